What follows belongs to an exercise in optimizing a design on an open flow for small area, a short achievable clock period and few clock cycles; a production flow would make more cautious choices.
Function was checked by simulation only, so behaviour that the tests miss may differ from the original.
Runs are listed by start time; runs that overlapped did not see each other's results, and the first one shown may already differ from the original design.
The series may have gaps, and a smaller design here may also do less where the tests do not look.

## flow/run.sh

```bash
#!/bin/bash
# synth_recipe.tcl (not shown) runs the flow's synth.tcl, then flattens the netlist and writes it again
# the make line also repeats each setting of config.mk as NAME=value (left out here)
make -C /OpenROAD-flow-scripts/flow DESIGN_CONFIG=/design/flow/config.mk WORK_HOME=/design/flow/orfs CLKGATE_MAP_FILE= SYNTH_SCRIPT=/design/flow/synth_recipe.tcl finish
```

## flow/config.mk

```make
export PLATFORM = sky130hd
export DESIGN_NAME = mycpu_top
export DESIGN_NICKNAME = mycpu_top
export VERILOG_FILES = /design/flow/design.v
export SDC_FILE = /design/flow/constraint.sdc
export NUM_CORES = 4
export LEC_CHECK = 0
export CAP_MARGIN = 20
export CORE_MARGIN = 2
export CORE_UTILIZATION = 40
export SLEW_MARGIN = 20
```

## flow/constraint.sdc

```tcl
create_clock -name core_clock -period 11.0 [get_ports {clk}]
set_input_delay 2.2000 -clock core_clock [delete_from_list [all_inputs] [get_ports {clk}]]
set_output_delay 2.2000 -clock core_clock [all_outputs]
set_load 0.01 [all_outputs]
```

## flow/design.v

```verilog
module alu(
	input [31:0] A,
	input [31:0] B,
	input [3:0] ALUop,
	output reg Overflow,
	output reg CarryOut,
	output reg Zero,
	output reg [31:0] Result
);
reg [31:0] reswithsign;
reg sltres1;
reg sltres2;
reg Cout;
reg [31:0] negb;
reg [30:0] negbs;
reg signed [31:0] A_shift_signed;
reg signed [31:0] B_shift_signed;
always@(A or B or ALUop) 
begin
	case(ALUop)
	4'b0000:  
	begin
		Result = A & B; 
		Zero = 0;
		CarryOut = 0;
		Overflow = 0;
	end
	4'b0001:  
	begin
		Result = A | B; 
		Zero = 0;
		CarryOut = 0;
		Overflow = 0; 
	end
	4'b0010:  
	begin
		{CarryOut,Result} = A + B; 
		reswithsign = A[30:0] + B[30:0];
		Overflow = reswithsign[31] ^ CarryOut; 
		Zero = (Result == 0);
	end
	4'b0011:  
	begin
		Result = B << A[4:0];  
		Overflow = 0;  
		CarryOut = 0;  
		Zero = (Result == 0);  
    	end
	4'b0100:  
	begin
		Result = {B[15:0],16'b0};  
		Overflow = 0;  
		CarryOut = 0;  
		Zero = (Result == 0);  
	end
	4'b0101:  
	begin
		negb = ~B;
		negbs = ~B[30:0];
		{Cout,Result} = A + negb + 1;
		reswithsign = A[30:0] + negbs + 1;
		Overflow = reswithsign[31] ^ Cout;
		CarryOut = ~Cout; 
		sltres2 = CarryOut; 
		Result = {{(31){1'b0}},sltres2};
		Zero = 0;
	end
	4'b0110:  
	begin
		negb = ~B;
		negbs = ~B[30:0];
		{Cout,Result} = A + negb + 1;
		reswithsign = A[30:0] + negbs + 1;
		Overflow = reswithsign[31] ^ Cout;
		CarryOut = ~Cout; 
		Zero = (A == B);
	end
	4'b0111:  
	begin
		negb = ~B;
		negbs = ~B[30:0];
		{Cout,Result} = A + negb + 1;
		reswithsign = A[30:0] + negbs + 1;
		Overflow = reswithsign[31] ^ Cout;
		CarryOut = ~Cout; 
		sltres1 = Overflow ^ Result[31]; 
		Result = {{(31){1'b0}},sltres1};
		Zero = 0;
	end
    4'b1000:  
    begin
        Result = ~(A | B);
        Zero = 0;
        CarryOut = 0;
        Overflow = 0;
    end
    4'b1001:  
    begin
        Result = A ^ B;
        Zero = 0;
        CarryOut = 0;
        Overflow = 0;
    end
    4'b1010:  
    begin
        Result = B >> A[4:0]; 
        Overflow = 0;  
        CarryOut = 0;  
        Zero = (Result == 0);  
    end
    4'b1011:  
    begin
        B_shift_signed = B;
        Result = B_shift_signed >>> A[4:0];
        Overflow = 0;  
        CarryOut = 0;  
        Zero = (Result == 0);  
    end
    default:
	begin
		Overflow = 0;
		CarryOut = 0;
		Zero = 0;
		Result = 0;
	end
	endcase
end
endmodule
module regfile_2r1w(
    input         clk,
    input         resetn,
    input  [ 4:0] ra1,
    output [31:0] rd1,
    input  [ 4:0] ra2,
    output [31:0] rd2,
    input         we1,
    input  [ 4:0] wa1,
    input  [31:0] wd1
);
reg  [31:0] heap [31:0];
assign rd1 = heap[ra1];
assign rd2 = heap[ra2];
integer i;
always @(posedge clk)
begin
    if(~resetn) begin
    for (i=0;i<32;i=i+1) heap[i] <= 32'b0; 
    end
    heap[0] <= 32'b0;
    if (we1 && (|wa1)) begin
        heap[wa1] <= wd1;
    end
end
endmodule  
module mul(
    input  wire        mul_clk,
    input  wire        resetn,
    input  wire        mul_signed,
    input  wire [31:0] x,
    input  wire [31:0] y,    
    output wire [63:0] result
);
wire [63:0] exe_C;
wire [63:0] exe_S;
wire        exe_cout;
reg  [63:0] C;
reg  [63:0] S;
reg         cin;
always @(posedge mul_clk)
begin
    if (!resetn)
    begin
        C          <= 64'd0;
        S          <= 64'd0;
        cin        <= 1'b0;
    end
    else
    begin
        C          <= exe_C;
        S          <= exe_S;
        cin        <= exe_cout;
    end
end
mul_exe mul_exe(
    .x( {{34{ mul_signed&x[31]}},x}),
    .y({ {2{ mul_signed&y[31]}},y} ),
    .C(exe_C),
    .S(exe_S),
    .cout(exe_cout)
);
mul_mem mul_meml(
    .C     ( C    ),
    .S     ( S    ),
    .cin   (cin   ),
    .result(result)
);
endmodule
module mul_exe(
    input  wire [65:0] x,
    input  wire [33:0] y,
    output wire [63:0] C,
    output wire [63:0] S,
    output wire        cout
);
wire [1121:66]  booth_sum;                  
wire [1121:0]   part_sum;                   
wire [1121:0]   switch_sum;                 
wire [16:0]     c;                          
wire [989:0]    tree_c;                     
wire [66:0]     add_C;                     
wire [65:0]     add_S;
booth booth_0(
    .x    ( x             ),
    .y    ( {y[1:0],1'b0} ),
    .p    ( part_sum[65:0]),
    .c    ( c[0]          )
);
    generate
        genvar i;
        for (i = 1; i < 17; i = i + 1)
        begin:BOOTH
            booth booth_i(
                .x    ( x                   ),
                .y    ( y[i*2+1:i*2-1]      ),
                .p    ( booth_sum[66*i+:66] ),
                .c    ( c[i]                )
            );
            assign part_sum[66*i+:66] = {booth_sum[66*i+:66-2*i],{i*2{c[i]}}};
        end
    endgenerate
    generate
        genvar j,k;
        for (j = 0; j < 66; j = j + 1)
        begin:SWITCH
            for(k = 0; k < 17; k = k + 1)
            begin:SWITCH
                assign switch_sum[j*17+k] = part_sum[k*66+j];
            end
        end
    endgenerate
    Wallace tree_0(
        .x     (switch_sum[16:0]),
        .cin   (c[14:0]         ),
        .cout  (tree_c[14:0]    ),
        .C     (add_C[1]        ),
        .S     (add_S[0]        )
    );
    generate
        genvar l;
        for (l = 1; l < 66; l = l + 1)
        begin:plus64
            Wallace tree_i(
                .x     (switch_sum[17*l+:17]),
                .cin   (tree_c[15*(l-1)+:15]),
                .cout  (tree_c[15*l+:15]    ),
                .C     (add_C[l+1]          ),
                .S     (add_S[l]            )
            );
        end
    endgenerate
    assign add_C[0] = c[15];
    assign cout = c[16];
    assign C = add_C[63:0];
    assign S = add_S[63:0];
endmodule
module bit_plus(
    input  wire a,
    input  wire b,
    input  wire cin,
    output wire cout,
    output wire s
);
    assign s = a^b^cin;
    assign cout = a&b | a&cin | b&cin;
endmodule
module Wallace(
    input  wire [16:0] x,
    input  wire [14:0] cin,
    output wire [14:0] cout,
    output wire C,
    output wire S
);
    wire [14:0]s;
    bit_plus p00(x[0] ,x[1] ,x[2] ,cout[0],s[0]);
    bit_plus p01(x[3] ,x[4] ,x[5] ,cout[1],s[1]);
    bit_plus p02(x[6] ,x[7] ,x[8] ,cout[2],s[2]);
    bit_plus p03(x[9] ,x[10],x[11],cout[3],s[3]);
    bit_plus p04(x[12],x[13],x[14],cout[4],s[4]);
    bit_plus p05(x[15],x[16],1'b0 ,cout[5],s[5]);
    bit_plus p10(s[0]  ,s[1]  ,s[2]  ,cout[6],s[6]);
    bit_plus p11(s[3]  ,s[4]  ,s[5]  ,cout[7],s[7]);
    bit_plus p12(cin[0],cin[1],cin[2],cout[8],s[8]);
    bit_plus p13(cin[3],cin[4],cin[5],cout[9],s[9]);
    bit_plus p20(s[6],s[7]  ,s[8]  ,cout[10],s[10]);
    bit_plus p21(s[9],cin[6],cin[7],cout[11],s[11]);
    bit_plus p30(s[10] ,s[11]  ,cin[8] ,cout[12],s[12]);
    bit_plus p31(cin[9],cin[10],cin[11],cout[13],s[13]);
    bit_plus p40(s[12],s[13],cin[12],cout[14],s[14]);
    bit_plus p50(s[14],cin[13],cin[14],C,S);
endmodule
module booth(
    input  wire [65:0] x,
    input  wire [ 2:0] y,
    output wire [65:0] p,
    output wire        c
);
    wire [65:0] x_;
    wire [65:0] x2;
    wire [65:0] x_2;
    assign x_ = ~x;
    assign x2 = {x[64:0],1'b0};
    assign x_2 = ~x2;
    assign {c,p} = (y==3'b000) ? 67'b0:
                   (y==3'b001) ? {1'b0,x}:
                   (y==3'b010) ? {1'b0,x}:
                   (y==3'b011) ? {1'b0,x2}:
                   (y==3'b100) ? {1'b1,x_2}:
                   (y==3'b101) ? {1'b1,x_}:
                   (y==3'b110) ? {1'b1,x_}:
                   0;
endmodule 
module mul_mem(
    input  wire [63:0] C,
    input  wire [63:0] S,
    input  wire        cin,
    output wire [63:0] result
);
    assign result = C+S+cin;
endmodule
module divider
(	input wire clk,
	input wire resetn,
	input wire div_en,
	input wire sign_en,
	input wire [31:0] nume,  
	input wire [31:0] deno,  
	output wire [31:0] quot,  
	output wire [31:0] rema,  
	output wire 	   calc,  
	output wire 	   done
);
	wire nume_sign = nume[31] & sign_en;
	wire deno_sign = deno[31] & sign_en;
	wire [31:0] nume_0;  
	wire [31:0] deno_0;  
	assign nume_0 = (({32{nume_sign}}^nume) + nume_sign);
	assign deno_0 = (({32{deno_sign}}^deno) + deno_sign);
	wire quot_sign = (nume[31]^deno[31]) & sign_en;
	wire rema_sign = nume[31] & sign_en;
	reg [31:0] count;
	reg [63:0] nume_div;
	reg [31:0] deno_div;
	reg quot_sign_tmp;
	reg rema_sign_tmp;
	reg start;
	assign calc = |count;
	always @(posedge clk)
	begin
		if(!resetn) begin
			start    <= 0;
		end
		else
			if(div_en) begin		
				nume_div 	  <= {32'b0,nume_0};
				deno_div 	  <= deno_0;
				quot_sign_tmp <= quot_sign;
				rema_sign_tmp <= rema_sign;
				start	 	  <= ~calc & ~start;
			end
			else begin
				start 		  <= 0;
			end
	end
	wire [32:0] div_tmp0;
	wire [32:0] div_tmp1;
	wire [32:0] div_tmp2;
	wire [32:0] div_tmp3;
	wire [32:0] div_tmp4;
	wire [32:0] div_tmp5;
	wire [32:0] div_tmp6;
	wire [32:0] div_tmp7;
	wire [32:0] div_tmp8;
	wire [32:0] div_tmp9;
	wire [32:0] div_tmp10;
	wire [32:0] div_tmp11;
	wire [32:0] div_tmp12;
	wire [32:0] div_tmp13;
	wire [32:0] div_tmp14;
	wire [32:0] div_tmp15;
	wire [32:0] div_tmp16;
	wire [32:0] div_tmp17;
	wire [32:0] div_tmp18;
	wire [32:0] div_tmp19;
	wire [32:0] div_tmp20;
	wire [32:0] div_tmp21;
	wire [32:0] div_tmp22;
	wire [32:0] div_tmp23;
	wire [32:0] div_tmp24;
	wire [32:0] div_tmp25;
	wire [32:0] div_tmp26;
	wire [32:0] div_tmp27;
	wire [32:0] div_tmp28;
	wire [32:0] div_tmp29;
	wire [32:0] div_tmp30;
	wire [32:0] div_tmp31;
	wire [32:0] deno_expend;
	assign deno_expend = {1'b0,deno_div};
	assign div_tmp0  = nume_div  [63:31] - deno_expend;
	assign div_tmp1  = nume_tmp0 [62:30] - deno_expend;
	assign div_tmp2  = nume_tmp1 [61:29] - deno_expend;
	assign div_tmp3  = nume_tmp2 [60:28] - deno_expend;
	assign div_tmp4  = nume_tmp3 [59:27] - deno_expend;
	assign div_tmp5  = nume_tmp4 [58:26] - deno_expend;
	assign div_tmp6  = nume_tmp5 [57:25] - deno_expend;
	assign div_tmp7  = nume_tmp6 [56:24] - deno_expend;
	assign div_tmp8  = nume_tmp7 [55:23] - deno_expend;
	assign div_tmp9  = nume_tmp8 [54:22] - deno_expend;
	assign div_tmp10 = nume_tmp9 [53:21] - deno_expend;
	assign div_tmp11 = nume_tmp10[52:20] - deno_expend;
	assign div_tmp12 = nume_tmp11[51:19] - deno_expend;
	assign div_tmp13 = nume_tmp12[50:18] - deno_expend;
	assign div_tmp14 = nume_tmp13[49:17] - deno_expend;
	assign div_tmp15 = nume_tmp14[48:16] - deno_expend;
	assign div_tmp16 = nume_tmp15[47:15] - deno_expend;
	assign div_tmp17 = nume_tmp16[46:14] - deno_expend;
	assign div_tmp18 = nume_tmp17[45:13] - deno_expend;
	assign div_tmp19 = nume_tmp18[44:12] - deno_expend;
	assign div_tmp20 = nume_tmp19[43:11] - deno_expend;
	assign div_tmp21 = nume_tmp20[42:10] - deno_expend;
	assign div_tmp22 = nume_tmp21[41: 9] - deno_expend;
	assign div_tmp23 = nume_tmp22[40: 8] - deno_expend;
	assign div_tmp24 = nume_tmp23[39: 7] - deno_expend;
	assign div_tmp25 = nume_tmp24[38: 6] - deno_expend;
	assign div_tmp26 = nume_tmp25[37: 5] - deno_expend;
	assign div_tmp27 = nume_tmp26[36: 4] - deno_expend;
	assign div_tmp28 = nume_tmp27[35: 3] - deno_expend;
	assign div_tmp29 = nume_tmp28[34: 2] - deno_expend;
	assign div_tmp30 = nume_tmp29[33: 1] - deno_expend;
	assign div_tmp31 = nume_tmp30[32: 0] - deno_expend;
	reg [31:0] quot_0;
	reg [63:0] nume_tmp0;
	reg [63:0] nume_tmp1;
	reg [63:0] nume_tmp2;
	reg [63:0] nume_tmp3;
	reg [63:0] nume_tmp4;
	reg [63:0] nume_tmp5;
	reg [63:0] nume_tmp6;
	reg [63:0] nume_tmp7;
	reg [63:0] nume_tmp8;
	reg [63:0] nume_tmp9;
	reg [63:0] nume_tmp10;
	reg [63:0] nume_tmp11;
	reg [63:0] nume_tmp12;
	reg [63:0] nume_tmp13;
	reg [63:0] nume_tmp14;
	reg [63:0] nume_tmp15;
	reg [63:0] nume_tmp16;
	reg [63:0] nume_tmp17;
	reg [63:0] nume_tmp18;
	reg [63:0] nume_tmp19;
	reg [63:0] nume_tmp20;
	reg [63:0] nume_tmp21;
	reg [63:0] nume_tmp22;
	reg [63:0] nume_tmp23;
	reg [63:0] nume_tmp24;
	reg [63:0] nume_tmp25;
	reg [63:0] nume_tmp26;
	reg [63:0] nume_tmp27;
	reg [63:0] nume_tmp28;
	reg [63:0] nume_tmp29;
	reg [63:0] nume_tmp30;
	reg [63:0] nume_tmp31;
	always @(posedge clk)
	begin
		quot_0[31]			<= !div_tmp0[32];
		nume_tmp0[63:31]	<= div_tmp0[32] ? nume_div[63:31] : div_tmp0;
		nume_tmp0[30: 0]	<= nume_div[30: 0];
	end
	always @(posedge clk)
	begin
		quot_0[30]			<= !div_tmp1[32];
		nume_tmp1[62:30]	<= div_tmp1[32] ? nume_tmp0[62:30] : div_tmp1;
		nume_tmp1[29: 0]	<= nume_tmp0[29: 0];
	end
	always @(posedge clk)
	begin
		quot_0[29]			<= !div_tmp2[32];
		nume_tmp2[61:29]	<= div_tmp2[32] ? nume_tmp1[61:29] : div_tmp2;
		nume_tmp2[28: 0]	<= nume_tmp1[28: 0];
	end
	always @(posedge clk)
	begin
		quot_0[28]			<= !div_tmp3[32];
		nume_tmp3[60:28]	<= div_tmp3[32] ? nume_tmp2[60:28] : div_tmp3;
		nume_tmp3[27: 0]	<= nume_tmp2[27: 0];
	end
	always @(posedge clk)
	begin
		quot_0[27]			<= !div_tmp4[32];
		nume_tmp4[59:27]	<= div_tmp4[32] ? nume_tmp3[59:27] : div_tmp4;
		nume_tmp4[26: 0]	<= nume_tmp3[26: 0];
	end
	always @(posedge clk)
	begin
		quot_0[26]			<= !div_tmp5[32];
		nume_tmp5[58:26]	<= div_tmp5[32] ? nume_tmp4[58:26] : div_tmp5;
		nume_tmp5[25: 0]	<= nume_tmp4[25: 0];
	end
	always @(posedge clk)
	begin
		quot_0[25]			<= !div_tmp6[32];
		nume_tmp6[57:25]	<= div_tmp6[32] ? nume_tmp5[57:25] : div_tmp6;
		nume_tmp6[24: 0]	<= nume_tmp5[24: 0];
	end
	always @(posedge clk)
	begin
		quot_0[24]			<= !div_tmp7[32];
		nume_tmp7[56:24]	<= div_tmp7[32] ? nume_tmp6[56:24] : div_tmp7;
		nume_tmp7[23: 0]	<= nume_tmp6[23: 0];
	end
	always @(posedge clk)
	begin
		quot_0[23]			<= !div_tmp8[32];
		nume_tmp8[55:23]	<= div_tmp8[32] ? nume_tmp7[55:23] : div_tmp8;
		nume_tmp8[22: 0]	<= nume_tmp7[22: 0];
	end
	always @(posedge clk)
	begin
		quot_0[22]			<= !div_tmp9[32];
		nume_tmp9[54:22]	<= div_tmp9[32] ? nume_tmp8[54:22] : div_tmp9;
		nume_tmp9[21: 0]	<= nume_tmp8[21: 0];
	end
	always @(posedge clk)
	begin
		quot_0[21]			<= !div_tmp10[32];
		nume_tmp10[53:21]	<= div_tmp10[32] ? nume_tmp9[53:21] : div_tmp10;
		nume_tmp10[20: 0]	<= nume_tmp9[20: 0];
	end
	always @(posedge clk)
	begin
		quot_0[20]			<= !div_tmp11[32];
		nume_tmp11[52:20]	<= div_tmp11[32] ? nume_tmp10[52:20] : div_tmp11;
		nume_tmp11[19: 0]	<= nume_tmp10[19: 0];
	end
	always @(posedge clk)
	begin
		quot_0[19]			<= !div_tmp12[32];
		nume_tmp12[51:19]	<= div_tmp12[32] ? nume_tmp11[51:19] : div_tmp12;
		nume_tmp12[18: 0]	<= nume_tmp11[18: 0];
	end
	always @(posedge clk)
	begin
		quot_0[18]			<= !div_tmp13[32];
		nume_tmp13[50:18]	<= div_tmp13[32] ? nume_tmp12[50:18] : div_tmp13;
		nume_tmp13[17: 0]	<= nume_tmp12[17: 0];
	end
	always @(posedge clk)
	begin
		quot_0[17]			<= !div_tmp14[32];
		nume_tmp14[49:17]	<= div_tmp14[32] ? nume_tmp13[49:17] : div_tmp14;
		nume_tmp14[16: 0]	<= nume_tmp13[16: 0];
	end
	always @(posedge clk)
	begin
		quot_0[16]			<= !div_tmp15[32];
		nume_tmp15[48:16]	<= div_tmp15[32] ? nume_tmp14[48:16] : div_tmp15;
		nume_tmp15[15: 0]	<= nume_tmp14[15: 0];
	end
	always @(posedge clk)
	begin
		quot_0[15]			<= !div_tmp16[32];
		nume_tmp16[47:15]	<= div_tmp16[32] ? nume_tmp15[47:15] : div_tmp16;
		nume_tmp16[14: 0]	<= nume_tmp15[14: 0];
	end
	always @(posedge clk)
	begin
		quot_0[14]			<= !div_tmp17[32];
		nume_tmp17[46:14]	<= div_tmp17[32] ? nume_tmp16[46:14] : div_tmp17;
		nume_tmp17[13: 0]	<= nume_tmp16[13: 0];
	end
	always @(posedge clk)
	begin
		quot_0[13]			<= !div_tmp18[32];
		nume_tmp18[45:13]	<= div_tmp18[32] ? nume_tmp17[45:13] : div_tmp18;
		nume_tmp18[12: 0]	<= nume_tmp17[12: 0];
	end
	always @(posedge clk)
	begin
		quot_0[12]			<= !div_tmp19[32];
		nume_tmp19[44:12]	<= div_tmp19[32] ? nume_tmp18[44:12] : div_tmp19;
		nume_tmp19[11: 0]	<= nume_tmp18[11: 0];
	end
	always @(posedge clk)
	begin
		quot_0[11]			<= !div_tmp20[32];
		nume_tmp20[43:11]	<= div_tmp20[32] ? nume_tmp19[43:11] : div_tmp20;
		nume_tmp20[10: 0]	<= nume_tmp19[10: 0];
	end
	always @(posedge clk)
	begin
		quot_0[10]			<= !div_tmp21[32];
		nume_tmp21[42:10]	<= div_tmp21[32] ? nume_tmp20[42:10] : div_tmp21;
		nume_tmp21[ 9: 0]	<= nume_tmp20[ 9: 0];
	end
	always @(posedge clk)
	begin
		quot_0[ 9]			<= !div_tmp22[32];
		nume_tmp22[41: 9]	<= div_tmp22[32] ? nume_tmp21[41: 9] : div_tmp22;
		nume_tmp22[ 8: 0]	<= nume_tmp21[ 8: 0];
	end
	always @(posedge clk)
	begin
		quot_0[ 8]			<= !div_tmp23[32];
		nume_tmp23[40: 8]	<= div_tmp23[32] ? nume_tmp22[40: 8] : div_tmp23;
		nume_tmp23[ 7: 0]	<= nume_tmp22[ 7: 0];
	end
	always @(posedge clk)
	begin
		quot_0[ 7]			<= !div_tmp24[32];
		nume_tmp24[39: 7]	<= div_tmp24[32] ? nume_tmp23[39: 7] : div_tmp24;
		nume_tmp24[ 6: 0]	<= nume_tmp23[ 6: 0];
	end
	always @(posedge clk)
	begin
		quot_0[ 6]			<= !div_tmp25[32];
		nume_tmp25[38: 6]	<= div_tmp25[32] ? nume_tmp24[38: 6] : div_tmp25;
		nume_tmp25[ 5: 0]	<= nume_tmp24[ 5: 0];
	end
	always @(posedge clk)
	begin
		quot_0[ 5]			<= !div_tmp26[32];
		nume_tmp26[37: 5]	<= div_tmp26[32] ? nume_tmp25[37: 5] : div_tmp26;
		nume_tmp26[ 4: 0]	<= nume_tmp25[ 4: 0];
	end
	always @(posedge clk)
	begin
		quot_0[ 4]			<= !div_tmp27[32];
		nume_tmp27[36: 4]	<= div_tmp27[32] ? nume_tmp26[36: 4] : div_tmp27;
		nume_tmp27[ 3: 0]	<= nume_tmp26[ 3: 0];
	end
	always @(posedge clk)
	begin
		quot_0[ 3]			<= !div_tmp28[32];
		nume_tmp28[35: 3]	<= div_tmp28[32] ? nume_tmp27[35: 3] : div_tmp28;
		nume_tmp28[ 2: 0]	<= nume_tmp27[ 2: 0];
	end
	always @(posedge clk)
	begin
		quot_0[ 2]			<= !div_tmp29[32];
		nume_tmp29[34: 2]	<= div_tmp29[32] ? nume_tmp28[34: 2] : div_tmp29;
		nume_tmp29[ 1: 0]	<= nume_tmp28[ 1: 0];
	end
	always @(posedge clk)
	begin
		quot_0[ 1]			<= !div_tmp30[32];
		nume_tmp30[33: 1]	<= div_tmp30[32] ? nume_tmp29[33: 1] : div_tmp30;
		nume_tmp30[0]		<= nume_tmp29[0];
	end
	always @(posedge clk)
	begin
		quot_0[ 0]			<= !div_tmp31[32];
		nume_tmp31[32: 0]	<= div_tmp31[32] ? nume_tmp30[32: 0] : div_tmp31;
	end
	assign quot = ({32{quot_sign_tmp}}^quot_0) + {30'd0,quot_sign_tmp}; 
	assign rema = ({32{rema_sign_tmp}}^nume_tmp31[31:0]) + rema_sign_tmp;
	always @(posedge clk)
	begin
		if(!resetn)
			count <= 32'b0;
		else
			count <= {count[30:0], start};
	end
	assign done = count[31];
endmodule
module nextpc_gen(
    input  wire        resetn,
    input  wire [31:0] fe_pc,
    input  wire        fe_wen,
    input  wire        de_br_taken,      
    input  wire        de_br_is_br,      
    input  wire        de_br_is_j,       
    input  wire        de_br_is_jr,      
    input  wire [15:0] de_br_offset,     
    input  wire [25:0] de_br_index,      
    input  wire [31:0] de_br_target,     
    output wire        inst_sram_en,
    output wire [31:0] inst_sram_addr,
    output wire [31:0] nextpc
);
assign inst_sram_en   = fe_wen;
assign inst_sram_addr = fe_pc;
wire [31: 0] fe_pc_add      = de_br_is_br ? {{14{de_br_offset[15]}},de_br_offset,2'd0} : 32'd4;
wire [31: 0] fe_alu_result;
assign nextpc               = de_br_is_jr ? de_br_target :
                              de_br_is_j ? {fe_pc[31:28],de_br_index,2'b0}:
                              fe_alu_result;
alu alu_pc_cal
	(
	.A       (fe_pc          ),
	.B       (fe_pc_add      ),
	.ALUop   (2              ),
	.Result  (fe_alu_result  )
    );
endmodule  
module fetch_stage(
    input  wire        clk,
    input  wire        resetn,
    input  wire [31:0] nextpc,
    input  wire [31:0] inst_sram_rdata,
    output reg  [31:0] fe_pc,            
    output wire        fe_wen,
    output wire [31:0] fe_inst,           
    input  wire        next_allowin,
    output wire        now_allowin,
    input  wire        pre_to_now_valid,
    output wire        now_to_next_valid,
    output reg         now_valid,
    input  wire        now_ready_go        
);
assign now_allowin = !now_valid || now_ready_go && next_allowin;
assign now_to_next_valid = now_valid && now_ready_go;
assign fe_inst = inst_sram_rdata;
assign fe_wen  = pre_to_now_valid && now_allowin && resetn;
always @(posedge clk)
begin
    if (!resetn) begin
        fe_pc <= 32'hbfc0_0000;
    end
    else if (pre_to_now_valid && now_allowin) begin 
        fe_pc <= nextpc;	
    end
end
always @(posedge clk)
begin
    if (!resetn) begin
        now_valid <= 0;
    end
    else if (now_allowin) begin 
        now_valid <= pre_to_now_valid;
    end
end
endmodule  
module decode_stage(
    input  wire        clk,
    input  wire        resetn,
    input  wire [31:0] fe_inst,
    input  wire [31:0] fe_pc,
    output wire [ 4:0] de_rf_raddr1,
    input  wire [31:0] de_rf_rdata1,
    output wire [ 4:0] de_rf_raddr2,
    input  wire [31:0] de_rf_rdata2,
    output wire        de_br_taken,      
    output wire        de_br_is_br,      
    output wire        de_br_is_j,       
    output wire        de_br_is_jr,      
    output wire [15:0] de_br_offset,     
    output wire [25:0] de_br_index,      
    output wire [31:0] de_br_target,     
    output wire [39:0] de_out_op,        
    output wire [ 4:0] de_dest,          
    output wire [31:0] de_vsrc1,         
    output wire [31:0] de_vsrc2,         
    output wire [31:0] de_st_value,       
    input  wire [ 4:0] exe_dest,
    input  wire [ 4:0] mem_dest,
    input  wire [ 4:0] wb_dest,
    input  wire        exe_RegWrite,
    input  wire        mem_RegWrite,
    input  wire        wb_RegWrite,
    input  wire [31:0] exe_value,
    input  wire [31:0] mem_value,
    input  wire [31:0] wb_value,
    input  wire        exe_valid,
    input  wire        mem_valid,
    input  wire        wb_valid,
    output reg  [31:0] de_pc,
    output      [31:0] de_inst,          
    input  wire        next_allowin,
    output wire        now_allowin,
    input  wire        pre_to_now_valid,
    output wire        now_to_next_valid,
    output reg         now_valid,
    input  wire        now_ready_go        
);
assign now_allowin = !now_valid || now_ready_go && next_allowin;
assign now_to_next_valid = now_valid && now_ready_go;
wire [31:0] de_tempsrc1;
wire [31:0] de_tempsrc2;
wire [1 :0] de_forward_control1;
wire [1 :0] de_forward_control2;
wire [31:0 ] Instruction = fe_inst;
wire [5 :0 ] op_code = Instruction[31:26];
wire [4 :0 ] shamt = Instruction[10:6];
wire [5 :0 ] func = Instruction[5:0];  
wire [15:0 ] immediate = Instruction[15:0];
wire [31:0 ] sign_extend = {{16{immediate[15]}},immediate};
wire [31:0 ] zero_extend = {{16'b0},immediate};
wire [4 :0 ] regf = Instruction[20:16];
wire inst_addiu = (op_code==6'b001001                   );   
wire inst_addu  = (op_code==6'b000000 && func==6'b100001);   
wire inst_nop   = (op_code==6'b000000 && func==6'b000000);   
wire inst_lw    = (op_code==6'b100011                   );   
wire inst_sw    = (op_code==6'b101011                   );   
wire inst_bne   = (op_code==6'b000101                   );   
wire inst_beq   = (op_code==6'b000100                   );   
wire inst_j     = (op_code==6'b000010                   );   
wire inst_jal   = (op_code==6'b000011                   );   
wire inst_jr    = (op_code==6'b000000 && func==6'b001000);   
wire inst_lui   = (op_code==6'b001111                   );   
wire inst_or    = (op_code==6'b000000 && func==6'b100101);   
wire inst_sll   = (op_code==6'b000000 && func==6'b000000);   
wire inst_slt   = (op_code==6'b000000 && func==6'b101010);   
wire inst_sltu  = (op_code==6'b000000 && func==6'b101011);   
wire inst_slti  = (op_code==6'b001010                   );   
wire inst_sltiu = (op_code==6'b001011                   );   
wire inst_add   = (op_code==6'b000000 && func==6'b100000);   
wire inst_addi  = (op_code==6'b001000                   );   
wire inst_sub   = (op_code==6'd000000 && func==6'b100010);   
wire inst_subu  = (op_code==6'b000000 && func==6'b100011);   
wire inst_and   = (op_code==6'b000000 && func==6'b100100);   
wire inst_andi  = (op_code==6'b001100                   );   
wire inst_nor   = (op_code==6'b000000 && func==6'b100111);   
wire inst_ori   = (op_code==6'b001101                   );   
wire inst_xor   = (op_code==6'b000000 && func==6'b100110);   
wire inst_xori  = (op_code==6'b001110                   );   
wire inst_sllv  = (op_code==6'b000000 && func==6'b000100);   
wire inst_sra   = (op_code==6'b000000 && func==6'b000011);   
wire inst_srav  = (op_code==6'b000000 && func==6'b000111);   
wire inst_srl   = (op_code==6'b000000 && func==6'b000010);   
wire inst_srlv  = (op_code==6'b000000 && func==6'b000110);   
wire inst_div   = (op_code==6'b000000 && func==6'b011010);   
wire inst_divu  = (op_code==6'b000000 && func==6'b011011);   
wire inst_mult  = (op_code==6'b000000 && func==6'b011000);   
wire inst_multu = (op_code==6'b000000 && func==6'b011001);   
wire inst_mfhi  = (op_code==6'b000000 && func==6'b010000);   
wire inst_mflo  = (op_code==6'b000000 && func==6'b010010);   
wire inst_mthi  = (op_code==6'b000000 && func==6'b010001);   
wire inst_mtlo  = (op_code==6'b000000 && func==6'b010011);   
wire inst_bgez  = (op_code==6'b000001 && regf==5'b00001 );   
wire inst_bgtz  = (op_code==6'b000111 && regf==5'b00000 );   
wire inst_blez  = (op_code==6'b000110 && regf==5'b00000 );   
wire inst_bltz  = (op_code==6'b000001 && regf==5'b00000 );   
wire inst_bltzal= (op_code==6'b000001 && regf==5'b10000 );   
wire inst_bgezal= (op_code==6'b000001 && regf==5'b10001 );   
wire inst_jalr  = (op_code==6'b000000 && func==6'b001001);   
wire r_type     = (op_code==6'b000000 && !inst_jr       );
assign de_rf_raddr1 = Instruction[25:21];
assign de_rf_raddr2 = Instruction[20:16];
wire         de_pc_zero;
wire [31:0 ] de_pc_slt;
assign         de_br_is_br  = (inst_bne && !de_pc_zero) || 
                              (inst_beq && de_pc_zero) ||
                              (inst_bgez && !de_tempsrc1[31]) ||
                              (inst_bgtz && !de_tempsrc1[31] && |de_tempsrc1) ||
                              (inst_blez && !(!de_tempsrc1[31] && |de_tempsrc1)) ||
                              (inst_bltz && de_tempsrc1[31]) ||
                              (inst_bgezal && !de_tempsrc1[31]) ||
                              (inst_bltzal && de_tempsrc1[31]);
assign         de_br_is_j   = inst_j || inst_jal;
assign         de_br_is_jr  = inst_jr || inst_jalr;
assign         de_br_taken  = de_br_is_br || de_br_is_j || de_br_is_jr;
assign         de_br_offset = Instruction[15:0];
assign         de_br_index  = Instruction[25:0];
assign         de_br_target = de_tempsrc1;
wire RegDst = r_type;   
wire use_sign_extend_imme = inst_addiu|inst_addi|inst_lui|inst_lw|inst_sw|inst_beq|inst_bne|inst_slti|inst_sltiu;
wire use_zero_extend_imme = inst_andi|inst_ori|inst_xori;
wire use_shamt = inst_sll|inst_srl|inst_sra;
wire save_ra   = inst_jal|inst_bgezal|inst_bltzal;
assign de_dest = r_type ? Instruction[15:11] : 
                 save_ra ? 31 :
                 Instruction[20:16];
assign de_st_value = (save_ra||inst_jalr) ? fe_pc+4 : de_tempsrc2;
assign de_forward_control1 = (exe_valid && exe_RegWrite && (|exe_dest) && exe_dest==de_rf_raddr1) ? 2:
                             (mem_valid && mem_RegWrite && (|mem_dest) && mem_dest==de_rf_raddr1) ? 1:
                             (wb_valid  && wb_RegWrite  && (|wb_dest)  && wb_dest==de_rf_raddr1) ? 3:
                             0;
assign de_forward_control2 = (exe_valid && exe_RegWrite && (|exe_dest) && exe_dest==de_rf_raddr2) ? 2:
                             (mem_valid && mem_RegWrite && (|mem_dest) && mem_dest==de_rf_raddr2) ? 1:
                             (wb_valid  && wb_RegWrite  && (|wb_dest)  && wb_dest==de_rf_raddr2 ) ? 3:
                             0; 
assign de_vsrc1    = use_shamt? shamt : de_tempsrc1;
assign de_vsrc2    = use_sign_extend_imme ? sign_extend :
                     use_zero_extend_imme ? zero_extend :
                     de_tempsrc2;
assign de_tempsrc1 = (de_forward_control1==0) ?  de_rf_rdata1:    
                     (de_forward_control1==2) ?  exe_value   :
                     (de_forward_control1==3) ?  wb_value    :
                      mem_value;
assign de_tempsrc2 = (de_forward_control2==0) ?  de_rf_rdata2:    
                     (de_forward_control2==2) ?  exe_value   :
                     (de_forward_control2==3) ?  wb_value    :
                     mem_value;
wire [3 :0 ] exe_alu_op   = (inst_addiu|inst_addu|inst_lw|inst_sw|inst_add|inst_addi)   ? 2 :    
                            (inst_sub|inst_subu)                                        ? 6 :    
                            (inst_and|inst_andi)                                        ? 0 :    
                            (inst_nor)                                                  ? 8 :    
                            (inst_xor|inst_xori)                                        ? 9 :    
                            (inst_or|inst_ori|inst_mthi|inst_mtlo)                      ? 1 :    
                            (inst_slt|inst_slti)                                        ? 7 :    
                            (inst_sll|inst_sllv)                                        ? 3 :    
                            (inst_srl|inst_srlv)                                        ? 10:    
                            (inst_sra|inst_srav)                                        ? 11:    
                            (inst_sltiu|inst_sltu)                                      ? 5 :    
                            (inst_lui)                                                  ? 4 :    
                            (inst_div)                                                  ? 12:    
                            (inst_divu)                                                 ? 13:    
                            (inst_mult)                                                 ? 14:    
                            (inst_multu)                                                ? 15:    
                            16;                                                                  
wire  mem_MemRead  = inst_lw;
wire  mem_MemWrite = inst_sw;
wire  de_RegWrite  = inst_addiu|inst_addi|r_type|inst_lw|inst_lui|inst_sll|inst_slti|inst_sltiu|save_ra|
                     inst_ori|inst_andi|inst_xori|inst_mfhi|inst_mflo;
wire  wb_MemtoReg  = inst_lw;
assign de_out_op[23]   = inst_mult|inst_multu;                               
assign de_out_op[24]   = inst_mult;                                         
assign de_out_op[25]   = inst_mfhi;                                          
assign de_out_op[26]   = inst_mflo;                                          
assign de_out_op[27]   = inst_mthi;                                          
assign de_out_op[28]   = inst_mtlo;                                          
assign de_out_op[29]   = inst_mult|inst_multu|inst_div|inst_divu;            
assign de_out_op[22:19] = exe_alu_op;
assign de_out_op[10] = mem_MemRead;
assign de_out_op[11] = mem_MemWrite;
assign de_out_op[12] = save_ra || inst_jalr;
assign de_out_op[0] = de_RegWrite;
assign de_out_op[1] = wb_MemtoReg;
always @(posedge clk)
begin
    if (!resetn) begin
        now_valid <= 0;
    end
    else if (now_allowin) begin 
        now_valid <= pre_to_now_valid;
    end
end
alu alu_pc_judge
  (
  .A       (de_tempsrc1),
  .B       (de_tempsrc2),
  .ALUop   (6           ),
  .Zero    (de_pc_zero  ),
  .Result  (de_pc_slt   )
    );
assign de_inst = fe_inst;
always @(posedge clk)
begin
    if (!resetn) begin
        de_pc <= 0;
    end
    else if (pre_to_now_valid && now_allowin) begin 
      de_pc   <= fe_pc;
  end
end
endmodule  
module execute_stage(
    input  wire        clk,
    input  wire        resetn,
    input  wire [39:0] de_out_op,        
    input  wire [ 4:0] de_dest,          
    input  wire [31:0] de_vsrc1,         
    input  wire [31:0] de_vsrc2,         
    input  wire [31:0] de_st_value,      
    output wire [39:0] exe_out_op,       
    output reg  [ 4:0] exe_dest,         
    output wire [31:0] exe_value,        
    output wire        data_sram_en,
    output wire [ 3:0] data_sram_wen,
    output wire [31:0] data_sram_addr,
    output wire [31:0] data_sram_wdata, 
    output wire [31:0] exe_reg_hi,
    output wire [31:0] exe_reg_lo,
    input  wire [31:0] de_pc,            
    input  wire [31:0] de_inst,          
    output reg  [31:0] exe_pc,           
    output reg  [31:0] exe_inst,         
    output wire [31:0] exe_mul_x,
    output wire [31:0] exe_mul_y,
    output wire        exe_div_ing,
    output wire        exe_div_ok,
    input  wire        next_allowin,
    output wire        now_allowin,
    input  wire        pre_to_now_valid,
    output wire        now_to_next_valid,
    output reg         now_valid,
    input  wire        now_ready_go        
);
reg  [39:0] exe_op;
reg  [31:0] exe_vsrc1;
reg  [31:0] exe_vsrc2;
reg  [31:0] exe_st_value;
assign now_allowin = !now_valid || now_ready_go && next_allowin;
assign now_to_next_valid = now_valid && now_ready_go;
wire [31:0 ]  exe_alu_result;
wire [31:0 ]  exe_alu_res2;
wire [3 :0 ]  exe_alu_op = exe_op[22:19];
assign  data_sram_en  = exe_op[10] | data_sram_wen;
assign  data_sram_wen = {4{exe_op[11]}};
assign  data_sram_addr = exe_alu_result;
assign  data_sram_wdata = exe_st_value;
wire exe_div_en= (exe_alu_op[3:1] == 3'b110);
wire exe_div_sign = (exe_alu_op == 4'b1100);
assign exe_out_op = exe_op;
assign exe_value = exe_op[12]    ? exe_st_value   : 
                   exe_alu_result;
always @(posedge clk)
begin
    if (!resetn) begin
        exe_dest <= 0;
        exe_st_value <= 0;
        exe_vsrc1 <= 0;
        exe_vsrc2 <= 0;
        exe_op   <= 0;
    end
    else if (pre_to_now_valid && now_allowin) begin 
        exe_dest <= de_dest;
        exe_st_value <= de_st_value;
        exe_vsrc1 <= de_vsrc1;
        exe_vsrc2 <= de_vsrc2; 
        exe_op <= de_out_op;
    end
end
always @(posedge clk)
begin
    if (!resetn) begin
        now_valid <= 0;
    end
    else if (now_allowin) begin 
        now_valid <= pre_to_now_valid;
    end
end
assign exe_mul_x = exe_vsrc1;
assign exe_mul_y = exe_vsrc2;
alu alu4cpu
	(
	.A       (exe_vsrc1),
	.B       (exe_vsrc2),
	.ALUop   (exe_alu_op   ),
	.Result  (exe_alu_result)
    );
divider div4cpu
(
    .clk    (clk        ),
    .resetn (resetn     ),
    .div_en (exe_div_en ),
    .sign_en(exe_div_sign),
    .nume   (exe_vsrc1  ),
    .deno   (exe_vsrc2  ),
    .quot   (exe_reg_lo ),
    .rema   (exe_reg_hi ),
    .calc   (exe_div_ing),
    .done   (exe_div_ok )
    );
always @(posedge clk)
begin
    if (!resetn) begin
        exe_pc <= 0;
        exe_inst <= 0;
    end
    else if (pre_to_now_valid && now_allowin) begin 
	exe_pc <= de_pc;
	exe_inst <= de_inst;
	end
end
endmodule  
module memory_stage(
    input  wire        clk,
    input  wire        resetn,
    input  wire [39:0] exe_out_op,       
    input  wire [ 4:0] exe_dest,         
    input  wire [31:0] exe_value,        
    input  wire [31:0] data_sram_rdata,
    input  wire [63:0] mem_mul_result,
    input  wire [31:0] exe_reg_hi,
    input  wire [31:0] exe_reg_lo,
    output wire [31:0] mem_reg_hi,
    output wire [31:0] mem_reg_lo,
    output wire [39:0] mem_out_op,       
    output reg  [ 4:0] mem_dest,         
    output wire [31:0] mem_value,         
    input  wire [31:0] exe_pc,           
    input  wire [31:0] exe_inst,         
    output reg  [31:0] mem_pc,           
    output reg  [31:0] mem_inst,         
    input  wire        next_allowin,
    output wire        now_allowin,
    input  wire        pre_to_now_valid,
    output wire        now_to_next_valid,
    output reg         now_valid,
    input  wire        now_ready_go        
);
assign now_allowin = !now_valid || now_ready_go && next_allowin;
assign now_to_next_valid = now_valid && now_ready_go;
reg  [39:0] mem_op;
reg  [31:0] value;
reg  [31:0] mem_hi;
reg  [31:0] mem_lo;
assign mem_reg_hi = mem_op[23] ? mem_mul_result[63:32] : mem_hi;
assign mem_reg_lo = mem_op[23] ? mem_mul_result[31:0 ] : mem_lo;
assign mem_out_op = mem_op;
assign mem_value = mem_op[1] ? data_sram_rdata : value;
always @(posedge clk)
begin
    if (!resetn) begin
        mem_op <= 0;
        value <=0;
        mem_dest <=0;
        mem_hi <= 0;
        mem_lo <= 0;
    end
    else if (pre_to_now_valid && now_allowin) begin 
        mem_op <= exe_out_op;
        value <= exe_value;
        mem_dest <= exe_dest;
        mem_hi <= exe_reg_hi;
        mem_lo <= exe_reg_lo;
    end
end
always @(posedge clk)
begin
    if (!resetn) begin
        now_valid <= 0;
    end
    else if (now_allowin) begin 
        now_valid <= pre_to_now_valid;
    end
end
always @(posedge clk)
begin
    if (!resetn) begin
        mem_pc <= 0;
        mem_inst <= 0;
    end
    else if (pre_to_now_valid && now_allowin) begin 
	mem_pc <= exe_pc;
	mem_inst <= exe_inst;
	end
end
endmodule  
module writeback_stage(
    input  wire        clk,
    input  wire        resetn,
    input  wire [39:0] mem_out_op,       
    input  wire [ 4:0] mem_dest,         
    input  wire [31:0] mem_value,        
    input  wire [31:0] mem_reg_hi,
    input  wire [31:0] mem_reg_lo,
    output wire        wb_rf_wen,
    output wire [ 4:0] wb_rf_waddr,
    output wire [31:0] wb_rf_wdata, 
    input  wire [31:0] mem_pc,           
    input  wire [31:0] mem_inst,         
    output reg  [31:0] wb_pc,
    output wire [39:0] wb_out_op,
    input  wire        next_allowin,
    output wire        now_allowin,
    input  wire        pre_to_now_valid,
    output wire        now_to_next_valid,
    output reg         now_valid,
    input  wire        now_ready_go        
);
reg  [31:0] HI;
reg  [31:0] LO;
reg  [39:0] wb_op;
reg  [ 4:0] wb_dest;
reg  [31:0] wb_value;
reg  [31:0] wb_hi;
reg  [31:0] wb_lo;
assign now_allowin = !now_valid || now_ready_go && next_allowin;
assign now_to_next_valid = now_valid && now_ready_go;
assign wb_rf_wen = wb_op[0] && now_valid;
assign wb_rf_waddr = wb_dest; 
assign wb_rf_wdata = wb_op[25] ? HI:
                     wb_op[26] ? LO:
                     wb_value;
assign wb_out_op = wb_op;
always @(posedge clk)
begin
    if (!resetn) begin
        wb_op <= 0;
        wb_value <=0;
        wb_dest <=0;
        wb_lo <= 0;
        wb_hi <= 0;
        HI <= 0;
        LO <= 0;
    end
    else if (pre_to_now_valid && now_allowin) begin 
        wb_op <= mem_out_op;
        wb_value <= mem_value;
        wb_dest <= mem_dest;
        wb_hi <= mem_reg_hi;
        wb_lo  <= mem_reg_lo;
        HI <= wb_op[27] ? wb_value:
              wb_op[29] ? wb_hi:
              HI;
        LO <= wb_op[28] ? wb_value:
              wb_op[29] ? wb_lo:
              LO;        
    end
end
always @(posedge clk)
begin
    if (!resetn) begin
        now_valid <= 0;
    end
    else if (now_allowin) begin 
        now_valid <= pre_to_now_valid;
    end
end
reg  [31:0] wb_inst;      
always @(posedge clk)
begin
    if (!resetn) begin
        wb_pc <= 0;
        wb_inst <= 0;
    end
    else if (pre_to_now_valid && now_allowin) begin 
	wb_pc <= mem_pc;
	wb_inst <= mem_inst;
	end
end
endmodule  
module mycpu_top(
    input  wire        clk,
    input  wire        resetn,             
    output wire        inst_sram_en,
    output wire [ 3:0] inst_sram_wen,
    output wire [31:0] inst_sram_addr,
    output wire [31:0] inst_sram_wdata,
    input  wire [31:0] inst_sram_rdata,
    output wire        data_sram_en,
    output wire [ 3:0] data_sram_wen,
    output wire [31:0] data_sram_addr,
    output wire [31:0] data_sram_wdata,
    input  wire [31:0] data_sram_rdata 
   ,output wire [31:0] debug_wb_pc,
    output wire [ 3:0] debug_wb_rf_wen,
    output wire [ 4:0] debug_wb_rf_wnum,
    output wire [31:0] debug_wb_rf_wdata
);
wire [31:0] nextpc;
wire [31:0] fe_pc;
wire [31:0] fe_inst;
wire        fe_wen;
wire [ 4:0] de_rf_raddr1;
wire [ 4:0] de_rf_raddr2;
wire        de_br_taken;    
wire        de_br_is_br;    
wire        de_br_is_j;     
wire        de_br_is_jr;    
wire [15:0] de_br_offset;   
wire [25:0] de_br_index;    
wire [31:0] de_br_target;   
wire [39:0] de_out_op;      
wire [ 4:0] de_dest;         
wire [31:0] de_vsrc1;        
wire [31:0] de_vsrc2;        
wire [31:0] de_st_value;
wire [39:0] exe_out_op;
wire [ 4:0] exe_dest;
wire [31:0] exe_value;
wire [39:0] mem_out_op;
wire [ 4:0] mem_dest;
wire [31:0] mem_value;
wire        wb_rf_wen;
wire [ 4:0] wb_rf_waddr;
wire [31:0] wb_rf_wdata;
wire [31:0] de_rf_rdata1;
wire [31:0] de_rf_rdata2;
wire [63:0] mul_result;
wire [31:0] mul_x;
wire [31:0] mul_y;
wire [31:0] exe_reg_hi;
wire [31:0] exe_reg_lo;
wire [31:0] mem_reg_hi;
wire [31:0] mem_reg_lo;
wire [39:0] wb_out_op;
wire [31:0] de_pc;
wire [31:0] de_inst;
wire [31:0] exe_pc;
wire [31:0] exe_inst;
wire [31:0] mem_pc;
wire [31:0] mem_inst;
wire [31:0] wb_pc;
wire        fe_allowin;
wire        de_allowin;
wire        exe_allowin;
wire        mem_allowin;
wire        wb_allowin;
wire        fe_to_de_valid;
wire        de_to_exe_valid;
wire        exe_to_mem_valid;
wire        mem_to_wb_valid;
wire        fe_valid;
wire        de_valid;
wire        mem_valid;
wire        exe_valid;
wire        wb_valid;
wire        fe_ready_go;
wire        de_ready_go;
wire        exe_ready_go;
wire        mem_ready_go;
wire        wb_ready_go;
wire        exe_div_ing;
wire        exe_div_ok;
assign      fe_ready_go = 1;
assign      de_ready_go = !(exe_valid&&exe_out_op[10]&&exe_out_op[0]&&(|exe_dest)&&(de_rf_raddr2==exe_dest||de_rf_raddr1==exe_dest)
                           || (exe_valid&&(|exe_out_op[28:25])) || (mem_valid&&(|mem_out_op[28:25])) || (wb_valid&&(|wb_out_op[28:25]))
                           );  
assign      exe_ready_go = !(exe_div_ing || exe_out_op[22:20] == 3'b110) || exe_div_ok;
assign      mem_ready_go = 1;
assign      wb_ready_go = 1;
assign inst_sram_wen   = 4'b0;
assign inst_sram_wdata = 32'b0;
nextpc_gen nextpc_gen
    (
    .resetn         (resetn         ),  
    .fe_pc          (fe_pc          ),  
    .fe_wen         (fe_wen         ),  
    .de_br_taken    (de_br_taken    ),  
    .de_br_is_br    (de_br_is_br    ),  
    .de_br_is_j     (de_br_is_j     ),  
    .de_br_is_jr    (de_br_is_jr    ),  
    .de_br_offset   (de_br_offset   ),  
    .de_br_index    (de_br_index    ),  
    .de_br_target   (de_br_target   ),  
    .inst_sram_en   (inst_sram_en   ),  
    .inst_sram_addr (inst_sram_addr ),  
    .nextpc         (nextpc         )   
    );
fetch_stage fe_stage
    (
    .clk            (clk            ),  
    .resetn         (resetn         ),  
    .nextpc         (nextpc         ),  
    .inst_sram_rdata(inst_sram_rdata),  
    .fe_pc          (fe_pc          ),  
    .fe_inst        (fe_inst        ),  
    .fe_wen         (fe_wen         ),  
    .now_allowin    (fe_allowin     ),  
    .next_allowin   (de_allowin     ),   
    .pre_to_now_valid (1             ),  
    .now_to_next_valid(fe_to_de_valid),   
    .now_valid        (fe_valid),        
    .now_ready_go      (fe_ready_go)        
    );
decode_stage de_stage
    (
    .clk            (clk            ),  
    .resetn         (resetn         ),  
    .fe_inst        (fe_inst        ),  
    .fe_pc          (fe_pc          ),  
    .de_rf_raddr1   (de_rf_raddr1   ),  
    .de_rf_rdata1   (de_rf_rdata1   ),  
    .de_rf_raddr2   (de_rf_raddr2   ),  
    .de_rf_rdata2   (de_rf_rdata2   ),  
    .de_br_taken    (de_br_taken    ),  
    .de_br_is_br    (de_br_is_br    ),  
    .de_br_is_j     (de_br_is_j     ),  
    .de_br_is_jr    (de_br_is_jr    ),  
    .de_br_offset   (de_br_offset   ),  
    .de_br_index    (de_br_index    ),  
    .de_br_target   (de_br_target   ),  
    .de_out_op      (de_out_op      ),  
    .de_dest        (de_dest        ),  
    .de_vsrc1       (de_vsrc1       ),  
    .de_vsrc2       (de_vsrc2       ),  
    .de_st_value    (de_st_value    ),   
    .exe_dest       (exe_dest       ), 
    .mem_dest       (mem_dest       ), 
    .wb_dest        (wb_rf_waddr    ), 
    .exe_RegWrite   (exe_out_op[0]  ), 
    .mem_RegWrite   (mem_out_op[0]  ), 
    .wb_RegWrite    (wb_rf_wen      ), 
    .exe_value      (exe_value      ), 
    .mem_value      (mem_value      ), 
    .wb_value       (wb_rf_wdata    ), 
    .exe_valid      (exe_valid      ), 
    .mem_valid      (mem_valid      ), 
    .wb_valid       (wb_valid       ), 
    .de_pc          (de_pc          ),  
    .de_inst        (de_inst        ),   
    .now_allowin    (de_allowin     ),  
    .next_allowin   (exe_allowin    ),   
    .pre_to_now_valid (fe_to_de_valid),  
    .now_to_next_valid(de_to_exe_valid),   
    .now_valid        (de_valid),        
    .now_ready_go      (de_ready_go)        
    );
execute_stage exe_stage
    (
    .clk            (clk            ),  
    .resetn         (resetn         ),  
    .de_out_op      (de_out_op      ),  
    .de_dest        (de_dest        ),  
    .de_vsrc1       (de_vsrc1       ),  
    .de_vsrc2       (de_vsrc2       ),  
    .de_st_value    (de_st_value    ),  
    .exe_out_op     (exe_out_op     ),  
    .exe_dest       (exe_dest       ),  
    .exe_value      (exe_value      ),  
    .exe_mul_x      (mul_x          ),
    .exe_mul_y      (mul_y          ),
    .exe_div_ing    (exe_div_ing    ),  
    .exe_div_ok     (exe_div_ok     ),  
    .data_sram_en   (data_sram_en   ),  
    .data_sram_wen  (data_sram_wen  ),  
    .data_sram_addr (data_sram_addr),  
    .data_sram_wdata(data_sram_wdata),   
    .exe_reg_hi     (exe_reg_hi     ), 
    .exe_reg_lo     (exe_reg_lo     ), 
    .de_pc          (de_pc          ),  
    .de_inst        (de_inst        ),  
    .exe_pc         (exe_pc         ),  
    .exe_inst       (exe_inst       ),   
    .now_allowin    (exe_allowin    ),  
    .next_allowin   (mem_allowin    ),   
    .pre_to_now_valid (de_to_exe_valid),  
    .now_to_next_valid(exe_to_mem_valid),   
    .now_valid        (exe_valid),        
    .now_ready_go      (exe_ready_go)        
    );
memory_stage mem_stage
    (
    .clk            (clk            ),  
    .resetn         (resetn         ),  
    .exe_out_op     (exe_out_op     ),  
    .exe_dest       (exe_dest       ),  
    .exe_value      (exe_value      ),  
    .data_sram_rdata(data_sram_rdata),  
    .mem_mul_result (mul_result     ),  
    .exe_reg_hi     (exe_reg_hi     ), 
    .exe_reg_lo     (exe_reg_lo     ), 
    .mem_reg_hi     (mem_reg_hi     ), 
    .mem_reg_lo     (mem_reg_lo     ), 
    .mem_out_op     (mem_out_op     ),  
    .mem_dest       (mem_dest       ),  
    .mem_value      (mem_value      ),   
    .exe_pc         (exe_pc         ),  
    .exe_inst       (exe_inst       ),  
    .mem_pc         (mem_pc         ),  
    .mem_inst       (mem_inst       ),   
    .next_allowin   (wb_allowin     ),   
    .now_allowin    (mem_allowin    ),  
    .pre_to_now_valid (exe_to_mem_valid),  
    .now_to_next_valid(mem_to_wb_valid),   
    .now_valid        (mem_valid),        
    .now_ready_go     (mem_ready_go)      
    );
writeback_stage wb_stage
    (
    .clk            (clk            ),  
    .resetn         (resetn         ),  
    .mem_out_op     (mem_out_op     ),  
    .mem_dest       (mem_dest       ),  
    .mem_value      (mem_value      ),  
    .mem_reg_hi     (mem_reg_hi     ), 
    .mem_reg_lo     (mem_reg_lo     ), 
    .wb_rf_wen      (wb_rf_wen      ),  
    .wb_rf_waddr    (wb_rf_waddr    ),  
    .wb_rf_wdata    (wb_rf_wdata    ),   
    .mem_pc         (mem_pc         ),  
    .mem_inst       (mem_inst       ),  
    .wb_pc          (wb_pc          ),   
    .wb_out_op      (wb_out_op      ),  
    .now_allowin    (wb_allowin     ),  
    .next_allowin   (1'b1           ),  
    .pre_to_now_valid (mem_to_wb_valid),   
    .now_valid        (wb_valid),        
    .now_ready_go      (fe_ready_go)        
    );
mul uut (
    .mul_clk         (clk), 
    .resetn          (resetn), 
    .mul_signed      (exe_out_op[24]), 
    .x               (mul_x), 
    .y               (mul_y), 
    .result          (mul_result)
);
regfile_2r1w regfile
    (
    .clk    (clk            ),  
    .resetn (resetn        ),  
    .ra1    (de_rf_raddr1   ),  
    .rd1    (de_rf_rdata1   ),  
    .ra2    (de_rf_raddr2   ),  
    .rd2    (de_rf_rdata2   ),  
    .we1    (wb_rf_wen      ),  
    .wa1    (wb_rf_waddr    ),  
    .wd1    (wb_rf_wdata    )   
    );
assign debug_wb_pc       = wb_pc;
assign debug_wb_rf_wen   = {4{wb_rf_wen}};
assign debug_wb_rf_wnum  = wb_rf_waddr;
assign debug_wb_rf_wdata = wb_rf_wdata;
endmodule  
```

==> qor.csv, run 1 <==
metric,value,unit
maxCapViolations,0,
synth_common_cells,"nor2_1 (2730), dfxtp_1 (2307), a21oi_1 (1508)",
worstSetupPathType,in2reg,
cp_slowest_cell,a211oi_1,
gr-total-overflow,0,
finalHoldViolations,0,
grt_pass1_vias,176900,
clock_skew,0.1258,ns
dr.pass1.iters,10,
finalSetupViolCount,0,
dieArea,0.5581,mm²
drc,0,
end_kind,register,
crit_cells,38,
clockBufferDepth,4,
place_congestion,1.022,
fmaxAchievable,95.04,MHz
fin_cells,30320,
synth_seq_area_share,0.3530,
ys_types,115,
clk_pin_slew,0.06,ns
dp_hpwl,611.8,mm
numClockSinks,3365,
cp_top_family,compound AO/OA/AOI/OAI gates,
rsz0062_at_grt,no,
cp-endpoint,fe_stage.fe_pc[30],
antenna_found_initial,81,
drt_iter0_drc,21610,
grt_max_degree,199,
cts_setup_buffers,0,
crit_start,inst_sram_rdata[16],
reg2reg_depth,41,
design_area,0.2506,mm²
synth_area,0.2208,mm²
hold_path_class,reg2reg,
die_h,747.0,µm
cp.required,11.93,ns
cts_max_level,5,
drive_gt1_frac,0.1583,
ant_nets,0,
grt_usage,0.2974,
syn_to_final_growth,13.46,%
ys_async_sr_fraction,0,
status,"complete, no violations",
start_kind,input port,
wire_per_inst,28.39,µm
synthFlopType,dfxtp_1,
dpl_cell_area,0.2372,mm²
rr_endpoint,fe_stage.fe_pc[30],
avgSynthCellArea,9.903,µm²
cts-resized-gates,0,
fillCellCount,51590,
synth_top_area_cell,dfxtp_1,
fin_nets,24790,
fin_crit,10.52,ns
initial_core_util,0.4021,
via_per_inst,6.019,
synth_cells,22300,
yosys-top-cells-area,"dfxtp_1 (21%), edfxtp_1 (14%), fa_1 (7.2%)",
r2r_slack,0.61,ns
crit_arrival,11.45,ns
cts-root-buf,clkbuf_16,
slew_violations,0,
clk-insertion-delay-late,1.08,ns
path_max_fanout,17,
ctsHoldBuffers,0,
slowest_delay,0.60,ns
yosysMostFrequentCell,nor2_1,
timing.rr.start,exe_stage.exe_vsrc1[9],
rows,272,
wirelength,860.6,mm
netlist.area_leader.share,0.2091,
dp_cells,29570,
worst_slew_pin_slew,1.268,ns
core,0.5493,mm²
portBuffers,240,
ys_ff_latch,3365,
fin_crit_sh,0.9565,
max_slew_margin,0.1460,
critPathBufInv,6,
yosys_warnings,36,
crit_top_cell,buf_4,
grt_pass1_wl,1231,mm
cts_tree,built,
io_pins,277,
vias,182500,
die_w,747.0,µm
synth_edf_count,1058,
cts_buffers,382,
-- metrics by stage --
step	setup slack, ns	hold slack, ns	util	TNS [ns]
global route	0.04234	0.2824	0.4561	0
detailed placement	-0.6000	0.3121	0.4319	-1.958
floorplan	1.059	0.3096	-	0
global placement	-1.465	0.3100	0.4318	-11.14
CTS	0.4297	0.2395	0.4559	0
finish	0.4781	0.2970	0.4562	0
-- metal layers --
metal | GRT usage | wire [µm] | vias to the layer above
li1 | - | - | 80660
met1 | 0.3783 | 335000 | 89360
met2 | 0.4577 | 373900 | 10120
met3 | 0.08175 | 93930 | 2282
met4 | 0.1632 | 57350 | 50
met5 | 0.0008574 | 417 | -
-- logic make-up (layout without fill, tap and decap cells) --
group / Yosys count / count (layout) / share of synthesized area
and+or+nand+nor: 5965 / 5965 / 0.1211
xor gates and xnor gates: 1650 / 1650 / 0.06550
muxes: 1932 / 1932 / 0.1281
adders and majority gates: 2029 / 2029 / 0.1421
AOI/OAI and AO/OA: 4767 / 4767 / 0.1432
buffers and inverters: 2593 / 3218 / 0.04690
other: 1 / 131 / 0.00001698
DFF: 3365 / 3365 / 0.3530
-- layout by cell type (no fill, tap or decap), types with 95 or more instances in the layout --
master and count:
a221o_1 260, nor2b_1 265, mux2_2 825, o211ai_1 106
nor2_1 2718, or3_1 115, xnor2_1 951, xor2_1 652
fa_1 798, edfxtp_1 1058, dfxtp_1 2248, inv_1 1071
and2_1 211, a211oi_1 338, ha_1 1230, clkdlybuf4s50_1 229
clkbuf_16 392, mux4_2 631, nand2_1 1229, and3_1 121
a221oi_1 95, o21ai_0 663, nand2b_1 229, a41oi_1 111
a21o_1 338, o21a_1 166, buf_4 1095, nand3_1 317
mux2i_1 470, o22ai_1 240, a21oi_1 1476, nor3_1 357
a31oi_1 159
-- cell type report --
| cell class | instances | area [µm²] | share of cell area |
|---|---|---|---|
| antenna | 44 | 110.1 | 0.0004394 |
| clock buffer | 525 | 10870 | 0.04338 |
| clock inverter | 177 | 2330 | 0.009297 |
| inverter | 1123 | 4227 | 0.01687 |
| multi-input combinational | 16430 | 134100 | 0.5352 |
| sequential | 3365 | 78050 | 0.3115 |
| tap | 7261 | 9085 | 0.03626 |
| timing repair buffer | 1393 | 11810 | 0.04712 |
-- how the worst min path moves through the flow --
stage                     slack, ns                            start  cells past startpoint                                to
after floorplan                0.31   exe_stage.div4cpu.nume_tmp9[0]                      0   exe_stage.div4cpu.nume_tmp10[0]
after global placement         0.31  exe_stage.div4cpu.nume_tmp20[4]                      0   exe_stage.div4cpu.nume_tmp21[4]
after detailed placement       0.31  exe_stage.div4cpu.nume_tmp9[11]                      0  exe_stage.div4cpu.nume_tmp10[11]
after CTS                      0.24  exe_stage.div4cpu.nume_tmp5[18]                      0   exe_stage.div4cpu.nume_tmp6[18]
after global routing           0.28  exe_stage.div4cpu.nume_tmp5[18]                      0   exe_stage.div4cpu.nume_tmp6[18]
final                          0.30  exe_stage.div4cpu.nume_tmp5[12]                      0   exe_stage.div4cpu.nume_tmp6[12]
-- flip-flops by register name, summed over array words and instances, names as in the netlist, 51 cells and up --
register,cells
exe_stage.div4cpu.nume_tmp7,56
uut.S,64
exe_stage.div4cpu.nume_tmp3,60
exe_stage.div4cpu.nume_tmp2,61
exe_stage.div4cpu.nume_tmp11,52
exe_stage.div4cpu.nume_tmp4,59
exe_stage.div4cpu.nume_tmp12,51
exe_stage.div4cpu.nume_tmp10,53
exe_stage.div4cpu.nume_tmp0,63
exe_stage.div4cpu.nume_tmp6,57
regfile.heap,1024
uut.C,64
exe_stage.div4cpu.nume_tmp5,58
exe_stage.div4cpu.nume_tmp9,54
exe_stage.div4cpu.nume_tmp1,62
exe_stage.div4cpu.nume_tmp8,55
-- worst reg2reg max path: cells and delay by family (launching register included) --
kind                       cells  cell delay, ns
buffers and inverters          5            1.40
AOI/OAI and AO/OA             21            4.85
xor gates and xnor gates       2            0.37
and+or+nand+nor               10            2.27
DFF                            1            0.34
adders and majority gates      3            1.04
Testbench counts, summed over its fixed seeds: cycles 51,352.
Power of run 1 is not shown: the default activity estimate is doubtful for this run.
==> run 2, diff against run 1 <==
==> flow/design.v (replaced) <==
module alu(
    input  wire [31:0] a,
    input  wire [31:0] b,
    input  wire        sub,
    input  wire [ 4:0] sa,
    input  wire        sh_left,
    input  wire        sh_arith,
    input  wire [15:0] imm,
    input  wire [31:0] hi,
    input  wire [31:0] lo,
    input  wire [31:0] link,
    input  wire [11:0] sel,    
    output wire [31:0] sum,
    output wire [31:0] result
);
wire [32:0] s33 = {1'b0, a} + {1'b0, b ^ {32{sub}}} + {32'd0, sub};
assign sum = s33[31:0];
wire slt  = (a[31] ^ b[31]) ? a[31] : s33[31];
wire sltu = ~s33[32];
function [31:0] rev(input [31:0] x);
    integer i;
    for (i = 0; i < 32; i = i + 1) rev[i] = x[31 - i];
endfunction
wire [31:0] shin  = sh_left ? rev(b) : b;
wire        fill  = sh_arith & b[31];
wire [31:0] shr   = (shin >> sa) | ({32{fill}} & ~(32'hffffffff >> sa));
wire [31:0] sft   = sh_left ? rev(shr) : shr;
assign result = ({32{sel[0]}}  & sum)
              | ({32{sel[1]}}  & {31'd0, slt})
              | ({32{sel[2]}}  & {31'd0, sltu})
              | ({32{sel[3]}}  & (a & b))
              | ({32{sel[4]}}  & (a | b))
              | ({32{sel[5]}}  & (a ^ b))
              | ({32{sel[6]}}  & ~(a | b))
              | ({32{sel[7]}}  & sft)
              | ({32{sel[8]}}  & {imm, 16'd0})
              | ({32{sel[9]}}  & hi)
              | ({32{sel[10]}} & lo)
              | ({32{sel[11]}} & link);
endmodule
module regfile_2r1w(
    input         clk,
    input         resetn,
    input  [ 4:0] ra1,
    output [31:0] rd1,
    input  [ 4:0] ra2,
    output [31:0] rd2,
    input         we1,
    input  [ 4:0] wa1,
    input  [31:0] wd1
);
reg  [31:0] vld;
wire [31:0] q [31:0];
assign q[0] = 32'b0;
genvar g;
generate
    for (g = 1; g < 32; g = g + 1) begin : R
        reg [31:0] r;
        always @(posedge clk)
            if (we1 && wa1 == g) r <= wd1;
        assign q[g] = r;
    end
endgenerate
always @(posedge clk) begin
    if (!resetn) vld <= 32'b0;
    else if (we1) vld[wa1] <= (wa1 != 5'd0);
end
wire [31:0] a1 [15:0], a2 [7:0], a3 [3:0], a4 [1:0];
wire [31:0] b1 [15:0], b2 [7:0], b3 [3:0], b4 [1:0];
generate
    for (g = 0; g < 16; g = g + 1) begin : L1
        assign a1[g] = ra1[0] ? q[2*g+1] : q[2*g];
        assign b1[g] = ra2[0] ? q[2*g+1] : q[2*g];
    end
    for (g = 0; g < 8; g = g + 1) begin : L2
        assign a2[g] = ra1[1] ? a1[2*g+1] : a1[2*g];
        assign b2[g] = ra2[1] ? b1[2*g+1] : b1[2*g];
    end
    for (g = 0; g < 4; g = g + 1) begin : L3
        assign a3[g] = ra1[2] ? a2[2*g+1] : a2[2*g];
        assign b3[g] = ra2[2] ? b2[2*g+1] : b2[2*g];
    end
    for (g = 0; g < 2; g = g + 1) begin : L4
        assign a4[g] = ra1[3] ? a3[2*g+1] : a3[2*g];
        assign b4[g] = ra2[3] ? b3[2*g+1] : b3[2*g];
    end
endgenerate
assign rd1 = (ra1[4] ? a4[1] : a4[0]) & {32{vld[ra1]}};
assign rd2 = (ra2[4] ? b4[1] : b4[0]) & {32{vld[ra2]}};
endmodule
module muldiv(
    input  wire        clk,
    input  wire        resetn,
    input  wire        start_mul,
    input  wire        start_div,
    input  wire        sgn,
    input  wire [31:0] a,
    input  wire [31:0] b,
    input  wire        wr_hi,
    input  wire        wr_lo,
    input  wire [31:0] wdata,
    output reg  [31:0] hi,
    output reg  [31:0] lo,
    output wire        busy
);
localparam IDLE = 3'd0, MUL = 3'd1, DALN = 3'd2, DIT = 3'd3, DFIX = 3'd4;
reg  [ 2:0] st;
reg  [ 4:0] cnt;
reg  [31:0] m;
reg         msgn;
reg         qneg;
reg         rneg;
assign busy = (st != IDLE);
wire        last  = (cnt == 5'd0);
wire        neg3  = msgn & last;
wire [36:0] aext  = {{5{msgn & m[31]}}, m};
wire [36:0] accx  = {{5{msgn & hi[31]}}, hi};
wire [36:0] pp0   = lo[0] ? aext : 37'd0;
wire [36:0] pp1   = lo[1] ? {aext[35:0], 1'b0} : 37'd0;
wire [36:0] pp2   = lo[2] ? {aext[34:0], 2'b0} : 37'd0;
wire [36:0] pp3   = lo[3] ? ({aext[33:0], 3'b0} ^ {37{neg3}}) : 37'd0;
wire [36:0] msum  = accx + pp0 + pp1 + pp2 + pp3 + {36'd0, lo[3] & neg3};
wire [31:0] a_abs = (sgn & a[31]) ? (~a + 32'd1) : a;
wire [31:0] b_abs = (sgn & b[31]) ? (~b + 32'd1) : b;
wire [32:0] rsh   = {hi, lo[31]};
wire [32:0] diff  = rsh - {1'b0, m};
wire [31:0] aa    = {hi[30:0], lo[31]};    
wire        m_zero = (m == 32'd0);
wire [1:0]  ba = aa[31:24] != 0 ? 2'd3 : aa[23:16] != 0 ? 2'd2 : aa[15:8] != 0 ? 2'd1 : 2'd0;
wire [1:0]  bb = m[31:24]  != 0 ? 2'd3 : m[23:16]  != 0 ? 2'd2 : m[15:8]  != 0 ? 2'd1 : 2'd0;
wire [1:0]  bd = ba - bb;                  
wire [1:0]  k  = 2'd3 - bd;                
wire [63:0] aln = {32'd0, aa} << {k, 3'b000};
always @(posedge clk) begin
    if (!resetn) begin
        st <= IDLE;
        hi <= 32'd0;
        lo <= 32'd0;
    end else begin
        case (st)
        IDLE: begin
            if (start_mul) begin
                m    <= a;
                msgn <= sgn;
                hi   <= 32'd0;
                lo   <= b;
                cnt  <= 5'd7;
                st   <= MUL;
            end else if (start_div) begin
                m    <= b_abs;
                hi   <= {1'b0, a_abs[31:1]};
                lo   <= {a_abs[0], 31'd0};
                qneg <= sgn & (a[31] ^ b[31]);
                rneg <= sgn & a[31];
                st   <= DALN;
            end else begin
                if (wr_hi) hi <= wdata;
                if (wr_lo) lo <= wdata;
            end
        end
        MUL: begin
            hi  <= msum[35:4];
            lo  <= {msum[3:0], lo[31:4]};
            cnt <= cnt - 5'd1;
            if (last) st <= IDLE;
        end
        DALN: begin
            if (m_zero) begin
                hi <= aa;
                lo <= 32'hffffffff;
                st <= DFIX;
            end else if (diff[32]) begin
                hi <= aa;
                lo <= 32'd0;
                st <= DFIX;
            end else begin
                hi  <= aln[63:32];
                lo  <= aln[31:0];
                cnt <= {bd, 3'b111};
                st  <= DIT;
            end
        end
        DIT: begin
            hi  <= diff[32] ? rsh[31:0] : diff[31:0];
            lo  <= {lo[30:0], ~diff[32]};
            cnt <= cnt - 5'd1;
            if (cnt == 5'd0) st <= DFIX;
        end
        DFIX: begin
            if (rneg) hi <= ~hi + 32'd1;
            if (qneg) lo <= ~lo + 32'd1;
            st <= IDLE;
        end
        default: st <= IDLE;
        endcase
    end
end
endmodule
module mycpu_top(
    input  wire        clk,
    input  wire        resetn,
    output wire        inst_sram_en,
    output wire [ 3:0] inst_sram_wen,
    output wire [31:0] inst_sram_addr,
    output wire [31:0] inst_sram_wdata,
    input  wire [31:0] inst_sram_rdata,
    output wire        data_sram_en,
    output wire [ 3:0] data_sram_wen,
    output wire [31:0] data_sram_addr,
    output wire [31:0] data_sram_wdata,
    input  wire [31:0] data_sram_rdata,
    output wire [31:0] debug_wb_pc,
    output wire [ 3:0] debug_wb_rf_wen,
    output wire [ 4:0] debug_wb_rf_wnum,
    output wire [31:0] debug_wb_rf_wdata
);
reg  [13:0] fe_pc;       
reg         id_valid;
reg  [13:0] id_pc;
reg         ex_valid;
reg  [13:0] ex_pc;
reg  [31:0] ex_a, ex_b;
reg  [15:0] ex_imm;
reg         ex_late_a, ex_late_b;
reg         ex_wr;
reg  [ 4:0] ex_dest;
reg         ex_load, ex_store;
reg         ex_sub, ex_useimm, ex_zext;
reg  [11:0] ex_sel;
reg         ex_sh_left, ex_sh_arith, ex_sh_var;
reg         ex_br, ex_jr, ex_pred;
reg  [ 5:0] ex_brt;      
reg         ex_mul, ex_div, ex_msgn, ex_mthi, ex_mtlo, ex_hilo;
reg         mem_valid;
reg  [13:0] mem_pc;
reg  [31:0] mem_res;
reg         mem_wr;
reg  [ 4:0] mem_dest;
reg         mem_load;
reg         wb_wen;
reg  [13:0] wb_pc;
reg  [ 4:0] wb_wnum;
reg  [31:0] wb_wdata;
wire        md_busy;
wire [31:0] hi, lo;
wire stall = ex_valid & (ex_late_a | ex_late_b | (ex_hilo & md_busy));
wire        redirect;
wire [13:0] redirect_pc;
assign inst_sram_en    = ~stall;
assign inst_sram_wen   = 4'b0;
assign inst_sram_wdata = 32'b0;
assign inst_sram_addr  = {16'hbfc0, fe_pc, 2'b00};
wire [31:0] ir = inst_sram_rdata;
wire [ 5:0] op = ir[31:26];
wire [ 5:0] fn = ir[5:0];
wire [ 4:0] rs = ir[25:21];
wire [ 4:0] rt = ir[20:16];
wire [ 4:0] rd = ir[15:11];
wire op_sp    = (op == 6'b000000);
wire op_ri    = (op == 6'b000001);
wire i_j      = (op == 6'b000010);
wire i_jal    = (op == 6'b000011);
wire i_beq    = (op == 6'b000100);
wire i_bne    = (op == 6'b000101);
wire i_blez   = (op == 6'b000110);
wire i_bgtz   = (op == 6'b000111);
wire i_addi   = (op == 6'b001000) | (op == 6'b001001);
wire i_slti   = (op == 6'b001010);
wire i_sltiu  = (op == 6'b001011);
wire i_andi   = (op == 6'b001100);
wire i_ori    = (op == 6'b001101);
wire i_xori   = (op == 6'b001110);
wire i_lui    = (op == 6'b001111);
wire i_lw     = (op == 6'b100011);
wire i_sw     = (op == 6'b101011);
wire f_add    = op_sp & ((fn == 6'b100000) | (fn == 6'b100001));
wire f_sub    = op_sp & ((fn == 6'b100010) | (fn == 6'b100011));
wire f_and    = op_sp & (fn == 6'b100100);
wire f_or     = op_sp & (fn == 6'b100101);
wire f_xor    = op_sp & (fn == 6'b100110);
wire f_nor    = op_sp & (fn == 6'b100111);
wire f_slt    = op_sp & (fn == 6'b101010);
wire f_sltu   = op_sp & (fn == 6'b101011);
wire f_sll    = op_sp & (fn == 6'b000000);
wire f_srl    = op_sp & (fn == 6'b000010);
wire f_sra    = op_sp & (fn == 6'b000011);
wire f_sllv   = op_sp & (fn == 6'b000100);
wire f_srlv   = op_sp & (fn == 6'b000110);
wire f_srav   = op_sp & (fn == 6'b000111);
wire f_jr     = op_sp & (fn == 6'b001000);
wire f_jalr   = op_sp & (fn == 6'b001001);
wire f_mfhi   = op_sp & (fn == 6'b010000);
wire f_mthi   = op_sp & (fn == 6'b010001);
wire f_mflo   = op_sp & (fn == 6'b010010);
wire f_mtlo   = op_sp & (fn == 6'b010011);
wire f_mult   = op_sp & ((fn == 6'b011000) | (fn == 6'b011001));
wire f_div    = op_sp & ((fn == 6'b011010) | (fn == 6'b011011));
wire ri_link  = op_ri & rt[4];
wire cond_br  = i_beq | i_bne | i_blez | i_bgtz | op_ri;
wire f_shift  = f_sll | f_srl | f_sra | f_sllv | f_srlv | f_srav;
wire d_wr_rd  = f_add | f_sub | f_and | f_or | f_xor | f_nor | f_slt | f_sltu |
                f_shift | f_mfhi | f_mflo | f_jalr;
wire d_wr_rt  = i_addi | i_slti | i_sltiu | i_andi | i_ori | i_xori | i_lui | i_lw;
wire d_wr_31  = i_jal | ri_link;
wire [4:0] d_dest = d_wr_rd ? rd : d_wr_rt ? rt : d_wr_31 ? 5'd31 : 5'd0;
wire       d_wr   = d_wr_rd | d_wr_rt | d_wr_31;
wire uses_rs = ~(i_j | i_jal);
wire uses_rt = op_sp | i_beq | i_bne | i_sw;
wire [31:0] rf_rd1, rf_rd2;
wire [31:0] ex_result;
wire [31:0] mem_value = mem_load ? data_sram_rdata : mem_res;
wire ex_hit_a  = ex_valid & ex_wr & (ex_dest == rs) & (rs != 5'd0);
wire ex_hit_b  = ex_valid & ex_wr & (ex_dest == rt) & (rt != 5'd0);
wire mem_hit_a = mem_valid & mem_wr & (mem_dest == rs) & (rs != 5'd0);
wire mem_hit_b = mem_valid & mem_wr & (mem_dest == rt) & (rt != 5'd0);
wire [31:0] d_a = ex_hit_a ? ex_result : mem_hit_a ? mem_value : rf_rd1;
wire [31:0] d_b = ex_hit_b ? ex_result : mem_hit_b ? mem_value : rf_rd2;
wire d_late_a = ex_hit_a & ex_load & uses_rs;
wire d_late_b = ex_hit_b & ex_load & uses_rt;
wire [13:0] br_tgt  = id_pc + 14'd1 + ir[13:0];
wire        pred_br = cond_br & ir[15];
wire        id_take = id_valid & (i_j | i_jal | pred_br);
wire [13:0] id_tgt  = (i_j | i_jal) ? ir[13:0] : br_tgt;
regfile_2r1w regfile(
    .clk    (clk),
    .resetn (resetn),
    .ra1    (rs),
    .rd1    (rf_rd1),
    .ra2    (rt),
    .rd2    (rf_rd2),
    .we1    (mem_valid & mem_wr),
    .wa1    (mem_dest),
    .wd1    (mem_value)
);
always @(posedge clk) begin
    if (!resetn) begin
        fe_pc    <= 14'd1;           
        id_valid <= 1'b0;
    end else if (!stall) begin
        fe_pc    <= redirect ? redirect_pc : id_take ? id_tgt : fe_pc + 14'd1;
        id_valid <= ~redirect;
    end
end
always @(posedge clk) begin
    if (!stall) id_pc <= fe_pc;
end
always @(posedge clk) begin
    if (!resetn) begin
        ex_valid <= 1'b0;
    end else if (!stall) begin
        ex_valid <= id_valid;
    end
end
always @(posedge clk) begin
    if (!stall) begin
        ex_pc       <= id_pc;
        ex_a        <= d_a;
        ex_b        <= d_b;
        ex_imm      <= ir[15:0];
        ex_late_a   <= d_late_a;
        ex_late_b   <= d_late_b;
        ex_wr       <= d_wr;
        ex_dest     <= d_dest;
        ex_load     <= i_lw;
        ex_store    <= i_sw;
        ex_sub      <= f_sub | f_slt | f_sltu | i_slti | i_sltiu;
        ex_useimm   <= i_addi | i_slti | i_sltiu | i_andi | i_ori | i_xori | i_lw | i_sw;
        ex_zext     <= i_andi | i_ori | i_xori;
        ex_sel      <= {f_jalr | d_wr_31,                     
                        f_mflo, f_mfhi, i_lui, f_shift,
                        f_nor, f_xor | i_xori, f_or | i_ori, f_and | i_andi,
                        f_sltu | i_sltiu, f_slt | i_slti,
                        f_add | f_sub | i_addi | i_lw | i_sw};
        ex_sh_left  <= f_sll | f_sllv;
        ex_sh_arith <= f_sra | f_srav;
        ex_sh_var   <= f_sllv | f_srlv | f_srav;
        ex_br       <= cond_br;
        ex_jr       <= f_jr | f_jalr;
        ex_pred     <= pred_br;
        ex_brt      <= {op_ri & rt[0], op_ri & ~rt[0], i_bgtz, i_blez, i_bne, i_beq};
        ex_mul      <= f_mult;
        ex_div      <= f_div;
        ex_msgn     <= ~fn[0];
        ex_mthi     <= f_mthi;
        ex_mtlo     <= f_mtlo;
        ex_hilo     <= f_mult | f_div | f_mthi | f_mtlo | f_mfhi | f_mflo;
    end else begin
        if (ex_late_a) ex_a <= mem_value;
        if (ex_late_b) ex_b <= mem_value;
        ex_late_a <= 1'b0;
        ex_late_b <= 1'b0;
    end
end
wire [31:0] ex_immx = ex_zext ? {16'd0, ex_imm} : {{16{ex_imm[15]}}, ex_imm};
wire [31:0] alu_b   = ex_useimm ? ex_immx : ex_b;
wire [13:0] ex_seq  = ex_pc + 14'd2;
wire [31:0] ex_link = {16'hbfc0, ex_pc, 2'b00} + 32'd8;
wire [31:0] ex_sum;
alu alu(
    .a        (ex_a),
    .b        (alu_b),
    .sub      (ex_sub),
    .sa       (ex_sh_var ? ex_a[4:0] : ex_imm[10:6]),
    .sh_left  (ex_sh_left),
    .sh_arith (ex_sh_arith),
    .imm      (ex_imm),
    .hi       (hi),
    .lo       (lo),
    .link     (ex_link),
    .sel      (ex_sel),
    .sum      (ex_sum),
    .result   (ex_result)
);
wire a_eq   = (ex_a == ex_b);
wire a_zero = (ex_a == 32'd0);
wire a_neg  = ex_a[31];
wire taken  = (ex_brt[0] & a_eq) | (ex_brt[1] & ~a_eq) |
              (ex_brt[2] & (a_neg | a_zero)) | (ex_brt[3] & ~(a_neg | a_zero)) |
              (ex_brt[4] & a_neg) | (ex_brt[5] & ~a_neg);
wire [13:0] ex_tgt = ex_pc + 14'd1 + ex_imm[13:0];
assign redirect    = ex_valid & ~stall &
                     ((ex_br & (taken ^ ex_pred)) | (ex_jr & (ex_a[15:2] != ex_seq)));
assign redirect_pc = ex_jr ? ex_a[15:2] : taken ? ex_tgt : ex_seq;
wire ex_go = ex_valid & ~ex_late_a & ~ex_late_b;
assign data_sram_en    = ex_go & (ex_load | ex_store);
assign data_sram_wen   = {4{ex_go & ex_store}};
assign data_sram_addr  = ex_sum;
assign data_sram_wdata = ex_b;
muldiv md(
    .clk       (clk),
    .resetn    (resetn),
    .start_mul (ex_valid & ~stall & ex_mul),
    .start_div (ex_valid & ~stall & ex_div),
    .sgn       (ex_msgn),
    .a         (ex_a),
    .b         (ex_b),
    .wr_hi     (ex_valid & ~stall & ex_mthi),
    .wr_lo     (ex_valid & ~stall & ex_mtlo),
    .wdata     (ex_a),
    .hi        (hi),
    .lo        (lo),
    .busy      (md_busy)
);
always @(posedge clk) begin
    if (!resetn) mem_valid <= 1'b0;
    else         mem_valid <= ex_valid & ~stall;
end
always @(posedge clk) begin
    mem_pc   <= ex_pc;
    mem_res  <= ex_result;
    mem_wr   <= ex_wr;
    mem_dest <= ex_dest;
    mem_load <= ex_load;
end
always @(posedge clk) begin
    if (!resetn) wb_wen <= 1'b0;
    else         wb_wen <= mem_valid & mem_wr & (mem_dest != 5'd0);
end
always @(posedge clk) begin
    wb_pc    <= mem_pc;
    wb_wnum  <= mem_dest;
    wb_wdata <= mem_value;
end
assign debug_wb_pc       = {16'hbfc0, wb_pc, 2'b00};
assign debug_wb_rf_wen   = {4{wb_wen}};
assign debug_wb_rf_wnum  = wb_wnum;
assign debug_wb_rf_wdata = wb_wdata;
endmodule
==> qor.csv, run 2 <==
metric,value,unit
netlist.area_leader.share,0.4151,
end_kind,output pin,
numClockSinks,1404,
synth_common_cells,"edfxtp_1 (1181), mux4_2 (628), nor2_1 (430)",
dp_hpwl,235.4,mm
ys_ff_latch,1404,
synth_edf_count,1181,
path_max_fanout,19,
finalSetupViolCount,0,
portBuffers,204,
dieArea,0.2173,mm²
clk_pin_slew,0.06,ns
synth_area,0.08543,mm²
gr-total-overflow,0,
mostFrequentLayoutCell,edfxtp_1,
largest_register_ffs,992,
die_w,466.2,µm
maxCapViolations,0,
yosysMostFrequentCell,edfxtp_1,
hp-start,mem_pc[1],
status,"complete, no violations",
core,0.2123,mm²
timing.rr.start,md.cnt[0],
ys_async_sr_fraction,0,
synthFlopType,edfxtp_1,
hold_path_class,reg2reg,
drc,0,
cts-root-buf,clkbuf_16,
fin_crit_sh,0.8422,
cts_buffers,158,
synth_cells,6770,
grt_usage,0.3102,
syn_to_final_growth,12.51,%
clk-insertion-delay-late,0.85,ns
drive_gt1_frac,0.1886,
initial_core_util,0.4024,
fin_nets,7203,
clockBufferDepth,3,
cts_setup_buffers,0,
crit_arrival,7.06,ns
fin_crit,9.264,ns
vias,63680,
crit_start,ex_useimm,
worst_slew_pin_slew,1.201,ns
die_h,466.2,µm
clock_skew,0.06513,ns
slew_violations,0,
io_pins,277,
rows,169,
rsz0062_at_grt,no,
avgSynthCellArea,12.62,µm²
synth_seq_area_share,0.4674,
grt_pass1_vias,61390,
grt_pass1_wl,479.1,mm
cts_max_level,4,
start_kind,register,
grt_max_degree,102,
drt_iter0_drc,8706,
wire_per_inst,35.20,µm
place_congestion,1.030,
worstHoldEndpoint,wb_pc[1],
ant_nets,0,
worstSetupPathType,reg2out,
max_slew_margin,0.1995,
antenna_found_initial,11,
via_per_inst,6.509,
synth_top_area_cell,edfxtp_1,
wirelength,344.4,mm
fmaxAchievable,107.9,MHz
cts-resized-gates,0,
yosys-top-cells-area,"edfxtp_1 (42%), mux4_2 (17%), dfxtp_1 (5.2%)",
yosys_warnings,4,
reg2reg_depth,23,
ctsHoldBuffers,0,
dr.pass1.iters,8,
fin_setup_tns,0,ns
finalHoldViolations,0,
cp.required,8.80,ns
ys_types,103,
cts_tree,built,
r2r_slack,4.02,ns
layout_common_cells,"edfxtp_1 (1181), mux4_2 (628), nor2_1 (394)",
top_register,regfile.R.r,
whs_path_depth,0,
rr_endpoint,md.hi[29],
[run 2: cell types whose count changed after synthesis, sizes merged, moves of 696 or more]
cell | previous run | this run
a21oi | 1510 | 345
dfxtp | 2307 | 223
fa | 799 | 103
ha | 1230 | 206
inv | 1113 | 381
mux2 | 828 | 95
nand2 | 1268 | 360
nor2 | 2732 | 430
xnor2 | 986 | 282
[run 2: worst max-delay path, stage by stage (launching register included)]
cell,delay [ns]
edfxtp_1,0.80
buf_4,0.46
nand2_1,0.08
o21ai_1,0.33
inv_1,0.31
xnor2_1,0.19
ha_1,0.42
and3_1,0.19
o211ai_1,0.16
a211oi_1,0.51
o21ai_0,0.38
nor4_1,0.42
o22a_1,0.44
xor2_1,0.82
clkdlybuf4s50_1,0.70
[run 2: layout make-up]
cell class,count,area [µm²]
inverters,383,1440
flip-flops and latches,1404,39930
clock buffers,214,4324
well taps,2821,3530
repair buffers,410,3781
clock inverters,80,960.9
fillers,19210,116200
diodes,1,2.502
multi-input cells,4471,42150
[run 2: kinds of logic (layout without fill, tap and decap cells)]
| group | count (synthesis) | count (layout) | share of synthesized area |
|---|---|---|---|
| adders and majority gates | 309 | 309 | 0.05431 |
| buffers and inverters | 965 | 1087 | 0.04665 |
| xor gates and xnor gates | 369 | 369 | 0.03831 |
| muxes | 942 | 942 | 0.2046 |
| and+or+nand+nor | 1340 | 1340 | 0.07393 |
| other | 2 | 73 | 0.00008790 |
| DFF | 1404 | 1404 | 0.4674 |
| AOI/OAI and AO/OA | 1439 | 1439 | 0.1148 |
[run 2: through the flow]
stage | setup WS, ns | instance area (µm²) | utilization | hold slack, ns | cells
after floorplan | 4.732 | 85700 | - | 0.3096 | 6840
after global placement | 2.805 | 90630 | 0.4269 | 0.3102 | 9480
after detailed placement | 2.887 | 90680 | 0.4271 | 0.3121 | 9482
after CTS | 1.947 | 95960 | 0.4520 | 0.3268 | 9776
after global routing | 1.660 | 96120 | 0.4528 | 0.3297 | 9783
final | 1.736 | 96120 | 0.4528 | 0.3260 | 9784
[run 2: worst max-delay path by stage]
stage                                    end  slack [ns]  depth (start not counted)
after floorplan                 inst_sram_en        4.73                          7
after global placement    data_sram_addr[28]        2.80                         14
after detailed placement  data_sram_addr[28]        2.89                         14
after CTS                 data_sram_addr[28]        1.95                         14
after global routing      data_sram_addr[28]        1.66                         14
final                     data_sram_addr[28]        1.74                         14
[run 2: metal layers]
| metal | part of all wire | global-route usage | up-vias |
|---|---|---|---|
| li1 | - | - | 26230 |
| met4 | 0.062 | 0.1615 | 8 |
| met3 | 0.095 | 0.06487 | 833 |
| met2 | 0.46 | 0.4881 | 3857 |
| met1 | 0.38 | 0.4044 | 32760 |
| met5 | 0.00017 | 0 | - |
Testbench counts for the RTL of run 2, summed over its fixed seeds: cycles 40,110.
Power of run 2 is not shown: the default activity estimate is doubtful for this run.
==> run 3, diff against run 2 <==
--- a/flow/design.v
+++ b/flow/design.v
@@ -14,8 +14,8 @@
     output wire [31:0] result
 );
-wire [32:0] s33 = {1'b0, a} + {1'b0, b ^ {32{sub}}} + {32'd0, sub};
-assign sum = s33[31:0];
-wire slt  = (a[31] ^ b[31]) ? a[31] : s33[31];
-wire sltu = ~s33[32];
+wire        cout;
+ksadd #(32) add(.a(a), .b(b ^ {32{sub}}), .cin(sub), .s(sum), .cout(cout));
+wire slt  = (a[31] ^ b[31]) ? a[31] : sum[31];
+wire sltu = ~cout;
 function [31:0] rev(input [31:0] x);
     integer i;
@@ -39,4 +39,34 @@
               | ({32{sel[11]}} & link);
 endmodule
+module ksadd #(parameter W = 32) (
+    input  wire [W-1:0] a,
+    input  wire [W-1:0] b,
+    input  wire         cin,
+    output wire [W-1:0] s,
+    output wire         cout
+);
+localparam L = (W <= 2) ? 1 : (W <= 4) ? 2 : (W <= 8) ? 3 : (W <= 16) ? 4 : (W <= 32) ? 5 : 6;
+wire [W*(L+1)-1:0] G, P;
+wire [W-1:0] p0 = a ^ b;
+wire [W-1:0] g0 = a & b;
+assign G[W-1:0] = {g0[W-1:1], g0[0] | (p0[0] & cin)};
+assign P[W-1:0] = p0;
+genvar l, i;
+generate
+    for (l = 0; l < L; l = l + 1) begin : LV
+        for (i = 0; i < W; i = i + 1) begin : B
+            if (i >= (1 << l)) begin : C
+                assign G[(l+1)*W + i] = G[l*W + i] | (P[l*W + i] & G[l*W + i - (1 << l)]);
+                assign P[(l+1)*W + i] = P[l*W + i] & P[l*W + i - (1 << l)];
+            end else begin : T
+                assign G[(l+1)*W + i] = G[l*W + i];
+                assign P[(l+1)*W + i] = P[l*W + i];
+            end
+        end
+    end
+endgenerate
+assign s    = p0 ^ {G[L*W +: W-1], cin};
+assign cout = G[L*W + W-1];
+endmodule
 module regfile_2r1w(
     input         clk,
@@ -50,7 +80,8 @@
     input  [31:0] wd1
 );
-reg  [31:0] vld;
-wire [31:0] q [31:0];
-assign q[0] = 32'b0;
+reg  [31:0]   vld;
+wire [1023:0] q;
+wire [31:0]   s1, s2;
+assign q[31:0] = 32'b0;
 genvar g;
 generate
@@ -59,5 +90,9 @@
         always @(posedge clk)
             if (we1 && wa1 == g) r <= wd1;
-        assign q[g] = r;
+        assign q[32*g +: 32] = r;
+    end
+    for (g = 0; g < 32; g = g + 1) begin : SEL
+        assign s1[g] = (ra1 == g) & vld[g];
+        assign s2[g] = (ra2 == g) & vld[g];
     end
 endgenerate
@@ -66,26 +101,13 @@
     else if (we1) vld[wa1] <= (wa1 != 5'd0);
 end
-wire [31:0] a1 [15:0], a2 [7:0], a3 [3:0], a4 [1:0];
-wire [31:0] b1 [15:0], b2 [7:0], b3 [3:0], b4 [1:0];
-generate
-    for (g = 0; g < 16; g = g + 1) begin : L1
-        assign a1[g] = ra1[0] ? q[2*g+1] : q[2*g];
-        assign b1[g] = ra2[0] ? q[2*g+1] : q[2*g];
-    end
-    for (g = 0; g < 8; g = g + 1) begin : L2
-        assign a2[g] = ra1[1] ? a1[2*g+1] : a1[2*g];
-        assign b2[g] = ra2[1] ? b1[2*g+1] : b1[2*g];
-    end
-    for (g = 0; g < 4; g = g + 1) begin : L3
-        assign a3[g] = ra1[2] ? a2[2*g+1] : a2[2*g];
-        assign b3[g] = ra2[2] ? b2[2*g+1] : b2[2*g];
-    end
-    for (g = 0; g < 2; g = g + 1) begin : L4
-        assign a4[g] = ra1[3] ? a3[2*g+1] : a3[2*g];
-        assign b4[g] = ra2[3] ? b3[2*g+1] : b3[2*g];
+function [31:0] aor(input [31:0] s, input [1023:0] d);
+    integer k;
+    begin
+        aor = 32'b0;
+        for (k = 1; k < 32; k = k + 1) aor = aor | ({32{s[k]}} & d[32*k +: 32]);
     end
-endgenerate
-assign rd1 = (ra1[4] ? a4[1] : a4[0]) & {32{vld[ra1]}};
-assign rd2 = (ra2[4] ? b4[1] : b4[0]) & {32{vld[ra2]}};
+endfunction
+assign rd1 = aor(s1, q);
+assign rd2 = aor(s2, q);
 endmodule
 module muldiv(
@@ -102,25 +124,44 @@
     output reg  [31:0] hi,
     output reg  [31:0] lo,
-    output wire        busy
+    output wire        busy,
+    output wire        busy_next
 );
-localparam IDLE = 3'd0, MUL = 3'd1, DALN = 3'd2, DIT = 3'd3, DFIX = 3'd4;
+localparam IDLE = 3'd0, MUL = 3'd1, MFIN = 3'd2, DALN = 3'd3, DIT = 3'd4, FIX = 3'd5, DSH = 3'd6;
 reg  [ 2:0] st;
 reg  [ 4:0] cnt;
 reg  [31:0] m;
-reg         msgn;
-reg         qneg;
-reg         rneg;
+reg  [31:0] mc;          
+reg         cbit;        
+reg         last;        
+reg         qneg;        
+reg         rneg;        
+reg         fixmul;      
+reg         lozero;      
+reg         d_zero;      
+reg         d_less;      
+reg  [1:0]  d_k;         
 assign busy = (st != IDLE);
-wire        last  = (cnt == 5'd0);
-wire        neg3  = msgn & last;
-wire [36:0] aext  = {{5{msgn & m[31]}}, m};
-wire [36:0] accx  = {{5{msgn & hi[31]}}, hi};
-wire [36:0] pp0   = lo[0] ? aext : 37'd0;
-wire [36:0] pp1   = lo[1] ? {aext[35:0], 1'b0} : 37'd0;
-wire [36:0] pp2   = lo[2] ? {aext[34:0], 2'b0} : 37'd0;
-wire [36:0] pp3   = lo[3] ? ({aext[33:0], 3'b0} ^ {37{neg3}}) : 37'd0;
-wire [36:0] msum  = accx + pp0 + pp1 + pp2 + pp3 + {36'd0, lo[3] & neg3};
+assign busy_next = (st == IDLE) ? (start_mul | start_div) :
+                   (st == MUL)  ? 1'b1 :
+                   (st == MFIN) ? qneg :
+                   (st != FIX);
 wire [31:0] a_abs = (sgn & a[31]) ? (~a + 32'd1) : a;
 wire [31:0] b_abs = (sgn & b[31]) ? (~b + 32'd1) : b;
+wire [35:0] pp0 = lo[0] ? {4'd0, m}        : 36'd0;
+wire [35:0] pp1 = lo[1] ? {3'd0, m, 1'b0}  : 36'd0;
+wire [35:0] pp2 = lo[2] ? {2'd0, m, 2'b0}  : 36'd0;
+wire [35:0] pp3 = lo[3] ? {1'd0, m, 3'b0}  : 36'd0;
+wire [35:0] x0  = {4'd0, hi};
+wire [35:0] x1  = {4'd0, mc};
+wire [35:0] s1  = x0 ^ x1 ^ pp0;
+wire [35:0] c1  = {((x0 & x1) | (x0 & pp0) | (x1 & pp0)), 1'b0};
+wire [35:0] s2  = pp1 ^ pp2 ^ pp3;
+wire [35:0] c2  = {((pp1 & pp2) | (pp1 & pp3) | (pp2 & pp3)), 1'b0};
+wire [35:0] s3  = s1 ^ c1 ^ s2;
+wire [35:0] c3  = {((s1 & c1) | (s1 & s2) | (c1 & s2)), 1'b0};
+wire [35:0] s4  = s3 ^ c3 ^ c2;
+wire [35:0] c4  = {((s3 & c3) | (s3 & c2) | (c3 & c2)), 1'b0};
+wire [ 4:0] low = {1'b0, s4[3:0]} + {1'b0, c4[3:0]} + {4'd0, cbit};
+wire [31:0] mfin = hi + mc + {31'd0, cbit};
 wire [32:0] rsh   = {hi, lo[31]};
 wire [32:0] diff  = rsh - {1'b0, m};
@@ -131,5 +172,6 @@
 wire [1:0]  bd = ba - bb;                  
 wire [1:0]  k  = 2'd3 - bd;                
-wire [63:0] aln = {32'd0, aa} << {k, 3'b000};
+wire [63:0] aln = {32'd0, aa} << {d_k, 3'b000};
+wire        hcin = ~fixmul | lozero;
 always @(posedge clk) begin
     if (!resetn) begin
@@ -141,17 +183,23 @@
         IDLE: begin
             if (start_mul) begin
-                m    <= a;
-                msgn <= sgn;
-                hi   <= 32'd0;
-                lo   <= b;
-                cnt  <= 5'd7;
-                st   <= MUL;
+                m      <= a_abs;
+                hi     <= 32'd0;
+                mc     <= 32'd0;
+                cbit   <= 1'b0;
+                lo     <= b_abs;
+                qneg   <= sgn & (a[31] ^ b[31]);
+                rneg   <= sgn & (a[31] ^ b[31]);
+                fixmul <= 1'b1;
+                cnt    <= 5'd7;
+                last   <= 1'b0;
+                st     <= MUL;
             end else if (start_div) begin
-                m    <= b_abs;
-                hi   <= {1'b0, a_abs[31:1]};
-                lo   <= {a_abs[0], 31'd0};
-                qneg <= sgn & (a[31] ^ b[31]);
-                rneg <= sgn & a[31];
-                st   <= DALN;
+                m      <= b_abs;
+                hi     <= {1'b0, a_abs[31:1]};
+                lo     <= {a_abs[0], 31'd0};
+                qneg   <= sgn & (a[31] ^ b[31]);
+                rneg   <= sgn & a[31];
+                fixmul <= 1'b0;
+                st     <= DALN;
             end else begin
                 if (wr_hi) hi <= wdata;
@@ -160,22 +208,36 @@
         end
         MUL: begin
-            hi  <= msum[35:4];
-            lo  <= {msum[3:0], lo[31:4]};
-            cnt <= cnt - 5'd1;
-            if (last) st <= IDLE;
+            hi   <= s4[35:4];
+            mc   <= c4[35:4];
+            lo   <= {low[3:0], lo[31:4]};
+            cbit <= low[4];
+            cnt  <= cnt - 5'd1;
+            last <= (cnt == 5'd1);
+            if (last) st <= MFIN;
+        end
+        MFIN: begin
+            hi <= mfin;
+            lozero <= (lo == 32'd0);
+            st <= qneg ? FIX : IDLE;
         end
         DALN: begin
-            if (m_zero) begin
+            d_zero <= m_zero;
+            d_less <= diff[32];
+            d_k    <= k;
+            cnt    <= {bd, 3'b111};
+            st     <= DSH;
+        end
+        DSH: begin
+            if (d_zero) begin
                 hi <= aa;
                 lo <= 32'hffffffff;
-                st <= DFIX;
-            end else if (diff[32]) begin
+                st <= FIX;
+            end else if (d_less) begin
                 hi <= aa;
                 lo <= 32'd0;
-                st <= DFIX;
+                st <= FIX;
             end else begin
                 hi  <= aln[63:32];
                 lo  <= aln[31:0];
-                cnt <= {bd, 3'b111};
                 st  <= DIT;
             end
@@ -185,8 +247,8 @@
             lo  <= {lo[30:0], ~diff[32]};
             cnt <= cnt - 5'd1;
-            if (cnt == 5'd0) st <= DFIX;
+            if (cnt == 5'd0) st <= FIX;
         end
-        DFIX: begin
-            if (rneg) hi <= ~hi + 32'd1;
+        FIX: begin
+            if (rneg) hi <= ~hi + {31'd0, hcin};
             if (qneg) lo <= ~lo + 32'd1;
             st <= IDLE;
@@ -220,11 +282,12 @@
 reg         ex_valid;
 reg  [13:0] ex_pc;
-reg  [31:0] ex_a, ex_b;
+reg  [31:0] ex_a, ex_b;    
+reg  [31:0] ex_sd;         
 reg  [15:0] ex_imm;
-reg         ex_late_a, ex_late_b;
+reg         ex_la2, ex_la1, ex_lb2, ex_lb1;    
 reg         ex_wr;
 reg  [ 4:0] ex_dest;
 reg         ex_load, ex_store;
-reg         ex_sub, ex_useimm, ex_zext;
+reg         ex_sub, ex_useimm;
 reg  [11:0] ex_sel;
 reg         ex_sh_left, ex_sh_arith, ex_sh_var;
@@ -232,20 +295,32 @@
 reg  [ 5:0] ex_brt;      
 reg         ex_mul, ex_div, ex_msgn, ex_mthi, ex_mtlo, ex_hilo;
+reg         ex_addsub;   
 reg         mem_valid;
 reg  [13:0] mem_pc;
-reg  [31:0] mem_res;
+reg  [31:0] mem_res;     
+reg  [31:0] mem_sd;      
 reg         mem_wr;
 reg  [ 4:0] mem_dest;
 reg         mem_load;
-reg         wb_wen;
+reg         mem_en;      
+reg         mem_st;      
+reg         wb_valid;
 reg  [13:0] wb_pc;
-reg  [ 4:0] wb_wnum;
-reg  [31:0] wb_wdata;
-wire        md_busy;
+reg  [31:0] wb_res;
+reg         wb_wr;
+reg  [ 4:0] wb_dest;
+reg         wb_load;
+reg         dbg_wen;
+reg  [13:0] dbg_pc;
+reg  [ 4:0] dbg_wnum;
+reg  [31:0] dbg_wdata;
+wire        md_busy, md_busy_next;
+reg         stall_q;     
+reg         fetch_en_q;  
 wire [31:0] hi, lo;
-wire stall = ex_valid & (ex_late_a | ex_late_b | (ex_hilo & md_busy));
+wire stall = stall_q;
 wire        redirect;
 wire [13:0] redirect_pc;
-assign inst_sram_en    = ~stall;
+assign inst_sram_en    = fetch_en_q;
 assign inst_sram_wen   = 4'b0;
 assign inst_sram_wdata = 32'b0;
@@ -309,16 +384,34 @@
 wire [31:0] rf_rd1, rf_rd2;
 wire [31:0] ex_result;
-wire [31:0] mem_value = mem_load ? data_sram_rdata : mem_res;
+wire [31:0] wb_value = wb_load ? data_sram_rdata : wb_res;
 wire ex_hit_a  = ex_valid & ex_wr & (ex_dest == rs) & (rs != 5'd0);
 wire ex_hit_b  = ex_valid & ex_wr & (ex_dest == rt) & (rt != 5'd0);
 wire mem_hit_a = mem_valid & mem_wr & (mem_dest == rs) & (rs != 5'd0);
 wire mem_hit_b = mem_valid & mem_wr & (mem_dest == rt) & (rt != 5'd0);
-wire [31:0] d_a = ex_hit_a ? ex_result : mem_hit_a ? mem_value : rf_rd1;
-wire [31:0] d_b = ex_hit_b ? ex_result : mem_hit_b ? mem_value : rf_rd2;
-wire d_late_a = ex_hit_a & ex_load & uses_rs;
-wire d_late_b = ex_hit_b & ex_load & uses_rt;
-wire [13:0] br_tgt  = id_pc + 14'd1 + ir[13:0];
+wire wb_hit_a  = wb_valid & wb_wr & (wb_dest == rs) & (rs != 5'd0);
+wire wb_hit_b  = wb_valid & wb_wr & (wb_dest == rt) & (rt != 5'd0);
+wire [31:0] d_a = ex_hit_a ? ex_result : mem_hit_a ? mem_res : wb_hit_a ? wb_value : rf_rd1;
+wire [31:0] d_b = ex_hit_b ? ex_result : mem_hit_b ? mem_res : wb_hit_b ? wb_value : rf_rd2;
+wire        d_useimm = i_addi | i_slti | i_sltiu | i_andi | i_ori | i_xori | i_lw | i_sw;
+wire        d_zext   = i_andi | i_ori | i_xori;
+wire [31:0] d_immx   = {{16{ir[15] & ~d_zext}}, ir[15:0]};
+wire [31:0] d_bop    = d_useimm ? d_immx : d_b;
+wire d_la2 = ex_hit_a & ex_load & uses_rs;
+wire d_lb2 = ex_hit_b & ex_load & uses_rt;
+wire d_la1 = ~ex_hit_a & mem_hit_a & mem_load & uses_rs;
+wire d_lb1 = ~ex_hit_b & mem_hit_b & mem_load & uses_rt;
+wire        ex_zero;     
+wire id_jr     = f_jr | f_jalr;
+wire jr_fast   = id_jr & ((ex_hit_a & ~ex_load) | (~ex_hit_a & mem_hit_a & ~mem_load));
+wire [13:0] jr_tgt = ex_hit_a ? ex_result[15:2] : mem_res[15:2];
+wire br_fast   = (i_beq | i_bne) &
+                 (((rt == 5'd0) & ex_hit_a & ex_addsub) | ((rs == 5'd0) & ex_hit_b & ex_addsub));
+wire br_fast_t = i_beq ? ex_zero : ~ex_zero;
+wire [13:0] br_tgt;
+wire        br_tgt_co;
+ksadd #(14) tgt_add(.a(fe_pc), .b(ir[13:0]), .cin(1'b0), .s(br_tgt), .cout(br_tgt_co));
 wire        pred_br = cond_br & ir[15];
-wire        id_take = id_valid & (i_j | i_jal | pred_br);
+wire        id_pred = br_fast ? br_fast_t : pred_br;
+wire        id_take = id_valid & (i_j | i_jal | id_pred);
 wire [13:0] id_tgt  = (i_j | i_jal) ? ir[13:0] : br_tgt;
 regfile_2r1w regfile(
@@ -329,7 +422,7 @@
     .ra2    (rt),
     .rd2    (rf_rd2),
-    .we1    (mem_valid & mem_wr),
-    .wa1    (mem_dest),
-    .wd1    (mem_value)
+    .we1    (wb_valid & wb_wr),
+    .wa1    (wb_dest),
+    .wd1    (wb_value)
 );
 always @(posedge clk) begin
@@ -338,5 +431,7 @@
         id_valid <= 1'b0;
     end else if (!stall) begin
-        fe_pc    <= redirect ? redirect_pc : id_take ? id_tgt : fe_pc + 14'd1;
+        fe_pc    <= redirect ? redirect_pc :
+                    (id_valid & jr_fast) ? jr_tgt :
+                    id_take ? id_tgt : fe_pc + 14'd1;
         id_valid <= ~redirect;
     end
@@ -356,8 +451,11 @@
         ex_pc       <= id_pc;
         ex_a        <= d_a;
-        ex_b        <= d_b;
-        ex_imm      <= ir[15:0];
-        ex_late_a   <= d_late_a;
-        ex_late_b   <= d_late_b;
+        ex_b        <= d_bop;
+        ex_sd       <= d_b;
+        ex_imm      <= cond_br ? {2'b00, br_tgt} : ir[15:0];    
+        ex_la2      <= d_la2;
+        ex_la1      <= d_la1;
+        ex_lb2      <= d_lb2;
+        ex_lb1      <= d_lb1;
         ex_wr       <= d_wr;
         ex_dest     <= d_dest;
@@ -365,6 +463,5 @@
         ex_store    <= i_sw;
         ex_sub      <= f_sub | f_slt | f_sltu | i_slti | i_sltiu;
-        ex_useimm   <= i_addi | i_slti | i_sltiu | i_andi | i_ori | i_xori | i_lw | i_sw;
-        ex_zext     <= i_andi | i_ori | i_xori;
+        ex_useimm   <= d_useimm;
         ex_sel      <= {f_jalr | d_wr_31,                     
                         f_mflo, f_mfhi, i_lui, f_shift,
@@ -377,5 +474,6 @@
         ex_br       <= cond_br;
         ex_jr       <= f_jr | f_jalr;
-        ex_pred     <= pred_br;
+        ex_pred     <= id_jr ? jr_fast : id_pred;
+        ex_addsub   <= (f_add | f_sub | i_addi) & ~(i_lw);
         ex_brt      <= {op_ri & rt[0], op_ri & ~rt[0], i_bgtz, i_blez, i_bne, i_beq};
         ex_mul      <= f_mult;
@@ -386,13 +484,18 @@
         ex_hilo     <= f_mult | f_div | f_mthi | f_mtlo | f_mfhi | f_mflo;
     end else begin
-        if (ex_late_a) ex_a <= mem_value;
-        if (ex_late_b) ex_b <= mem_value;
-        ex_late_a <= 1'b0;
-        ex_late_b <= 1'b0;
+        if (ex_la1) ex_a <= wb_value;
+        if (ex_lb1) begin
+            ex_sd <= wb_value;
+            if (!ex_useimm) ex_b <= wb_value;
+        end
+        ex_la1 <= ex_la2;
+        ex_lb1 <= ex_lb2;
+        ex_la2 <= 1'b0;
+        ex_lb2 <= 1'b0;
     end
 end
-wire [31:0] ex_immx = ex_zext ? {16'd0, ex_imm} : {{16{ex_imm[15]}}, ex_imm};
-wire [31:0] alu_b   = ex_useimm ? ex_immx : ex_b;
+wire [31:0] alu_b   = ex_b;
 wire [13:0] ex_seq  = ex_pc + 14'd2;
+wire [13:0] ex_tgt  = ex_imm[13:0];
 wire [31:0] ex_link = {16'hbfc0, ex_pc, 2'b00} + 32'd8;
 wire [31:0] ex_sum;
@@ -412,4 +515,6 @@
     .result   (ex_result)
 );
+wire [31:0] zb = alu_b ^ {32{ex_sub}};
+assign ex_zero = &(~(ex_a ^ zb ^ {ex_a[30:0] | zb[30:0], ex_sub}));
 wire a_eq   = (ex_a == ex_b);
 wire a_zero = (ex_a == 32'd0);
@@ -418,13 +523,7 @@
               (ex_brt[2] & (a_neg | a_zero)) | (ex_brt[3] & ~(a_neg | a_zero)) |
               (ex_brt[4] & a_neg) | (ex_brt[5] & ~a_neg);
-wire [13:0] ex_tgt = ex_pc + 14'd1 + ex_imm[13:0];
 assign redirect    = ex_valid & ~stall &
-                     ((ex_br & (taken ^ ex_pred)) | (ex_jr & (ex_a[15:2] != ex_seq)));
+                     ((ex_br & (taken ^ ex_pred)) | (ex_jr & ~ex_pred & (ex_a[15:2] != ex_seq)));
 assign redirect_pc = ex_jr ? ex_a[15:2] : taken ? ex_tgt : ex_seq;
-wire ex_go = ex_valid & ~ex_late_a & ~ex_late_b;
-assign data_sram_en    = ex_go & (ex_load | ex_store);
-assign data_sram_wen   = {4{ex_go & ex_store}};
-assign data_sram_addr  = ex_sum;
-assign data_sram_wdata = ex_b;
 muldiv md(
     .clk       (clk),
@@ -440,29 +539,67 @@
     .hi        (hi),
     .lo        (lo),
-    .busy      (md_busy)
+    .busy      (md_busy),
+    .busy_next (md_busy_next)
 );
+wire n_ex_valid = stall ? ex_valid : id_valid;
+wire n_late     = stall ? (ex_la2 | ex_lb2) : (d_la2 | d_la1 | d_lb2 | d_lb1);
+wire n_hilo     = stall ? ex_hilo : (f_mult | f_div | f_mthi | f_mtlo | f_mfhi | f_mflo);
+wire n_stall    = n_ex_valid & (n_late | (n_hilo & md_busy_next));
 always @(posedge clk) begin
-    if (!resetn) mem_valid <= 1'b0;
-    else         mem_valid <= ex_valid & ~stall;
+    if (!resetn) begin
+        stall_q    <= 1'b0;
+        fetch_en_q <= 1'b1;
+    end else begin
+        stall_q    <= n_stall;
+        fetch_en_q <= ~n_stall;
+    end
+end
+wire ex_go = ex_valid & ~stall;
+always @(posedge clk) begin
+    if (!resetn) begin
+        mem_valid <= 1'b0;
+        mem_en    <= 1'b0;
+        mem_st    <= 1'b0;
+    end else begin
+        mem_valid <= ex_go;
+        mem_en    <= ex_go & (ex_load | ex_store);
+        mem_st    <= ex_go & ex_store;
+    end
 end
 always @(posedge clk) begin
     mem_pc   <= ex_pc;
     mem_res  <= ex_result;
+    mem_sd   <= ex_sd;
     mem_wr   <= ex_wr;
     mem_dest <= ex_dest;
     mem_load <= ex_load;
 end
+assign data_sram_en    = mem_en;
+assign data_sram_wen   = {4{mem_st}};
+assign data_sram_addr  = mem_res;
+assign data_sram_wdata = mem_sd;
+always @(posedge clk) begin
+    if (!resetn) wb_valid <= 1'b0;
+    else         wb_valid <= mem_valid;
+end
 always @(posedge clk) begin
-    if (!resetn) wb_wen <= 1'b0;
-    else         wb_wen <= mem_valid & mem_wr & (mem_dest != 5'd0);
+    wb_pc   <= mem_pc;
+    wb_res  <= mem_res;
+    wb_wr   <= mem_wr;
+    wb_dest <= mem_dest;
+    wb_load <= mem_load;
 end
 always @(posedge clk) begin
-    wb_pc    <= mem_pc;
-    wb_wnum  <= mem_dest;
-    wb_wdata <= mem_value;
-end
-assign debug_wb_pc       = {16'hbfc0, wb_pc, 2'b00};
-assign debug_wb_rf_wen   = {4{wb_wen}};
-assign debug_wb_rf_wnum  = wb_wnum;
-assign debug_wb_rf_wdata = wb_wdata;
+    if (!resetn) dbg_wen <= 1'b0;
+    else         dbg_wen <= wb_valid & wb_wr & (wb_dest != 5'd0);
+end
+always @(posedge clk) begin
+    dbg_pc    <= wb_pc;
+    dbg_wnum  <= wb_dest;
+    dbg_wdata <= wb_value;
+end
+assign debug_wb_pc       = {16'hbfc0, dbg_pc, 2'b00};
+assign debug_wb_rf_wen   = {4{dbg_wen}};
+assign debug_wb_rf_wnum  = dbg_wnum;
+assign debug_wb_rf_wdata = dbg_wdata;
 endmodule
==> flow/flow/run.sh (new file) <==
#!/bin/bash
# The standard layout (standard.sh), with two knobs changed:
#  - port buffers are buf_8 cells instead of the default delay-cell buffers
set -euo pipefail
bash standard.sh "BUFFER_PORTS_ARGS=-buffer_cell sky130_fd_sc_hd__buf_8" \
    SETUP_SLACK_MARGIN=6.5 finish > make_finish.log 2>&1
==> flow/standard.sh (new file) <==
#!/bin/bash
# synth_recipe.tcl (not shown) runs the flow's synth.tcl, then flattens the netlist and writes it again
# the make line also repeats each setting of config.mk as NAME=value (left out here)
make -C /OpenROAD-flow-scripts/flow DESIGN_CONFIG=/design/flow/config.mk WORK_HOME=/design/flow/orfs CLKGATE_MAP_FILE= SYNTH_SCRIPT=/design/flow/synth_recipe.tcl "${@:-finish}"
removed: flow/run.sh
==> qor.csv, run 3 <==
metric,value,unit
drive_gt1_frac,0.1355,
hold_path_class,reg2reg,
path_max_fanout,25,
finalHoldViolations,0,
fillCellCount,19800,
synth_area,0.08770,mm²
die_h,472.3,µm
yosys_warnings,4,
synth_edf_count,1251,
via_per_inst,7.122,
dieArea,0.2230,mm²
cts-root-buf,clkbuf_16,
fin_crit_sh,0.4339,
gr-total-overflow,0,
clock_skew,0.09235,ns
grt_max_degree,71,
start_kind,input port,
finalSetupViolCount,0,
fmaxAchievable,209.5,MHz
mostFrequentLayoutCell,edfxtp_1,
fin_crit,4.773,ns
vias,80060,
top_register,regfile.R.r,
clk-insertion-delay-late,0.87,ns
dpl_cell_area,0.09383,mm²
die_w,472.3,µm
synth_common_cells,"edfxtp_1 (1251), a22oi_1 (807), nand2_1 (580)",
ys_types,88,
wl_met2,190.4,mm
drt-met1-wl,144.5,mm
ctsHoldBuffers,0,
dp_slack,5.048,ns
synth_cells,8216,
rows,171,
reg2reg_depth,13,
synth_seq_area_share,0.5002,
dp_cells,10840,
avgSynthCellArea,10.67,µm²
max_slew_margin,0.2480,
dp_hpwl,281.4,mm
ant_nets,0,
io_pins,277,
clockBufferDepth,3,
crit_arrival,5.44,ns
numClockSinks,1566,
worstSetupPathType,in2reg,
syn_to_final_growth,15.79,%
initial_core_util,0.4031,
regArea,0.04388,mm²
wl_met3,56.67,mm
multiInputGateArea,0.04102,mm²
yosysMostFrequentCell,edfxtp_1,
slew_violations,0,
place_congestion,1.016,
core,0.2176,mm²
cts_tree,built,
wire_per_inst,39.36,µm
largest_register_ffs,992,
grt_pass1_vias,76380,
status,"complete, no violations",
slowest_delay,0.56,ns
antenna_found_initial,13,
fin_setup_tns,0,ns
cp.required,11.67,ns
fin_nets,8652,
portBuffers,204,
end_kind,register,
routed.top_layer,met5,
yosys-top-cells-area,"edfxtp_1 (43%), dfxtp_1 (7.2%), a22oi_1 (6.9%)",
ys_async_sr_fraction,0,
maxCapViolations,0,
worst_slew_pin_slew,1.128,ns
grt_usage,0.3804,
cts_max_level,4,
synth_top_area_cell,edfxtp_1,
netlist.area_leader.share,0.4283,
design_area,0.1016,mm²
layout_setup_ws,6.227,ns
cts_buffers,168,
dr.pass1.iters,17,
wirelength,442.5,mm
clk_pin_slew,0.07,ns
drc,0,
fin_cells,11240,
whs_path_depth,0,
synthFlopType,edfxtp_1,
cp_slowest_cell,and4b_4,
ys_ff_latch,1566,
drt_iter0_drc,17360,
rsz0062_at_grt,yes,
grt_pass1_wl,601.0,mm
crit_chain,buf_8 -> and3b_2 -> and4b_4 -> buf_6 -> a222oi_1 -> nand3_1 -> nor4_2 -> a211oi_1 -> a211oi_2 -> nor3_1 -> a21oi_1 -> o21ai_0,
layout_common_cells,"edfxtp_1 (1251), a22oi_1 (803), nand2_1 (575)",
## run 3: logic make-up after synthesis
| family | after synthesis | share of synthesized area |
|---|---|---|
| DFF | 1566 | 0.5002 |
| muxes | 277 | 0.03407 |
| adders and majority gates | 355 | 0.06169 |
| AOI/OAI and AO/OA | 2565 | 0.2069 |
| and+or+nand+nor | 2081 | 0.1171 |
| other | 2 | 0.00008563 |
| buffers and inverters | 1060 | 0.04895 |
| xor gates and xnor gates | 310 | 0.03096 |
## run 3: through the flow
stage,utilization,hold slack [ns]
after floorplan,-,0.3096
after global placement,0.4312,0.3096
after detailed placement,0.4312,0.3121
after CTS,0.4625,0.3224
after global routing,0.4666,0.3278
final,0.4667,0.3209
## run 3: layer usage
layer	up-vias	track usage
met2	7495	0.5844
met4	10	0.3225
met3	2555	0.1225
li1	31590	-
met5	-	0.003894
met1	38410	0.4289
## run 3: repair_timing
action,CTS,global route
gates resized for setup,97,155
gates cloned,0,4
setup buffers,47,28
endpoints found under the setup margin,117,112
hold endpoints to repair,0,0
pin swaps,4,19
## run 3: worst paths after layout
check	start	end	slack [ns]
max reg2reg	md.lo[0]	md.lo[31]	6.46
min reg2reg	wb_pc[8]	dbg_pc[8]	0.32
min	wb_pc[8]	dbg_pc[8]	0.32
max	inst_sram_rdata[19]	ex_b[11]	6.23
## run 3: area by class of cell
type	count	area share
Sequential cell	1566	0.4321
Multi-Input combinational cell	5663	0.4040
Timing Repair Buffer	506	0.05691
Clock buffer	217	0.04596
Tap cell	2854	0.03516
Clock inverter	98	0.01341
Inverter	326	0.01220
Antenna cell	11	0.0002711
## run 3: critical path: cells and delay by family
family,cells,cell delay [ns]
AND/OR/NAND/NOR,5,1.49
AO/OA/AOI/OAI,5,1.06
buffers and inverters,2,0.64
Testbench counts for the RTL of run 3, summed over its fixed seeds: cycles 39,777.
Power of run 3 is not shown: the default activity estimate is doubtful for this run.
==> run 4, diff against run 3 <==
--- a/flow/design.v
+++ b/flow/design.v
@@ -285,5 +285,7 @@
 reg  [31:0] ex_sd;         
 reg  [15:0] ex_imm;
-reg         ex_la2, ex_la1, ex_lb2, ex_lb1;    
+reg         fa_m, fa_w, fa_d, fa_ld;
+reg         fb_m, fb_w, fb_d, fb_ld;
+reg         fs_m, fs_w, fs_d, fs_ld;
 reg         ex_wr;
 reg  [ 4:0] ex_dest;
@@ -391,14 +393,19 @@
 wire wb_hit_a  = wb_valid & wb_wr & (wb_dest == rs) & (rs != 5'd0);
 wire wb_hit_b  = wb_valid & wb_wr & (wb_dest == rt) & (rt != 5'd0);
-wire [31:0] d_a = ex_hit_a ? ex_result : mem_hit_a ? mem_res : wb_hit_a ? wb_value : rf_rd1;
-wire [31:0] d_b = ex_hit_b ? ex_result : mem_hit_b ? mem_res : wb_hit_b ? wb_value : rf_rd2;
 wire        d_useimm = i_addi | i_slti | i_sltiu | i_andi | i_ori | i_xori | i_lw | i_sw;
 wire        d_zext   = i_andi | i_ori | i_xori;
 wire [31:0] d_immx   = {{16{ir[15] & ~d_zext}}, ir[15:0]};
-wire [31:0] d_bop    = d_useimm ? d_immx : d_b;
-wire d_la2 = ex_hit_a & ex_load & uses_rs;
-wire d_lb2 = ex_hit_b & ex_load & uses_rt;
-wire d_la1 = ~ex_hit_a & mem_hit_a & mem_load & uses_rs;
-wire d_lb1 = ~ex_hit_b & mem_hit_b & mem_load & uses_rt;
+wire [31:0] d_bop    = d_useimm ? d_immx : rf_rd2;
+wire da_m  = uses_rs & ex_hit_a;
+wire da_w  = uses_rs & ~ex_hit_a & mem_hit_a;
+wire da_d  = uses_rs & ~ex_hit_a & ~mem_hit_a & wb_hit_a;
+wire da_ld = ex_hit_a ? ex_load : mem_load;
+wire ub    = uses_rt & ~d_useimm;
+wire us    = i_sw;
+wire dt_m  = ex_hit_b;
+wire dt_w  = ~ex_hit_b & mem_hit_b;
+wire dt_d  = ~ex_hit_b & ~mem_hit_b & wb_hit_b;
+wire dt_ld = ex_hit_b ? ex_load : mem_load;
+wire d_nr  = (da_ld & (da_m | da_w)) | ((ub | us) & dt_ld & (dt_m | dt_w));
 wire        ex_zero;     
 wire id_jr     = f_jr | f_jalr;
@@ -450,12 +457,20 @@
     if (!stall) begin
         ex_pc       <= id_pc;
-        ex_a        <= d_a;
+        ex_a        <= rf_rd1;
         ex_b        <= d_bop;
-        ex_sd       <= d_b;
+        ex_sd       <= rf_rd2;
         ex_imm      <= cond_br ? {2'b00, br_tgt} : ir[15:0];    
-        ex_la2      <= d_la2;
-        ex_la1      <= d_la1;
-        ex_lb2      <= d_lb2;
-        ex_lb1      <= d_lb1;
+        fa_m        <= da_m;
+        fa_w        <= da_w;
+        fa_d        <= da_d;
+        fa_ld       <= da_ld;
+        fb_m        <= ub & dt_m;
+        fb_w        <= ub & dt_w;
+        fb_d        <= ub & dt_d;
+        fb_ld       <= dt_ld;
+        fs_m        <= us & dt_m;
+        fs_w        <= us & dt_w;
+        fs_d        <= us & dt_d;
+        fs_ld       <= dt_ld;
         ex_wr       <= d_wr;
         ex_dest     <= d_dest;
@@ -484,16 +499,15 @@
         ex_hilo     <= f_mult | f_div | f_mthi | f_mtlo | f_mfhi | f_mflo;
     end else begin
-        if (ex_la1) ex_a <= wb_value;
-        if (ex_lb1) begin
-            ex_sd <= wb_value;
-            if (!ex_useimm) ex_b <= wb_value;
-        end
-        ex_la1 <= ex_la2;
-        ex_lb1 <= ex_lb2;
-        ex_la2 <= 1'b0;
-        ex_lb2 <= 1'b0;
+        if (fa_d) ex_a  <= dbg_wdata;
+        if (fb_d) ex_b  <= dbg_wdata;
+        if (fs_d) ex_sd <= dbg_wdata;
+        fa_d <= fa_w;  fa_w <= fa_m;  fa_m <= 1'b0;
+        fb_d <= fb_w;  fb_w <= fb_m;  fb_m <= 1'b0;
+        fs_d <= fs_w;  fs_w <= fs_m;  fs_m <= 1'b0;
     end
 end
-wire [31:0] alu_b   = ex_b;
+wire [31:0] op_a  = fa_m ? mem_res : fa_w ? wb_res : fa_d ? dbg_wdata : ex_a;
+wire [31:0] alu_b = fb_m ? mem_res : fb_w ? wb_res : fb_d ? dbg_wdata : ex_b;
+wire [31:0] op_sd = fs_m ? mem_res : fs_w ? wb_res : fs_d ? dbg_wdata : ex_sd;
 wire [13:0] ex_seq  = ex_pc + 14'd2;
 wire [13:0] ex_tgt  = ex_imm[13:0];
@@ -501,8 +515,8 @@
 wire [31:0] ex_sum;
 alu alu(
-    .a        (ex_a),
+    .a        (op_a),
     .b        (alu_b),
     .sub      (ex_sub),
-    .sa       (ex_sh_var ? ex_a[4:0] : ex_imm[10:6]),
+    .sa       (ex_sh_var ? op_a[4:0] : ex_imm[10:6]),
     .sh_left  (ex_sh_left),
     .sh_arith (ex_sh_arith),
@@ -516,14 +530,14 @@
 );
 wire [31:0] zb = alu_b ^ {32{ex_sub}};
-assign ex_zero = &(~(ex_a ^ zb ^ {ex_a[30:0] | zb[30:0], ex_sub}));
-wire a_eq   = (ex_a == ex_b);
-wire a_zero = (ex_a == 32'd0);
-wire a_neg  = ex_a[31];
+assign ex_zero = &(~(op_a ^ zb ^ {op_a[30:0] | zb[30:0], ex_sub}));
+wire a_eq   = (op_a == alu_b);
+wire a_zero = (op_a == 32'd0);
+wire a_neg  = op_a[31];
 wire taken  = (ex_brt[0] & a_eq) | (ex_brt[1] & ~a_eq) |
               (ex_brt[2] & (a_neg | a_zero)) | (ex_brt[3] & ~(a_neg | a_zero)) |
               (ex_brt[4] & a_neg) | (ex_brt[5] & ~a_neg);
 assign redirect    = ex_valid & ~stall &
-                     ((ex_br & (taken ^ ex_pred)) | (ex_jr & ~ex_pred & (ex_a[15:2] != ex_seq)));
-assign redirect_pc = ex_jr ? ex_a[15:2] : taken ? ex_tgt : ex_seq;
+                     ((ex_br & (taken ^ ex_pred)) | (ex_jr & ~ex_pred & (op_a[15:2] != ex_seq)));
+assign redirect_pc = ex_jr ? op_a[15:2] : taken ? ex_tgt : ex_seq;
 muldiv md(
     .clk       (clk),
@@ -532,9 +546,9 @@
     .start_div (ex_valid & ~stall & ex_div),
     .sgn       (ex_msgn),
-    .a         (ex_a),
-    .b         (ex_b),
+    .a         (op_a),
+    .b         (alu_b),
     .wr_hi     (ex_valid & ~stall & ex_mthi),
     .wr_lo     (ex_valid & ~stall & ex_mtlo),
-    .wdata     (ex_a),
+    .wdata     (op_a),
     .hi        (hi),
     .lo        (lo),
@@ -543,5 +557,5 @@
 );
 wire n_ex_valid = stall ? ex_valid : id_valid;
-wire n_late     = stall ? (ex_la2 | ex_lb2) : (d_la2 | d_la1 | d_lb2 | d_lb1);
+wire n_late     = stall ? ((fa_ld & fa_m) | (fb_ld & fb_m) | (fs_ld & fs_m)) : d_nr;
 wire n_hilo     = stall ? ex_hilo : (f_mult | f_div | f_mthi | f_mtlo | f_mfhi | f_mflo);
 wire n_stall    = n_ex_valid & (n_late | (n_hilo & md_busy_next));
@@ -570,5 +584,5 @@
     mem_pc   <= ex_pc;
     mem_res  <= ex_result;
-    mem_sd   <= ex_sd;
+    mem_sd   <= op_sd;
     mem_wr   <= ex_wr;
     mem_dest <= ex_dest;
==> flow/flow/run.sh (replaced) <==
#!/bin/bash
# The standard layout (standard.sh), with these knobs changed:
#  - port buffers are buf_8 cells instead of the default delay-cell buffers
#  - a lower placement density and one site of padding, for the router
# The SDC, clock period and every other step are the standard flow's own.
set -euo pipefail
bash standard.sh "BUFFER_PORTS_ARGS=-buffer_cell sky130_fd_sc_hd__buf_8" \
    SETUP_SLACK_MARGIN=6.5 PLACE_DENSITY=0.45 CELL_PAD_IN_SITES_DETAIL_PLACEMENT=1 \
    finish > make_finish.log 2>&1
--- a/flow/config.mk
+++ b/flow/config.mk
@@ -8,4 +8,4 @@
 export CAP_MARGIN = 20
 export CORE_MARGIN = 2
-export CORE_UTILIZATION = 40
+export CORE_UTILIZATION = 35
 export SLEW_MARGIN = 20
==> qor.csv, run 4 <==
metric,value,unit
start_kind,register,
worstSetupPathType,reg2reg,
cp_slowest_cell,mux2i_1,
yosys_warnings,4,
end_kind,register,
yosys-top-cells-area,"edfxtp_1 (39%), dfxtp_1 (9.4%), a22oi_1 (4.5%)",
syn_to_final_growth,19.95,%
ys_ff_latch,1572,
status,"complete, no violations",
die_h,507.9,µm
via_per_inst,6.921,
fmaxAchievable,211.4,MHz
fin_crit_sh,0.4301,
dieArea,0.2580,mm²
path_max_fanout,7,
grt_pass1_wl,707.4,mm
cp.required,11.74,ns
crit_chain,buf_12 -> mux2i_1 -> a211o_2 -> inv_1 -> mux2i_1 -> mux2i_1 -> mux2i_2 -> o21ai_0 -> o21a_1 -> a2111o_1 -> a31o_1 -> o31a_1 -> a221o_1,
largest_register_ffs,992,
cts_buffers,184,
rows,184,
wirelength,533.4,mm
cts-root-buf,clkbuf_16,
crit_top_cell,mux2i_1,
dr.pass1.iters,9,
synth_compound_area_frac,0.2098,
antenna_found_initial,30,
numClockSinks,1572,
max_slew_margin,0.1481,
io_pins,277,
drc,0,
clockBufferDepth,3,
mostFrequentLayoutCell,edfxtp_1,
core,0.2519,mm²
layout_common_cells,"edfxtp_1 (1156), a22oi_1 (528), nand2_1 (485)",
crit_arrival,5.47,ns
fin_nets,8976,
slew_violations,0,
initial_core_util,0.3529,
ys_async_sr_fraction,0,
grt_usage,0.3976,
slowest_delay,0.59,ns
place_congestion,1.024,
drive_gt1_frac,0.1801,
clk_pin_slew,0.06,ns
clock_skew,0.1362,ns
hold_path_class,reg2reg,
synth_common_cells,"edfxtp_1 (1156), clkbuf_1 (545), a22oi_1 (528)",
synth_cells,8384,
synth_top_family_by_area,compound AO/OA/AOI/OAI gates,
grt_max_degree,85,
clk-insertion-delay-late,0.96,ns
netlist.area_leader.share,0.3906,
wire_per_inst,44.18,µm
drt_iter0_drc,12880,
fin_crit,4.731,ns
synth_top_area_cell,edfxtp_1,
maxCapViolations,0,
ant_nets,0,
vias,83560,
avgSynthCellArea,10.60,µm²
synthFlopType,edfxtp_1,
finalSetupViolCount,0,
fin_setup_tns,0,ns
muxShareOfSynthArea,0.04715,
dp_hpwl,356.3,mm
grt_pass1_vias,80430,
ctsHoldBuffers,0,
cts_tree,built,
synth_seq_area_share,0.4843,
worst_slew_pin_slew,1.278,ns
finalHoldViolations,0,
synth-adder-area-share,0.06101,
gr-total-overflow,0,
die_w,507.9,µm
synth_area,0.08888,mm²
rsz0062_at_grt,yes,
synth_simple_gate_area_frac,0.1163,
cts_max_level,4,
ys_types,106,
synth_xor_area_frac,0.03055,
yosysMostFrequentCell,edfxtp_1,
portBuffers,204,
top_register,regfile.R.r,
synth_edf_count,1156,
==> run 4: cell types whose count changed in the layout (fill, tap and decap cells not counted), sizes merged, moves of 29 or more <==
cell / previous run / this run
nand2: 580 / 490
mux2i: 186 / 273
or4: 20 / 49
a221oi: 137 / 316
nor4: 91 / 59
edfxtp: 1251 / 1156
dfxtp: 315 / 416
a22o: 85 / 257
buf: 504 / 641
a22oi: 807 / 528
nor2: 432 / 529
==> run 4: worst paths after layout <==
check,startpoint,to,slack [ns],cells past startpoint
worst max-delay path,fb_d,fe_pc[1],6.27,13
worst min-delay path,mem_pc[7],wb_pc[7],0.33,0
worst max register to register,fb_d,fe_pc[1],6.27,13
worst min register to register,mem_pc[7],wb_pc[7],0.33,0
==> run 4: final cells by class <==
class                           count  area (µm²)
Timing Repair Buffer              648        7044
Sequential cell                  1572       43100
Tap cell                         3348        4189
Inverter                          341        1339
Fill cell                       27130      145300
Antenna cell                       14       35.03
Multi-Input combinational cell   5807       44430
Clock inverter                    103        1419
Clock buffer                      241        5055
==> run 4: logic make-up (layout without fill, tap and decap cells) <==
logic type,count (synthesis),after routing
AOI/OAI and AO/OA,2585,2588
DFF,1572,1572
other,2,86
xor gates and xnor gates,310,310
buffers and inverters,1081,1333
muxes,377,377
and+or+nand+nor,2101,2104
adders and majority gates,356,356
==> run 4: what timing repair did <==
action / in CTS / in global routing
resized for setup: 271 / 263
pin swaps: 26 / 65
cloned: 9 / 9
setup endpoints to repair: 143 / 80
setup buffers: 42 / 125
==> run 4: routing by layer <==
metal  up-vias  wire (µm)  global-route usage
met4        20      46130              0.2710
met1     42550     193200              0.4830
met5         -        172                   0
met2      6568     235000              0.6179
met3      1972      58880              0.1038
li1      32450          -                   -
==> run 4: critical path, delay by kind of cell, from the launching register on <==
family	cells	cell delay (ns)
AO/OA/AOI/OAI	7	2.35
buffers and inverters	2	0.37
flip-flops	1	0.43
multiplexers	4	1.42
==> run 4: stage by stage <==
| step | cell area, µm² | utilization | hold WS [ns] | setup slack [ns] | std cells |
|---|---|---|---|---|---|
| 2_1_floorplan | 89230 | - | 0.3096 | 6.449 | 8454 |
| 3_3_place_gp | 95690 | 0.3799 | 0.3106 | 4.732 | 11530 |
| 3_5_place_dp | 95740 | 0.3801 | 0.3135 | 4.613 | 11530 |
| 4_1_cts | 104000 | 0.4131 | 0.3269 | 6.412 | 11930 |
| 5_1_grt | 106600 | 0.4232 | 0.3322 | 6.297 | 12060 |
| 6_report | 106600 | 0.4233 | 0.3267 | 6.269 | 12070 |
Testbench counts for the RTL of run 4, summed over its fixed seeds: cycles 39,777.
Power of run 4 is not shown: the default activity estimate is doubtful for this run.
==> run 5, diff against run 4 <==
--- a/flow/design.v
+++ b/flow/design.v
@@ -72,8 +72,14 @@
     input         clk,
     input         resetn,
+    input  [31:0] fmask,
     input  [ 4:0] ra1,
+    input  [31:0] byp1,
     output [31:0] rd1,
     input  [ 4:0] ra2,
+    input  [31:0] byp2,
     output [31:0] rd2,
+    input         kill2x,
+    input  [31:0] byp2x,
+    output [31:0] rd2x,
     input         we1,
     input  [ 4:0] wa1,
@@ -82,5 +88,4 @@
 reg  [31:0]   vld;
 wire [1023:0] q;
-wire [31:0]   s1, s2;
 assign q[31:0] = 32'b0;
 genvar g;
@@ -92,8 +97,4 @@
         assign q[32*g +: 32] = r;
     end
-    for (g = 0; g < 32; g = g + 1) begin : SEL
-        assign s1[g] = (ra1 == g) & vld[g];
-        assign s2[g] = (ra2 == g) & vld[g];
-    end
 endgenerate
 always @(posedge clk) begin
@@ -101,13 +102,31 @@
     else if (we1) vld[wa1] <= (wa1 != 5'd0);
 end
-function [31:0] aor(input [31:0] s, input [1023:0] d);
-    integer k;
+wire [7:0] lo1 = 8'b1 << ra1[2:0];
+wire [3:0] hi1 = 4'b1 << ra1[4:3];
+wire [7:0] lo2 = 8'b1 << ra2[2:0];
+wire [3:0] hi2 = 4'b1 << ra2[4:3];
+function [31:0] grp(input [7:0] lo, input [7:0] v, input [255:0] d);
+    integer j;
     begin
-        aor = 32'b0;
-        for (k = 1; k < 32; k = k + 1) aor = aor | ({32{s[k]}} & d[32*k +: 32]);
+        grp = 32'b0;
+        for (j = 0; j < 8; j = j + 1) grp = grp | ({32{lo[j] & v[j]}} & d[32*j +: 32]);
+    end
+endfunction
+wire [31:0] g1 [3:0];
+wire [31:0] g2 [3:0];
+generate
+    for (g = 0; g < 4; g = g + 1) begin : G
+        assign g1[g] = grp(lo1, vld[8*g +: 8] & ~fmask[8*g +: 8], q[256*g +: 256]);
+        assign g2[g] = grp(lo2, vld[8*g +: 8] & ~fmask[8*g +: 8], q[256*g +: 256]);
     end
+endgenerate
+function [31:0] top(input [3:0] hi, input [31:0] byp,
+                    input [31:0] a0, input [31:0] a1, input [31:0] a2, input [31:0] a3);
+    top = ({32{hi[0]}} & a0) | ({32{hi[1]}} & a1) |
+          ({32{hi[2]}} & a2) | ({32{hi[3]}} & a3) | byp;
 endfunction
-assign rd1 = aor(s1, q);
-assign rd2 = aor(s2, q);
+assign rd1  = top(hi1,                byp1,  g1[0], g1[1], g1[2], g1[3]);
+assign rd2  = top(hi2,                byp2,  g2[0], g2[1], g2[2], g2[3]);
+assign rd2x = top(hi2 & {4{~kill2x}}, byp2x, g2[0], g2[1], g2[2], g2[3]);
 endmodule
 module muldiv(
@@ -285,7 +304,5 @@
 reg  [31:0] ex_sd;         
 reg  [15:0] ex_imm;
-reg         fa_m, fa_w, fa_d, fa_ld;
-reg         fb_m, fb_w, fb_d, fb_ld;
-reg         fs_m, fs_w, fs_d, fs_ld;
+reg         ex_la2, ex_la1, ex_lb2, ex_lb1;    
 reg         ex_wr;
 reg  [ 4:0] ex_dest;
@@ -384,5 +401,5 @@
 wire uses_rs = ~(i_j | i_jal);
 wire uses_rt = op_sp | i_beq | i_bne | i_sw;
-wire [31:0] rf_rd1, rf_rd2;
+wire [31:0] rf_rd1, rf_rd2, rf_rd2x;
 wire [31:0] ex_result;
 wire [31:0] wb_value = wb_load ? data_sram_rdata : wb_res;
@@ -393,19 +410,21 @@
 wire wb_hit_a  = wb_valid & wb_wr & (wb_dest == rs) & (rs != 5'd0);
 wire wb_hit_b  = wb_valid & wb_wr & (wb_dest == rt) & (rt != 5'd0);
+wire [31:0] fmask   = (({31'd0, ex_valid  & ex_wr } << ex_dest)  |
+                       ({31'd0, mem_valid & mem_wr} << mem_dest) |
+                       ({31'd0, wb_valid  & wb_wr } << wb_dest)) & 32'hfffffffe;
+wire        hit_a   = ex_hit_a | mem_hit_a | wb_hit_a;
+wire        hit_b   = ex_hit_b | mem_hit_b | wb_hit_b;
+wire [31:0] fwd_a   = ex_hit_a ? ex_result : mem_hit_a ? mem_res : wb_value;
+wire [31:0] fwd_b   = ex_hit_b ? ex_result : mem_hit_b ? mem_res : wb_value;
+wire [31:0] d_a     = rf_rd1;
+wire [31:0] d_b     = rf_rd2;
 wire        d_useimm = i_addi | i_slti | i_sltiu | i_andi | i_ori | i_xori | i_lw | i_sw;
 wire        d_zext   = i_andi | i_ori | i_xori;
 wire [31:0] d_immx   = {{16{ir[15] & ~d_zext}}, ir[15:0]};
-wire [31:0] d_bop    = d_useimm ? d_immx : rf_rd2;
-wire da_m  = uses_rs & ex_hit_a;
-wire da_w  = uses_rs & ~ex_hit_a & mem_hit_a;
-wire da_d  = uses_rs & ~ex_hit_a & ~mem_hit_a & wb_hit_a;
-wire da_ld = ex_hit_a ? ex_load : mem_load;
-wire ub    = uses_rt & ~d_useimm;
-wire us    = i_sw;
-wire dt_m  = ex_hit_b;
-wire dt_w  = ~ex_hit_b & mem_hit_b;
-wire dt_d  = ~ex_hit_b & ~mem_hit_b & wb_hit_b;
-wire dt_ld = ex_hit_b ? ex_load : mem_load;
-wire d_nr  = (da_ld & (da_m | da_w)) | ((ub | us) & dt_ld & (dt_m | dt_w));
+wire [31:0] d_bop    = rf_rd2x;
+wire d_la2 = ex_hit_a & ex_load & uses_rs;
+wire d_lb2 = ex_hit_b & ex_load & uses_rt;
+wire d_la1 = ~ex_hit_a & mem_hit_a & mem_load & uses_rs;
+wire d_lb1 = ~ex_hit_b & mem_hit_b & mem_load & uses_rt;
 wire        ex_zero;     
 wire id_jr     = f_jr | f_jalr;
@@ -425,8 +444,14 @@
     .clk    (clk),
     .resetn (resetn),
-    .ra1    (rs),
-    .rd1    (rf_rd1),
-    .ra2    (rt),
-    .rd2    (rf_rd2),
+    .ra1      (rs),
+    .fmask    (fmask),
+    .byp1     (fwd_a & {32{hit_a}}),
+    .rd1      (rf_rd1),
+    .ra2      (rt),
+    .byp2     (fwd_b & {32{hit_b}}),
+    .rd2      (rf_rd2),
+    .kill2x   (d_useimm),
+    .byp2x    (d_useimm ? d_immx : (fwd_b & {32{hit_b}})),
+    .rd2x     (rf_rd2x),
     .we1    (wb_valid & wb_wr),
     .wa1    (wb_dest),
@@ -457,20 +482,12 @@
     if (!stall) begin
         ex_pc       <= id_pc;
-        ex_a        <= rf_rd1;
+        ex_a        <= d_a;
         ex_b        <= d_bop;
-        ex_sd       <= rf_rd2;
+        ex_sd       <= d_b;
         ex_imm      <= cond_br ? {2'b00, br_tgt} : ir[15:0];    
-        fa_m        <= da_m;
-        fa_w        <= da_w;
-        fa_d        <= da_d;
-        fa_ld       <= da_ld;
-        fb_m        <= ub & dt_m;
-        fb_w        <= ub & dt_w;
-        fb_d        <= ub & dt_d;
-        fb_ld       <= dt_ld;
-        fs_m        <= us & dt_m;
-        fs_w        <= us & dt_w;
-        fs_d        <= us & dt_d;
-        fs_ld       <= dt_ld;
+        ex_la2      <= d_la2;
+        ex_la1      <= d_la1;
+        ex_lb2      <= d_lb2;
+        ex_lb1      <= d_lb1;
         ex_wr       <= d_wr;
         ex_dest     <= d_dest;
@@ -499,15 +516,16 @@
         ex_hilo     <= f_mult | f_div | f_mthi | f_mtlo | f_mfhi | f_mflo;
     end else begin
-        if (fa_d) ex_a  <= dbg_wdata;
-        if (fb_d) ex_b  <= dbg_wdata;
-        if (fs_d) ex_sd <= dbg_wdata;
-        fa_d <= fa_w;  fa_w <= fa_m;  fa_m <= 1'b0;
-        fb_d <= fb_w;  fb_w <= fb_m;  fb_m <= 1'b0;
-        fs_d <= fs_w;  fs_w <= fs_m;  fs_m <= 1'b0;
+        if (ex_la1) ex_a <= wb_value;
+        if (ex_lb1) begin
+            ex_sd <= wb_value;
+            if (!ex_useimm) ex_b <= wb_value;
+        end
+        ex_la1 <= ex_la2;
+        ex_lb1 <= ex_lb2;
+        ex_la2 <= 1'b0;
+        ex_lb2 <= 1'b0;
     end
 end
-wire [31:0] op_a  = fa_m ? mem_res : fa_w ? wb_res : fa_d ? dbg_wdata : ex_a;
-wire [31:0] alu_b = fb_m ? mem_res : fb_w ? wb_res : fb_d ? dbg_wdata : ex_b;
-wire [31:0] op_sd = fs_m ? mem_res : fs_w ? wb_res : fs_d ? dbg_wdata : ex_sd;
+wire [31:0] alu_b   = ex_b;
 wire [13:0] ex_seq  = ex_pc + 14'd2;
 wire [13:0] ex_tgt  = ex_imm[13:0];
@@ -515,8 +533,8 @@
 wire [31:0] ex_sum;
 alu alu(
-    .a        (op_a),
+    .a        (ex_a),
     .b        (alu_b),
     .sub      (ex_sub),
-    .sa       (ex_sh_var ? op_a[4:0] : ex_imm[10:6]),
+    .sa       (ex_sh_var ? ex_a[4:0] : ex_imm[10:6]),
     .sh_left  (ex_sh_left),
     .sh_arith (ex_sh_arith),
@@ -530,14 +548,14 @@
 );
 wire [31:0] zb = alu_b ^ {32{ex_sub}};
-assign ex_zero = &(~(op_a ^ zb ^ {op_a[30:0] | zb[30:0], ex_sub}));
-wire a_eq   = (op_a == alu_b);
-wire a_zero = (op_a == 32'd0);
-wire a_neg  = op_a[31];
+assign ex_zero = &(~(ex_a ^ zb ^ {ex_a[30:0] | zb[30:0], ex_sub}));
+wire a_eq   = (ex_a == ex_b);
+wire a_zero = (ex_a == 32'd0);
+wire a_neg  = ex_a[31];
 wire taken  = (ex_brt[0] & a_eq) | (ex_brt[1] & ~a_eq) |
               (ex_brt[2] & (a_neg | a_zero)) | (ex_brt[3] & ~(a_neg | a_zero)) |
               (ex_brt[4] & a_neg) | (ex_brt[5] & ~a_neg);
 assign redirect    = ex_valid & ~stall &
-                     ((ex_br & (taken ^ ex_pred)) | (ex_jr & ~ex_pred & (op_a[15:2] != ex_seq)));
-assign redirect_pc = ex_jr ? op_a[15:2] : taken ? ex_tgt : ex_seq;
+                     ((ex_br & (taken ^ ex_pred)) | (ex_jr & ~ex_pred & (ex_a[15:2] != ex_seq)));
+assign redirect_pc = ex_jr ? ex_a[15:2] : taken ? ex_tgt : ex_seq;
 muldiv md(
     .clk       (clk),
@@ -546,9 +564,9 @@
     .start_div (ex_valid & ~stall & ex_div),
     .sgn       (ex_msgn),
-    .a         (op_a),
-    .b         (alu_b),
+    .a         (ex_a),
+    .b         (ex_b),
     .wr_hi     (ex_valid & ~stall & ex_mthi),
     .wr_lo     (ex_valid & ~stall & ex_mtlo),
-    .wdata     (op_a),
+    .wdata     (ex_a),
     .hi        (hi),
     .lo        (lo),
@@ -557,5 +575,5 @@
 );
 wire n_ex_valid = stall ? ex_valid : id_valid;
-wire n_late     = stall ? ((fa_ld & fa_m) | (fb_ld & fb_m) | (fs_ld & fs_m)) : d_nr;
+wire n_late     = stall ? (ex_la2 | ex_lb2) : (d_la2 | d_la1 | d_lb2 | d_lb1);
 wire n_hilo     = stall ? ex_hilo : (f_mult | f_div | f_mthi | f_mtlo | f_mfhi | f_mflo);
 wire n_stall    = n_ex_valid & (n_late | (n_hilo & md_busy_next));
@@ -584,5 +602,5 @@
     mem_pc   <= ex_pc;
     mem_res  <= ex_result;
-    mem_sd   <= op_sd;
+    mem_sd   <= ex_sd;
     mem_wr   <= ex_wr;
     mem_dest <= ex_dest;
==> flow/flow/run.sh (replaced) <==
#!/bin/bash
# The standard layout (standard.sh), with two knobs changed:
#  - port buffers are buf_8 cells instead of the default delay-cell buffers
set -euo pipefail
bash standard.sh "BUFFER_PORTS_ARGS=-buffer_cell sky130_fd_sc_hd__buf_8" \
    SETUP_SLACK_MARGIN=6.5 finish > make_finish.log 2>&1
--- a/flow/config.mk
+++ b/flow/config.mk
@@ -8,4 +8,4 @@
 export CAP_MARGIN = 20
 export CORE_MARGIN = 2
-export CORE_UTILIZATION = 35
+export CORE_UTILIZATION = 40
 export SLEW_MARGIN = 20
==> qor.csv, run 5 <==
metric,value,unit
drt_iter0_drc,12790,
wire_per_inst,35.07,µm
crit_arrival,5.24,ns
hold_path_class,reg2reg,
reg2reg_depth,14,
slew_violations,0,
synth_common_cells,"edfxtp_1 (1251), clkbuf_1 (561), nand2_1 (544)",
gr-total-overflow,0,
cp_slowest_cell,ha_1,
drive_gt1_frac,0.1397,
ant_nets,0,
yosys-top-cells-area,"edfxtp_1 (42%), dfxtp_1 (7.1%), ha_1 (3.2%)",
avgSynthCellArea,10.69,µm²
ys_types,97,
die_h,474.4,µm
place_congestion,1.033,
mostFrequentLayoutCell,edfxtp_1,
cp-endpoint,fe_pc[12],
layout_setup_ws,6.441,ns
numClockSinks,1566,
ys_ff_latch,1566,
via_per_inst,6.808,
drc,0,
dr.pass1.iters,12,
clock_skew,0.08759,ns
grt_usage,0.3455,
regArea,0.04389,mm²
clockBufferDepth,3,
vias,78120,
cts_buffers,171,
rr_endpoint,fe_pc[12],
start_kind,register,
finalSetupViolCount,0,
initial_core_util,0.4025,
hold_slack,0.2866,ns
synth_cells,8284,
die_w,474.4,µm
top_register,regfile.R.r,
grt_pass1_wl,561.9,mm
antenna_found_initial,19,
finalHoldViolations,0,
dp_slack,5.042,ns
fillCellCount,20010,
yosysMostFrequentCell,edfxtp_1,
cts_tree,built,
crit_chain,buf_4 -> clkinvlp_4 -> ha_1 -> nor4_1 -> nand4_1 -> nor2_2 -> mux2_2 -> nor4_4 -> buf_6 -> mux2i_1 -> a41o_4 -> inv_2 -> a211oi_2 -> o31ai_1,
io_pins,277,
layout_common_cells,"edfxtp_1 (1251), nand2_1 (536), a21oi_1 (528)",
clk-insertion-delay-late,0.88,ns
cp_top_family,simple AND/OR/NAND/NOR gates,
crit_cells,14,
cts_max_level,4,
netlist.area_leader.share,0.4244,
fmaxAchievable,219.3,MHz
maxCapViolations,0,
fin_nets,8786,
r2r_slack,6.44,ns
cp.required,11.68,ns
clk_pin_slew,0.07,ns
grt_max_degree,76,
rows,172,
rsz0062_at_grt,yes,
synth_seq_area_share,0.4956,
ys_async_sr_fraction,0,
synthFlopType,edfxtp_1,
slowest_delay,0.42,ns
fin_crit_sh,0.4145,
synth_top_area_cell,edfxtp_1,
grt_pass1_vias,74280,
fin_setup_tns,0,ns
dieArea,0.2251,mm²
status,"complete, no violations",
yosys_warnings,4,
worstSetupPathType,reg2reg,
max_slew_margin,0.1698,
core,0.2199,mm²
largest_register_ffs,992,
end_kind,register,
multiInputGateArea,0.04228,mm²
timing.rr.start,ex_a[15],
synth_area,0.08852,mm²
worst_slew_pin_slew,1.211,ns
dp_hpwl,280.8,mm
critPathBufInv,4,
fin_crit,4.559,ns
syn_to_final_growth,16.56,%
wirelength,402.4,mm
cts-root-buf,clkbuf_16,
crit_start,ex_a[15],
portBuffers,204,
path_max_fanout,19,
synth_edf_count,1251,
run 5: cell count changes in the layout (fill, tap and decap cells not counted), moves of 51 or more:
cell | before | now
nand2_1 | 485 | 536
buf_4 | 371 | 305
a21oi_1 | 395 | 528
nor2_1 | 476 | 392
dfxtp_1 | 385 | 306
a22oi_1 | 528 | 315
edfxtp_1 | 1156 | 1251
a222oi_1 | 45 | 178
run 5: layout make-up:
cell class              count  share of cell area
clock buffers             219             0.04503
multi-input cells        5714              0.4098
flip-flops and latches   1566              0.4254
inverters                 360             0.01333
well taps                2958             0.03587
clock inverters           104             0.01261
repair buffers            550             0.05785
diodes                      4          0.00009702
run 5: kinds of logic (layout without fill, tap and decap cells):
family / after synthesis / count (layout) / synth area share
compound gates: 2651 / 2652 / 0.2169
simple gates: 2062 / 2062 / 0.1134
flops: 1566 / 1566 / 0.4956
buf+inv: 1075 / 1233 / 0.04973
fa+ha+maj: 357 / 357 / 0.06140
xor+xnor: 303 / 303 / 0.02998
mux: 268 / 268 / 0.03295
other cells: 2 / 76 / 0.00008484
run 5: stage by stage:
stage	cell area, µm²	instances	utilization
floorplan	89100	8354	-
global placement	95390	11060	0.4337
detailed placement	95410	11060	0.4338
CTS	101900	11410	0.4635
global route	103200	11470	0.4691
finish	103200	11480	0.4691
run 5: how the worst min path moves through the flow:
stage                    from         end  slack [ns]  cells after the start
CTS                 ex_sd[17]  mem_sd[17]        0.29                      0
finish              ex_sd[17]  mem_sd[17]        0.29                      0
global route        ex_sd[17]  mem_sd[17]        0.31                      0
detailed placement   wb_pc[5]   dbg_pc[5]        0.31                      0
global placement    wb_pc[13]  dbg_pc[13]        0.32                      0
floorplan            wb_pc[0]   dbg_pc[0]        0.31                      0
run 5: metal layers:
| layer | GRT usage | routed length [µm] | vias to the layer above |
|---|---|---|---|
| met2 | 0.5549 | 184600 | 5894 |
| li1 | - | - | 32310 |
| met1 | 0.4149 | 141900 | 38520 |
| met4 | 0.2486 | 35010 | 12 |
| met5 | 0 | 74 | - |
| met3 | 0.06679 | 40910 | 1396 |
run 5: what timing repair did:
| action | CTS | global route |
|---|---|---|
| pin swaps | 7 | 18 |
| hold buffers | 0 | 0 |
| buffers inserted | 32 | 50 |
| resized for setup | 82 | 139 |
| endpoints found under the hold margin | 0 | 0 |
| gates cloned | 1 | 1 |
| setup endpoints to repair | 130 | 97 |
Testbench counts for the RTL of run 5, summed over its fixed seeds: cycles 39,777.
Power of run 5 is not shown: the default activity estimate is doubtful for this run.
==> run 6, diff against run 5 <==
--- a/flow/flow/run.sh
+++ b/flow/flow/run.sh
@@ -4,3 +4,3 @@
 set -euo pipefail
 bash standard.sh "BUFFER_PORTS_ARGS=-buffer_cell sky130_fd_sc_hd__buf_8" \
-    SETUP_SLACK_MARGIN=6.5 finish > make_finish.log 2>&1
+    SETUP_SLACK_MARGIN=6.8 finish > make_finish.log 2>&1
==> qor.csv, run 6 <==
metric,value,unit
dieArea,0.2251,mm²
grt_usage,0.3583,
fillCellCount,19680,
ctsHoldBuffers,0,
crit_arrival,4.90,ns
cp.required,11.53,ns
top_register,regfile.R.r,
max_slew_margin,0.1119,
vias,79920,
mostFrequentLayoutCell,edfxtp_1,
dp_hpwl,280.0,mm
initial_core_util,0.4025,
cts_tree,built,
grt_max_degree,88,
r2r_slack,6.66,ns
antenna_found_initial,21,
path_max_fanout,12,
core,0.2199,mm²
yosys_warnings,4,
place_congestion,1.051,
timing.rr.start,ex_sub,
ys_ff_latch,1566,
finalHoldViolations,0,
yosysMostFrequentCell,edfxtp_1,
crit_chain,buf_8 -> inv_6 -> or3_4 -> nor3_4 -> buf_12 -> buf_12 -> a22o_1 -> a221oi_1 -> nand3_1 -> o211ai_1 -> o221ai_2 -> a21oi_1 -> a21oi_1,
design_area,0.1067,mm²
fin_setup_tns,0,ns
drc,0,
cts_max_level,4,
die_w,474.4,µm
io_pins,277,
finalSetupViolCount,0,
fin_nets,8919,
yosys-top-cells-area,"edfxtp_1 (42%), dfxtp_1 (7.1%), ha_1 (3.2%)",
wirelength,420.5,mm
clk_pin_slew,0.06,ns
layout_common_cells,"edfxtp_1 (1251), nand2_1 (530), a21oi_1 (517)",
synth_common_cells,"edfxtp_1 (1251), clkbuf_1 (561), nand2_1 (544)",
synth_top_area_cell,edfxtp_1,
worst_slew_pin_slew,1.299,ns
grt_pass1_wl,578.0,mm
fin_crit_sh,0.3970,
rr_endpoint,fe_pc[12],
hp-start,ex_sd[21],
via_per_inst,6.883,
cts-root-buf,clkbuf_16,
synth_seq_area_share,0.4956,
slew_violations,0,
die_h,474.4,µm
dpl_cell_area,0.09561,mm²
ys_types,97,
rsz0062_at_grt,yes,
avgSynthCellArea,10.69,µm²
numClockSinks,1566,
cp_top_family,compound AO/OA/AOI/OAI gates,
synth_edf_count,1251,
hold_path_class,reg2reg,
drive_gt1_frac,0.1775,
largest_register_ffs,992,
ant_nets,0,
synth_area,0.08852,mm²
maxCapViolations,0,
reg2reg_depth,18,
syn_to_final_growth,20.59,%
slowest_delay,0.71,ns
ys_async_sr_fraction,0,
fin_crit,4.367,ns
dr.pass1.iters,12,
start_kind,input port,
cp_slowest_cell,o211ai_1,
synth_cells,8284,
clk-insertion-delay-late,0.89,ns
grt_pass1_vias,74920,
critPathBufInv,4,
synthFlopType,edfxtp_1,
cts_buffers,171,
end_kind,register,
wire_per_inst,36.21,µm
netlist.area_leader.share,0.4244,
worstHoldEndpoint,mem_sd[21],
rows,172,
fmaxAchievable,229.0,MHz
clock_skew,0.08207,ns
clockBufferDepth,3,
whs_path_depth,0,
worstSetupPathType,in2reg,
gr-total-overflow,0,
drt_iter0_drc,13990,
portBuffers,204,
status,"complete, no violations",
run 6: cell counts after synthesis:
No cell type changed its count.
run 6: worst max path at each step:
| stage | end | from | depth (start not counted) | slack, ns |
|---|---|---|---|---|
| 6_report | ex_sd[21] | inst_sram_rdata[16] | 13 | 6.63 |
| 3_3_place_gp | ex_b[25] | inst_sram_rdata[19] | 11 | 4.92 |
| 4_1_cts | md.hi[31] | md.hi[2] | 11 | 6.69 |
| 2_1_floorplan | fe_pc[4] | inst_sram_rdata[29] | 13 | 6.51 |
| 3_5_place_dp | ex_b[25] | inst_sram_rdata[19] | 11 | 4.96 |
| 5_1_grt | fe_pc[12] | ex_sub | 19 | 6.60 |
run 6: final cells by class:
class | count | area [µm²] | share of cell area
Sequential cell | 1566 | 43900 | 0.4112
Timing Repair inverter | 1 | 5.005 | 0.00004689
Inverter | 360 | 1403 | 0.01314
Clock buffer | 215 | 4663 | 0.04369
Clock inverter | 108 | 1359 | 0.01273
Antenna cell | 8 | 20.02 | 0.0001875
Timing Repair Buffer | 678 | 7562 | 0.07084
Multi-Input combinational cell | 5718 | 44130 | 0.4134
Tap cell | 2958 | 3701 | 0.03467
run 6: layer usage:
layer	share of wire	vias up	track usage	routed length, µm
met5	0.00024	-	0	100
li1	-	32590	-	-
met4	0.10	16	0.2818	42750
met2	0.45	6417	0.5635	188000
met1	0.34	39170	0.4219	143200
met3	0.11	1728	0.08368	46530
run 6: cells by family after synthesis:
logic type / Yosys count / share of synthesized area
other: 2 / 0.00008484
AO/OA/AOI/OAI: 2651 / 0.2169
adder cells (fa/ha/maj): 357 / 0.06140
AND/OR/NAND/NOR: 2062 / 0.1134
buffers and inverters: 1075 / 0.04973
XOR/XNOR: 303 / 0.02998
flip-flops: 1566 / 0.4956
multiplexers: 268 / 0.03295
run 6: repair_timing:
action	4_1_cts	5_1_grt
resized for setup	284	296
pin swaps	49	81
endpoints found under the setup margin	164	131
setup buffers	128	94
cloned	9	8
run 6: stage by stage:
step	setup WS (ns)	cells	hold slack, ns	utilization
4_1_cts	6.689	11500	0.3198	0.4741
3_3_place_gp	4.919	11040	0.3151	0.4347
6_report	6.633	11610	0.3157	0.4853
3_5_place_dp	4.957	11040	0.3128	0.4347
2_1_floorplan	6.511	8354	0.3096	-
5_1_grt	6.604	11610	0.3300	0.4853
Power of run 6 is not shown: the default activity estimate is doubtful for this run.
==> run 7, diff against run 6 <==
--- a/flow/flow/run.sh
+++ b/flow/flow/run.sh
@@ -4,3 +4,3 @@
 set -euo pipefail
 bash standard.sh "BUFFER_PORTS_ARGS=-buffer_cell sky130_fd_sc_hd__buf_8" \
-    SETUP_SLACK_MARGIN=6.8 finish > make_finish.log 2>&1
+    SETUP_SLACK_MARGIN=7.0 finish > make_finish.log 2>&1
==> qor.csv, run 7 <==
metric,value,unit
fin_setup_tns,0,ns
dp_hpwl,280.8,mm
synth-adder-area-share,0.06140,
synth_seq_area_share,0.4956,
mostFrequentLayoutCell,edfxtp_1,
rsz0062_at_grt,yes,
grt_usage,0.3640,
ys_types,97,
yosys_warnings,4,
cp_slowest_cell,edfxtp_1,
antenna_found_initial,21,
synth_cells,8284,
drc,0,
worst_slew_pin_slew,1.256,ns
grt_pass1_vias,76570,
ys_ff_latch,1566,
vias,80670,
initial_core_util,0.4025,
layout_common_cells,"edfxtp_1 (1251), nand2_1 (522), a21oi_1 (492)",
rows,172,
start_kind,register,
slowest_delay,0.43,ns
cp.required,11.71,ns
ys_async_sr_fraction,0,
crit_arrival,5.02,ns
largest_register_ffs,992,
drt_iter0_drc,14380,
dr.pass1.iters,13,
synth_area,0.08852,mm²
cts-root-buf,clkbuf_16,
core,0.2199,mm²
portBuffers,204,
max_slew_margin,0.1561,
grt_pass1_wl,587.3,mm
synth_xor_area_frac,0.02998,
via_per_inst,6.890,
finalHoldViolations,0,
dieArea,0.2251,mm²
drive_gt1_frac,0.2071,
die_w,474.4,µm
dpl_cell_area,0.09582,mm²
fillCellCount,19310,
critPathBufInv,5,
synth_common_cells,"edfxtp_1 (1251), clkbuf_1 (561), nand2_1 (544)",
clockBufferDepth,3,
fin_crit_sh,0.3914,
synthFlopType,edfxtp_1,
die_h,474.4,µm
io_pins,277,
ant_nets,0,
hold_slack,0.3045,ns
netlist.area_leader.share,0.4244,
cp_top_family,simple AND/OR/NAND/NOR gates,
fmaxAchievable,232.2,MHz
maxCapViolations,0,
synth_simple_gate_area_frac,0.1134,
yosysMostFrequentCell,edfxtp_1,
synth_edf_count,1251,
grt_max_degree,83,
numClockSinks,1566,
hold_path_class,reg2reg,
clock_skew,0.08105,ns
clk-insertion-delay-late,0.89,ns
crit_chain,buf_6 -> buf_12 -> xor2_4 -> inv_2 -> ha_4 -> xor2_4 -> nand4_1 -> nor4_2 -> nand4_1 -> xnor2_4 -> a21oi_4 -> buf_6 -> buf_16 -> nand3_2 -> o211ai_1 -> nand3_1 -> a211o_1,
finalSetupViolCount,0,
slew_violations,0,
synth_top_area_cell,edfxtp_1,
cts_max_level,4,
avgSynthCellArea,10.69,µm²
fin_nets,9015,
worstSetupPathType,reg2reg,
place_congestion,1.047,
path_max_fanout,6,
clk_pin_slew,0.06,ns
ctsHoldBuffers,0,
synth_top_family_by_area,compound AO/OA/AOI/OAI gates,
cts_buffers,173,
gr-total-overflow,0,
synth_compound_area_frac,0.2169,
yosys-top-cells-area,"edfxtp_1 (42%), dfxtp_1 (7.1%), ha_1 (3.2%)",
end_kind,register,
muxShareOfSynthArea,0.03295,
wirelength,428.1,mm
design_area,0.1097,mm²
syn_to_final_growth,23.88,%
status,"complete, no violations",
fin_crit,4.306,ns
top_register,regfile.R.r,
wire_per_inst,36.57,µm
cts_tree,built,
## run 7: cell counts after synthesis
No cell type changed its count.
## run 7: final cells by class
cell class,instances,area (µm²),share of cell area
clock inverters,92,1090,0.009938
multi-input cells,5715,45420,0.4142
clock buffers,232,4949,0.04513
diodes,8,20.02,0.0001826
well taps,2958,3701,0.03375
inverters,360,1420,0.01295
flip-flops and latches,1566,43910,0.4004
repair buffers,774,9145,0.08339
repair inverters,2,10.01,0.00009128
## run 7: worst register-to-register path, delay by kind of cell, from the launching register on
family          cells  cell delay [ns]
simple gates        5             1.32
xor+xnor            3             0.85
flops               1             0.43
buf+inv             5             0.65
compound gates      3             0.59
fa+ha+maj           1             0.31
## run 7: logic make-up (layout without fill, tap and decap cells)
| family | count (synthesis) | count (layout) |
|---|---|---|
| AO/OA/AOI/OAI | 2651 | 2652 |
| AND/OR/NAND/NOR | 2062 | 2063 |
| flip-flops | 1566 | 1566 |
| buffers and inverters | 1075 | 1460 |
| adder cells (fa/ha/maj) | 357 | 357 |
| XOR/XNOR | 303 | 303 |
| multiplexers | 268 | 268 |
| other | 2 | 80 |
## run 7: through the flow
step                setup WS [ns]  cells    util
floorplan                   6.512   8354       -
global placement            5.317  11040  0.4356
detailed placement          5.298  11040  0.4356
CTS                         6.843  11580  0.4856
global route                6.703  11700  0.4985
finish                      6.694  11710  0.4986
## run 7: final timing paths
kind	startpoint	endpoint	slack (ns)	cells after the start
max	ex_sub	fe_pc[5]	6.69	17
min	ex_sd[21]	mem_sd[21]	0.30	0
max reg2reg	ex_sub	fe_pc[5]	6.69	17
min reg2reg	ex_sd[21]	mem_sd[21]	0.30	0
## run 7: what timing repair did
item	in CTS	in global routing
pin swaps	126	186
resized for setup	567	353
buffers inserted	192	99
setup endpoints to repair	182	146
gates cloned	22	12
## run 7: per-layer routing
layer | routed length, µm | track usage | vias up
li1 | - | - | 32810
met1 | 143800 | 0.4252 | 39550
met2 | 192000 | 0.5744 | 6510
met3 | 48490 | 0.09108 | 1780
met4 | 43590 | 0.2809 | 26
met5 | 172 | 0 | -
Power of run 7 is not shown: the default activity estimate is doubtful for this run.
==> run 8, diff against run 7 <==
--- a/flow/flow/run.sh
+++ b/flow/flow/run.sh
@@ -4,3 +4,3 @@
 set -euo pipefail
 bash standard.sh "BUFFER_PORTS_ARGS=-buffer_cell sky130_fd_sc_hd__buf_8" \
-    SETUP_SLACK_MARGIN=7.0 finish > make_finish.log 2>&1
+    SETUP_SLACK_MARGIN=6.9 finish > make_finish.log 2>&1
--- a/flow/config.mk
+++ b/flow/config.mk
@@ -8,4 +8,4 @@
 export CAP_MARGIN = 20
 export CORE_MARGIN = 2
-export CORE_UTILIZATION = 40
+export CORE_UTILIZATION = 50
 export SLEW_MARGIN = 20
==> qor.csv, run 8 <==
metric,value,unit
yosys_warnings,4,
cp_slowest_cell,xor2_1,
gr-total-overflow,0,
finalSetupViolCount,0,
fin_crit_sh,0.3961,
whs_path_depth,0,
rows,154,
crit_start,inst_sram_rdata[16],
fin_nets,8954,
critPathBufInv,2,
dp_hpwl,283.6,mm
path_max_fanout,20,
clock_skew,0.09811,ns
crit_chain,clkbuf_16 -> buf_4 -> xor2_1 -> or4_4 -> nand2_1 -> o211ai_1 -> o211ai_1 -> a311oi_2 -> o21ai_0 -> and2_1,
slowest_delay,0.83,ns
drc,0,
antenna_found_initial,21,
yosys-top-cells-area,"edfxtp_1 (42%), dfxtp_1 (7.1%), ha_1 (3.2%)",
synth_edf_count,1251,
core,0.1761,mm²
rr_endpoint,fe_pc[8],
hold_slack,0.3249,ns
cp.required,11.62,ns
cts_buffers,168,
numClockSinks,1566,
drive_gt1_frac,0.1919,
die_h,424.8,µm
dieArea,0.1804,mm²
ys_ff_latch,1566,
synth_top_area_cell,edfxtp_1,
crit_cells,10,
fin_util,0.6081,
crit_arrival,4.98,ns
grt_pass1_wl,578.5,mm
reg2reg_depth,8,
die_w,424.8,µm
cts_max_level,4,
crit_top_cell,o211ai_1,
finalHoldViolations,0,
clk-insertion-delay-late,0.87,ns
cts-root-buf,clkbuf_16,
worst_slew_pin_slew,1.231,ns
worstSetupPathType,in2reg,
r2r_slack,6.80,ns
largest_register_ffs,992,
cts_tree,built,
fin_cells,11030,
synth_common_cells,"edfxtp_1 (1251), clkbuf_1 (561), nand2_1 (544)",
ant_nets,0,
slew_violations,0,
layout_common_cells,"edfxtp_1 (1251), nand2_1 (523), a21oi_1 (505)",
fin_crit,4.357,ns
maxCapViolations,0,
dp_cells,10450,
ys_types,97,
netlist.area_leader.share,0.4244,
max_slew_margin,0.1791,
initial_core_util,0.5026,
grt_usage,0.4492,
grt_max_degree,77,
dr.pass1.iters,13,
synth_area,0.08852,mm²
fmaxAchievable,229.5,MHz
drt_iter0_drc,15240,
wire_per_inst,38.52,µm
synthFlopType,edfxtp_1,
cp-endpoint,ex_b[25],
synth_seq_area_share,0.4956,
vias,80930,
place_congestion,1.061,
wirelength,424.6,mm
hold_path_class,reg2reg,
status,"complete, no violations",
via_per_inst,7.340,
timing.rr.start,ex_sel[7],
rsz0062_at_grt,yes,
portBuffers,204,
syn_to_final_growth,20.99,%
top_register,regfile.R.r,
fin_setup_tns,0,ns
start_kind,input port,
end_kind,register,
clockBufferDepth,3,
ys_async_sr_fraction,0,
clk_pin_slew,0.06,ns
avgSynthCellArea,10.69,µm²
mostFrequentLayoutCell,edfxtp_1,
grt_pass1_vias,74570,
io_pins,277,
cp_top_family,XOR/XNOR gates,
yosysMostFrequentCell,edfxtp_1,
synth_cells,8284,
-- run 8: worst min path at each step --
stage | to | from
6_report | wb_pc[13] | mem_pc[13]
5_1_grt | wb_pc[11] | mem_pc[11]
4_1_cts | dbg_pc[4] | wb_pc[4]
3_5_place_dp | dbg_pc[13] | wb_pc[13]
3_3_place_gp | wb_pc[1] | mem_pc[1]
2_1_floorplan | dbg_pc[0] | wb_pc[0]
-- run 8: kinds of logic (layout without fill, tap and decap cells) --
group / count (synthesis) / count (layout) / share of synthesized area
buffers and inverters: 1075 / 1393 / 0.04973
and+or+nand+nor: 2062 / 2065 / 0.1134
DFF: 1566 / 1566 / 0.4956
other: 2 / 79 / 0.00008484
muxes: 268 / 269 / 0.03295
adders and majority gates: 357 / 357 / 0.06140
AOI/OAI and AO/OA: 2651 / 2653 / 0.2169
xor gates and xnor gates: 303 / 303 / 0.02998
-- run 8: cell type report --
class	instances	area [µm²]
inverter	360	1406
timing repair buffer	716	8217
antenna	7	17.52
clock inverter	87	1094
fill	14330	69010
clock buffer	230	4815
tap	2340	2928
multi-input combinational	5719	44720
sequential	1566	43900
-- run 8: per-stage QoR --
| step | setup slack, ns | area [µm²] |
|---|---|---|
| floorplan | 6.511 | 90230 |
| global placement | 4.991 | 95140 |
| detailed placement | 4.919 | 95180 |
| CTS | 6.793 | 103900 |
| global route | 6.731 | 107100 |
| finish | 6.643 | 107100 |
-- run 8: what timing repair did --
action | 4_1_cts | 5_1_grt
setup endpoints to repair | 175 | 131
gates cloned | 6 | 20
resized for setup | 364 | 362
setup buffers | 121 | 101
pin swaps | 49 | 98
hold buffers | 0 | 0
-- run 8: per-layer routing --
metal | GRT usage | wire, µm | up-vias
met5 | 0 | 146 | -
met4 | 0.3125 | 39750 | 22
met3 | 0.1169 | 54070 | 1716
met2 | 0.6825 | 184800 | 7052
met1 | 0.5604 | 145900 | 39450
li1 | - | - | 32690
Power of run 8 is not shown: the default activity estimate is doubtful for this run.
==> run 9, diff against run 8 <==
--- a/flow/design.v
+++ b/flow/design.v
@@ -431,6 +431,5 @@
 wire jr_fast   = id_jr & ((ex_hit_a & ~ex_load) | (~ex_hit_a & mem_hit_a & ~mem_load));
 wire [13:0] jr_tgt = ex_hit_a ? ex_result[15:2] : mem_res[15:2];
-wire br_fast   = (i_beq | i_bne) &
-                 (((rt == 5'd0) & ex_hit_a & ex_addsub) | ((rs == 5'd0) & ex_hit_b & ex_addsub));
+wire br_fast   = (i_beq | i_bne) & (rt == 5'd0) & ex_hit_a & ex_addsub;
 wire br_fast_t = i_beq ? ex_zero : ~ex_zero;
 wire [13:0] br_tgt;
@@ -530,5 +529,5 @@
 wire [13:0] ex_seq  = ex_pc + 14'd2;
 wire [13:0] ex_tgt  = ex_imm[13:0];
-wire [31:0] ex_link = {16'hbfc0, ex_pc, 2'b00} + 32'd8;
+wire [31:0] ex_link = {(ex_pc > 14'h3ffd) ? 16'hbfc1 : 16'hbfc0, ex_seq, 2'b00};
 wire [31:0] ex_sum;
 alu alu(
--- a/flow/flow/run.sh
+++ b/flow/flow/run.sh
@@ -4,3 +4,3 @@
 set -euo pipefail
 bash standard.sh "BUFFER_PORTS_ARGS=-buffer_cell sky130_fd_sc_hd__buf_8" \
-    SETUP_SLACK_MARGIN=6.9 finish > make_finish.log 2>&1
+    SETUP_SLACK_MARGIN=6.8 finish > make_finish.log 2>&1
--- a/flow/config.mk
+++ b/flow/config.mk
@@ -6,6 +6,6 @@
 export NUM_CORES = 4
 export LEC_CHECK = 0
-export CAP_MARGIN = 20
+export CAP_MARGIN = 10
 export CORE_MARGIN = 2
-export CORE_UTILIZATION = 50
-export SLEW_MARGIN = 20
+export CORE_UTILIZATION = 40
+export SLEW_MARGIN = 10
==> qor.csv, run 9 <==
metric,value,unit
status,"complete, no violations",
syn_to_final_growth,20.61,%
hp-start,mem_pc[9],
critPathBufInv,3,
grt.busiest_layer,met2,
synth_common_cells,"edfxtp_1 (1251), nand2_1 (699), a21oi_1 (562)",
drc,0,
dieArea,0.2238,mm²
rows,172,
clock_skew,0.09664,ns
worstSetupPathType,in2reg,
cp.required,11.59,ns
place_congestion,1.021,
fin_nets,9002,
max_slew_margin,0.02486,
die_h,473.1,µm
fin_crit_sh,0.3960,
timing.rr.start,ex_a[0],
crit_chain,buf_12 -> or3_4 -> nor4bb_4 -> buf_4 -> buf_12 -> a22oi_2 -> nand3_1 -> a221oi_1 -> nand2_1 -> nand4_1 -> o211ai_1 -> nor3_1 -> nor2_1,
ys_types,103,
rr_endpoint,fe_pc[0],
grt_usage,0.3587,
finalHoldViolations,0,
ys_async_sr_fraction,0,
crit_top_cell,buf_12,
initial_core_util,0.4014,
synth_top_area_cell,edfxtp_1,
mostFrequentLayoutCell,edfxtp_1,
slowest_delay,0.46,ns
grt_pass1_vias,74490,
clockBufferDepth,3,
met3_usage,0.09800,
synth_area,0.08803,mm²
grt_pass1_wl,574.4,mm
drive_gt1_frac,0.1701,
wire_per_inst,36.09,µm
netlist.area_leader.share,0.4268,
cts-root-buf,clkbuf_16,
cp_slowest_cell,or3_4,
use_met1,0.4409,
crit_cells,13,
ant_nets,0,
io_pins,277,
worst_slew_pin_slew,1.422,ns
antenna_found_initial,25,
grt_use_met2,0.5441,
top_register,regfile.R.r,
synth_seq_area_share,0.4984,
ctsHoldBuffers,0,
yosys-top-cells-area,"edfxtp_1 (43%), dfxtp_1 (7.2%), ha_1 (3.2%)",
worstHoldEndpoint,wb_pc[9],
fin_crit,4.356,ns
vias,79470,
rsz0062_at_grt,yes,
slew_violations,0,
finalSetupViolCount,0,
largest_register_ffs,992,
drt_iter0_drc,14460,
hold_path_class,reg2reg,
yosys_warnings,4,
whs_path_depth,0,
numClockSinks,1566,
cts_tree,built,
r2r_slack,6.75,ns
path_max_fanout,6,
layout_common_cells,"edfxtp_1 (1251), nand2_1 (689), a21oi_1 (523)",
synth_cells,8371,
via_per_inst,6.843,
wirelength,419.1,mm
cts_max_level,4,
fmaxAchievable,229.6,MHz
crit_arrival,4.94,ns
dr.pass1.iters,13,
cts_buffers,174,
grt_max_degree,77,
fin_setup_tns,0,ns
synth_edf_count,1251,
reg2reg_depth,18,
portBuffers,204,
ys_ff_latch,1566,
yosysMostFrequentCell,edfxtp_1,
synthFlopType,edfxtp_1,
clk_pin_slew,0.05,ns
cp_top_family,simple AND/OR/NAND/NOR gates,
avgSynthCellArea,10.52,µm²
gr-total-overflow,0,
core,0.2193,mm²
end_kind,register,
maxCapViolations,0,
die_w,473.1,µm
dp_hpwl,278.5,mm
clk-insertion-delay-late,0.88,ns
start_kind,input port,
-- run 9: cell types whose count changed in the layout (fill, tap and decap cells not counted), moves of 44 or more --
cell	change
and2_1	-72
a22oi_1	+44
o21ai_0	+74
a22o_1	-152
nand4_1	-57
a222oi_1	+47
nand2_1	+166
nand3_1	+47
-- run 9: layout make-up --
cell class,instances,area [µm²]
Antenna cell,12,30.03
Clock buffer,228,4770
Clock inverter,99,1378
Fill cell,19630,113100
Inverter,376,1473
Multi-Input combinational cell,5787,43310
Sequential cell,1566,43910
Tap cell,2871,3592
Timing Repair Buffer,673,7709
Timing Repair inverter,1,5.005
-- run 9: cells by family after synthesis --
| kind of cell | after synthesis | synth area share |
|---|---|---|
| compound gates | 2566 | 0.2072 |
| simple gates | 2204 | 0.1180 |
| flops | 1566 | 0.4984 |
| buf+inv | 1094 | 0.05086 |
| fa+ha+maj | 357 | 0.06174 |
| xor+xnor | 316 | 0.03144 |
| mux | 266 | 0.03228 |
| other cells | 2 | 0.00008531 |
-- run 9: routing by layer --
| metal | routed length (µm) | up-vias |
|---|---|---|
| met5 | 98 | - |
| met2 | 183200 | 6445 |
| met1 | 147300 | 38900 |
| met3 | 52540 | 1528 |
| li1 | - | 32580 |
| met4 | 35970 | 16 |
-- run 9: worst max path at each step --
stage / end / from
after floorplan: fe_pc[12] / inst_sram_rdata[24]
after global placement: fe_pc[4] / inst_sram_rdata[24]
after detailed placement: fe_pc[1] / inst_sram_rdata[28]
after CTS: ex_a[31] / inst_sram_rdata[23]
after global routing: ex_b[7] / inst_sram_rdata[16]
final: ex_b[6] / inst_sram_rdata[17]
-- run 9: what timing repair did --
action                     CTS  global route
cloned                      14             5
gates resized for setup    321           299
pin swaps                   42            83
setup endpoints to repair  173           135
buffers inserted           104           106
-- run 9: per-stage QoR --
stage / area [µm²] / std cells / util / setup WS [ns] / hold slack, ns
floorplan: 89260 / 8441 / - / 6.254 / 0.3096
global placement: 94990 / 11040 / 0.4331 / 4.504 / 0.3117
detailed placement: 94990 / 11040 / 0.4331 / 4.631 / 0.3121
CTS: 103700 / 11490 / 0.4728 / 6.742 / 0.3147
global route: 106100 / 11610 / 0.4840 / 6.696 / 0.3157
finish: 106200 / 11610 / 0.4841 / 6.644 / 0.3173
Testbench counts for the RTL of run 9, summed over its fixed seeds: cycles 39,777.
Power of run 9 is not shown: the default activity estimate is doubtful for this run.
==> run 10, diff against run 9 <==
--- a/flow/config.mk
+++ b/flow/config.mk
@@ -10,2 +10,3 @@
 export CORE_UTILIZATION = 40
 export SLEW_MARGIN = 10
+export TNS_END_PERCENT = 20
==> qor.csv, run 10 <==
metric,value,unit
status,"complete, no violations",
io_pins,277,
synth_top_area_cell,edfxtp_1,
finalHoldViolations,0,
numClockSinks,1566,
drive_gt1_frac,0.1665,
layout_common_cells,"edfxtp_1 (1251), nand2_1 (682), a21oi_1 (533)",
core,0.2193,mm²
synth_edf_count,1251,
grt_pass1_vias,74660,
die_h,473.1,µm
fin_nets,9038,
dp_cells,11070,
ant_nets,0,
fin_cells,11660,
via_per_inst,6.926,
path_max_fanout,16,
clockBufferDepth,3,
rows,172,
drc,0,
grt_max_degree,72,
place_congestion,1.045,
top_register,regfile.R.r,
initial_core_util,0.4014,
dp_slack,4.857,ns
cp.required,11.66,ns
wirelength,433.6,mm
cts_tree,built,
dieArea,0.2238,mm²
fin_setup_tns,0,ns
worstSetupPathType,in2reg,
clk_pin_slew,0.06,ns
design_area,0.1052,mm²
fmaxAchievable,222.4,MHz
yosys_warnings,4,
crit_arrival,5.16,ns
clk-insertion-delay-late,0.88,ns
mostFrequentLayoutCell,edfxtp_1,
cts_buffers,169,
vias,80730,
slew_violations,0,
rsz0062_at_grt,yes,
clock_skew,0.08943,ns
wire_per_inst,37.20,µm
hold_path_class,reg2reg,
die_w,473.1,µm
synth_common_cells,"edfxtp_1 (1251), nand2_1 (699), a21oi_1 (562)",
synth_area,0.08803,mm²
dpl_cell_area,0.09479,mm²
dp_hpwl,286.4,mm
grt_pass1_wl,588.8,mm
end_kind,register,
portBuffers,204,
netlist.area_leader.share,0.4268,
ys_async_sr_fraction,0,
finalSetupViolCount,0,
synth_cells,8371,
layout_setup_ws,6.503,ns
yosysMostFrequentCell,edfxtp_1,
maxCapViolations,0,
largest_register_ffs,992,
fin_crit_sh,0.4088,
fin_crit,4.497,ns
avgSynthCellArea,10.52,µm²
yosys-top-cells-area,"edfxtp_1 (43%), dfxtp_1 (7.2%), ha_1 (3.2%)",
synth_seq_area_share,0.4984,
gr-total-overflow,0,
synthFlopType,edfxtp_1,
antenna_found_initial,30,
grt_usage,0.3703,
start_kind,input port,
syn_to_final_growth,19.55,%
worst_slew_pin_slew,1.370,ns
cts-root-buf,clkbuf_16,
ys_ff_latch,1566,
ys_types,103,
max_slew_margin,0.08678,
cts_max_level,4,
drt_iter0_drc,15970,
dr.pass1.iters,13,
-- run 10: routing by layer --
| layer | part of all wire | track usage | up-vias | routed length, µm |
|---|---|---|---|---|
| met5 | 0.00019 | 0 | - | 84 |
| met4 | 0.090 | 0.2644 | 14 | 39150 |
| met3 | 0.14 | 0.1215 | 1655 | 60230 |
| met2 | 0.42 | 0.5458 | 7185 | 183000 |
| met1 | 0.35 | 0.4553 | 39210 | 151100 |
| li1 | - | - | 32670 | - |
-- run 10: final cells by class --
| cell class | count | area [µm²] |
|---|---|---|
| tap | 2871 | 3592 |
| timing repair inverter | 1 | 5.005 |
| antenna | 21 | 52.55 |
| multi-input combinational | 5785 | 42390 |
| clock buffer | 243 | 4902 |
| fill | 19820 | 114100 |
| clock inverter | 77 | 833.3 |
| sequential | 1566 | 43900 |
| inverter | 376 | 1453 |
| timing repair buffer | 716 | 8122 |
-- run 10: repair_timing --
action / in CTS / in global routing
pin swaps: 29 / 103
gates resized for setup: 246 / 268
buffers inserted: 101 / 113
hold buffers: 0 / 0
endpoints found under the setup margin: 170 / 178
cloned: 8 / 15
-- run 10: final timing paths --
path,start,to,slack (ns),cells after the start
setup / recovery,inst_sram_rdata[17],ex_sd[0],6.50,12
hold / removal,mem_pc[13],wb_pc[13],0.32,0
setup reg to reg,wb_dest[3],ex_b[31],6.55,11
hold reg to reg,mem_pc[13],wb_pc[13],0.32,0
-- run 10: critical path, cell delays in order --
cell and delay [ns]:
buf_12 0.11, or3_4 0.49, nor4_4 0.38, buf_4 0.24, buf_6 0.28, a22oi_1 0.11
nand2_1 0.08, a221oi_1 0.06, a22oi_2 0.50, a221oi_1 0.23, a21boi_1 0.20, a21boi_0 0.25
-- run 10: cells by family (layout without fill, tap and decap cells) --
family / after synthesis / count (layout) / share of synthesized area
xor gates and xnor gates: 316 / 316 / 0.03144
buffers and inverters: 1094 / 1413 / 0.05086
AOI/OAI and AO/OA: 2566 / 2567 / 0.2072
muxes: 266 / 266 / 0.03228
adders and majority gates: 357 / 357 / 0.06174
and+or+nand+nor: 2204 / 2207 / 0.1180
other: 2 / 93 / 0.00008531
DFF: 1566 / 1566 / 0.4984
-- run 10: per-stage QoR --
step                hold slack [ns]  utilization
floorplan                    0.3096            -
global placement             0.3095       0.4323
detailed placement           0.3121       0.4323
CTS                          0.3253       0.4684
global route                 0.3304       0.4797
finish                       0.3220       0.4799
Power of run 10 is not shown: the default activity estimate is doubtful for this run.
==> run 11, diff against run 10 <==
--- a/flow/config.mk
+++ b/flow/config.mk
@@ -9,4 +9,5 @@
 export CORE_MARGIN = 2
 export CORE_UTILIZATION = 40
+export CTS_CLUSTER_DIAMETER = 80
+export CTS_CLUSTER_SIZE = 22
 export SLEW_MARGIN = 10
-export TNS_END_PERCENT = 20
==> qor.csv, run 11 <==
metric,value,unit
syn_to_final_growth,17.87,%
antenna_found_initial,21,
yosysMostFrequentCell,edfxtp_1,
max_slew_margin,0.1134,
synthFlopType,edfxtp_1,
start_kind,input port,
cp.required,11.45,ns
hold_path_class,reg2reg,
rows,172,
fin_crit,4.429,ns
whs_path_depth,0,
muxShareOfSynthArea,0.03228,
fin_nets,8949,
r2r_slack,6.68,ns
synth_top_area_cell,edfxtp_1,
largest_register_ffs,992,
cts-root-buf,clkbuf_16,
drc,0,
ant_nets,0,
timing.rr.start,wb_dest[2],
grt_usage,0.3567,
cts_buffers,104,
gr-total-overflow,0,
ys_ff_latch,1566,
worstHoldEndpoint,dbg_pc[13],
clock_skew,0.1470,ns
drt_iter0_drc,14410,
ctsHoldBuffers,0,
mostFrequentLayoutCell,edfxtp_1,
cts_tree,built,
numClockSinks,1566,
synth_compound_area_frac,0.2072,
ys_async_sr_fraction,0,
cts_max_level,3,
fin_crit_sh,0.4027,
yosys-top-cells-area,"edfxtp_1 (43%), dfxtp_1 (7.2%), ha_1 (3.2%)",
wire_per_inst,36.45,µm
regArea,0.04391,mm²
die_h,473.1,µm
finalHoldViolations,0,
dieArea,0.2238,mm²
crit_arrival,4.88,ns
fillCellCount,19900,
fin_setup_tns,0,ns
synth_common_cells,"edfxtp_1 (1251), nand2_1 (699), a21oi_1 (562)",
dr.pass1.iters,12,
dpl_cell_area,0.09499,mm²
maxCapViolations,0,
reg2reg_depth,11,
grt_max_degree,77,
via_per_inst,6.878,
drive_gt1_frac,0.1615,
avgSynthCellArea,10.52,µm²
io_pins,277,
synth_cells,8371,
wirelength,419.0,mm
synth_seq_area_share,0.4984,
hp-start,wb_pc[13],
clockBufferDepth,3,
initial_core_util,0.4014,
synth_edf_count,1251,
clk-insertion-delay-late,0.88,ns
dp_hpwl,278.5,mm
synth-adder-area-share,0.06174,
yosys_warnings,4,
slew_violations,0,
top_register,regfile.R.r,
portBuffers,204,
die_w,473.1,µm
design_area,0.1038,mm²
netlist.area_leader.share,0.4268,
path_max_fanout,32,
worst_slew_pin_slew,1.322,ns
dp_cells,11040,
clk_pin_slew,0.09,ns
end_kind,register,
rr_endpoint,ex_a[2],
grt_pass1_vias,73730,
multiInputGateArea,0.04320,mm²
rsz0062_at_grt,yes,
grt_pass1_wl,570.9,mm
vias,79050,
synth_area,0.08803,mm²
synth_simple_gate_area_frac,0.1180,
status,"complete, no violations",
place_congestion,1.021,
ys_types,103,
core,0.2193,mm²
worstSetupPathType,in2reg,
synth_xor_area_frac,0.03144,
fmaxAchievable,225.8,MHz
synth_top_family_by_area,compound AO/OA/AOI/OAI gates,
finalSetupViolCount,0,
fin_cells,11490,
layout_common_cells,"edfxtp_1 (1251), nand2_1 (688), a21oi_1 (521)",
[run 11: cell counts after synthesis]
No cell type changed its count.
[run 11: worst max-delay path: stages]
cell      delay [ns]
buf_8           0.13
nand3b_1        0.14
buf_4           0.19
nor3_4          0.07
buf_6           0.23
a222oi_1        0.34
nand4_1         0.24
o211ai_1        0.74
o211ai_1        0.19
a21oi_1         0.18
o22ai_1         0.14
[run 11: routing by layer]
layer,GRT usage,up-vias,share of wire
met2,0.5434,6439,0.44
met3,0.08974,1529,0.12
li1,-,32390,-
met5,0,-,0.00049
met4,0.2546,16,0.088
met1,0.4413,38680,0.35
[run 11: cells by family (layout without fill, tap and decap cells)]
logic type	Yosys count	in the layout
buffers and inverters	1094	1264
multiplexers	266	266
other	2	81
flip-flops	1566	1566
AO/OA/AOI/OAI	2566	2567
adder cells (fa/ha/maj)	357	357
AND/OR/NAND/NOR	2204	2206
XOR/XNOR	316	316
[run 11: area by class of cell]
type | count | share of cell area
clock buffer | 148 | 0.02697
timing repair buffer | 693 | 0.07782
clock inverter | 46 | 0.006668
inverter | 376 | 0.01414
sequential | 1566 | 0.4231
multi-input combinational | 5784 | 0.4164
antenna | 9 | 0.0002171
tap | 2871 | 0.03462
timing repair inverter | 1 | 0.00004823
[run 11: worst max-delay path by stage]
| stage | startpoint | end | slack (ns) |
|---|---|---|---|
| after floorplan | inst_sram_rdata[24] | fe_pc[12] | 6.25 |
| after global placement | inst_sram_rdata[24] | fe_pc[4] | 4.50 |
| after detailed placement | inst_sram_rdata[28] | fe_pc[1] | 4.63 |
| after CTS | ex_sh_left | ex_b[8] | 6.71 |
| after global routing | inst_sram_rdata[16] | ex_b[7] | 6.63 |
| final | inst_sram_rdata[22] | ex_a[2] | 6.57 |
[run 11: what timing repair did]
action                                  CTS  global route
pin swaps                                37           109
gates resized for setup                 326           311
endpoints found under the setup margin  171           141
buffers inserted                        111           115
gates cloned                             11            10
hold endpoints to repair                  0             0
[run 11: metrics by stage]
step | worst slack, ns | util | hold slack (ns)
floorplan | 6.254 | - | 0.3096
detailed placement | 4.631 | 0.4331 | 0.3121
global placement | 4.504 | 0.4331 | 0.3117
finish | 6.571 | 0.4732 | 0.3287
CTS | 6.713 | 0.4610 | 0.3312
global route | 6.629 | 0.4731 | 0.3359
Power of run 11 is not shown: the default activity estimate is doubtful for this run.
==> run 12, diff against run 11 <==
--- a/flow/config.mk
+++ b/flow/config.mk
@@ -9,5 +9,5 @@
 export CORE_MARGIN = 2
 export CORE_UTILIZATION = 40
-export CTS_CLUSTER_DIAMETER = 80
-export CTS_CLUSTER_SIZE = 22
+export CTS_CLUSTER_DIAMETER = 100
+export CTS_CLUSTER_SIZE = 18
 export SLEW_MARGIN = 10
==> qor.csv, run 12 <==
metric,value,unit
hold_slack,0.3282,ns
largest_register_ffs,992,
hold_path_class,reg2reg,
yosys_warnings,4,
via_per_inst,6.887,
crit_start,inst_sram_rdata[17],
start_kind,input port,
dp_hpwl,278.5,mm
dp_cells,11040,
clockBufferDepth,3,
fin_crit,4.472,ns
numClockSinks,1566,
dr.pass1.iters,10,
fillCellCount,20000,
netlist.area_leader.share,0.4268,
wl_met3,50.82,mm
top_register,regfile.R.r,
ant_nets,0,
yosysMostFrequentCell,edfxtp_1,
cts_buffers,105,
ys_types,103,
finalHoldViolations,0,
clk-insertion-delay-late,0.86,ns
wire_per_inst,36.44,µm
crit_arrival,5.06,ns
worst_slew_pin_slew,1.334,ns
ys_ff_latch,1566,
reg2reg_depth,13,
ctsHoldBuffers,0,
layout_common_cells,"edfxtp_1 (1251), nand2_1 (690), a21oi_1 (524)",
io_pins,277,
synth_top_area_cell,edfxtp_1,
fin_crit_sh,0.4066,
finalSetupViolCount,0,
synth_cells,8371,
syn_to_final_growth,17.12,%
synth_edf_count,1251,
wl_met2,183.9,mm
worstSetupPathType,in2reg,
mostFrequentLayoutCell,edfxtp_1,
hp-start,wb_pc[13],
status,"complete, no violations",
dpl_cell_area,0.09499,mm²
drt-met1-wl,147.6,mm
whs_path_depth,0,
synth_seq_area_share,0.4984,
max_slew_margin,0.1100,
core,0.2193,mm²
rows,172,
design_area,0.1031,mm²
drive_gt1_frac,0.1553,
timing.rr.start,ex_b[3],
end_kind,register,
portBuffers,204,
cts_tree,built,
die_w,473.1,µm
avgSynthCellArea,10.52,µm²
gr-total-overflow,0,
grt_max_degree,77,
slew_violations,0,
dieArea,0.2238,mm²
place_congestion,1.021,
regArea,0.04391,mm²
fmaxAchievable,223.6,MHz
cts_max_level,3,
drt_iter0_drc,14850,
worstHoldEndpoint,dbg_pc[13],
antenna_found_initial,28,
fin_setup_tns,0,ns
cp.required,11.59,ns
drc,0,
r2r_slack,6.71,ns
synth_area,0.08803,mm²
clk_pin_slew,0.08,ns
wirelength,418.8,mm
fin_nets,8935,
die_h,473.1,µm
multiInputGateArea,0.04314,mm²
clock_skew,0.1032,ns
vias,79160,
routed.top_layer,met5,
rr_endpoint,ex_a[5],
fin_cells,11490,
synthFlopType,edfxtp_1,
grt_pass1_vias,73750,
grt_pass1_wl,571.2,mm
synth_common_cells,"edfxtp_1 (1251), nand2_1 (699), a21oi_1 (562)",
cts-root-buf,clkbuf_16,
ys_async_sr_fraction,0,
grt_usage,0.3565,
rsz0062_at_grt,yes,
initial_core_util,0.4014,
maxCapViolations,0,
path_max_fanout,5,
yosys-top-cells-area,"edfxtp_1 (43%), dfxtp_1 (7.2%), ha_1 (3.2%)",
run 12: cell counts after synthesis:
No cell type changed its count.
run 12: layout make-up:
type                            count  share of cell area
Sequential cell                  1566              0.4259
Multi-Input combinational cell   5788              0.4184
Timing Repair Buffer              674             0.07443
Tap cell                         2871             0.03484
Clock buffer                      172             0.02802
Inverter                          376             0.01414
Clock inverter                     28            0.003835
Antenna cell                       17           0.0004126
Timing Repair inverter              1          0.00004854
run 12: stage by stage:
| stage | worst slack [ns] | utilization |
|---|---|---|
| 2_1_floorplan | 6.254 | - |
| 3_3_place_gp | 4.504 | 0.4331 |
| 3_5_place_dp | 4.631 | 0.4331 |
| 4_1_cts | 6.741 | 0.4595 |
| 5_1_grt | 6.575 | 0.4700 |
| 6_report | 6.528 | 0.4701 |
run 12: critical path, cell delays in order:
cell,delay [ns]
buf_12,0.11
or3_4,0.45
buf_6,0.15
nor4bb_4,0.29
buf_6,0.17
buf_12,0.15
a22oi_2,0.06
nand3_1,0.11
a221oi_1,0.05
nand2_1,0.20
nand4_1,0.45
o211ai_1,0.31
nor3_1,0.07
nor2_1,0.27
run 12: worst max-delay path by stage:
stage           endpoint  cells after the start  slack (ns)
6_report         ex_b[6]                     14        6.53
5_1_grt          ex_a[5]                     15        6.57
4_1_cts        ex_sd[26]                     16        6.74
3_5_place_dp    fe_pc[1]                     12        4.63
3_3_place_gp    fe_pc[4]                     13        4.50
2_1_floorplan  fe_pc[12]                     12        6.25
run 12: cell families (layout without fill, tap and decap cells):
group,Yosys count,in the layout,synth area share
compound gates,2566,2569,0.2072
simple gates,2204,2207,0.1180
flops,1566,1566,0.4984
buf+inv,1094,1251,0.05086
fa+ha+maj,357,357,0.06174
xor+xnor,316,316,0.03144
mux,266,267,0.03228
other cells,2,89,0.00008531
run 12: layer usage:
layer  track usage  vias to the layer above
met1        0.4445                    38810
met2        0.5445                     6437
met5             0                        -
met3       0.08460                     1484
met4        0.2513                       24
li1              -                    32400
run 12: what timing repair did:
action	4_1_cts	5_1_grt
setup buffers	103	103
pin swaps	43	91
gates resized for setup	320	258
cloned	12	13
endpoints found under the setup margin	174	139
Power of run 12 is not shown: the default activity estimate is doubtful for this run.
==> run 13, diff against run 12 <==
==> flow/flow/run.sh (replaced) <==
#!/bin/bash
# The standard layout (standard.sh), with two knobs changed:
#  - port buffers are buf_4 cells instead of the default delay-cell buffers
set -euo pipefail
bash standard.sh "BUFFER_PORTS_ARGS=-buffer_cell sky130_fd_sc_hd__buf_4" \
    SETUP_SLACK_MARGIN=6.8 finish > make_finish.log 2>&1
==> qor.csv, run 13 <==
metric,value,unit
dp_hpwl,277.5,mm
wire_per_inst,36.38,µm
fin_crit_sh,0.4067,
synth_seq_area_share,0.4984,
grt_pass1_vias,73770,
antenna_found_initial,25,
dp_cells,11030,
cp.required,11.48,ns
yosys-top-cells-area,"edfxtp_1 (43%), dfxtp_1 (7.2%), ha_1 (3.2%)",
slowest_delay,0.60,ns
cts_tree,built,
grt_usage,0.3547,
crit_cells,11,
fin_cells,11540,
maxCapViolations,0,
grt.busiest_layer,met2,
layout_common_cells,"edfxtp_1 (1251), nand2_1 (688), buf_4 (590)",
crit_arrival,4.96,ns
met3_usage,0.09226,
core,0.2193,mm²
via_per_inst,6.893,
avgSynthCellArea,10.52,µm²
grt_max_degree,91,
rows,172,
reg2reg_depth,12,
use_met1,0.4362,
io_pins,277,
yosys_warnings,4,
largest_register_ffs,992,
syn_to_final_growth,16.29,%
ys_types,103,
cts-root-buf,clkbuf_16,
synth_common_cells,"edfxtp_1 (1251), nand2_1 (699), a21oi_1 (562)",
ys_ff_latch,1566,
clock_skew,0.1095,ns
ant_nets,0,
rsz0062_at_grt,yes,
synth_edf_count,1251,
synth_area,0.08803,mm²
finalSetupViolCount,0,
fin_util,0.4668,
ys_async_sr_fraction,0,
crit_top_cell,a211oi_1,
cp_top_family,compound AO/OA/AOI/OAI gates,
cp_slowest_cell,a211oi_1,
status,"complete, no violations",
start_kind,input port,
dieArea,0.2238,mm²
clockBufferDepth,3,
drt_iter0_drc,15090,
place_congestion,1.019,
fmaxAchievable,223.6,MHz
wirelength,419.6,mm
hold_path_class,reg2reg,
grt_pass1_wl,569.0,mm
dr.pass1.iters,13,
path_max_fanout,32,
portBuffers,204,
gr-total-overflow,0,
synth_top_area_cell,edfxtp_1,
finalHoldViolations,0,
drc,0,
fin_nets,8985,
netlist.area_leader.share,0.4268,
cts_max_level,3,
clk-insertion-delay-late,0.85,ns
top_register,regfile.R.r,
critPathBufInv,2,
mostFrequentLayoutCell,edfxtp_1,
worstSetupPathType,in2reg,
worst_slew_pin_slew,1.356,ns
crit_chain,buf_8 -> nor2_1 -> nand2_2 -> nor2_4 -> buf_4 -> a221oi_1 -> nand3_1 -> a21oi_2 -> a211oi_1 -> a211oi_1 -> a21boi_0,
numClockSinks,1566,
grt_use_met2,0.5463,
drive_gt1_frac,0.1620,
ctsHoldBuffers,0,
whs_path_depth,0,
end_kind,register,
max_slew_margin,0.09575,
die_h,473.1,µm
vias,79510,
yosysMostFrequentCell,edfxtp_1,
fin_crit,4.473,ns
clk_pin_slew,0.08,ns
cts_buffers,105,
die_w,473.1,µm
slew_violations,0,
fin_setup_tns,0,ns
initial_core_util,0.4014,
synth_cells,8371,
synthFlopType,edfxtp_1,
## run 13: logic make-up after synthesis
logic type                 share of synthesized area
and+or+nand+nor                               0.1180
muxes                                        0.03228
DFF                                           0.4984
adders and majority gates                    0.06174
buffers and inverters                        0.05086
xor gates and xnor gates                     0.03144
AOI/OAI and AO/OA                             0.2072
other                                     0.00008531
## run 13: per-layer routing
metal	vias up	routed length (µm)
met4	10	36640
li1	32480	-
met3	1644	52360
met5	-	60
met1	38860	145900
met2	6507	184700
## run 13: worst register-to-register path: cells and delay by family, from the launching register on
| family | cells | cell delay [ns] |
|---|---|---|
| AO/OA/AOI/OAI | 5 | 1.79 |
| buffers and inverters | 3 | 0.55 |
| flip-flops | 1 | 0.60 |
| AND/OR/NAND/NOR | 4 | 1.07 |
## run 13: per-stage QoR
step / hold slack (ns) / setup WS (ns) / cell area (µm²)
2_1_floorplan: 0.3096 / 6.254 / 89260
3_3_place_gp: 0.3110 / 4.594 / 93430
3_5_place_dp: 0.3121 / 4.586 / 93430
4_1_cts: 0.3282 / 6.709 / 99290
5_1_grt: 0.3344 / 6.476 / 102400
6_report: 0.3288 / 6.527 / 102400
## run 13: timing repair
action | 4_1_cts | 5_1_grt
endpoints found under the setup margin | 202 | 147
resized for setup | 298 | 339
cloned | 8 | 15
hold endpoints to repair | 0 | 0
buffers inserted | 117 | 151
pin swaps | 39 | 107
## run 13: final timing paths
path                                  end                start  slack, ns
worst max-delay path             ex_a[31]  inst_sram_rdata[22]       6.53
worst min register to register  dbg_pc[7]             wb_pc[7]       0.33
worst max register to register   ex_sd[7]          mem_dest[4]       6.69
worst min-delay path            dbg_pc[7]             wb_pc[7]       0.33
## run 13: final cells by class
| class | instances | area [µm²] |
|---|---|---|
| Multi-Input combinational cell | 5786 | 43310 |
| Tap cell | 2871 | 3592 |
| Clock buffer | 172 | 2879 |
| Fill cell | 20060 | 116900 |
| Inverter | 376 | 1466 |
| Timing Repair Buffer | 727 | 6768 |
| Clock inverter | 25 | 417.9 |
| Antenna cell | 12 | 30.03 |
| Sequential cell | 1566 | 43910 |
Power of run 13 is not shown: the default activity estimate is doubtful for this run.
==> run 14, diff against run 13 <==
--- a/flow/config.mk
+++ b/flow/config.mk
@@ -8,5 +8,5 @@
 export CAP_MARGIN = 10
 export CORE_MARGIN = 2
-export CORE_UTILIZATION = 40
+export CORE_UTILIZATION = 45
 export CTS_CLUSTER_DIAMETER = 100
 export CTS_CLUSTER_SIZE = 18
==> qor.csv, run 14 <==
metric,value,unit
status,"complete, no violations",
dieArea,0.1992,mm²
cts_tree,built,
synth_top_area_cell,edfxtp_1,
grt_pass1_vias,73360,
synth_edf_count,1251,
grt_max_degree,133,
clk-insertion-delay-late,0.83,ns
syn_to_final_growth,16.22,%
clk_pin_slew,0.09,ns
cp-endpoint,ex_sd[27],
yosys-top-cells-area,"edfxtp_1 (43%), dfxtp_1 (7.2%), ha_1 (3.2%)",
portBuffers,204,
wire_per_inst,38.81,µm
avgSynthCellArea,10.52,µm²
crit_arrival,4.97,ns
ys_ff_latch,1566,
crit_start,inst_sram_rdata[18],
drt_iter0_drc,14820,
place_congestion,1.037,
yosysMostFrequentCell,edfxtp_1,
clockBufferDepth,3,
fin_crit,4.417,ns
ant_nets,0,
fin_nets,9029,
finalHoldViolations,0,
dp_hpwl,287.2,mm
via_per_inst,7.110,
worstSetupPathType,in2reg,
maxCapViolations,0,
cp.required,11.55,ns
slowest_delay,0.64,ns
numClockSinks,1566,
netlist.area_leader.share,0.4268,
core,0.1946,mm²
cts_max_level,3,
grt_pass1_wl,588.9,mm
mostFrequentLayoutCell,edfxtp_1,
largest_register_ffs,992,
antenna_found_initial,19,
fillCellCount,17210,
drc,0,
synth_cells,8371,
synth_area,0.08803,mm²
wirelength,436.8,mm
vias,80030,
die_w,446.3,µm
layout_common_cells,"edfxtp_1 (1251), nand2_1 (681), buf_4 (628)",
fin_setup_tns,0,ns
rows,162,
clock_skew,0.07071,ns
r2r_slack,6.65,ns
synth_seq_area_share,0.4984,
hold_path_class,reg2reg,
ctsHoldBuffers,0,
worst_slew_pin_slew,1.277,ns
dr.pass1.iters,13,
rsz0062_at_grt,yes,
slew_violations,0,
ys_types,103,
cp_slowest_cell,nand4_1,
critPathBufInv,2,
cp_top_family,compound AO/OA/AOI/OAI gates,
end_kind,register,
cts_buffers,101,
timing.rr.start,ex_dest[1],
grt_usage,0.4196,
crit_cells,10,
fmaxAchievable,226.4,MHz
path_max_fanout,32,
top_register,regfile.R.r,
crit_chain,clkbuf_16 -> nand3_4 -> nor4_4 -> buf_6 -> a222oi_1 -> nand4_1 -> o211ai_1 -> o21ai_2 -> a211oi_2 -> a21oi_1,
fin_crit_sh,0.4015,
die_h,446.3,µm
finalSetupViolCount,0,
yosys_warnings,4,
ys_async_sr_fraction,0,
cts-root-buf,clkbuf_16,
drive_gt1_frac,0.1687,
synth_common_cells,"edfxtp_1 (1251), nand2_1 (699), a21oi_1 (562)",
rr_endpoint,ex_sd[22],
reg2reg_depth,11,
io_pins,277,
initial_core_util,0.4524,
max_slew_margin,0.1476,
gr-total-overflow,0,
start_kind,input port,
synthFlopType,edfxtp_1,
## run 14: cell families (layout without fill, tap and decap cells)
group,Yosys count,after routing,synth area share
buffers and inverters,1094,1340,0.05086
other,2,92,0.00008531
AOI/OAI and AO/OA,2566,2568,0.2072
adders and majority gates,357,357,0.06174
DFF,1566,1566,0.4984
muxes,266,266,0.03228
xor gates and xnor gates,316,316,0.03144
and+or+nand+nor,2204,2209,0.1180
## run 14: final cells by class
type,instances,area (µm²),area share
Inverter,376,1470,0.01437
Sequential cell,1566,43910,0.4292
Multi-Input combinational cell,5788,43380,0.4241
Antenna cell,20,50.05,0.0004892
Tap cell,2542,3181,0.03109
Timing Repair inverter,1,5.005,0.00004892
Clock inverter,18,235.2,0.002299
Clock buffer,173,2840,0.02776
Timing Repair Buffer,772,7232,0.07069
## run 14: through the flow
step                cells  area [µm²]  hold WS, ns    util  setup WS, ns
CTS                 11090       99580       0.3300  0.5118         6.691
global placement    10740       93250       0.3126  0.4792         4.774
global route        11240      102300       0.3363  0.5255         6.656
floorplan            8441       89260       0.3096       -         6.254
detailed placement  10740       93270       0.3132  0.4793         4.728
finish              11260      102300       0.3273  0.5258         6.583
## run 14: per-layer routing
layer | global-route usage | wire [µm]
met5 | 0 | 156
met4 | 0.3289 | 44980
met3 | 0.1070 | 53340
met2 | 0.6368 | 189200
met1 | 0.5096 | 149200
## run 14: how the worst min path moves through the flow
stage	startpoint	end	slack (ns)	cells after the start
2_1_floorplan	wb_pc[0]	dbg_pc[0]	0.31	0
3_3_place_gp	wb_pc[8]	dbg_pc[8]	0.31	0
3_5_place_dp	wb_pc[7]	dbg_pc[7]	0.31	0
4_1_cts	wb_pc[7]	dbg_pc[7]	0.33	0
5_1_grt	wb_pc[2]	dbg_pc[2]	0.34	0
6_report	wb_pc[7]	dbg_pc[7]	0.33	0
## run 14: repair_timing
item                                    in CTS  in global routing
endpoints found under the setup margin     180                135
cloned                                      13                 22
buffers inserted                           142                122
resized for setup                          392                291
pin swaps                                   66                103
Power of run 14 is not shown: the default activity estimate is doubtful for this run.
==> run 15, diff against run 14 <==
--- a/flow/config.mk
+++ b/flow/config.mk
@@ -8,5 +8,5 @@
 export CAP_MARGIN = 10
 export CORE_MARGIN = 2
-export CORE_UTILIZATION = 45
+export CORE_UTILIZATION = 50
 export CTS_CLUSTER_DIAMETER = 100
 export CTS_CLUSTER_SIZE = 18
==> qor.csv, run 15 <==
metric,value,unit
status,"complete, no violations",
hold_path_class,reg2reg,
fmaxAchievable,224.8,MHz
synthFlopType,edfxtp_1,
synth_common_cells,"edfxtp_1 (1251), nand2_1 (699), a21oi_1 (562)",
start_kind,input port,
drc,0,
syn_to_final_growth,15.68,%
die_w,423.6,µm
layout_common_cells,"edfxtp_1 (1251), nand2_1 (683), buf_4 (630)",
dp_hpwl,282.4,mm
drt_iter0_drc,15450,
fin_nets,9030,
path_max_fanout,8,
yosys_warnings,4,
top_register,regfile.R.r,
largest_register_ffs,992,
fin_crit,4.448,ns
initial_core_util,0.5048,
fillCellCount,14800,
reg2reg_depth,9,
cp_slowest_cell,nand4_1,
cts-root-buf,clkbuf_16,
cts_max_level,3,
clockBufferDepth,3,
clock_skew,0.08359,ns
wire_per_inst,38.94,µm
finalSetupViolCount,0,
netlist.area_leader.share,0.4268,
rows,153,
clk_pin_slew,0.09,ns
r2r_slack,6.61,ns
gr-total-overflow,0,
fin_setup_tns,0,ns
fin_cells,11030,
antenna_found_initial,32,
end_kind,register,
cts_tree,built,
io_pins,277,
synth_seq_area_share,0.4984,
slew_violations,0,
crit_arrival,5.02,ns
cp-endpoint,ex_a[3],
regArea,0.04390,mm²
mostFrequentLayoutCell,edfxtp_1,
rr_endpoint,ex_a[3],
core,0.1744,mm²
rsz0062_at_grt,yes,
finalHoldViolations,0,
multiInputGateArea,0.04320,mm²
synth_area,0.08803,mm²
max_slew_margin,0.1199,
fin_util,0.5839,
maxCapViolations,0,
yosys-top-cells-area,"edfxtp_1 (43%), dfxtp_1 (7.2%), ha_1 (3.2%)",
numClockSinks,1566,
portBuffers,204,
synth_top_area_cell,edfxtp_1,
worstSetupPathType,in2reg,
synth_edf_count,1251,
ys_types,103,
cp.required,11.57,ns
dr.pass1.iters,12,
dp_cells,10520,
crit_chain,buf_12 -> or3b_4 -> nor4_4 -> buf_12 -> a222oi_1 -> nand4_1 -> o211ai_1 -> o21ai_2 -> o31a_1,
clk-insertion-delay-late,0.82,ns
wirelength,429.5,mm
ant_nets,0,
worst_slew_pin_slew,1.320,ns
place_congestion,1.051,
hold_slack,0.3228,ns
drive_gt1_frac,0.1660,
grt_pass1_wl,579.6,mm
synth_cells,8371,
yosysMostFrequentCell,edfxtp_1,
crit_top_cell,buf_12,
dieArea,0.1794,mm²
cts_buffers,100,
slowest_delay,0.87,ns
fin_crit_sh,0.4043,
via_per_inst,7.248,
timing.rr.start,ex_dest[3],
avgSynthCellArea,10.52,µm²
grt_pass1_vias,72770,
grt_usage,0.4568,
grt_max_degree,75,
crit_start,inst_sram_rdata[23],
vias,79940,
die_h,423.6,µm
ys_async_sr_fraction,0,
ys_ff_latch,1566,
==> run 15: cell counts after synthesis <==
No cell type changed its count.
==> run 15: metrics by stage <==
stage                     instance area [µm²]  setup slack (ns)
after CTS                               98700             6.671
after global routing                   101800             6.587
after detailed placement                92940             4.829
after global placement                  92920             4.516
after floorplan                         89260             6.254
final                                  101800             6.552
==> run 15: what timing repair did <==
item                                    CTS  global route
buffers inserted                        110           164
cloned                                   12            19
hold buffers                              0             0
endpoints found under the setup margin  177           138
pin swaps                                49           141
resized for setup                       346           332
==> run 15: critical path, delay by kind of cell <==
family,cells,cell delay (ns)
buffers and inverters,2,0.30
AOI/OAI and AO/OA,4,1.24
and+or+nand+nor,3,1.27
==> run 15: worst min-delay path by stage <==
| stage | from | to | slack [ns] | cells past startpoint |
|---|---|---|---|---|
| final | mem_pc[7] | wb_pc[7] | 0.32 | 0 |
| after global routing | mem_pc[7] | wb_pc[7] | 0.33 | 0 |
| after CTS | mem_pc[11] | wb_pc[11] | 0.33 | 0 |
| after detailed placement | mem_pc[11] | wb_pc[11] | 0.31 | 0 |
| after global placement | wb_pc[2] | dbg_pc[2] | 0.31 | 0 |
| after floorplan | wb_pc[0] | dbg_pc[0] | 0.31 | 0 |
==> run 15: layout make-up <==
cell class / instances / share of cell area
antenna: 10 / 0.0002457
inverter: 376 / 0.01450
timing repair buffer: 776 / 0.07140
sequential: 1566 / 0.4311
clock buffer: 176 / 0.02789
clock inverter: 13 / 0.002052
tap: 2325 / 0.02857
multi-input combinational: 5787 / 0.4242
==> run 15: cell families (layout without fill, tap and decap cells) <==
family / Yosys count / after routing / synth area share
xor gates and xnor gates: 316 / 316 / 0.03144
adders and majority gates: 357 / 357 / 0.06174
buffers and inverters: 1094 / 1341 / 0.05086
AOI/OAI and AO/OA: 2566 / 2568 / 0.2072
muxes: 266 / 266 / 0.03228
DFF: 1566 / 1566 / 0.4984
and+or+nand+nor: 2204 / 2208 / 0.1180
other: 2 / 82 / 0.00008531
==> run 15: per-layer routing <==
metal	vias to the layer above	wire [µm]	global-route usage
li1	32530	-	-
met2	6826	185000	0.6751
met3	1607	55660	0.1239
met1	38950	143900	0.5580
met5	-	105	0
met4	16	44820	0.3798
Power of run 15 is not shown: the default activity estimate is doubtful for this run.
==> run 16, diff against run 15 <==
--- a/flow/flow/run.sh
+++ b/flow/flow/run.sh
@@ -4,3 +4,3 @@
 set -euo pipefail
 bash standard.sh "BUFFER_PORTS_ARGS=-buffer_cell sky130_fd_sc_hd__buf_4" \
-    SETUP_SLACK_MARGIN=6.8 finish > make_finish.log 2>&1
+    SETUP_SLACK_MARGIN=6.9 finish > make_finish.log 2>&1
--- a/flow/config.mk
+++ b/flow/config.mk
@@ -8,5 +8,5 @@
 export CAP_MARGIN = 10
 export CORE_MARGIN = 2
-export CORE_UTILIZATION = 50
+export CORE_UTILIZATION = 45
 export CTS_CLUSTER_DIAMETER = 100
 export CTS_CLUSTER_SIZE = 18
==> qor.csv, run 16 <==
metric,value,unit
wirelength,439.5,mm
wire_per_inst,38.53,µm
io_pins,277,
clock_skew,0.08540,ns
synthFlopType,edfxtp_1,
grt_pass1_wl,586.2,mm
maxCapViolations,0,
cp.required,11.56,ns
antenna_found_initial,25,
so_faults,max-slew violations,
hold_slack,0.3275,ns
yosys-top-cells-area,"edfxtp_1 (43%), dfxtp_1 (7.2%), ha_1 (3.2%)",
initial_core_util,0.4524,
synth_seq_area_share,0.4984,
cp_top_family,compound AO/OA/AOI/OAI gates,
cp_slowest_cell,a222oi_1,
netlist.area_leader.share,0.4268,
grt_usage,0.4169,
synth_common_cells,"edfxtp_1 (1251), nand2_1 (699), a21oi_1 (562)",
largest_register_ffs,992,
whs_path_depth,0,
portBuffers,204,
fin_crit,4.406,ns
yosys_warnings,4,
numClockSinks,1566,
finalHoldViolations,0,
avgSynthCellArea,10.52,µm²
drc,0,
fin_crit_sh,0.4005,
worstHoldEndpoint,wb_pc[1],
slew_violations,1,
core,0.1946,mm²
cts_max_level,3,
hold_path_class,reg2reg,
slowest_delay,1.37,ns
critPathBufInv,3,
synth_area,0.08803,mm²
clockBufferDepth,3,
via_per_inst,7.131,
dp_cells,10740,
reg2reg_depth,14,
layout_setup_ws,6.594,ns
start_kind,input port,
crit_top_cell,buf_12,
die_h,446.3,µm
timing.rr.start,ex_a[4],
ys_ff_latch,1566,
dieArea,0.1992,mm²
crit_chain,buf_12 -> or3b_4 -> nor4_4 -> buf_6 -> buf_12 -> a222oi_1 -> a22oi_2 -> a2111oi_2 -> a21oi_1,
drive_gt1_frac,0.1975,
rr_endpoint,fe_pc[0],
dp_hpwl,286.9,mm
worstSetupPathType,in2reg,
top_register,regfile.R.r,
gr-total-overflow,0,
fin_setup_tns,0,ns
vias,81330,
path_max_fanout,7,
layout_common_cells,"edfxtp_1 (1251), buf_4 (719), nand2_1 (675)",
drt_iter0_drc,15850,
cts-root-buf,clkbuf_16,
grt_pass1_vias,73400,
fin_nets,9185,
status,"complete, but fails checks",
dr.pass1.iters,14,
die_w,446.3,µm
finalSetupViolCount,0,
clk_pin_slew,0.09,ns
place_congestion,1.018,
crit_arrival,4.97,ns
r2r_slack,6.72,ns
synth_top_area_cell,edfxtp_1,
fmaxAchievable,227.0,MHz
end_kind,register,
rows,162,
hp-start,mem_pc[1],
max_slew_margin,-0.1231,
rsz0062_at_grt,yes,
syn_to_final_growth,19.59,%
ant_nets,0,
ys_types,103,
yosysMostFrequentCell,edfxtp_1,
worst_slew_pin_slew,1.685,ns
grt_max_degree,75,
synth_cells,8371,
synth_edf_count,1251,
cts_buffers,103,
dp_slack,4.683,ns
fin_cells,11410,
cts_tree,built,
mostFrequentLayoutCell,edfxtp_1,
ys_async_sr_fraction,0,
clk-insertion-delay-late,0.85,ns
run 16: cell counts after synthesis:
No cell type changed its count.
run 16: logic make-up after synthesis:
| logic type | share of synthesized area |
|---|---|
| xor+xnor | 0.03144 |
| flops | 0.4984 |
| buf+inv | 0.05086 |
| mux | 0.03228 |
| simple gates | 0.1180 |
| compound gates | 0.2072 |
| other cells | 0.00008531 |
| fa+ha+maj | 0.06174 |
run 16: worst max-delay path by stage:
stage	from	to	slack [ns]	cells after the start
6_report	inst_sram_rdata[23]	ex_a[1]	6.59	9
5_1_grt	inst_sram_rdata[22]	ex_a[23]	6.72	11
4_1_cts	inst_sram_rdata[23]	ex_a[23]	6.78	10
3_5_place_dp	inst_sram_rdata[28]	fe_pc[1]	4.68	12
3_3_place_gp	inst_sram_rdata[28]	fe_pc[13]	4.59	13
2_1_floorplan	inst_sram_rdata[24]	fe_pc[12]	6.25	12
run 16: metal layers:
layer	track usage	wire [µm]
met5	0	91
met4	0.3222	44950
met3	0.1116	53910
met2	0.6399	191000
met1	0.4985	149500
run 16: metrics by stage:
stage                     instance area, µm²  utilization
after detailed placement               93380       0.4799
after global placement                 93370       0.4799
after global routing                  105200       0.5409
after CTS                             100600       0.5169
after floorplan                        89520            -
final                                 105300       0.5410
run 16: worst register-to-register path: cells and delay by family, from the launching register on:
kind | cells | cell delay, ns
AO/OA/AOI/OAI | 4 | 0.88
buffers and inverters | 3 | 0.50
flip-flops | 1 | 0.60
multiplexers | 1 | 0.19
AND/OR/NAND/NOR | 6 | 1.97
run 16: cell type report:
cell class | instances | area (µm²)
Sequential cell | 1566 | 43900
Clock buffer | 172 | 2869
Multi-Input combinational cell | 5788 | 44290
Inverter | 376 | 1499
Antenna cell | 12 | 30.03
Timing Repair Buffer | 927 | 9175
Clock inverter | 22 | 325.3
Fill cell | 16920 | 89310
Tap cell | 2542 | 3181
run 16: what timing repair did:
| item | CTS | global route |
|---|---|---|
| setup buffers | 177 | 230 |
| setup endpoints to repair | 189 | 180 |
| pin swaps | 97 | 206 |
| gates resized for setup | 454 | 504 |
| hold buffers | 0 | 0 |
| cloned | 17 | 30 |
Power of run 16 is not shown: the default activity estimate is doubtful for this run.

==> port drivers added, routing unchanged <==
Ports are ideal in the flow. The routed layouts listed here were re-timed in OpenROAD. Step 1 assumes that a clkbuf_16 drives the clock port and a buf_2 every other input. Step 2 also shifts input and output timing later by t, the mid clock arrival at the registers, as if the neighbouring blocks saw the same clock. Slacks: ideal / step 1 / step 2; pairs: ideal / step 1.
run | t (ns) | setup slack, ns | worst setup path at the end | clock arrival spread, ns | slew at the worst register clock pin (ns)
run 1 | 1.155 | 0.478 / 0.549 / -0.607 | input to register | 0.139 / 0.139 | 0.09 / 0.09
run 2 | 0.908 | 1.736 / 1.643 / 2.551 | register to output | 0.066 / 0.066 | 0.07 / 0.07
run 3 | 0.918 | 6.227 / 6.263 / 5.345 | input to register | 0.093 / 0.093 | 0.07 / 0.07
run 4 | 0.991 | 6.269 / 6.269 / 5.365 | input to register | 0.137 / 0.138 | 0.07 / 0.07
run 5 | 0.939 | 6.441 / 6.441 / 5.584 | input to register | 0.087 / 0.088 | 0.07 / 0.07
run 6 | 0.939 | 6.633 / 6.657 / 5.727 | input to register | 0.085 / 0.085 | 0.07 / 0.07
run 7 | 0.953 | 6.694 / 6.583 / 5.630 | input to register | 0.085 / 0.085 | 0.08 / 0.08
run 8 | 0.911 | 6.643 / 6.562 / 5.651 | input to register | 0.098 / 0.098 | 0.07 / 0.07
run 9 | 0.919 | 6.644 / 6.472 / 5.552 | input to register | 0.097 / 0.097 | 0.07 / 0.07
run 10 | 0.931 | 6.503 / 6.330 / 5.399 | input to register | 0.092 / 0.091 | 0.07 / 0.07
run 11 | 0.907 | 6.571 / 6.420 / 5.513 | input to register | 0.148 / 0.148 | 0.10 / 0.10
run 12 | 0.897 | 6.528 / 6.264 / 5.367 | input to register | 0.108 / 0.108 | 0.09 / 0.09
run 13 | 0.888 | 6.527 / 6.363 / 5.474 | input to register | 0.109 / 0.109 | 0.10 / 0.10
run 14 | 0.893 | 6.583 / 6.457 / 5.564 | input to register | 0.073 / 0.074 | 0.10 / 0.10
run 15 | 0.883 | 6.552 / 6.499 / 5.616 | input to register | 0.091 / 0.091 | 0.10 / 0.10
run 16 | 0.899 | 6.594 / 6.439 / 5.540 | input to register | 0.085 / 0.086 | 0.09 / 0.09
Met with ideal ports but missed after step 2: setup timing in run 1. For run 12, which loses most, drivers alone change the setup slack by -0.264 ns; drivers and shift together by -1.161 ns.
